Source: an optimization exercise on an open RTL-to-GDS flow (aim: small area, a short achievable clock period and few clock cycles per item). Production flows keep margins and buffers that such runs may drop.
At most, simulation tests tie the RTL to the original design; equivalence was not proved.
The runs stand in the order in which they began. Some may have run side by side, so a run need not build on the results above it, and the first need not be the original design.
The series may have gaps, and a smaller design here may also do less where the tests do not look.
Only the layout flow was run in runs 2 to 4, 6, 7, 9, 29 and 30; the RTL was not checked for function there.
Power and IR drop assume default switching activity.

==> design/flow/design.v <==
module projectCPU2020(
  clk,
  rst,
  wrEn,
  data_fromRAM,
  addr_toRAM,
  data_toRAM,
  PC,
  W
);
input clk, rst;
input wire [15:0] data_fromRAM;
output reg [15:0] data_toRAM;
output reg wrEn;
output reg [12:0] addr_toRAM;
output reg [12:0] PC;  
output reg [15:0] W;  
reg [15:0] Wnext;
reg [2:0] state, stateNext;
reg [12:0] a, aNext;
reg [15:0] starA, starAnext;
reg [2:0] opcode, opcodeNext;
reg [12:0] pcNext;
always @(posedge clk) begin
state <= stateNext;
PC <= pcNext;
W <= Wnext;
opcode <= opcodeNext;
starA <= starAnext;
a <= aNext;
end
always @* begin
stateNext = state;
opcodeNext = opcode;
aNext = a;
starAnext = starA;
pcNext = PC;
data_toRAM = 0;
addr_toRAM = 0;
wrEn = 0;
Wnext = W;
if(rst)
  begin
  stateNext = 0;
  opcodeNext = 0;
  aNext = 0;
  starAnext = 0;
  Wnext = 0;
  pcNext = 0;
  wrEn = 0;
  data_toRAM = 0;
  addr_toRAM = 0;
end
else
case(state)
  0: begin
  pcNext = PC;
  opcodeNext = opcode;
  aNext = 0;
  addr_toRAM = PC;
  starAnext = 0;
  wrEn = 0;
  data_toRAM = 0;
  stateNext = 1;
  end
  1: begin
  pcNext = PC;
  opcodeNext = data_fromRAM[15:13];
  aNext = data_fromRAM[12:0];
  addr_toRAM = data_fromRAM[12:0];
  starAnext = 0;
  wrEn = 0;
  data_toRAM = 0;
  stateNext = 2;
  end
  2: begin
  pcNext = PC;
  opcodeNext = opcode;
  aNext = a;
  addr_toRAM = a;
  starAnext = data_fromRAM;
  wrEn = 0;
  data_toRAM = 0;
    if(a==0)begin
      stateNext = 4;
      starAnext = 0;
      addr_toRAM = 2;
    end else
      stateNext = 3;
    end
  3: begin
  opcodeNext = opcode;
  aNext = a;
  addr_toRAM = a;
    case(opcode)
      3'b111: begin
        data_toRAM = 0;
        pcNext = starA;
        wrEn = 0;
        stateNext = 0;
      end
      3'b110: begin
        pcNext = PC+1;
        wrEn = 1;
        data_toRAM = W;
        stateNext = 0;
      end
      3'b101: begin
        pcNext = PC+1;
        wrEn = 0;
        data_toRAM = 0;
        Wnext = starA;
        stateNext = 0;
      end
      3'b100: begin
        if(starA==0)
          pcNext = PC+2;
        else
          pcNext = PC+1;
        wrEn = 0;
        data_toRAM = 0;
        stateNext = 0;
      end
      3'b011: begin
        pcNext = PC+1;
        wrEn = 0;
        data_toRAM = 0;
        Wnext = W > starA;
        stateNext = 0;
      end
      3'b010: begin
        pcNext = PC+1;
        wrEn = 0;
        data_toRAM = 0;
        if(starA<16)
        Wnext = W >> starA;
        else if(starA<32)
        Wnext = W << starA[3:0];
        else if(starA<48)
        Wnext = (W >> starA[3:0] | W << (5'd16 - starA[3:0]));
        else
        Wnext = (W << starA[3:0] | W >> (5'd16 - starA[3:0]));
        stateNext = 0;
      end
      3'b001: begin
        pcNext = PC+1;
        wrEn = 0;
        data_toRAM = 0;
        Wnext = ~(W | starA);
        stateNext = 0;
      end
      3'b000: begin
        pcNext = PC+1;
        wrEn = 0;
        data_toRAM = 0;
        Wnext = W + starA;
        stateNext = 0;
      end
    endcase
  end
  4: begin
    pcNext = PC;
  	data_toRAM = 0;
  	opcodeNext = opcode;
  	addr_toRAM = data_fromRAM;
    starAnext = 0;
    aNext = data_fromRAM;
    wrEn = 0;
    data_toRAM = 0;
    stateNext = 5;
    end
  5: begin
    pcNext = PC;
    data_toRAM = 0;
    opcodeNext = opcode;
    addr_toRAM = a;
    starAnext = data_fromRAM;
    aNext = a;
    wrEn = 0;
    data_toRAM = 0;
    stateNext = 3;
      end
endcase
end
endmodule
==> design/flow/run.sh <==
#!/bin/bash
# synth_recipe.tcl (not shown) runs the flow's synth.tcl, then flattens the netlist and writes it again
# the make line also repeats each setting of config.mk as NAME=value (left out here)
make -C /OpenROAD-flow-scripts/flow DESIGN_CONFIG=/design/flow/config.mk WORK_HOME=/design/flow/orfs CLKGATE_MAP_FILE= SYNTH_SCRIPT=/design/flow/synth_recipe.tcl finish
==> design/flow/config.mk <==
export PLATFORM = sky130hd
export DESIGN_NAME = projectCPU2020
export DESIGN_NICKNAME = projectCPU2020
export VERILOG_FILES = /design/flow/design.v
export SDC_FILE = /design/flow/constraint.sdc
export NUM_CORES = 4
export LEC_CHECK = 0
export CAP_MARGIN = 20
export CORE_MARGIN = 2
export CORE_UTILIZATION = 40
export SLEW_MARGIN = 20
==> design/flow/constraint.sdc <==
create_clock -name core_clock -period 6.0 [get_ports {clk}]
set_input_delay 1.2000 -clock core_clock [delete_from_list [all_inputs] [get_ports {clk}]]
set_output_delay 1.2000 -clock core_clock [all_outputs]
set_load 0.01 [all_outputs]
==> impl_metrics.env, run 1 <==
export IMPL_synth_edf_count=0
export IMPL_worst_pin_slew_ns=1.13
export IMPL_fillers=2208
export IMPL_hpwl_um=26100
export IMPL_clk_latency_ns=0.35
export IMPL_layout_common_cells="nor2_1 (123), nand2_1 (89), clkdlybuf4s50_1 (75), dfxtp_1 (61), o21ai_0 (60)"
export IMPL_cts_tree="built"
export IMPL_grt_max_degree=61
export IMPL_cts_buffers_inserted=9
export IMPL_ctsLongestPathBuffers=2
export IMPL_placed_area_mm2=0.00989
export IMPL_powerDensity_mw_per_mm2=157
export IMPL_grt_util_met3=0.0524
export IMPL_synth_distinct_cells=79
export IMPL_die_x_um=154
export IMPL_antennaDiodeCount=0
export IMPL_fin_area_mm2=0.0102
export IMPL_max_cap_violations=0
export IMPL_routed_wl_um=37400
export IMPL_use_met2=0.483
export IMPL_syn_inst=1172
export IMPL_postCtsHoldBufs=0
export IMPL_synth_area_per_cell_um2=7.68
export IMPL_finalCriticalPeriod_ns=4.78
export IMPL_h_tree_depth=3
export IMPL_ant_nets=0
export IMPL_area_delta_synth_final_pct=13.0
export IMPL_power_mw=1.60
export IMPL_min_path_type="register to register"
export IMPL_yosysSeqAreaShare=0.142
export IMPL_drcViolationCount=0
export IMPL_slew_headroom=0.248
export IMPL_grt_pass1_wl_um=57300
export IMPL_setup_violations=0
export IMPL_die_area_mm2=0.0237
export IMPL_cp_required_ns=4.80
export IMPL_cp_data_arrival_time_ns=3.58
export IMPL_design_core_area_mm2=0.0220
export IMPL_track_usage=0.309
export IMPL_rsz0062_at_grt="no"
export IMPL_initial_core_util=0.410
export IMPL_root_buffer="clkbuf_16"
export IMPL_async_flop_share=0
export IMPL_crit_type="register to output pin"
export IMPL_grt_pass1_vias=9313
export IMPL_viasPerCell=6.90
export IMPL_max_freq_mhz=209
export IMPL_status="finished clean"
export IMPL_synth_adder_area_share=0.0773
export IMPL_num_vias=10100
export IMPL_synth_flop_cell="dfxtp_1"
export IMPL_use_met1=0.422
export IMPL_fin_worst_skew_ns=0.0140
export IMPL_cp_start_kind="register"
export IMPL_row_count=54
export IMPL_die_h_um=154
export IMPL_critPathMaxFanout=24
export IMPL_synthSimpleGateAreaFrac=0.212
export IMPL_fin_nets=1252
export IMPL_grt_overflow=0
export IMPL_synthesis_area_mm2=0.00900
export IMPL_drive_gt1_frac=0.109
export IMPL_fin_tns_setup_ns=0
export IMPL_p_leak_nw=3.53
export IMPL_initialDrtViolationCount=1341
export IMPL_yosysWarningCount=1
export IMPL_synth_seq_cells=64
export IMPL_num_io_pins=77
export IMPL_fin_crit_sh=0.796
export IMPL_peakVddDrop_uv=133
export IMPL_end_kind="output pin"
export IMPL_wl_per_cell_um=25.6
export IMPL_clk_pin_slew_ns=0.07
export IMPL_multi_input_area_mm2=0.00702
export IMPL_slew_violations=0
export IMPL_synth_top_family_by_area="compound AO/OA/AOI/OAI gates"
export IMPL_cts_sink_count=64
export IMPL_hold_viol_final=0
export IMPL_busiest_layer="met2"
export IMPL_routabilityCongestion=0.984
export IMPL_grt_antenna_before_repair=0
export IMPL_synth_compound_area_share=0.277
export IMPL_muxShareOfSynthArea=0.192
export IMPL_portBuffers=76
export IMPL_synth_xor_area_frac=0.0203
export IMPL_ctsResizeCount=0
export IMPL_seq_area_mm2=0.00129
export IMPL_final_common_cell="nor2_1"
export IMPL_post_cts_buffers=0
export IMPL_firstDrtPassIters=6
[registers in the layout, indices dropped and copies added (netlist names)]
name	cells
PC	13
W	16
a	13
opcode	3
starA	16
state	3
[cells in the mapped netlist, types with 16 or more instances]
library cell	n	area [um^2]
mux2_2	17	191
nor2b_1	18	113
nor4_1	34	213
dfxtp_1	64	1280
nor2_1	124	465
nand2_1	89	334
a21oi_1	56	280
o211ai_1	20	150
nor3_1	36	180
mux2i_1	59	591
nand3_1	26	130
inv_1	50	188
a31oi_1	17	106
o21ai_0	60	300
buf_2	19	95.1
ha_1	54	676
mux4_2	42	946
nand2b_1	16	100
clkbuf_1	78	293
a22oi_1	34	255
[worst max-delay path: stages, from the launching register on]
cell	delay (ns)
dfxtp_1	0.31
buf_4	0.27
and3b_1	0.63
nand2_1	0.83
nor4_1	0.56
clkdlybuf4s50_1	0.61
[layout make-up]
type / count / share of cell area
clock buffers: 10 / 0.0235
clock inverters: 6 / 0.00430
inverters: 55 / 0.0203
multi-input cells: 937 / 0.690
flip-flops and latches: 64 / 0.127
well taps: 280 / 0.0344
repair buffers: 112 / 0.101
[where the power goes]
group	switching, mW	internal, mW	total (mW)
Sequential	0.0364	0.443	0.480
Combinational	0.386	0.215	0.601
Clock	0.228	0.292	0.519
Total	0.650	0.950	1.60
[logic make-up (layout without fill, tap and decap cells)]
logic type	count (synthesis)	count (layout)
buffers and inverters	171	183
XOR/XNOR	20	20
flip-flops	64	64
AND/OR/NAND/NOR	393	393
adder cells (fa/ha/maj)	55	55
multiplexers	118	118
AO/OA/AOI/OAI	351	351
[stage by stage]
| stage | hold WS [ns] | setup slack, ns | std cells | utilization |
|---|---|---|---|---|
| after floorplan | 0.501 | 2.70 | 1172 | - |
| after global placement | 0.546 | 1.50 | 1448 | 0.450 |
| after detailed placement | 0.557 | 1.38 | 1448 | 0.450 |
| after CTS | 0.576 | 1.30 | 1464 | 0.463 |
| after global routing | 0.601 | 1.11 | 1464 | 0.463 |
| final | 0.571 | 1.22 | 1464 | 0.463 |
[metal layers]
metal	part of all wire	wire, um
met2	0.45	16700
met1	0.41	15300
met5	0	0
met3	0.10	3890
met4	0.040	1510
[final timing paths]
kind | from | end | slack [ns] | cells after the start
worst max-delay path | state[1] | data_toRAM[4] | 1.22 | 5
worst min-delay path | a[11] | a[11] | 0.57 | 2
worst max register to register | starA[0] | W[0] | 2.48 | 9
worst min register to register | a[11] | a[11] | 0.57 | 2
Testbench counts, summed over its fixed seeds: cycles 110,756, instructions 26,571.
==> run 2, diff against run 1 <==
==> design/flow/design.v (replaced) <==
module projectCPU2020(
  clk,
  rst,
  wrEn,
  data_fromRAM,
  addr_toRAM,
  data_toRAM,
  PC,
  W
);
input clk, rst;
input wire [15:0] data_fromRAM;
output reg [15:0] data_toRAM;
output reg wrEn;
output reg [12:0] addr_toRAM;
output reg [12:0] PC;
output reg [15:0] W;
localparam S_D = 2'd0, S_I = 2'd1, S_E = 2'd2;
reg [1:0] state;
reg [2:0] opcode;
wire [2:0]  op_in = data_fromRAM[15:13];
wire        a_zero = (data_fromRAM[12:0] == 13'd0);
wire [15:0] s = data_fromRAM;
wire        skip = (opcode == 3'b100) && (s == 16'd0);
wire [11:0] pc_hi_inc = PC[12:1] + 12'd1;
wire [12:0] pc_seq = {(skip | PC[0]) ? pc_hi_inc : PC[12:1], PC[0] ^ ~skip};
reg [15:0] w_alu;
always @* begin
  case (opcode)
    3'b000: w_alu = W + s;
    3'b001: w_alu = ~(W | s);
    3'b010:
      if (s < 16)      w_alu = W >> s[3:0];
      else if (s < 32) w_alu = W << s[3:0];
      else if (s < 48) w_alu = (W >> s[3:0]) | (W << (5'd16 - s[3:0]));
      else             w_alu = (W << s[3:0]) | (W >> (5'd16 - s[3:0]));
    3'b011: w_alu = {15'd0, W > s};
    3'b101: w_alu = s;
    default: w_alu = W;
  endcase
end
always @* begin
  data_toRAM = W;
  wrEn = 1'b0;
  addr_toRAM = data_fromRAM[12:0];
  case (state)
    S_D: begin
      if (a_zero) addr_toRAM = 13'd2;
      wrEn = (op_in == 3'b110) && !a_zero;
    end
    S_I: wrEn = (opcode == 3'b110);
    default: if (opcode != 3'b111) addr_toRAM = pc_seq;
  endcase
  if (rst) begin
    wrEn = 1'b0;
    addr_toRAM = 13'd0;
  end
end
always @(posedge clk) begin
  if (rst) begin
    state <= S_D;
    opcode <= 3'd0;
    PC <= 13'd0;
    W <= 16'd0;
  end else begin
    case (state)
      S_D: begin
        opcode <= op_in;
        state <= a_zero ? S_I : S_E;
      end
      S_I: state <= S_E;
      default: begin
        state <= S_D;
        PC <= addr_toRAM;
        W <= w_alu;
      end
    endcase
  end
end
endmodule
==> run 2 against run 1 <==
Combinational power increased by 24%. Global-route usage decreased by 0.15 points. Die area is 25% lower. Non-clock buffer count is 12 higher. Total power down 19%.
==> impl_metrics.env, run 2 <==
export IMPL_fin_tns_setup_ns=0
export IMPL_die_h_um=133
export IMPL_busiest_layer="met2"
export IMPL_ctsLongestPathBuffers=2
export IMPL_max_freq_mhz=173
export IMPL_cts_sink_count=34
export IMPL_instances_no_fill=1185
export IMPL_use_met1=0.451
export IMPL_die_x_um=133
export IMPL_setup_violations=0
export IMPL_synth_top_cell_by_area="dfxtp_1"
export IMPL_viasPerCell=6.44
export IMPL_power_mw=1.29
export IMPL_synth_distinct_cells=71
export IMPL_cp_start_kind="primary input"
export IMPL_cts_tree="built"
export IMPL_setup_slack_ns=0.219
export IMPL_rsz0062_at_grt="no"
export IMPL_fin_util=0.470
export IMPL_synth_most_common_cell="nand2_1"
export IMPL_yosysWarningCount=1
export IMPL_min_path_type="register to register"
export IMPL_grt_max_degree=58
export IMPL_fin_area_mm2=0.00774
export IMPL_drive_gt1_frac=0.112
export IMPL_p_int_mw=0.695
export IMPL_fillers=1675
export IMPL_portBuffers=76
export IMPL_hold_viol_final=0
export IMPL_synth_seq_cells=34
export IMPL_multi_input_area_mm2=0.00537
export IMPL_dp_cells=1177
export IMPL_cp_required_ns=4.80
export IMPL_largest_reg_flops=16
export IMPL_h_tree_depth=2
export IMPL_end_kind="output pin"
export IMPL_pre_cts_ws_ns=0.107
export IMPL_root_buffer="clkbuf_16"
export IMPL_r2r_slack_ns=2.77
export IMPL_fin_nets=1035
export IMPL_design_core_area_mm2=0.0165
export IMPL_crit_type="primary input to output pin"
export IMPL_critPathMaxFanout=5
export IMPL_die_area_mm2=0.0178
export IMPL_grt_util_met3=0.0411
export IMPL_p_leak_nw=3.10
export IMPL_slew_headroom=0.279
export IMPL_synth_common_cells="nand2_1 (94), nor2_1 (78), o21ai_0 (75), a21oi_1 (59), mux2i_1 (57)"
export IMPL_netlist_area_leader_share=0.102
export IMPL_routed_wl_um=27900
export IMPL_grt_pass1_vias=6941
export IMPL_firstDrtPassIters=5
export IMPL_placed_area_mm2=0.00760
export IMPL_layout_common_cells="nand2_1 (94), nor2_1 (78), o21ai_0 (75), clkdlybuf4s50_1 (73), a21oi_1 (59)"
export IMPL_clk_pin_slew_ns=0.06
export IMPL_ant_nets=0
export IMPL_track_usage=0.308
export IMPL_peakVddDrop_uv=102
export IMPL_net_switching_power_mw=0.599
export IMPL_synthesis_area_mm2=0.00669
export IMPL_synthTopCellsByArea="dfxtp_1 (10%), ha_1 (9.7%), mux2i_1 (8.5%)"
export IMPL_final_common_cell="nand2_1"
export IMPL_async_flop_share=0
export IMPL_combPwrFrac=0.576
export IMPL_regMostFlops="W"
export IMPL_clkPwrFrac=0.198
export IMPL_fin_crit_sh=0.963
export IMPL_area_delta_synth_final_pct=15.8
export IMPL_finalCriticalPeriod_ns=5.78
export IMPL_seqPwrFrac=0.226
export IMPL_drcViolationCount=0
export IMPL_syn_inst=926
export IMPL_cts_buffers_inserted=5
export IMPL_num_vias=7636
export IMPL_synth_area_per_cell_um2=7.22
export IMPL_use_met2=0.466
export IMPL_grt_overflow=0
export IMPL_postCtsHoldBufs=0
export IMPL_whs_ns=0.487
export IMPL_hpwl_um=20100
export IMPL_grt_antenna_before_repair=0
export IMPL_initialDrtViolationCount=1058
export IMPL_powerDensity_mw_per_mm2=167
export IMPL_cp_data_arrival_time_ns=4.58
export IMPL_worst_pin_slew_ns=1.08
export IMPL_seq_area_um2=681
export IMPL_slew_violations=0
export IMPL_num_io_pins=77
export IMPL_grt_pass1_wl_um=42500
export IMPL_reg_largest_list="W x16, PC x13, opcode x3"
export IMPL_wl_per_cell_um=23.5
export IMPL_routabilityCongestion=1.04
export IMPL_p_sw_frac=0.463
export IMPL_clk_latency_ns=0.29
export IMPL_synth_edf_count=0
export IMPL_fin_worst_skew_ns=0.0102
export IMPL_status="finished clean"
export IMPL_initial_core_util=0.406
export IMPL_row_count=47
export IMPL_synth_flop_cell="dfxtp_1"
export IMPL_max_cap_violations=0
export IMPL_yosysSeqAreaShare=0.102
==> run 2: cell types whose count changed in the layout (fill, tap and decap cells not counted), moves of 18 or more <==
| cell | before | now |
|---|---|---|
| nor2_1 | 123 | 78 |
| dfxtp_1 | 61 | 34 |
| nor4_1 | 34 | 8 |
| mux4_2 | 42 | 19 |
| a22oi_1 | 34 | 12 |
| nor3_1 | 36 | 18 |
==> run 2: power groups by stage <==
stage / Sequential, mW / Combinational (mW) / Clock (mW)
2_1_floorplan: 0.277 / 0.483 / 0
3_3_place_gp: 0.296 / 0.723 / 0
3_5_place_dp: 0.295 / 0.720 / 0
4_1_cts: 0.290 / 0.725 / 0.262
5_1_grt: 0.293 / 0.797 / 0.268
6_report: 0.293 / 0.745 / 0.257
==> run 2: metal layers <==
metal	share of wire	vias to the layer above	wire, um
met5	0	-	0
met4	0.032	0	886
met3	0.091	69	2540
met2	0.43	461	12000
met1	0.44	3636	12400
li1	-	3470	-
==> run 2: path summary, 6_finish.rpt <==
kind,cells past startpoint,start,end
max,12,data_fromRAM[13],addr_toRAM[9]
min,2,PC[10],PC[10]
max reg2reg,10,W[0],W[12]
min reg2reg,2,PC[10],PC[10]
==> run 2: cell type report <==
cell class,instances,area share
sequential,34,0.0879
clock buffer,5,0.0162
inverter,46,0.0223
antenna,1,0.000323
timing repair buffer,124,0.144
multi-input combinational,753,0.693
tap,220,0.0355
clock inverter,2,0.00129
==> run 2: critical path, cell delays in order <==
cell	delay [ns]
clkdlybuf4s50_1	0.42
nor3_1	0.42
nand4_1	0.17
or4_1	0.50
ha_1	0.22
nor2b_1	0.16
and3_1	0.23
and3_2	0.26
nand3_1	0.14
xor2_1	0.17
o21ai_0	0.14
clkdlybuf4s50_1	0.56
==> run 2: logic make-up after synthesis <==
kind of cell,after synthesis,synth area share
and+or+nand+nor,294,0.210
AOI/OAI and AO/OA,292,0.284
buffers and inverters,139,0.0969
muxes,92,0.176
adders and majority gates,53,0.100
DFF,34,0.102
xor gates and xnor gates,22,0.0311
==> run 2: repair_timing <==
item | CTS | global route
endpoints found under the setup margin | 0 | 3
resized for setup | 0 | 3
setup buffers | 0 | 0
hold endpoints to repair | 0 | 0
==> run 3, diff against run 2 <==
--- a/design/flow/design.v
+++ b/design/flow/design.v
@@ -26,2 +26,23 @@
 wire [12:0] pc_seq = {(skip | PC[0]) ? pc_hi_inc : PC[12:1], PC[0] ^ ~skip};
+wire [3:0]  n = s[3:0];
+wire        c_shr = ~|s[15:4];                  
+wire        c_shl = ~|s[15:5] & s[4];           
+wire        c_ror = ~|s[15:6] & s[5] & ~s[4];   
+wire        left = ~(c_shr | c_ror);
+wire [3:0]  r = left ? (~n + 4'd1) : n;
+wire [15:0] x1 = r[0] ? {W[0], W[15:1]} : W;
+wire [15:0] x2 = r[1] ? {x1[1:0], x1[15:2]} : x1;
+wire [15:0] x4 = r[2] ? {x2[3:0], x2[15:4]} : x2;
+wire [15:0] x8 = r[3] ? {x4[7:0], x4[15:8]} : x4;
+reg  [15:0] t, keep;
+integer k;
+always @* begin
+  for (k = 0; k < 16; k = k + 1) begin
+    t[k] = (k >= n);
+  end
+  for (k = 0; k < 16; k = k + 1) begin
+    keep[k] = ~(c_shr | c_shl) | (c_shl & t[k]) | (c_shr & t[15-k]);
+  end
+end
+wire [15:0] w_shift = x8 & keep;
 reg [15:0] w_alu;
@@ -31,7 +52,3 @@
     3'b001: w_alu = ~(W | s);
-    3'b010:
-      if (s < 16)      w_alu = W >> s[3:0];
-      else if (s < 32) w_alu = W << s[3:0];
-      else if (s < 48) w_alu = (W >> s[3:0]) | (W << (5'd16 - s[3:0]));
-      else             w_alu = (W << s[3:0]) | (W >> (5'd16 - s[3:0]));
+    3'b010: w_alu = w_shift;
     3'b011: w_alu = {15'd0, W > s};
--- a/design/flow/config.mk
+++ b/design/flow/config.mk
@@ -10,2 +10,3 @@
 export CORE_UTILIZATION = 40
+export SETUP_SLACK_MARGIN = 2.5
 export SLEW_MARGIN = 20
==> run 3 against run 2 <==
Wire length decreased by 15%. Global-route usage increased by 0.70 points. First-iteration DRC count decreased by 23%. Final area increased by 1.3%. Core utilization increased by 15 points. Clock-buffer cell count unchanged. Clock power increased by 25%. Sequential power decreased by 2%. Die area decreased by 21%.
==> impl_metrics.env, run 3 <==
export IMPL_status="finished clean"
export IMPL_end_kind="register"
export IMPL_track_usage=0.315
export IMPL_cp_common_cell="buf_6"
export IMPL_grt_max_degree=35
export IMPL_hold_viol_final=0
export IMPL_drive_gt1_frac=0.332
export IMPL_finalCriticalPeriod_ns=5.22
export IMPL_powerDensity_mw_per_mm2=151
export IMPL_r2r_end="W[9]"
export IMPL_critPathMaxFanout=2
export IMPL_slew_violations=0
export IMPL_synthTopCellsByArea="dfxtp_1 (13%), ha_1 (12%), mux4_2 (6.9%)"
export IMPL_hold_depth=2
export IMPL_initial_core_util=0.412
export IMPL_routed_wl_um=23600
export IMPL_h_tree_depth=2
export IMPL_grt_antenna_before_repair=0
export IMPL_ant_nets=0
export IMPL_portBuffers=76
export IMPL_synth_most_common_cell="o21ai_0"
export IMPL_synth_xor_area_frac=0.0336
export IMPL_ff2ff_path_depth=7
export IMPL_synth_common_cells="o21ai_0 (62), nand2_1 (60), a21oi_1 (52), ha_1 (52), nor2_1 (51)"
export IMPL_grt_overflow=0
export IMPL_die_area_mm2=0.0140
export IMPL_setup_violations=0
export IMPL_syn_inst=710
export IMPL_synth_compound_area_share=0.310
export IMPL_cp_start_kind="primary input"
export IMPL_final_common_cell="buf_6"
export IMPL_die_h_um=118
export IMPL_async_flop_share=0
export IMPL_synth_edf_count=0
export IMPL_synth_top_cell_by_area="dfxtp_1"
export IMPL_yosysWarningCount=1
export IMPL_crit_type="primary input to register"
export IMPL_muxShareOfSynthArea=0.112
export IMPL_routabilityCongestion=0.984
export IMPL_hold_path_endpoint="PC[0]"
export IMPL_synth_seq_cells=34
export IMPL_ctsLongestPathBuffers=2
export IMPL_drcViolationCount=0
export IMPL_cts_sink_count=34
export IMPL_cts_buffers_inserted=5
export IMPL_regMostFlops="W"
export IMPL_design_core_area_mm2=0.0127
export IMPL_firstDrtPassIters=6
export IMPL_clk_latency_ns=0.30
export IMPL_viasPerCell=6.37
export IMPL_cp_data_arrival_time_ns=5.37
export IMPL_num_vias=6622
export IMPL_fin_util=0.619
export IMPL_antennaDiodeCount=0
export IMPL_fin_worst_skew_ns=0.00932
export IMPL_slew_headroom=0.218
export IMPL_slowest_stage="nor4_4"
export IMPL_cpPeakStageDelay_ns=0.30
export IMPL_synthSimpleGateAreaFrac=0.190
export IMPL_synth_top_family_by_area="compound AO/OA/AOI/OAI gates"
export IMPL_synth_area_per_cell_um2=7.35
export IMPL_hpwl_um=15000
export IMPL_fin_nets=937
export IMPL_cp_top_family="buffers and inverters"
export IMPL_reg_largest_list="W x16, PC x13, opcode x3"
export IMPL_cts_tree="built"
export IMPL_crit_buf_inv=29
export IMPL_fin_crit_sh=0.870
export IMPL_yosysSeqAreaShare=0.130
export IMPL_grt_pass1_vias=6115
export IMPL_synthesis_area_mm2=0.00522
export IMPL_grt_pass1_wl_um=34600
export IMPL_synth_adder_area_share=0.129
export IMPL_fin_tns_setup_ns=0
export IMPL_reg2reg_from="state[1]"
export IMPL_wl_per_cell_um=22.7
export IMPL_netlist_area_leader_share=0.130
export IMPL_largest_reg_flops=16
export IMPL_area_delta_synth_final_pct=50.5
export IMPL_synth_flop_cell="dfxtp_1"
export IMPL_num_io_pins=77
export IMPL_layout_common_cells="buf_6 (71), buf_4 (68), nand2_1 (57), nor2_1 (47)"
export IMPL_peakVddDrop_uv=104
export IMPL_clk_pin_slew_ns=0.07
export IMPL_initialDrtViolationCount=811
export IMPL_die_x_um=118
export IMPL_max_freq_mhz=192
export IMPL_p_leak_nw=3.17
export IMPL_min_from="PC[0]"
export IMPL_r2r_slack_ns=2.72
export IMPL_max_cap_violations=0
export IMPL_synth_distinct_cells=69
export IMPL_cp_required_ns=6.15
export IMPL_min_path_type="register to register"
export IMPL_root_buffer="clkbuf_16"
export IMPL_rsz0062_at_grt="yes"
export IMPL_worst_pin_slew_ns=1.17
export IMPL_row_count=41
==> run 3: changes by cell type after synthesis, sizes merged, moves of 10 or more <==
cell    change
buf        -13
clkbuf     -17
mux2i      -45
nand2      -33
nand3b     -10
nor2       -26
o21ai      -16
==> run 3: area by class of cell <==
| class | count | area [um^2] |
|---|---|---|
| Sequential cell | 34 | 681 |
| Fill cell | 1091 | 4820 |
| Clock inverter | 3 | 45.0 |
| Tap cell | 172 | 215 |
| Inverter | 50 | 200 |
| Clock buffer | 5 | 125 |
| Timing Repair Buffer | 211 | 1980 |
| Multi-Input combinational cell | 564 | 4600 |
==> run 3: timing repair <==
item,4_1_cts,5_1_grt
hold buffers,0,0
gates resized for setup,225,80
setup endpoints to repair,40,36
cloned,2,0
pin swaps,38,37
buffers inserted,67,34
==> run 3: metrics by stage <==
step / total power, mW / instance area (um^2) / hold slack [ns] / setup WS (ns) / instances
2_1_floorplan: 0.594 / 5330 / 0.531 / 1.02 / 710
3_3_place_gp: 0.764 / 6210 / 0.515 / 0.161 / 928
3_5_place_dp: 0.769 / 6210 / 0.528 / 0.0903 / 928
4_1_cts: 1.13 / 7300 / 0.538 / 0.899 / 1005
5_1_grt: 1.23 / 7850 / 0.572 / 0.720 / 1039
6_report: 1.18 / 7850 / 0.533 / 0.778 / 1039
==> run 3: cells by family (layout without fill, tap and decap cells) <==
family                     after synthesis  in the layout
buffers and inverters                  113            269
xor gates and xnor gates                20             20
DFF                                     34             34
muxes                                   36             36
adders and majority gates               53             53
and+or+nand+nor                        204            205
AOI/OAI and AO/OA                      250            250
==> run 3: report_power, final <==
| group | switching, mW | internal [mW] | total, mW |
|---|---|---|---|
| registers | 0.0458 | 0.240 | 0.286 |
| clock network | 0.126 | 0.197 | 0.322 |
| logic | 0.315 | 0.259 | 0.574 |
| total | 0.487 | 0.695 | 1.18 |
==> run 3: worst max path at each step <==
stage	start	endpoint	depth (start not counted)	slack, ns
final	data_fromRAM[12]	W[10]	35	0.78
after global placement	data_fromRAM[9]	addr_toRAM[12]	12	0.16
after floorplan	data_fromRAM[9]	addr_toRAM[12]	12	1.02
after detailed placement	data_fromRAM[9]	addr_toRAM[12]	12	0.09
after global routing	data_fromRAM[12]	W[10]	35	0.72
after CTS	data_fromRAM[12]	addr_toRAM[12]	13	0.90
==> run 3: metal layers <==
| metal | GRT usage | wire (um) |
|---|---|---|
| met2 | 0.488 | 10700 |
| met5 | 0 | 0 |
| met3 | 0.0589 | 2140 |
| met4 | 0.163 | 1180 |
| met1 | 0.415 | 9510 |
==> run 3: worst min-delay path: stages, from the launching register on <==
cell,delay (ns)
dfxtp_1,0.33
nor2_1,0.10
a211oi_1,0.05
==> run 4, diff against run 3 <==
--- a/design/flow/config.mk
+++ b/design/flow/config.mk
@@ -10,3 +10,3 @@
 export CORE_UTILIZATION = 40
-export SETUP_SLACK_MARGIN = 2.5
+export SETUP_SLACK_MARGIN = 3.0
 export SLEW_MARGIN = 20
==> run 4 against run 3 <==
Critical path depth did not move. Hold slack barely moved. Setup slack got worse by 0.053 ns. Wire length fell by 0.92%. Clock-buffer cell count did not move. Critical path type unchanged. Final area rose by 2.4%. Synthesized cell count did not move. Core utilization rose by 1.5 points. Highest routed layer unchanged. Area after synthesis did not move. Sequential share of layout area fell by 0.21 points. Non-clock buffer count rose by 7. Still clean. Sequential power barely moved.
==> impl_metrics.env, run 4 <==
export IMPL_status="finished clean"
export IMPL_netlist_area_leader_share=0.130
export IMPL_num_vias=6685
export IMPL_hold_viol_final=0
export IMPL_cts_buffers_inserted=5
export IMPL_cp_start_kind="primary input"
export IMPL_synth_common_cells="o21ai_0 (62), nand2_1 (60), a21oi_1 (52), ha_1 (52), nor2_1 (51)"
export IMPL_max_cap_violations=0
export IMPL_async_flop_share=0
export IMPL_fin_nets=943
export IMPL_yosysSeqAreaShare=0.130
export IMPL_largest_reg_flops=16
export IMPL_design_core_area_mm2=0.0127
export IMPL_ctsLongestPathBuffers=2
export IMPL_final_common_cell="buf_6"
export IMPL_synth_most_common_cell="o21ai_0"
export IMPL_powerDensity_mw_per_mm2=149
export IMPL_num_io_pins=77
export IMPL_h_tree_depth=2
export IMPL_synth_distinct_cells=69
export IMPL_slew_headroom=0.131
export IMPL_drive_gt1_frac=0.345
export IMPL_syn_inst=710
export IMPL_min_path_type="register to register"
export IMPL_finalCriticalPeriod_ns=5.27
export IMPL_cp_required_ns=6.15
export IMPL_slew_violations=0
export IMPL_fin_tns_setup_ns=0
export IMPL_min_from="PC[0]"
export IMPL_critPathMaxFanout=2
export IMPL_initialDrtViolationCount=737
export IMPL_cp_common_cell="buf_6"
export IMPL_drcViolationCount=0
export IMPL_die_x_um=118
export IMPL_synth_seq_cells=34
export IMPL_antennaDiodeCount=0
export IMPL_synth_top_cell_by_area="dfxtp_1"
export IMPL_fin_crit_sh=0.879
export IMPL_hpwl_um=14800
export IMPL_fin_worst_skew_ns=0.00907
export IMPL_end_kind="register"
export IMPL_power_mw=1.20
export IMPL_viasPerCell=6.40
export IMPL_initial_core_util=0.412
export IMPL_grt_antenna_before_repair=0
export IMPL_cts_tree="built"
export IMPL_fillers=1081
export IMPL_max_freq_mhz=190
export IMPL_synth_edf_count=0
export IMPL_routed_wl_um=23400
export IMPL_synth_flop_cell="dfxtp_1"
export IMPL_reg_largest_list="W x16, PC x13, opcode x3"
export IMPL_worst_pin_slew_ns=1.30
export IMPL_portBuffers=76
export IMPL_setup_violations=0
export IMPL_synthTopCellsByArea="dfxtp_1 (13%), ha_1 (12%), mux4_2 (6.9%)"
export IMPL_synth_area_per_cell_um2=7.35
export IMPL_die_h_um=118
export IMPL_area_delta_synth_final_pct=54.1
export IMPL_firstDrtPassIters=6
export IMPL_grt_pass1_wl_um=35200
export IMPL_cpPeakStageDelay_ns=0.32
export IMPL_root_buffer="clkbuf_16"
export IMPL_yosysWarningCount=1
export IMPL_postCtsHoldBufs=0
export IMPL_routabilityCongestion=0.983
export IMPL_synthesis_area_mm2=0.00522
export IMPL_cp_data_arrival_time_ns=5.43
export IMPL_die_area_mm2=0.0140
export IMPL_clk_latency_ns=0.30
export IMPL_p_leak_nw=3.26
export IMPL_ant_nets=0
export IMPL_wl_per_cell_um=22.3
export IMPL_clk_pin_slew_ns=0.07
export IMPL_layout_common_cells="buf_6 (73), buf_4 (67), nand2_1 (54), ha_1 (49), nor2_1 (48)"
export IMPL_track_usage=0.317
export IMPL_row_count=41
export IMPL_peakVddDrop_uv=97.9
export IMPL_reg2reg_from="state[1]"
export IMPL_grt_max_degree=35
export IMPL_regMostFlops="W"
export IMPL_rsz0062_at_grt="yes"
export IMPL_cts_sink_count=34
export IMPL_grt_overflow=0
export IMPL_grt_pass1_vias=6214
export IMPL_slowest_stage="nor4_4"
export IMPL_crit_type="primary input to register"
export IMPL_crit_start="data_fromRAM[12]"
[run 4: layer usage]
layer / GRT usage / vias to the layer above / routed length [um]
met5: 0 / - / 0
met4: 0.136 / 0 / 1100
met3: 0.0545 / 93 / 2460
met2: 0.515 / 464 / 10700
met1: 0.414 / 3195 / 9090
li1: - / 2933 / -
[run 4: power by group]
part	total [mW]	internal, mW	leakage (nW)	switching [mW]
registers	0.289	0.240	0.278	0.0492
logic	0.588	0.271	2.91	0.316
clock network	0.319	0.196	0.0760	0.123
total	1.20	0.708	3.26	0.488
[run 4: worst paths after layout]
path	to	slack, ns	cells past startpoint
setup reg to reg	W[9]	2.80	7
hold / removal	PC[0]	0.53	2
setup / recovery	W[10]	0.73	35
hold reg to reg	PC[0]	0.53	2
[run 4: area by class of cell]
type                       count  area [um^2]  area share
timing repair buffer         218         2120       0.263
inverter                      50          200      0.0249
tap                          172          215      0.0268
multi-input combinational    563         4660       0.579
clock buffer                   5          125      0.0156
sequential                    34          681      0.0847
clock inverter                 3         45.0     0.00560
[run 4: kinds of logic (layout without fill, tap and decap cells)]
logic type	Yosys count	count (layout)	synth area share
muxes	36	36	0.112
DFF	34	34	0.130
and+or+nand+nor	204	204	0.190
buffers and inverters	113	276	0.0962
adders and majority gates	53	53	0.129
xor gates and xnor gates	20	20	0.0336
AOI/OAI and AO/OA	250	250	0.310
[run 4: through the flow]
stage,setup slack [ns],util,hold slack [ns],area [um^2],instances
6_report,0.726,0.635,0.533,8040,1045
4_1_cts,0.878,0.605,0.533,7670,1027
2_1_floorplan,1.03,-,0.531,5440,710
3_3_place_gp,0.132,0.496,0.511,6280,926
3_5_place_dp,0.0839,0.496,0.524,6280,926
5_1_grt,0.675,0.635,0.541,8040,1045
[run 4: critical path, delay by kind of cell]
kind	cells	cell delay, ns
AO/OA/AOI/OAI	3	0.41
buffers and inverters	29	3.09
AND/OR/NAND/NOR	3	0.66
[run 4: timing repair]
action	4_1_cts	5_1_grt
buffers inserted	91	18
setup endpoints to repair	43	43
gates cloned	2	0
pin swaps	56	53
gates resized for setup	233	72
==> run 5, diff against run 4 <==
--- a/design/flow/design.v
+++ b/design/flow/design.v
@@ -17,3 +17,3 @@
 output reg [15:0] W;
-localparam S_D = 2'd0, S_I = 2'd1, S_E = 2'd2;
+localparam S_D = 2'd0, S_I = 2'd1, S_E = 2'd2, S_K = 2'd3;
 reg [1:0] state;
@@ -23,5 +23,8 @@
 wire [15:0] s = data_fromRAM;
-wire        skip = (opcode == 3'b100) && (s == 16'd0);
-wire [11:0] pc_hi_inc = PC[12:1] + 12'd1;
-wire [12:0] pc_seq = {(skip | PC[0]) ? pc_hi_inc : PC[12:1], PC[0] ^ ~skip};
+reg  [12:0] pc_inc;
+integer i;
+always @* begin
+  for (i = 0; i < 13; i = i + 1)
+    pc_inc[i] = PC[i] ^ (&(PC | ~((13'd1 << i) - 13'd1)));
+end
 wire [3:0]  n = s[3:0];
@@ -39,8 +42,6 @@
 always @* begin
-  for (k = 0; k < 16; k = k + 1) begin
+  for (k = 0; k < 16; k = k + 1)
     t[k] = (k >= n);
-  end
-  for (k = 0; k < 16; k = k + 1) begin
+  for (k = 0; k < 16; k = k + 1)
     keep[k] = ~(c_shr | c_shl) | (c_shl & t[k]) | (c_shr & t[15-k]);
-  end
 end
@@ -58,2 +59,3 @@
 end
+wire sel_pc = (state == S_K) || (state == S_E && opcode != 3'b111);
 always @* begin
@@ -61,11 +63,9 @@
   wrEn = 1'b0;
-  addr_toRAM = data_fromRAM[12:0];
-  case (state)
-    S_D: begin
-      if (a_zero) addr_toRAM = 13'd2;
-      wrEn = (op_in == 3'b110) && !a_zero;
-    end
-    S_I: wrEn = (opcode == 3'b110);
-    default: if (opcode != 3'b111) addr_toRAM = pc_seq;
-  endcase
+  addr_toRAM = sel_pc ? pc_inc : data_fromRAM[12:0];
+  if (state == S_D) begin
+    if (a_zero) addr_toRAM[1] = 1'b1;
+    wrEn = (op_in == 3'b110) && !a_zero;
+  end
+  if (state == S_I)
+    wrEn = (opcode == 3'b110);
   if (rst) begin
@@ -88,2 +88,7 @@
       S_I: state <= S_E;
+      S_E: begin
+        state <= (opcode == 3'b100 && s == 16'd0) ? S_K : S_D;
+        PC <= addr_toRAM;
+        W <= w_alu;
+      end
       default: begin
@@ -91,3 +96,2 @@
         PC <= addr_toRAM;
-        W <= w_alu;
       end
--- a/design/flow/config.mk
+++ b/design/flow/config.mk
@@ -10,3 +10,3 @@
 export CORE_UTILIZATION = 40
-export SETUP_SLACK_MARGIN = 3.0
+export SETUP_SLACK_MARGIN = 3.5
 export SLEW_MARGIN = 20
==> run 5 against run 4 <==
Via count fell by 20%. Hold slack lost 0.0024 ns. First-iteration DRC count decreased by 20%. Global-route usage shrank 2.0 points. Flip-flop and latch count did not move. Die area fell by 7.8%. Wire length down 17%. Clock skew shrank 0.0054 ns. Combinational power up 13%. Non-clock buffer count fell by 45. Sequential power about the same. Sequential share of layout area rose by 1.8 points. Largest power group unchanged.
==> impl_metrics.env, run 5 <==
export IMPL_fillers=965
export IMPL_slew_headroom=0.343
export IMPL_grt_overflow=0
export IMPL_num_vias=5335
export IMPL_postCtsHoldBufs=0
export IMPL_routabilityCongestion=0.954
export IMPL_layout_common_cells="buf_4 (73), nor2_1 (51), ha_1 (47), nand2_1 (46), a21oi_1 (42)"
export IMPL_async_flop_share=0
export IMPL_netlist_area_leader_share=0.142
export IMPL_synth_common_cells="nand2_1 (55), nor2_1 (55), ha_1 (54), a21oi_1 (52), mux2i_1 (49)"
export IMPL_synthesis_area_mm2=0.00479
export IMPL_min_path_type="register to register"
export IMPL_slew_violations=0
export IMPL_synth_top_cell_by_area="dfxtp_1"
export IMPL_grt_pass1_wl_um=29700
export IMPL_end_kind="output pin"
export IMPL_cp_data_arrival_time_ns=2.37
export IMPL_finalCriticalPeriod_ns=3.57
export IMPL_yosysWarningCount=1
export IMPL_cp_required_ns=4.80
export IMPL_row_count=39
export IMPL_die_area_mm2=0.0129
export IMPL_synth_distinct_cells=57
export IMPL_die_h_um=113
export IMPL_fin_worst_skew_ns=0.00369
export IMPL_cts_buffers_inserted=5
export IMPL_syn_inst=598
export IMPL_instances_no_fill=874
export IMPL_cts_sink_count=34
export IMPL_rsz0062_at_grt="yes"
export IMPL_routed_wl_um=19300
export IMPL_ctsLongestPathBuffers=2
export IMPL_p_leak_nw=3.30
export IMPL_peakVddDrop_uv=109
export IMPL_synth_flop_cell="dfxtp_1"
export IMPL_root_buffer="clkbuf_16"
export IMPL_hold_depth=1
export IMPL_hpwl_um=12700
export IMPL_h_tree_depth=2
export IMPL_fin_nets=803
export IMPL_num_io_pins=77
export IMPL_clk_latency_ns=0.29
export IMPL_initialDrtViolationCount=590
export IMPL_ant_nets=0
export IMPL_synth_area_per_cell_um2=8.02
export IMPL_ff2ff_path_depth=11
export IMPL_design_core_area_mm2=0.0116
export IMPL_synth_edf_count=0
export IMPL_cts_tree="built"
export IMPL_max_freq_mhz=280
export IMPL_drive_gt1_frac=0.380
export IMPL_wl_per_cell_um=22.1
export IMPL_drcViolationCount=0
export IMPL_final_common_cell="buf_4"
export IMPL_portBuffers=76
export IMPL_critPathMaxFanout=4
export IMPL_setup_violations=0
export IMPL_fin_tns_setup_ns=0
export IMPL_die_x_um=113
export IMPL_status="finished clean"
export IMPL_track_usage=0.298
export IMPL_hold_viol_final=0
export IMPL_powerDensity_mw_per_mm2=174
export IMPL_grt_antenna_before_repair=0
export IMPL_cp_start_kind="primary input"
export IMPL_synthTopCellsByArea="dfxtp_1 (14%), ha_1 (14%), mux2i_1 (10%)"
export IMPL_yosysSeqAreaShare=0.142
export IMPL_viasPerCell=6.10
export IMPL_firstDrtPassIters=5
export IMPL_area_delta_synth_final_pct=54.6
export IMPL_crit_type="primary input to output pin"
export IMPL_grt_max_degree=25
export IMPL_reg_largest_list="W x16, PC x13, opcode x3"
export IMPL_worst_pin_slew_ns=0.978
export IMPL_dp_cells=781
export IMPL_regMostFlops="W"
export IMPL_largest_reg_flops=16
export IMPL_grt_pass1_vias=5190
export IMPL_synth_seq_cells=34
export IMPL_max_cap_violations=0
export IMPL_clk_pin_slew_ns=0.06
export IMPL_initial_core_util=0.415
export IMPL_antennaDiodeCount=0
export IMPL_fin_crit_sh=0.595
[run 5: critical path, stage by stage]
cell	delay, ns
buf_8	0.11
nor4_4	0.34
nand2_2	0.12
nor3_4	0.20
o32a_1	0.21
nor3_2	0.05
buf_2	0.14
[run 5: metrics by stage]
step | utilization | power, mW | hold slack [ns] | setup slack (ns) | cell area, um^2
3_3_place_gp | 0.506 | 0.804 | 0.524 | 1.22 | 5860
2_1_floorplan | - | 0.645 | 0.525 | 2.53 | 5220
6_report | 0.641 | 1.29 | 0.530 | 2.43 | 7410
5_1_grt | 0.641 | 1.34 | 0.560 | 2.39 | 7410
3_5_place_dp | 0.506 | 0.808 | 0.533 | 1.20 | 5860
4_1_cts | 0.610 | 1.24 | 0.543 | 2.35 | 7050
[run 5: final timing paths]
path,to,start,slack [ns]
worst max-delay path,wrEn,data_fromRAM[9],2.43
worst min register to register,PC[1],state[1],0.53
worst max register to register,W[14],W[0],3.20
worst min-delay path,PC[1],state[1],0.53
[run 5: power breakdown]
part	internal (mW)	leakage, nW	total, mW	switching (mW)
sequential	0.245	0.295	0.289	0.0437
combinational	0.324	2.91	0.663	0.339
clock	0.222	0.0922	0.336	0.114
total	0.791	3.30	1.29	0.497
[run 5: area by class of cell]
| cell class | count | area, um^2 | share of cell area |
|---|---|---|---|
| inverters | 43 | 188 | 0.0253 |
| flip-flops and latches | 34 | 763 | 0.103 |
| well taps | 143 | 179 | 0.0241 |
| repair buffers | 173 | 1790 | 0.242 |
| clock buffers | 6 | 150 | 0.0203 |
| multi-input cells | 473 | 4300 | 0.580 |
| clock inverters | 2 | 38.8 | 0.00523 |
[run 5: timing repair]
| action | in CTS | in global routing |
|---|---|---|
| endpoints found under the setup margin | 64 | 54 |
| setup buffers | 53 | 29 |
| gates resized for setup | 270 | 47 |
| endpoints found under the hold margin | 0 | 0 |
| pin swaps | 43 | 24 |
| gates cloned | 3 | 0 |
[run 5: kinds of logic after synthesis]
| family | Yosys count | synth area share |
|---|---|---|
| fa+ha+maj | 55 | 0.145 |
| buf+inv | 91 | 0.0892 |
| mux | 74 | 0.206 |
| simple gates | 161 | 0.156 |
| xor+xnor | 22 | 0.0441 |
| flops | 34 | 0.142 |
| compound gates | 161 | 0.218 |
[run 5: metal layers]
| metal | vias up | track usage | routed length [um] |
|---|---|---|---|
| li1 | 2436 | - | - |
| met1 | 2568 | 0.402 | 8030 |
| met2 | 280 | 0.480 | 9080 |
| met3 | 51 | 0.0484 | 1510 |
| met4 | 0 | 0.114 | 671 |
| met5 | - | 0 | 0 |
Testbench counts for the RTL of run 5, summed over its fixed seeds: cycles 56,082, instructions 26,571.
==> run 6, diff against run 5 <==
--- a/design/flow/design.v
+++ b/design/flow/design.v
@@ -23,8 +23,3 @@
 wire [15:0] s = data_fromRAM;
-reg  [12:0] pc_inc;
-integer i;
-always @* begin
-  for (i = 0; i < 13; i = i + 1)
-    pc_inc[i] = PC[i] ^ (&(PC | ~((13'd1 << i) - 13'd1)));
-end
+wire [12:0] pc_inc = PC + 13'd1;
 wire [3:0]  n = s[3:0];
@@ -60,16 +55,14 @@
 wire sel_pc = (state == S_K) || (state == S_E && opcode != 3'b111);
+wire a_or = |{data_fromRAM[12:2], data_fromRAM[0]};
+wire st_d = (state == S_D);
+wire st_i = (state == S_I);
 always @* begin
   data_toRAM = W;
-  wrEn = 1'b0;
-  addr_toRAM = sel_pc ? pc_inc : data_fromRAM[12:0];
-  if (state == S_D) begin
-    if (a_zero) addr_toRAM[1] = 1'b1;
-    wrEn = (op_in == 3'b110) && !a_zero;
+  addr_toRAM = 13'd0;
+  if (!rst) begin
+    addr_toRAM = sel_pc ? pc_inc : data_fromRAM[12:0];
+    if (!sel_pc && st_d && !a_or) addr_toRAM[1] = 1'b1;
   end
-  if (state == S_I)
-    wrEn = (opcode == 3'b110);
-  if (rst) begin
-    wrEn = 1'b0;
-    addr_toRAM = 13'd0;
-  end
+  wrEn = !rst && ((st_d && op_in == 3'b110 && (a_or || data_fromRAM[1])) ||
+                  (st_i && opcode == 3'b110));
 end
--- a/design/flow/config.mk
+++ b/design/flow/config.mk
@@ -10,3 +10,3 @@
 export CORE_UTILIZATION = 40
-export SETUP_SLACK_MARGIN = 3.5
+export SETUP_SLACK_MARGIN = 3.0
 export SLEW_MARGIN = 20
==> run 6 against run 5 <==
Clock skew is 0.00060 ns lower. Non-clock buffer count fell by 11. Maximum frequency decreased by 2.6%. Flip-flop and latch count is the same. Critical path depth is the same. Clock-buffer cell count is 1 higher. Hold slack lost 0.0080 ns. Die area up 3.1%. Final cell count increased by 2.9%.
==> impl_metrics.env, run 6 <==
export IMPL_slowest_stage="nor4_4"
export IMPL_cpPeakStageDelay_ns=0.37
export IMPL_initialDrtViolationCount=629
export IMPL_clk_latency_ns=0.28
export IMPL_clk_pin_slew_ns=0.06
export IMPL_synth_distinct_cells=62
export IMPL_grt_antenna_before_repair=0
export IMPL_fin_tns_setup_ns=0
export IMPL_cts_buffers_inserted=5
export IMPL_antennaDiodeCount=0
export IMPL_max_cap_violations=0
export IMPL_fin_area_mm2=0.00727
export IMPL_synthTopCellsByArea="dfxtp_1 (14%), ha_1 (13%), mux4_2 (8.6%)"
export IMPL_netlist_area_leader_share=0.138
export IMPL_reg_largest_list="W x16, PC x13, opcode x3"
export IMPL_synth_common_cells="nor2_1 (62), ha_1 (51), inv_1 (41), nand2_1 (41)"
export IMPL_drcViolationCount=0
export IMPL_placed_area_mm2=0.00585
export IMPL_viasPerCell=6.16
export IMPL_synth_seq_cells=34
export IMPL_synth_edf_count=0
export IMPL_cp_required_ns=4.80
export IMPL_portBuffers=76
export IMPL_status="finished clean"
export IMPL_largest_reg_flops=16
export IMPL_synth_most_common_cell="nor2_1"
export IMPL_min_path_type="register to register"
export IMPL_regMostFlops="W"
export IMPL_drive_gt1_frac=0.332
export IMPL_peakVddDrop_uv=79.7
export IMPL_yosysWarningCount=1
export IMPL_synth_top_cell_by_area="dfxtp_1"
export IMPL_final_common_cell="nor2_1"
export IMPL_syn_inst=608
export IMPL_grt_overflow=0
export IMPL_h_tree_depth=2
export IMPL_critPathMaxFanout=3
export IMPL_fin_nets=800
export IMPL_powerDensity_mw_per_mm2=164
export IMPL_dp_cells=814
export IMPL_crit_buf_inv=2
export IMPL_root_buffer="clkbuf_16"
export IMPL_synthesis_area_mm2=0.00495
export IMPL_num_vias=5536
export IMPL_instances_no_fill=899
export IMPL_cts_sink_count=34
export IMPL_ant_nets=0
export IMPL_hold_viol_final=0
export IMPL_grt_pass1_wl_um=30200
export IMPL_routed_wl_um=20100
export IMPL_rsz0062_at_grt="yes"
export IMPL_hpwl_um=13300
export IMPL_p_leak_nw=2.89
export IMPL_slew_headroom=0.278
export IMPL_wl_per_cell_um=22.3
export IMPL_r2r_slack_ns=3.12
export IMPL_pre_cts_ws_ns=1.13
export IMPL_cp_start_kind="primary input"
export IMPL_num_io_pins=77
export IMPL_design_core_area_mm2=0.0121
export IMPL_die_area_mm2=0.0133
export IMPL_cts_tree="built"
export IMPL_firstDrtPassIters=5
export IMPL_track_usage=0.299
export IMPL_crit_chain="buf_8, nor4_4, and2_4, and4_4, a31o_4, a21oi_2, buf_2"
export IMPL_end_kind="output pin"
export IMPL_cp_data_arrival_time_ns=2.47
export IMPL_crit_type="primary input to output pin"
export IMPL_layout_common_cells="nor2_1 (59), buf_4 (57), ha_1 (45), clkdlybuf4s50_1 (45)"
export IMPL_finalCriticalPeriod_ns=3.67
export IMPL_ctsLongestPathBuffers=2
export IMPL_power_mw=1.19
export IMPL_die_h_um=115
export IMPL_area_delta_synth_final_pct=47.0
export IMPL_initial_core_util=0.410
export IMPL_die_x_um=115
export IMPL_fin_crit_sh=0.611
export IMPL_cp_top_family="simple AND/OR/NAND/NOR gates"
export IMPL_async_flop_share=0
export IMPL_grt_pass1_vias=5329
export IMPL_fin_worst_skew_ns=0.00309
export IMPL_synth_area_per_cell_um2=8.14
export IMPL_row_count=40
export IMPL_worst_pin_slew_ns=1.08
export IMPL_synth_flop_cell="dfxtp_1"
export IMPL_routabilityCongestion=0.928
export IMPL_setup_violations=0
export IMPL_setup_slack_ns=2.33
export IMPL_yosysSeqAreaShare=0.138
export IMPL_grt_max_degree=21
export IMPL_slew_violations=0
export IMPL_max_freq_mhz=273
## run 6: path summary, 6_finish.rpt
kind | from | depth (start not counted) | endpoint
min | opcode[0] | 2 | opcode[0]
max reg2reg | W[9] | 9 | W[15]
min reg2reg | opcode[0] | 2 | opcode[0]
max | data_fromRAM[11] | 7 | wrEn
## run 6: stage by stage
step | util | hold WS [ns]
5_1_grt | 0.603 | 0.561
4_1_cts | 0.572 | 0.545
2_1_floorplan | - | 0.550
3_3_place_gp | 0.485 | 0.529
3_5_place_dp | 0.485 | 0.532
6_report | 0.603 | 0.522
## run 6: per-layer routing
metal / global-route usage / wire (um)
met4: 0.120 / 800
met2: 0.496 / 9560
met3: 0.0559 / 1840
met5: 0 / 0
met1: 0.383 / 7870
## run 6: area by class of cell
type	instances	area [um^2]
clock inverter	1	5.00
inverter	44	204
fill	1072	4790
clock buffer	7	143
multi-input combinational	483	4370
sequential	34	708
timing repair buffer	162	1640
tap	168	210
## run 6: where the power goes
| group | internal, mW | switching, mW |
|---|---|---|
| registers | 0.243 | 0.0570 |
| clock network | 0.165 | 0.103 |
| logic | 0.310 | 0.312 |
## run 6: timing repair
item,CTS,global route
hold endpoints to repair,0,0
endpoints found under the setup margin,30,30
pin swaps,39,25
gates cloned,3,0
gates resized for setup,250,40
setup buffers,44,30
hold buffers,0,0
## run 6: kinds of logic (layout without fill, tap and decap cells)
kind of cell | count (synthesis) | in the layout | share of synthesized area
mux | 60 | 60 | 0.201
buf+inv | 91 | 214 | 0.0827
xor+xnor | 23 | 23 | 0.0483
simple gates | 182 | 182 | 0.180
flops | 34 | 34 | 0.138
fa+ha+maj | 52 | 52 | 0.133
compound gates | 166 | 166 | 0.218
## run 6: worst register-to-register path: cells and delay by family (launching register included)
kind / cells / cell delay (ns)
buffers and inverters: 1 / 0.09
adder cells (fa/ha/maj): 1 / 0.42
AO/OA/AOI/OAI: 6 / 1.49
multiplexers: 1 / 0.14
flip-flops: 1 / 0.60
==> run 7, diff against run 6 <==
--- a/design/flow/config.mk
+++ b/design/flow/config.mk
@@ -10,3 +10,3 @@
 export CORE_UTILIZATION = 40
-export SETUP_SLACK_MARGIN = 3.0
+export SETUP_SLACK_MARGIN = 2.5
 export SLEW_MARGIN = 20
==> run 7 against run 6 <==
First-iteration DRC count fell by 22%. Flip-flop and latch count did not move. Core utilization fell by 6.7 points. Register-to-register slack got worse by 0.08 ns. Clock power barely moved. Sequential power barely moved. Highest routed layer unchanged. Maximum frequency rose by 0.21%. Clock-buffer cell count did not move. Synthesized cell count did not move.
==> impl_metrics.env, run 7 <==
export IMPL_status="finished clean"
export IMPL_combPwrFrac=0.489
export IMPL_async_flop_share=0
export IMPL_num_vias=5223
export IMPL_worst_pin_slew_ns=1.15
export IMPL_drcViolationCount=0
export IMPL_ctsLongestPathBuffers=2
export IMPL_synth_flop_cell="dfxtp_1"
export IMPL_firstDrtPassIters=5
export IMPL_grt_pass1_vias=5184
export IMPL_area_delta_synth_final_pct=30.6
export IMPL_max_cap_violations=0
export IMPL_regMostFlops="W"
export IMPL_instances_no_fill=854
export IMPL_track_usage=0.279
export IMPL_die_area_mm2=0.0133
export IMPL_p_leak_nw=2.56
export IMPL_net_switching_power_mw=0.435
export IMPL_postCtsHoldBufs=0
export IMPL_clkPwrFrac=0.240
export IMPL_num_io_pins=77
export IMPL_crit_buf_inv=2
export IMPL_drive_gt1_frac=0.213
export IMPL_grt_max_degree=33
export IMPL_hold_viol_final=0
export IMPL_min_path_type="register to register"
export IMPL_rsz0062_at_grt="yes"
export IMPL_slew_headroom=0.224
export IMPL_crit_start="data_fromRAM[12]"
export IMPL_setup_slack_ns=2.34
export IMPL_finalCriticalPeriod_ns=3.66
export IMPL_die_x_um=115
export IMPL_max_freq_mhz=273
export IMPL_synthTopCellsByArea="dfxtp_1 (14%), ha_1 (13%), mux4_2 (8.6%)"
export IMPL_synth_area_per_cell_um2=8.14
export IMPL_synth_edf_count=0
export IMPL_grt_antenna_before_repair=0
export IMPL_cp_num_cells=7
export IMPL_root_buffer="clkbuf_16"
export IMPL_seqPwrFrac=0.272
export IMPL_synth_top_cell_by_area="dfxtp_1"
export IMPL_final_common_cell="nor2_1"
export IMPL_use_met2=0.465
export IMPL_cts_buffers_inserted=5
export IMPL_slew_violations=0
export IMPL_yosysSeqAreaShare=0.138
export IMPL_cp_required_ns=4.80
export IMPL_placed_area_mm2=0.00576
export IMPL_reg2reg_from="opcode[0]"
export IMPL_crit_type="primary input to output pin"
export IMPL_synth_most_common_cell="nor2_1"
export IMPL_pre_cts_ws_ns=1.13
export IMPL_use_met1=0.360
export IMPL_end_kind="output pin"
export IMPL_busiest_layer="met2"
export IMPL_yosysWarningCount=1
export IMPL_synthesis_area_mm2=0.00495
export IMPL_cpPeakStageDelay_ns=0.34
export IMPL_r2r_slack_ns=3.04
export IMPL_synth_seq_cells=34
export IMPL_fin_nets=755
export IMPL_initial_core_util=0.410
export IMPL_hpwl_um=13400
export IMPL_ff2ff_path_depth=7
export IMPL_ant_nets=0
export IMPL_portBuffers=76
export IMPL_cp_data_arrival_time_ns=2.46
export IMPL_crit_chain="buf_8, nor4_4, and2_4, and4_4, nand3_2, a21oi_2, buf_2"
export IMPL_wl_per_cell_um=21.3
export IMPL_initialDrtViolationCount=489
export IMPL_design_core_area_mm2=0.0121
export IMPL_setup_violations=0
export IMPL_powerDensity_mw_per_mm2=171
export IMPL_row_count=40
export IMPL_slowest_stage="nor4_4"
export IMPL_synth_common_cells="nor2_1 (62), ha_1 (51), inv_1 (41), nand2_1 (41)"
export IMPL_h_tree_depth=2
export IMPL_cp_top_family="simple AND/OR/NAND/NOR gates"
export IMPL_routabilityCongestion=0.947
export IMPL_min_from="PC[12]"
export IMPL_grt_pass1_wl_um=28600
export IMPL_grt_overflow=0
export IMPL_cts_tree="built"
export IMPL_synth_distinct_cells=62
export IMPL_clk_pin_slew_ns=0.05
export IMPL_antennaDiodeCount=0
export IMPL_largest_reg_flops=16
export IMPL_netlist_area_leader_share=0.138
export IMPL_reg_largest_list="W x16, PC x13, opcode x3"
export IMPL_fin_worst_skew_ns=0.00556
export IMPL_fin_tns_setup_ns=0
export IMPL_syn_inst=608
export IMPL_fin_crit_sh=0.610
export IMPL_die_h_um=115
export IMPL_grt_util_met3=0.0501
export IMPL_fin_area_mm2=0.00646
export IMPL_layout_common_cells="nor2_1 (62), ha_1 (49), clkdlybuf4s50_1 (47), nand2_1 (41), inv_1 (38)"
export IMPL_critPathMaxFanout=3
export IMPL_peakVddDrop_uv=157
export IMPL_hold_depth=2
export IMPL_dp_cells=813
export IMPL_routed_wl_um=18200
export IMPL_cts_sink_count=34
export IMPL_p_int_mw=0.673
export IMPL_fin_util=0.536
export IMPL_viasPerCell=6.12
export IMPL_cp_start_kind="primary input"
export IMPL_p_sw_frac=0.393
export IMPL_clk_latency_ns=0.28
-- run 7: cell families after synthesis --
group,Yosys count,synth area share
XOR/XNOR,23,0.0483
adder cells (fa/ha/maj),52,0.133
multiplexers,60,0.201
buffers and inverters,91,0.0827
flip-flops,34,0.138
AND/OR/NAND/NOR,182,0.180
AO/OA/AOI/OAI,166,0.218
-- run 7: area by class of cell --
class                           instances  area, um^2
Tap cell                              168         210
Clock inverter                          1        5.00
Multi-Input combinational cell        483        4080
Fill cell                            1118        5600
Timing Repair Buffer                  117        1150
Clock buffer                            7         143
Sequential cell                        34         696
Inverter                               44         185
-- run 7: metal layers --
layer / wire length, um / share of wire / vias to the layer above
met4: 615 / 0.034 / 0
met5: 0 / 0 / -
met2: 8630 / 0.47 / 297
li1: - / - / 2385
met3: 1590 / 0.087 / 53
met1: 7390 / 0.41 / 2488
-- run 7: worst min-delay path, delay by kind of cell (launching register included) --
kind	cells	cell delay, ns
and+or+nand+nor	1	0.04
AOI/OAI and AO/OA	1	0.12
DFF	1	0.32
-- run 7: what timing repair did --
item	CTS	global route
resized for setup	140	35
buffers inserted	25	8
hold endpoints to repair	0	0
setup endpoints to repair	30	23
pin swaps	17	13
-- run 7: per-stage QoR --
step | hold slack, ns | total power, mW
floorplan | 0.550 | 0.611
CTS | 0.546 | 1.09
global route | 0.577 | 1.16
detailed placement | 0.533 | 0.785
global placement | 0.534 | 0.777
finish | 0.536 | 1.11
-- run 7: final timing paths --
kind,to
min,PC[12]
max,addr_toRAM[1]
max reg2reg,W[0]
min reg2reg,PC[12]
-- run 7: power by group through the flow --
stage          combinational [mW]  clock, mW  sequential (mW)
6_report                    0.541      0.266            0.301
4_1_cts                     0.521      0.268            0.299
5_1_grt                     0.582      0.277            0.303
3_3_place_gp                0.477          0            0.301
3_5_place_dp                0.483          0            0.302
2_1_floorplan               0.330          0            0.280
==> run 8, diff against run 7 <==
--- a/design/flow/design.v
+++ b/design/flow/design.v
@@ -23,3 +23,8 @@
 wire [15:0] s = data_fromRAM;
-wire [12:0] pc_inc = PC + 13'd1;
+reg  [12:0] pc_inc;
+integer i;
+always @* begin
+  for (i = 0; i < 13; i = i + 1)
+    pc_inc[i] = PC[i] ^ (&(PC | ~((13'd1 << i) - 13'd1)));
+end
 wire [3:0]  n = s[3:0];
@@ -55,14 +60,16 @@
 wire sel_pc = (state == S_K) || (state == S_E && opcode != 3'b111);
-wire a_or = |{data_fromRAM[12:2], data_fromRAM[0]};
-wire st_d = (state == S_D);
-wire st_i = (state == S_I);
 always @* begin
   data_toRAM = W;
-  addr_toRAM = 13'd0;
-  if (!rst) begin
-    addr_toRAM = sel_pc ? pc_inc : data_fromRAM[12:0];
-    if (!sel_pc && st_d && !a_or) addr_toRAM[1] = 1'b1;
+  wrEn = 1'b0;
+  addr_toRAM = sel_pc ? pc_inc : data_fromRAM[12:0];
+  if (state == S_D) begin
+    if (a_zero) addr_toRAM[1] = 1'b1;
+    wrEn = (op_in == 3'b110) && !a_zero;
   end
-  wrEn = !rst && ((st_d && op_in == 3'b110 && (a_or || data_fromRAM[1])) ||
-                  (st_i && opcode == 3'b110));
+  if (state == S_I)
+    wrEn = (opcode == 3'b110);
+  if (rst) begin
+    wrEn = 1'b0;
+    addr_toRAM = 13'd0;
+  end
 end
==> run 8 against run 7 <==
Via count down 0.69%. Wire length down 2.2%. Sequential share of layout area is essentially flat. Combinational power rose by 5.5%. Hold slack got worse by 0.026 ns. Largest power group unchanged.
==> impl_metrics.env, run 8 <==
export IMPL_route_met3_wl_um=1490
export IMPL_drcViolationCount=0
export IMPL_firstDrtPassIters=5
export IMPL_reg_largest_list="W x16, PC x13, opcode x3"
export IMPL_synthTopCellsByArea="dfxtp_1 (14%), ha_1 (14%), mux2i_1 (10%)"
export IMPL_max_freq_mhz=277
export IMPL_min_from="PC[1]"
export IMPL_reg2reg_from="W[1]"
export IMPL_drive_gt1_frac=0.250
export IMPL_row_count=39
export IMPL_largest_reg_flops=16
export IMPL_async_flop_share=0
export IMPL_yosysSeqAreaShare=0.142
export IMPL_ff2ff_path_depth=10
export IMPL_cp_required_ns=4.80
export IMPL_crit_type="primary input to output pin"
export IMPL_p_leak_nw=2.67
export IMPL_highest_layer="met4"
export IMPL_design_core_area_mm2=0.0116
export IMPL_end_kind="output pin"
export IMPL_hold_depth=2
export IMPL_instances_no_fill=832
export IMPL_dp_cells=780
export IMPL_hold_path_endpoint="PC[1]"
export IMPL_powerDensity_mw_per_mm2=180
export IMPL_grt_overflow=0
export IMPL_worst_pin_slew_ns=1.04
export IMPL_r2r_end="W[15]"
export IMPL_whs_ns=0.510
export IMPL_area_delta_synth_final_pct=33.3
export IMPL_syn_inst=598
export IMPL_regMostFlops="W"
export IMPL_min_path_type="register to register"
export IMPL_cts_tree="built"
export IMPL_cp_start_kind="primary input"
export IMPL_setup_slack_ns=2.39
export IMPL_cp_data_arrival_time_ns=2.41
export IMPL_max_cap_violations=0
export IMPL_initial_core_util=0.415
export IMPL_rsz0062_at_grt="yes"
export IMPL_power_mw=1.15
export IMPL_synth_distinct_cells=57
export IMPL_yosysWarningCount=1
export IMPL_cts_sink_count=34
export IMPL_netlist_area_leader_share=0.142
export IMPL_synth_top_cell_by_area="dfxtp_1"
export IMPL_cts_buffers_inserted=5
export IMPL_hpwl_um=12300
export IMPL_synth_area_per_cell_um2=8.02
export IMPL_status="finished clean"
export IMPL_die_area_mm2=0.0129
export IMPL_synth_flop_cell="dfxtp_1"
export IMPL_hold_viol_final=0
export IMPL_fin_nets=761
export IMPL_viasPerCell=6.23
export IMPL_ant_nets=0
export IMPL_grt_max_degree=26
export IMPL_grt_pass1_wl_um=27200
export IMPL_cpPeakStageDelay_ns=0.36
export IMPL_slowest_stage="nor4_4"
export IMPL_final_common_cell="nor2_1"
export IMPL_pre_cts_ws_ns=1.04
export IMPL_die_h_um=113
export IMPL_slew_violations=0
export IMPL_fin_crit_sh=0.601
export IMPL_peakVddDrop_uv=114
export IMPL_ctsLongestPathBuffers=2
export IMPL_cp_common_cell="nand2_2"
export IMPL_antennaDiodeCount=0
export IMPL_routabilityCongestion=0.928
export IMPL_crit_chain="buf_12, nor4_4, nand2_2, nor3_4, nand2_2, a21oi_2, buf_2"
export IMPL_finalCriticalPeriod_ns=3.61
export IMPL_fin_worst_skew_ns=0.00279
export IMPL_slew_headroom=0.302
export IMPL_fin_area_mm2=0.00639
export IMPL_crit_buf_inv=2
export IMPL_wl_met1_um=7440
export IMPL_num_vias=5187
export IMPL_fin_tns_setup_ns=0
export IMPL_initialDrtViolationCount=545
export IMPL_portBuffers=76
export IMPL_synth_edf_count=0
export IMPL_routed_wl_um=17800
export IMPL_fin_util=0.553
export IMPL_setup_violations=0
export IMPL_track_usage=0.269
export IMPL_h_tree_depth=2
export IMPL_grt_antenna_before_repair=0
export IMPL_clk_latency_ns=0.29
export IMPL_synthesis_area_mm2=0.00479
export IMPL_synth_common_cells="nand2_1 (55), nor2_1 (55), ha_1 (54), a21oi_1 (52), mux2i_1 (49)"
export IMPL_synth_seq_cells=34
export IMPL_grt_pass1_vias=4923
export IMPL_critPathMaxFanout=3
export IMPL_placed_area_mm2=0.00557
export IMPL_clk_pin_slew_ns=0.06
export IMPL_layout_common_cells="nor2_1 (55), nand2_1 (53), ha_1 (50), a21oi_1 (45), clkdlybuf4s50_1 (45)"
export IMPL_root_buffer="clkbuf_16"
export IMPL_r2r_slack_ns=2.95
export IMPL_wl_met2_um=8160
export IMPL_cp_top_family="simple AND/OR/NAND/NOR gates"
export IMPL_die_x_um=113
export IMPL_num_io_pins=77
export IMPL_wl_per_cell_um=21.4
==> run 8: cell count changes after synthesis, sizes merged, moves of 5 or more <==
cell,before,now
or3,5,0
nand2,41,55
xnor2,18,13
nand3,19,11
a21oi,39,52
mux2i,29,49
nand2b,8,3
o21ai,41,32
a211oi,18,10
mux4,28,19
nor2,62,55
==> run 8: cell families (layout without fill, tap and decap cells) <==
| kind of cell | count (synthesis) | in the layout | synth area share |
|---|---|---|---|
| AOI/OAI and AO/OA | 161 | 161 | 0.218 |
| and+or+nand+nor | 161 | 161 | 0.156 |
| buffers and inverters | 91 | 182 | 0.0892 |
| muxes | 74 | 74 | 0.206 |
| adders and majority gates | 55 | 55 | 0.145 |
| DFF | 34 | 34 | 0.142 |
| xor gates and xnor gates | 22 | 22 | 0.0441 |
==> run 8: routing by layer <==
layer / up-vias / global-route usage
li1: 2352 / -
met1: 2487 / 0.354
met2: 287 / 0.432
met3: 61 / 0.0531
met4: 0 / 0.110
met5: - / 0
==> run 8: where the power goes <==
| part | total, mW | switching, mW | leakage (nW) | internal, mW |
|---|---|---|---|---|
| sequential | 0.297 | 0.0540 | 0.280 | 0.243 |
| clock | 0.278 | 0.113 | 0.0739 | 0.165 |
| combinational | 0.571 | 0.298 | 2.31 | 0.273 |
==> run 8: cell type report <==
| cell class | count | area [um^2] |
|---|---|---|
| clock inverter | 1 | 5.00 |
| timing repair buffer | 131 | 1250 |
| sequential | 34 | 686 |
| multi-input combinational | 473 | 3960 |
| fill | 1093 | 5170 |
| clock buffer | 7 | 143 |
| inverter | 43 | 176 |
| tap | 143 | 179 |
==> run 8: worst max-delay path by stage <==
stage	from	to	depth (start not counted)
after floorplan	data_fromRAM[1]	W[8]	9
after global placement	data_fromRAM[2]	W[13]	11
after detailed placement	data_fromRAM[2]	W[13]	11
after CTS	data_fromRAM[12]	addr_toRAM[1]	7
after global routing	data_fromRAM[3]	addr_toRAM[1]	8
final	data_fromRAM[12]	addr_toRAM[1]	7
==> run 8: tightest hold or removal path: stages, from the launching register on <==
cell and delay (ns):
dfxtp_2 0.33, nor2_1 0.09, a211oi_1 0.05
==> run 8: timing repair <==
item,4_1_cts,5_1_grt
endpoints found under the setup margin,30,24
hold buffers,0,0
cloned,1,1
resized for setup,154,45
pin swaps,24,16
buffers inserted,28,14
Testbench counts for the RTL of run 8, summed over its fixed seeds: cycles 56,082, instructions 26,571.
==> run 9, diff against run 8 <==
--- a/design/flow/design.v
+++ b/design/flow/design.v
@@ -23,8 +23,3 @@
 wire [15:0] s = data_fromRAM;
-reg  [12:0] pc_inc;
-integer i;
-always @* begin
-  for (i = 0; i < 13; i = i + 1)
-    pc_inc[i] = PC[i] ^ (&(PC | ~((13'd1 << i) - 13'd1)));
-end
+wire [12:0] pc_inc = PC + 13'd1;
 wire [3:0]  n = s[3:0];
@@ -60,16 +55,14 @@
 wire sel_pc = (state == S_K) || (state == S_E && opcode != 3'b111);
+wire a_or = |{data_fromRAM[12:2], data_fromRAM[0]};
+wire st_d = (state == S_D);
+wire st_i = (state == S_I);
 always @* begin
   data_toRAM = W;
-  wrEn = 1'b0;
-  addr_toRAM = sel_pc ? pc_inc : data_fromRAM[12:0];
-  if (state == S_D) begin
-    if (a_zero) addr_toRAM[1] = 1'b1;
-    wrEn = (op_in == 3'b110) && !a_zero;
+  addr_toRAM = 13'd0;
+  if (!rst) begin
+    addr_toRAM = sel_pc ? pc_inc : data_fromRAM[12:0];
+    if (!sel_pc && st_d && !a_or) addr_toRAM[1] = 1'b1;
   end
-  if (state == S_I)
-    wrEn = (opcode == 3'b110);
-  if (rst) begin
-    wrEn = 1'b0;
-    addr_toRAM = 13'd0;
-  end
+  wrEn = !rst && ((st_d && op_in == 3'b110 && (a_or || data_fromRAM[1])) ||
+                  (st_i && opcode == 3'b110));
 end
==> design/flow/flow/run.sh (new file) <==
#!/bin/bash
# The standard layout, with plain buffers (not delay cells) on the ports.
set -euo pipefail
export BUFFER_PORTS_ARGS="-buffer_cell sky130_fd_sc_hd__buf_1"
bash standard.sh > flow_make.log 2>&1
==> design/flow/standard.sh (new file) <==
#!/bin/bash
# synth_recipe.tcl (not shown) runs the flow's synth.tcl, then flattens the netlist and writes it again
# the make line also repeats each setting of config.mk as NAME=value (left out here)
make -C /OpenROAD-flow-scripts/flow DESIGN_CONFIG=/design/flow/config.mk WORK_HOME=/design/flow/orfs CLKGATE_MAP_FILE= SYNTH_SCRIPT=/design/flow/synth_recipe.tcl "${@:-finish}"
--- a/design/flow/config.mk
+++ b/design/flow/config.mk
@@ -10,3 +10,3 @@
 export CORE_UTILIZATION = 40
-export SETUP_SLACK_MARGIN = 2.5
+export SETUP_SLACK_MARGIN = 2.8
 export SLEW_MARGIN = 20
removed: design/flow/run.sh
==> run 9 against run 8 <==
Total power fell by 5.6%. First-iteration DRC count rose by 5.3%. Sequential power barely moved. Wire length rose by 2.2%. Global-route usage rose by 0.31 points. Critical path depth rose by 1. Synthesized cell count rose by 1.7%. Via count rose by 1.7%. Clock power fell by 3%. Clock-buffer cell count did not move. Maximum frequency fell by 2.1%. Combinational power fell by about 10%. Largest cell class unchanged. Highest routed layer unchanged.
==> impl_metrics.env, run 9 <==
export IMPL_status="finished clean"
export IMPL_netlist_area_leader_share=0.138
export IMPL_p_leak_nw=2.34
export IMPL_reg_largest_list="W x16, PC x13, opcode x3"
export IMPL_root_buffer="clkbuf_16"
export IMPL_fillers=1155
export IMPL_instances_no_fill=848
export IMPL_wl_met1_um=7480
export IMPL_num_vias=5274
export IMPL_setup_violations=0
export IMPL_synthTopCellsByArea="dfxtp_1 (14%), ha_1 (13%), mux4_2 (8.6%)"
export IMPL_viasPerCell=6.22
export IMPL_fin_area_mm2=0.00611
export IMPL_max_freq_mhz=271
export IMPL_fin_util=0.506
export IMPL_cts_tree="built"
export IMPL_multi_input_area_mm2=0.00414
export IMPL_reg2reg_from="W[1]"
export IMPL_crit_chain="buf_12, nor4_4, buf_4, and2_4, and4_4, nand3_2, a21oi_2, buf_2"
export IMPL_placed_area_mm2=0.00529
export IMPL_synth_flop_cell="dfxtp_1"
export IMPL_fin_worst_skew_ns=0.00426
export IMPL_cpPeakStageDelay_ns=0.25
export IMPL_syn_inst=608
export IMPL_crit_start="data_fromRAM[8]"
export IMPL_synth_common_cells="nor2_1 (62), ha_1 (51), inv_1 (41), nand2_1 (41)"
export IMPL_layout_common_cells="nor2_1 (62), buf_1 (56), ha_1 (48), nand2_1 (40), inv_1 (40)"
export IMPL_ant_nets=0
export IMPL_slew_headroom=0.340
export IMPL_yosysSeqAreaShare=0.138
export IMPL_synth_area_per_cell_um2=8.14
export IMPL_fin_crit_sh=0.614
export IMPL_min_from="PC[12]"
export IMPL_powerDensity_mw_per_mm2=177
export IMPL_finalCriticalPeriod_ns=3.68
export IMPL_cp_data_arrival_time_ns=2.48
export IMPL_row_count=40
export IMPL_synth_edf_count=0
export IMPL_peakVddDrop_uv=96.9
export IMPL_rsz0062_at_grt="yes"
export IMPL_slowest_stage="and4_4"
export IMPL_cts_buffers_inserted=5
export IMPL_wl_per_cell_um=21.5
export IMPL_track_usage=0.272
export IMPL_grt_overflow=0
export IMPL_area_delta_synth_final_pct=23.4
export IMPL_portBuffers=76
export IMPL_design_core_area_mm2=0.0121
export IMPL_async_flop_share=0
export IMPL_die_x_um=115
export IMPL_slew_violations=0
export IMPL_h_tree_depth=2
export IMPL_wl_met2_um=8350
export IMPL_largest_reg_flops=16
export IMPL_cp_top_family="simple AND/OR/NAND/NOR gates"
export IMPL_synth_distinct_cells=62
export IMPL_ctsLongestPathBuffers=2
export IMPL_initial_core_util=0.410
export IMPL_cts_sink_count=34
export IMPL_fin_nets=749
export IMPL_critPathMaxFanout=3
export IMPL_highest_layer="met4"
export IMPL_cp_start_kind="primary input"
export IMPL_routed_wl_um=18200
export IMPL_synth_seq_cells=34
export IMPL_crit_buf_inv=3
export IMPL_min_path_type="register to register"
export IMPL_synthesis_area_mm2=0.00495
export IMPL_crit_type="primary input to output pin"
export IMPL_grt_max_degree=28
export IMPL_num_io_pins=77
export IMPL_antennaDiodeCount=0
export IMPL_dp_cells=810
export IMPL_cp_required_ns=4.80
export IMPL_drcViolationCount=0
export IMPL_fin_tns_setup_ns=0
export IMPL_grt_antenna_before_repair=0
export IMPL_whs_ns=0.538
export IMPL_synth_top_cell_by_area="dfxtp_1"
export IMPL_die_area_mm2=0.0133
export IMPL_final_common_cell="nor2_1"
export IMPL_power_mw=1.08
export IMPL_max_cap_violations=0
export IMPL_seq_area_um2=701
export IMPL_setup_slack_ns=2.32
export IMPL_regMostFlops="W"
export IMPL_pre_cts_ws_ns=1.59
export IMPL_firstDrtPassIters=5
export IMPL_yosysWarningCount=1
export IMPL_die_h_um=115
export IMPL_grt_pass1_wl_um=27800
export IMPL_route_met3_wl_um=1720
export IMPL_hold_viol_final=0
export IMPL_synth_most_common_cell="nor2_1"
export IMPL_grt_pass1_vias=5011
export IMPL_routabilityCongestion=0.961
export IMPL_clk_latency_ns=0.29
export IMPL_drive_gt1_frac=0.224
export IMPL_worst_pin_slew_ns=0.983
export IMPL_end_kind="output pin"
export IMPL_hpwl_um=13100
export IMPL_clk_pin_slew_ns=0.06
export IMPL_initialDrtViolationCount=574
[run 9: cell count changes after synthesis, moves of 5 or more]
cell      previous run  this run
a211oi_1            10        18
a21oi_1             52        39
nor2_1              55        62
nand3_1             11        19
nand2_1             55        41
nand2b_1             3         8
or3_1                0         5
o21ai_0             31        39
mux2i_1             49        28
mux4_1               1         9
[run 9: final timing paths]
path              cells past startpoint  slack (ns)            end
hold / removal                        2        0.54         PC[12]
setup reg to reg                      9        3.02          W[15]
setup / recovery                      8        2.32  addr_toRAM[1]
hold reg to reg                       2        0.54         PC[12]
[run 9: logic make-up after synthesis]
kind of cell,share of synthesized area
and+or+nand+nor,0.180
AOI/OAI and AO/OA,0.218
buffers and inverters,0.0827
muxes,0.201
adders and majority gates,0.133
DFF,0.138
xor gates and xnor gates,0.0483
[run 9: tightest hold or removal path: stages, from the launching register on]
cell and delay (ns):
dfxtp_1 0.33, a21oi_1 0.12, nor2_1 0.04
[run 9: area by class of cell]
cell class,instances,share of cell area
clock buffers,7,0.0234
repair buffers,111,0.119
well taps,168,0.0344
flip-flops and latches,34,0.115
inverters,44,0.0293
multi-input cells,483,0.678
clock inverters,1,0.000820
[run 9: routing by layer]
metal	up-vias	global-route usage
met1	2522	0.361
met3	56	0.0617
met4	0	0.0956
met2	327	0.435
li1	2369	-
met5	-	0
[run 9: timing repair]
item,4_1_cts,5_1_grt
hold endpoints to repair,0,0
buffers inserted,23,7
setup endpoints to repair,30,28
hold buffers,0,0
pin swaps,17,12
resized for setup,89,38
[run 9: power by group]
part	switching (mW)	total (mW)	internal, mW
sequential	0.0560	0.299	0.243
clock	0.106	0.270	0.165
combinational	0.284	0.513	0.229
==> run 10, diff against run 9 <==
--- a/design/flow/design.v
+++ b/design/flow/design.v
@@ -20,5 +20,5 @@
 reg [2:0] opcode;
-wire [2:0]  op_in = data_fromRAM[15:13];
-wire        a_zero = (data_fromRAM[12:0] == 13'd0);
 wire [15:0] s = data_fromRAM;
+wire [2:0]  op_in = s[15:13];
+wire        a_zero = (s[12:0] == 13'd0);
 wire [12:0] pc_inc = PC + 13'd1;
@@ -27,4 +27,3 @@
 wire        c_shl = ~|s[15:5] & s[4];           
-wire        c_ror = ~|s[15:6] & s[5] & ~s[4];   
-wire        left = ~(c_shr | c_ror);
+wire        left = (|s[15:6]) | s[4];           
 wire [3:0]  r = left ? (~n + 4'd1) : n;
@@ -55,14 +54,11 @@
 wire sel_pc = (state == S_K) || (state == S_E && opcode != 3'b111);
-wire a_or = |{data_fromRAM[12:2], data_fromRAM[0]};
 wire st_d = (state == S_D);
 wire st_i = (state == S_I);
+wire a_or = |{s[12:2], s[0]};
 always @* begin
   data_toRAM = W;
-  addr_toRAM = 13'd0;
-  if (!rst) begin
-    addr_toRAM = sel_pc ? pc_inc : data_fromRAM[12:0];
-    if (!sel_pc && st_d && !a_or) addr_toRAM[1] = 1'b1;
-  end
-  wrEn = !rst && ((st_d && op_in == 3'b110 && (a_or || data_fromRAM[1])) ||
-                  (st_i && opcode == 3'b110));
+  addr_toRAM = sel_pc ? pc_inc : s[12:0];
+  if (st_d && !a_or) addr_toRAM[1] = 1'b1;
+  wrEn = (st_d && op_in == 3'b110 && (a_or || s[1])) ||
+         (st_i && opcode == 3'b110);
 end
@@ -70,5 +66,5 @@
   if (rst) begin
-    state <= S_D;
+    state <= S_K;
     opcode <= 3'd0;
-    PC <= 13'd0;
+    PC <= 13'h1fff;
     W <= 16'd0;
==> design/flow/flow/run.sh (replaced) <==
#!/bin/bash
# The standard layout, except:
#  - synthesis is ORFS's own synthesis script, run with a different ABC
#    script (flow/remap.abc: area recovery under a delay target) in place of
#    abc_speed.script; everything else in synthesis, and the registers, stay
#    as the standard synthesis makes them;
#  - the ports get plain buffers (buf_1) instead of delay cells.
set -euo pipefail
here=$(pwd)
rm -rf "$here/scripts_custom"
cp -r "$FLOW_HOME/scripts" "$here/scripts_custom"
cp "$here/flow/remap.abc" "$here/scripts_custom/abc_speed.script"
SCRIPTS_DIR="$here/scripts_custom" bash standard.sh synth > make_synth.log 2>&1
export BUFFER_PORTS_ARGS="-buffer_cell sky130_fd_sc_hd__buf_1"
bash standard.sh > make_layout.log 2>&1
==> design/flow/flow/remap.abc (new file) <==
strash
balance -l; resub -K 6 -l; rewrite -l; resub -K 6 -N 2 -l; refactor -l; resub -K 8 -l; balance -l; resub -K 8 -N 2 -l; rewrite -l; resub -K 10 -l; rewrite -z -l; resub -K 10 -N 2 -l; balance -l; resub -K 12 -l; refactor -z -l; resub -K 12 -N 2 -l; rewrite -z -l; balance -l
dch
map -D 1000
topo
==> run 10 against run 9 <==
Maximum frequency is 1.5% higher. Sequential power is 3% lower. Area after synthesis is 16% lower. Critical path depth stayed put. Clock power is 3% higher. Clock-buffer cell count is 2 lower. Synthesized cell count is 9.9% higher. Sequential share of layout area is 0.24 points lower. Global-route usage is 3.6 points higher. Final cell count is 13% higher. Die area is 15% lower. Critical path type unchanged. Critical endpoint is now wrEn. Highest routed layer unchanged.
==> impl_metrics.env, run 10 <==
export IMPL_synth_flop_cell="dfxtp_1"
export IMPL_synth_xor_area_frac=0.0126
export IMPL_synth_distinct_cells=34
export IMPL_fin_worst_skew_ns=0.00930
export IMPL_max_cap_violations=0
export IMPL_die_area_mm2=0.0113
export IMPL_initialDrtViolationCount=479
export IMPL_synth_compound_area_share=0.333
export IMPL_end_kind="output pin"
export IMPL_grt_max_degree=27
export IMPL_synth_seq_cells=34
export IMPL_root_buffer="clkbuf_8"
export IMPL_seq_area_um2=689
export IMPL_synth_area_per_cell_um2=6.24
export IMPL_row_count=37
export IMPL_drcViolationCount=0
export IMPL_synth_top_cell_by_area="dfxtp_1"
export IMPL_fillers=975
export IMPL_whs_ns=0.519
export IMPL_final_common_cell="nand2_1"
export IMPL_layout_common_cells="nand2_1 (99), clkinv_1 (85), a21oi_1 (69), buf_1 (62), nor2_1 (56)"
export IMPL_finalCriticalPeriod_ns=3.63
export IMPL_routed_wl_um=18500
export IMPL_cts_buffers_inserted=5
export IMPL_async_flop_share=0
export IMPL_design_core_area_mm2=0.0102
export IMPL_firstDrtPassIters=5
export IMPL_netlist_area_leader_share=0.163
export IMPL_cp_data_arrival_time_ns=2.43
export IMPL_hpwl_um=11900
export IMPL_synth_common_cells="nand2_1 (102), clkinv_1 (99), a21oi_1 (90), o21ai_0 (84), nor2_1 (70)"
export IMPL_h_tree_depth=2
export IMPL_power_mw=1.20
export IMPL_reg_largest_list="W x16, PC x13, opcode x3"
export IMPL_crit_type="primary input to output pin"
export IMPL_die_x_um=106
export IMPL_fin_nets=888
export IMPL_synthesis_area_mm2=0.00417
export IMPL_cp_start_kind="primary input"
export IMPL_min_path_type="register to register"
export IMPL_setup_violations=0
export IMPL_regMostFlops="W"
export IMPL_synthSimpleGateAreaFrac=0.215
export IMPL_slew_violations=0
export IMPL_grt_antenna_before_repair=0
export IMPL_powerDensity_mw_per_mm2=195
export IMPL_rsz0062_at_grt="yes"
export IMPL_critPathMaxFanout=2
export IMPL_cp_required_ns=4.80
export IMPL_hold_depth=2
export IMPL_synthTopCellsByArea="dfxtp_1 (16%), ha_1 (15%), a21oi_1 (11%)"
export IMPL_cts_tree="built"
export IMPL_initial_core_util=0.407
export IMPL_drive_gt1_frac=0.256
export IMPL_num_io_pins=77
export IMPL_yosysSeqAreaShare=0.163
export IMPL_grt_pass1_wl_um=27200
export IMPL_clk_pin_slew_ns=0.09
export IMPL_muxShareOfSynthArea=0
export IMPL_ff2ff_path_depth=7
export IMPL_area_delta_synth_final_pct=47.3
export IMPL_synth_adder_area_share=0.158
export IMPL_yosysWarningCount=1
export IMPL_status="finished clean"
export IMPL_syn_inst=668
export IMPL_portBuffers=76
export IMPL_fin_util=0.600
export IMPL_synth_top_family_by_area="compound AO/OA/AOI/OAI gates"
export IMPL_p_leak_nw=2.42
export IMPL_track_usage=0.308
export IMPL_ctsLongestPathBuffers=2
export IMPL_fin_crit_sh=0.605
export IMPL_routabilityCongestion=0.974
export IMPL_antennaDiodeCount=0
export IMPL_clk_latency_ns=0.30
export IMPL_fin_tns_setup_ns=0
export IMPL_viasPerCell=5.94
export IMPL_synth_most_common_cell="nand2_1"
export IMPL_cts_sink_count=34
export IMPL_peakVddDrop_uv=111
export IMPL_largest_reg_flops=16
export IMPL_grt_overflow=0
export IMPL_multi_input_area_mm2=0.00365
export IMPL_wl_per_cell_um=19.4
export IMPL_synth_edf_count=0
export IMPL_ant_nets=0
export IMPL_worst_pin_slew_ns=0.870
export IMPL_grt_pass1_vias=5135
export IMPL_hold_viol_final=0
export IMPL_max_freq_mhz=275
export IMPL_die_h_um=106
export IMPL_slew_headroom=0.418
export IMPL_num_vias=5677
run 10: what timing repair did:
item                                    4_1_cts  5_1_grt
cloned                                        8        2
pin swaps                                    39       44
hold buffers                                  0        0
setup buffers                                42       26
endpoints found under the setup margin       30       30
gates resized for setup                      96       84
run 10: path summary, 6_finish.rpt:
path               startpoint      to  slack [ns]
max          data_fromRAM[11]    wrEn        2.37
min                    PC[11]  PC[11]        0.52
max reg2reg         opcode[0]    W[0]        2.74
min reg2reg            PC[11]  PC[11]        0.52
run 10: worst max-delay path, stage by stage:
cell and delay [ns]:
buf_8 0.10, nor4_4 0.33, clkinv_2 0.14, nor2_4 0.11
nand4_1 0.17, nor2_4 0.17, o21ai_1 0.07, buf_2 0.14
run 10: power breakdown:
group	leakage [nW]	internal (mW)	total [mW]	switching, mW
Clock	0.0683	0.167	0.277	0.111
Combinational	2.07	0.245	0.631	0.385
Sequential	0.283	0.250	0.290	0.0404
Total	2.42	0.662	1.20	0.536
run 10: layout make-up:
cell class              count  area share
clock buffers               5      0.0112
clock inverters             3      0.0112
inverters                  99      0.0726
multi-input cells         527       0.595
flip-flops and latches     34       0.112
well taps                 136      0.0277
repair buffers            151       0.170
run 10: cell families (layout without fill, tap and decap cells):
family	count (synthesis)	count (layout)
compound gates	243	250
xor+xnor	6	6
fa+ha+maj	52	52
buf+inv	115	258
flops	34	34
simple gates	218	219
run 10: stage by stage:
stage               cells  cell area, um^2  setup WS (ns)
CTS                   927             5610           2.31
detailed placement    869             4720           1.47
finish                955             6140           2.37
floorplan             668             4340           2.53
global route          955             6140           2.31
global placement      869             4720           1.53
run 10: per-layer routing:
metal	track usage	vias up	routed length (um)
met5	0	-	0
met4	0.118	0	774
met3	0.0515	70	1720
met2	0.507	324	8530
met1	0.401	2640	7520
li1	-	2643	-
Testbench counts for the RTL of run 10, summed over its fixed seeds: cycles 56,242, instructions 26,571.
==> run 11, diff against run 10 <==
--- a/design/flow/flow/remap.abc
+++ b/design/flow/flow/remap.abc
@@ -5 +5,5 @@
 topo
+stime -c
+buffer -c
+upsize -c
+dnsize -c
==> run 11 against run 10 <==
Still clean on timing, DRC and antenna. Core utilization is 3.3 points lower. Global-route usage shrank 1.6 points. Final cell count is 1.7% lower. Critical endpoint unchanged.
==> impl_metrics.env, run 11 <==
export IMPL_status="finished clean"
export IMPL_async_flop_share=0
export IMPL_slew_violations=0
export IMPL_routed_wl_um=18000
export IMPL_clk_latency_ns=0.31
export IMPL_synthesis_area_mm2=0.00442
export IMPL_grt_antenna_before_repair=0
export IMPL_grt_overflow=0
export IMPL_layout_common_cells="nand2_1 (89), inv_1 (87), a21oi_1 (67), buf_1 (64), o21ai_0 (52)"
export IMPL_h_tree_depth=2
export IMPL_busiest_layer="met2"
export IMPL_initial_core_util=0.409
export IMPL_synth_most_common_cell="nand2_1"
export IMPL_fillers=1047
export IMPL_cp_start_kind="primary input"
export IMPL_postCtsHoldBufs=0
export IMPL_cp_required_ns=4.80
export IMPL_worst_pin_slew_ns=1.07
export IMPL_syn_inst=692
export IMPL_firstDrtPassIters=5
export IMPL_synth_seq_cells=34
export IMPL_cts_buffers_inserted=5
export IMPL_p_leak_nw=2.60
export IMPL_setup_violations=0
export IMPL_fin_tns_setup_ns=0
export IMPL_wl_per_cell_um=19.2
export IMPL_hpwl_um=12100
export IMPL_cts_tree="built"
export IMPL_design_core_area_mm2=0.0108
export IMPL_cp_data_arrival_time_ns=2.47
export IMPL_synth_top_cell_by_area="dfxtp_1"
export IMPL_track_usage=0.292
export IMPL_powerDensity_mw_per_mm2=189
export IMPL_critPathMaxFanout=3
export IMPL_pre_cts_ws_ns=1.57
export IMPL_seq_area_um2=692
export IMPL_synth_area_per_cell_um2=6.38
export IMPL_ant_nets=0
export IMPL_max_freq_mhz=273
export IMPL_fin_nets=868
export IMPL_use_met1=0.378
export IMPL_drive_gt1_frac=0.277
export IMPL_ctsLongestPathBuffers=2
export IMPL_die_x_um=109
export IMPL_use_met2=0.473
export IMPL_largest_reg_flops=16
export IMPL_netlist_area_leader_share=0.154
export IMPL_fin_crit_sh=0.611
export IMPL_yosysSeqAreaShare=0.154
export IMPL_routabilityCongestion=1.04
export IMPL_rsz0062_at_grt="yes"
export IMPL_setup_slack_ns=2.33
export IMPL_portBuffers=76
export IMPL_viasPerCell=5.82
export IMPL_area_delta_synth_final_pct=38.5
export IMPL_final_common_cell="nand2_1"
export IMPL_cts_sink_count=34
export IMPL_synthTopCellsByArea="dfxtp_1 (15%), ha_1 (14%), a21oi_1 (9.5%)"
export IMPL_num_vias=5464
export IMPL_row_count=38
export IMPL_multi_input_area_mm2=0.00378
export IMPL_crit_type="primary input to output pin"
export IMPL_grt_pass1_wl_um=26600
export IMPL_die_h_um=109
export IMPL_num_io_pins=77
export IMPL_synth_distinct_cells=53
export IMPL_antennaDiodeCount=0
export IMPL_max_cap_violations=0
export IMPL_hold_viol_final=0
export IMPL_fin_worst_skew_ns=0.0145
export IMPL_synth_flop_cell="dfxtp_1"
export IMPL_grt_util_met3=0.0436
export IMPL_peakVddDrop_uv=127
export IMPL_synth_edf_count=0
export IMPL_grt_max_degree=25
export IMPL_finalCriticalPeriod_ns=3.67
export IMPL_drcViolationCount=0
export IMPL_initialDrtViolationCount=497
export IMPL_reg_largest_list="W x16, PC x13, opcode x3"
export IMPL_root_buffer="clkbuf_8"
export IMPL_die_area_mm2=0.0119
export IMPL_regMostFlops="W"
export IMPL_synth_common_cells="nand2_1 (101), inv_1 (95), a21oi_1 (84), nor2_1 (68), o21ai_0 (67)"
export IMPL_grt_pass1_vias=5075
export IMPL_min_path_type="register to register"
export IMPL_slew_headroom=0.283
export IMPL_end_kind="output pin"
export IMPL_yosysWarningCount=1
export IMPL_clk_pin_slew_ns=0.08
==> run 11: cells by family after synthesis <==
logic type | count (synthesis) | synth area share
flip-flops | 34 | 0.154
AO/OA/AOI/OAI | 243 | 0.331
AND/OR/NAND/NOR | 218 | 0.213
adder cells (fa/ha/maj) | 52 | 0.149
XOR/XNOR | 6 | 0.0161
buffers and inverters | 139 | 0.137
==> run 11: power by group <==
group / total, mW / switching (mW) / internal, mW
Combinational: 0.636 / 0.392 / 0.244
Sequential: 0.291 / 0.0414 / 0.250
Clock: 0.231 / 0.107 / 0.124
==> run 11: area by class of cell <==
cell class	instances	share of cell area
timing repair buffer	136	0.158
clock buffer	5	0.0112
inverter	99	0.0638
sequential	34	0.113
multi-input combinational	522	0.618
clock inverter	3	0.00736
tap	140	0.0286
==> run 11: worst max-delay path: stages <==
cell and delay [ns]:
buf_8 0.10, nor4_4 0.37, inv_2 0.10, nor2_4 0.09, nand4_1 0.18, nor2_2 0.20
o21ai_1 0.08, buf_2 0.14
==> run 11: path summary, 6_finish.rpt <==
check,start,endpoint,slack (ns),cells past startpoint
hold reg to reg,PC[12],PC[12],0.53,2
setup reg to reg,W[1],W[15],2.91,17
setup / recovery,data_fromRAM[11],wrEn,2.33,8
hold / removal,PC[12],PC[12],0.53,2
==> run 11: what timing repair did <==
item / 4_1_cts / 5_1_grt
setup endpoints to repair: 30 / 29
cloned: 6 / 0
setup buffers: 40 / 12
pin swaps: 58 / 68
resized for setup: 118 / 91
==> run 11: through the flow <==
step / util / instance area [um^2] / power (mW) / hold WS [ns] / std cells
global placement: 0.436 / 4710 / 0.744 / 0.507 / 873
finish: 0.567 / 6120 / 1.16 / 0.530 / 939
global route: 0.567 / 6120 / 1.22 / 0.594 / 939
detailed placement: 0.436 / 4710 / 0.742 / 0.515 / 873
floorplan: - / 4450 / 0.619 / 0.534 / 692
CTS: 0.524 / 5660 / 1.07 / 0.535 / 927
==> run 11: per-layer routing <==
metal	up-vias	wire length [um]
met4	0	770
met1	2567	7630
met5	-	0
met3	61	1300
li1	2565	-
met2	271	8320
==> run 12, diff against run 11 <==
--- a/design/flow/flow/remap.abc
+++ b/design/flow/flow/remap.abc
@@ -5,5 +5 @@
 topo
-stime -c
-buffer -c
-upsize -c
-dnsize -c
--- a/design/flow/config.mk
+++ b/design/flow/config.mk
@@ -10,3 +10,3 @@
 export CORE_UTILIZATION = 40
-export SETUP_SLACK_MARGIN = 2.8
+export SETUP_SLACK_MARGIN = 1.5
 export SLEW_MARGIN = 20
==> run 12 against run 11 <==
Still clean. Setup slack worse by 0.65 ns. Core utilization decreased by 11 points. Sequential power is essentially flat. Non-clock buffer count decreased by 52. Register-to-register slack lost 0.53 ns. First-iteration DRC count fell by 27%. Sequential share of layout area up 3.1 points. Clock skew down 0.0035 ns. Final cell count is 6.3% lower. Critical path depth up 9. Critical path type is now primary input to register. Critical endpoint is now W[13].
==> impl_metrics.env, run 12 <==
export IMPL_synth_common_cells="nand2_1 (102), clkinv_1 (99), a21oi_1 (90), o21ai_0 (84), nor2_1 (70)"
export IMPL_combPwrFrac=0.480
export IMPL_p_leak_nw=1.86
export IMPL_grt_pass1_wl_um=24400
export IMPL_slew_headroom=0.328
export IMPL_net_switching_power_mw=0.451
export IMPL_synth_distinct_cells=34
export IMPL_cts_sink_count=34
export IMPL_cp_data_arrival_time_ns=4.53
export IMPL_reg2reg_from="W[2]"
export IMPL_netlist_area_leader_share=0.163
export IMPL_portBuffers=76
export IMPL_dp_cells=872
export IMPL_num_vias=4959
export IMPL_synth_adder_area_share=0.158
export IMPL_fin_tns_setup_ns=0
export IMPL_grt_pass1_vias=4593
export IMPL_ctsLongestPathBuffers=2
export IMPL_h_tree_depth=2
export IMPL_die_area_mm2=0.0113
export IMPL_rsz0062_at_grt="no"
export IMPL_synth_xor_area_frac=0.0126
export IMPL_fin_nets=813
export IMPL_row_count=37
export IMPL_clk_latency_ns=0.30
export IMPL_cts_tree="built"
export IMPL_drive_gt1_frac=0.0390
export IMPL_critPathMaxFanout=8
export IMPL_hold_viol_final=0
export IMPL_cts_buffers_inserted=5
export IMPL_async_flop_share=0
export IMPL_drcViolationCount=0
export IMPL_antennaDiodeCount=0
export IMPL_num_io_pins=77
export IMPL_cp_required_ns=6.21
export IMPL_yosysWarningCount=1
export IMPL_powerDensity_mw_per_mm2=200
export IMPL_max_freq_mhz=232
export IMPL_hold_depth=2
export IMPL_largest_reg_flops=16
export IMPL_area_delta_synth_final_pct=13.1
export IMPL_firstDrtPassIters=5
export IMPL_fin_worst_skew_ns=0.0110
export IMPL_grt_antenna_before_repair=0
export IMPL_max_cap_violations=0
export IMPL_min_path_type="register to register"
export IMPL_synth_most_common_cell="nand2_1"
export IMPL_p_sw_frac=0.478
export IMPL_routabilityCongestion=0.958
export IMPL_hold_path_endpoint="PC[11]"
export IMPL_whs_ns=0.521
export IMPL_track_usage=0.277
export IMPL_fin_crit_sh=0.720
export IMPL_routed_wl_um=15600
export IMPL_cp_start_kind="primary input"
export IMPL_final_common_cell="nand2_1"
export IMPL_synthesis_area_mm2=0.00417
export IMPL_worst_pin_slew_ns=1.00
export IMPL_finalCriticalPeriod_ns=4.32
export IMPL_synth_top_family_by_area="compound AO/OA/AOI/OAI gates"
export IMPL_fillers=1143
export IMPL_clkPwrFrac=0.214
export IMPL_yosysSeqAreaShare=0.163
export IMPL_synthSimpleGateAreaFrac=0.215
export IMPL_reg_largest_list="W x16, PC x13, opcode x3"
export IMPL_design_core_area_mm2=0.0102
export IMPL_slew_violations=0
export IMPL_min_from="PC[11]"
export IMPL_synth_compound_area_share=0.333
export IMPL_end_kind="register"
export IMPL_die_x_um=106
export IMPL_instances_no_fill=880
export IMPL_peakVddDrop_uv=83.4
export IMPL_synth_area_per_cell_um2=6.24
export IMPL_r2r_end="W[13]"
export IMPL_p_int_mw=0.491
export IMPL_wl_per_cell_um=17.7
export IMPL_r2r_slack_ns=2.38
export IMPL_setup_violations=0
export IMPL_layout_common_cells="nand2_1 (102), clkinv_1 (97), a21oi_1 (89), o21ai_0 (81), buf_1 (75)"
export IMPL_die_h_um=106
export IMPL_synth_flop_cell="dfxtp_1"
export IMPL_synth_seq_cells=34
export IMPL_crit_type="primary input to register"
export IMPL_seqPwrFrac=0.306
export IMPL_clk_pin_slew_ns=0.09
export IMPL_postCtsHoldBufs=0
export IMPL_initial_core_util=0.407
export IMPL_synthTopCellsByArea="dfxtp_1 (16%), ha_1 (15%), a21oi_1 (11%)"
export IMPL_regMostFlops="W"
export IMPL_muxShareOfSynthArea=0
export IMPL_root_buffer="clkbuf_8"
export IMPL_grt_max_degree=40
export IMPL_hpwl_um=12000
export IMPL_synth_edf_count=0
export IMPL_initialDrtViolationCount=364
export IMPL_syn_inst=668
export IMPL_ff2ff_path_depth=16
export IMPL_viasPerCell=5.64
export IMPL_synth_top_cell_by_area="dfxtp_1"
export IMPL_grt_overflow=0
export IMPL_status="finished clean"
export IMPL_ant_nets=0
==> run 12: cell count changes after synthesis, sizes merged <==
cell	delta
clkinv	+96
inv	-96
buf	-7
clkbuf	-17
==> run 12: cell families (layout without fill, tap and decap cells) <==
| family | Yosys count | after routing |
|---|---|---|
| AO/OA/AOI/OAI | 243 | 243 |
| flip-flops | 34 | 34 |
| buffers and inverters | 115 | 191 |
| AND/OR/NAND/NOR | 218 | 218 |
| XOR/XNOR | 6 | 6 |
| adder cells (fa/ha/maj) | 52 | 52 |
==> run 12: worst max path at each step <==
stage,start,end
6_report,data_fromRAM[2],W[13]
5_1_grt,data_fromRAM[9],W[10]
4_1_cts,state[1],addr_toRAM[1]
3_5_place_dp,data_fromRAM[1],W[13]
3_3_place_gp,data_fromRAM[1],W[15]
2_1_floorplan,data_fromRAM[9],W[11]
==> run 12: area by class of cell <==
class / count / area (um^2) / area share
well taps: 136 / 170 / 0.0361
clock inverters: 2 / 12.5 / 0.00265
inverters: 99 / 375 / 0.0796
multi-input cells: 519 / 3030 / 0.643
clock buffers: 6 / 82.6 / 0.0175
flip-flops and latches: 34 / 681 / 0.144
repair buffers: 84 / 359 / 0.0762
==> run 12: power by group through the flow <==
stage	sequential (mW)	combinational, mW	clock [mW]
2_1_floorplan	0.293	0.302	0
3_3_place_gp	0.292	0.439	0
3_5_place_dp	0.293	0.438	0
4_1_cts	0.288	0.441	0.205
5_1_grt	0.293	0.506	0.211
6_report	0.288	0.452	0.202
==> run 12: stage by stage <==
| step | utilization | power (mW) | setup WS (ns) | area (um^2) |
|---|---|---|---|---|
| after floorplan | - | 0.595 | 1.80 | 4170 |
| after detailed placement | 0.447 | 0.732 | 1.07 | 4580 |
| after global routing | 0.461 | 1.01 | 1.49 | 4710 |
| after CTS | 0.457 | 0.934 | 1.53 | 4670 |
| after global placement | 0.447 | 0.731 | 1.14 | 4580 |
| final | 0.461 | 0.942 | 1.68 | 4710 |
==> run 12: timing repair <==
action	4_1_cts	5_1_grt
buffers inserted	0	0
endpoints found under the setup margin	3	22
hold endpoints to repair	0	0
gates resized for setup	2	11
==> run 12: worst max-delay path, cell delays in order <==
cell and delay [ns]:
buf_1 0.30, inv_4 0.13, ha_1 0.35, clkinv_1 0.16, o21bai_1 0.26, a21oi_1 0.12, o21bai_1 0.21, a21oi_1 0.11
o21bai_1 0.28, a21oi_1 0.16, o21bai_2 0.23, a31oi_1 0.15, o21ai_0 0.31, a21oi_1 0.11, o21ai_0 0.16, a21oi_1 0.10
a211oi_1 0.20
==> run 12: metal layers <==
layer | vias to the layer above | global-route usage | share of wire
met5 | - | 0 | 0
met4 | 0 | 0.110 | 0.031
met3 | 33 | 0.0343 | 0.065
met2 | 229 | 0.444 | 0.45
met1 | 2231 | 0.377 | 0.45
li1 | 2466 | - | -
==> run 13, diff against run 12 <==
==> design/flow/flow/run.sh (replaced) <==
#!/bin/bash
# The standard layout, with two changes:
#  - synthesis runs ORFS's own synth.tcl, patched (patch_synth.py) so that
#    ABC first maps the logic cone of the memory outputs (addr_toRAM, wrEn)
#    on its own, then the rest; optionally without full-adder extraction.
#    The registers, their cells and names are those of the standard synthesis.
#  - the ports get plain buffers (buf_1) instead of delay cells.
set -euo pipefail
here=$(pwd)
rm -rf "$here/scripts_custom"
cp -r "$FLOW_HOME/scripts" "$here/scripts_custom"
python3 "$here/flow/patch_synth.py" "$here/scripts_custom/synth.tcl"
cp "$FLOW_HOME/scripts/abc_speed.script" "$here/scripts_custom/abc_fast.script"
if [[ -f "$here/flow/main.abc" ]]; then cp "$here/flow/main.abc" "$here/scripts_custom/abc_speed.script"; fi
if [[ -f "$here/flow/no_extract_fa" ]]; then export NO_EXTRACT_FA=1; fi
SCRIPTS_DIR="$here/scripts_custom" bash standard.sh synth > make_synth.log 2>&1
unset NO_EXTRACT_FA
export BUFFER_PORTS_ARGS="-buffer_cell sky130_fd_sc_hd__buf_1"
bash standard.sh > make_layout.log 2>&1
==> design/flow/flow/no_extract_fa (new file) <==
present: synthesis skips full-adder extraction
==> design/flow/flow/patch_synth.py (new file) <==
import sys
p = sys.argv[1]
s = open(p).read()
old = "  log_cmd abc {*}$abc_args\n"
new = '''  # the cone of the memory address and write enable: map it on its own first
  select -set oc o:wrEn o:addr_toRAM %ci*:-sky130_fd_sc_hd__dfxtp_1
  log_cmd abc {*}[lreplace $abc_args 1 1 $::env(SCRIPTS_DIR)/abc_fast.script] @oc
  select -clear
  log_cmd abc {*}$abc_args
'''
assert s.count(old) == 1
s = s.replace(old, new)
old = "  extract_fa {*}[dont_use_extract_fa_args]\n"
assert s.count(old) == 1
s = s.replace(old, "  if {![info exists ::env(NO_EXTRACT_FA)]} { extract_fa {*}[dont_use_extract_fa_args] }\n")
open(p, 'w').write(s)
--- a/design/flow/config.mk
+++ b/design/flow/config.mk
@@ -10,3 +10,3 @@
 export CORE_UTILIZATION = 40
-export SETUP_SLACK_MARGIN = 1.5
+export SETUP_SLACK_MARGIN = 2.2
 export SLEW_MARGIN = 20
removed: design/flow/flow/remap.abc
==> run 13 against run 12 <==
Setup slack improved by 0.55 ns. Final cell count fell by 12%. Flip-flop and latch count did not move. Die area rose by 9.6%. Critical endpoint is now addr_toRAM[1]. Maximum frequency rose by 15%. Synthesized cell count fell by 8.5%.
==> impl_metrics.env, run 13 <==
export IMPL_synth_seq_cells=34
export IMPL_area_delta_synth_final_pct=10.4
export IMPL_die_x_um=111
export IMPL_synth_flop_cell="dfxtp_1"
export IMPL_h_tree_depth=2
export IMPL_yosysWarningCount=1
export IMPL_clk_pin_slew_ns=0.06
export IMPL_ant_nets=0
export IMPL_worst_pin_slew_ns=0.856
export IMPL_fin_crit_sh=0.628
export IMPL_synth_area_per_cell_um2=7.51
export IMPL_hpwl_um=11500
export IMPL_setup_violations=0
export IMPL_synth_distinct_cells=69
export IMPL_cp_top_family="simple AND/OR/NAND/NOR gates"
export IMPL_grt_overflow=0
export IMPL_wl_per_cell_um=20.6
export IMPL_max_freq_mhz=265
export IMPL_clk_latency_ns=0.29
export IMPL_cpPeakStageDelay_ns=0.49
export IMPL_cts_sink_count=34
export IMPL_cp_common_cell="buf_1"
export IMPL_drcViolationCount=0
export IMPL_reg2reg_from="W[5]"
export IMPL_crit_chain="buf_1, nor4_1, nand4_1, o211ai_1, buf_1"
export IMPL_drive_gt1_frac=0.105
export IMPL_fillers=1149
export IMPL_min_path_type="register to register"
export IMPL_peakVddDrop_uv=212
export IMPL_crit_start="data_fromRAM[6]"
export IMPL_die_h_um=111
export IMPL_grt_max_degree=39
export IMPL_grt_pass1_vias=4412
export IMPL_synthesis_area_mm2=0.00459
export IMPL_finalCriticalPeriod_ns=3.77
export IMPL_initialDrtViolationCount=366
export IMPL_antennaDiodeCount=0
export IMPL_synth_common_cells="mux2i_1 (62), o21ai_0 (49), a21oi_1 (44), nor2_1 (39), dfxtp_1 (34)"
export IMPL_slowest_stage="nor4_1"
export IMPL_cts_buffers_inserted=5
export IMPL_num_io_pins=77
export IMPL_routed_wl_um=16000
export IMPL_max_cap_violations=0
export IMPL_cp_data_arrival_time_ns=2.57
export IMPL_slew_headroom=0.424
export IMPL_power_mw=1.15
export IMPL_root_buffer="clkbuf_16"
export IMPL_ctsLongestPathBuffers=2
export IMPL_critPathMaxFanout=11
export IMPL_powerDensity_mw_per_mm2=226
export IMPL_min_from="PC[12]"
export IMPL_routabilityCongestion=1.03
export IMPL_cp_required_ns=4.80
export IMPL_status="finished clean"
export IMPL_synth_edf_count=0
export IMPL_fin_worst_skew_ns=0.00511
export IMPL_row_count=39
export IMPL_whs_ns=0.656
export IMPL_crit_buf_inv=2
export IMPL_multi_input_area_mm2=0.00354
export IMPL_syn_inst=611
export IMPL_fin_nets=648
export IMPL_firstDrtPassIters=4
export IMPL_portBuffers=76
export IMPL_regMostFlops="W"
export IMPL_slew_violations=0
export IMPL_grt_pass1_wl_um=24600
export IMPL_grt_antenna_before_repair=0
export IMPL_dp_cells=761
export IMPL_layout_common_cells="buf_1 (69), mux2i_1 (62), o21ai_0 (49), a21oi_1 (44), nor2_1 (39)"
export IMPL_fin_tns_setup_ns=0
export IMPL_synthTopCellsByArea="dfxtp_1 (15%), mux2i_1 (14%), o21ai_0 (5.3%)"
export IMPL_die_area_mm2=0.0123
export IMPL_rsz0062_at_grt="yes"
export IMPL_synth_most_common_cell="mux2i_1"
export IMPL_async_flop_share=0
export IMPL_num_vias=4864
export IMPL_hold_viol_final=0
export IMPL_end_kind="output pin"
export IMPL_cp_start_kind="primary input"
export IMPL_netlist_area_leader_share=0.148
export IMPL_reg_largest_list="W x16, PC x13, opcode x3"
export IMPL_instances_no_fill=774
export IMPL_initial_core_util=0.405
export IMPL_design_core_area_mm2=0.0113
export IMPL_seq_area_um2=681
export IMPL_synth_top_cell_by_area="dfxtp_1"
export IMPL_yosysSeqAreaShare=0.148
export IMPL_crit_type="primary input to output pin"
export IMPL_track_usage=0.248
export IMPL_viasPerCell=6.28
export IMPL_p_leak_nw=1.92
export IMPL_cts_tree="built"
export IMPL_final_common_cell="buf_1"
export IMPL_largest_reg_flops=16
==> run 13: cell count changes after synthesis, moves of 18 or more <==
| cell | change |
|---|---|
| nand2_1 | -70 |
| clkinv_1 | -99 |
| ha_1 | -51 |
| xnor2_1 | +21 |
| clkbuf_1 | +32 |
| buf_2 | +18 |
| mux2i_1 | +62 |
| o21ai_0 | -35 |
| a21oi_1 | -46 |
| inv_1 | +23 |
| nor2b_1 | +19 |
| nor2_1 | -31 |
==> run 13: cell type report <==
type / instances / area share
tap: 143 / 0.0353
sequential: 34 / 0.134
clock inverter: 3 / 0.00890
inverter: 23 / 0.0171
clock buffer: 5 / 0.0247
timing repair buffer: 88 / 0.0801
multi-input combinational: 478 / 0.699
==> run 13: power by group <==
part / total [mW] / switching, mW / internal [mW] / leakage [nW]
Clock: 0.312 / 0.116 / 0.196 / 0.0760
Sequential: 0.327 / 0.0741 / 0.253 / 0.282
Combinational: 0.507 / 0.307 / 0.200 / 1.56
==> run 13: timing repair <==
item	in CTS	in global routing
hold buffers	0	0
setup buffers	1	2
pin swaps	2	1
cloned	1	1
gates resized for setup	9	15
endpoints found under the setup margin	30	30
==> run 13: cells by family (layout without fill, tap and decap cells) <==
group,after synthesis,count (layout),synth area share
buffers and inverters,101,119,0.108
XOR/XNOR,32,34,0.0628
AND/OR/NAND/NOR,179,179,0.214
multiplexers,65,65,0.148
adder cells (fa/ha/maj),13,13,0.0284
flip-flops,34,34,0.148
AO/OA/AOI/OAI,187,187,0.289
==> run 13: worst min-delay path, stage by stage, from the launching register on <==
cell and delay, ns:
dfxtp_1 0.38, nor2b_1 0.15, a211o_1 0.10
==> run 13: stage by stage <==
| stage | util | area (um^2) | worst slack [ns] |
|---|---|---|---|
| floorplan | - | 4590 | 2.52 |
| global placement | 0.417 | 4720 | 1.40 |
| detailed placement | 0.417 | 4720 | 1.27 |
| CTS | 0.437 | 4950 | 2.16 |
| global route | 0.447 | 5060 | 2.14 |
| finish | 0.447 | 5060 | 2.23 |
==> run 13: path summary, 6_finish.rpt <==
kind                                 endpoint  slack [ns]  cells past startpoint
worst max-delay path            addr_toRAM[1]        2.23                      5
worst max register to register          W[12]        2.84                     10
worst min register to register         PC[12]        0.66                      2
worst min-delay path                   PC[12]        0.66                      2
==> run 13: layer usage <==
layer | vias up | wire, um | global-route usage
met5 | - | 0 | 0
met1 | 2332 | 6990 | 0.338
met2 | 201 | 7400 | 0.393
met4 | 0 | 437 | 0.0840
met3 | 41 | 1130 | 0.0492
li1 | 2290 | - | -
==> run 14, diff against run 13 <==
removed: design/flow/flow/no_extract_fa
==> run 14 against run 13 <==
Still clean on timing, DRC and antenna. Sequential share of layout area is 1.9 points lower. Setup slack worse by 0.028 ns. Die area is 14% higher. Synthesized cell count is 11% higher. Final cell count is 17% higher. First-iteration DRC count is 89% higher. Area after synthesis is 14% higher. Core utilization is 1.7 points higher. Wire length is 25% higher. Largest power group unchanged.
==> impl_metrics.env, run 14 <==
export IMPL_critPathMaxFanout=6
export IMPL_p_leak_nw=2.43
export IMPL_drcViolationCount=0
export IMPL_netlist_area_leader_share=0.130
export IMPL_fin_nets=799
export IMPL_drive_gt1_frac=0.110
export IMPL_synth_common_cells="a21oi_1 (61), mux2i_1 (60), inv_1 (54), ha_1 (51), nand2_1 (47)"
export IMPL_wl_per_cell_um=22.1
export IMPL_fin_worst_skew_ns=0.0125
export IMPL_synth_top_cell_by_area="dfxtp_1"
export IMPL_die_h_um=118
export IMPL_root_buffer="clkbuf_16"
export IMPL_grt_pass1_wl_um=30400
export IMPL_largest_reg_flops=16
export IMPL_instances_no_fill=902
export IMPL_hpwl_um=14800
export IMPL_ctsLongestPathBuffers=2
export IMPL_async_flop_share=0
export IMPL_r2r_end="W[4]"
export IMPL_dp_cells=886
export IMPL_area_delta_synth_final_pct=12.5
export IMPL_fin_tns_setup_ns=0
export IMPL_cp_common_cell="buf_1"
export IMPL_setup_violations=0
export IMPL_max_freq_mhz=263
export IMPL_synth_flop_cell="dfxtp_1"
export IMPL_fin_util=0.464
export IMPL_fillers=1295
export IMPL_layout_common_cells="buf_1 (73), a21oi_1 (60), mux2i_1 (60), inv_1 (54), ha_1 (49)"
export IMPL_slowest_stage="nor4_2"
export IMPL_seq_area_um2=681
export IMPL_track_usage=0.271
export IMPL_antennaDiodeCount=0
export IMPL_row_count=41
export IMPL_worst_pin_slew_ns=1.27
export IMPL_crit_type="primary input to output pin"
export IMPL_min_from="PC[12]"
export IMPL_peakVddDrop_uv=128
export IMPL_clk_latency_ns=0.29
export IMPL_grt_overflow=0
export IMPL_max_cap_violations=0
export IMPL_cts_buffers_inserted=5
export IMPL_yosysWarningCount=1
export IMPL_yosysSeqAreaShare=0.130
export IMPL_grt_max_degree=29
export IMPL_cp_start_kind="primary input"
export IMPL_reg_largest_list="W x16, PC x13, opcode x3"
export IMPL_cts_sink_count=34
export IMPL_ff2ff_path_depth=5
export IMPL_powerDensity_mw_per_mm2=207
export IMPL_hold_viol_final=0
export IMPL_regMostFlops="W"
export IMPL_ant_nets=0
export IMPL_routabilityCongestion=1.02
export IMPL_num_io_pins=77
export IMPL_design_core_area_mm2=0.0127
export IMPL_hold_depth=2
export IMPL_die_area_mm2=0.0140
export IMPL_slew_headroom=0.154
export IMPL_h_tree_depth=2
export IMPL_status="finished clean"
export IMPL_die_x_um=118
export IMPL_rsz0062_at_grt="yes"
export IMPL_cp_data_arrival_time_ns=2.60
export IMPL_pre_cts_ws_ns=1.47
export IMPL_postCtsHoldBufs=0
export IMPL_min_path_type="register to register"
export IMPL_synth_most_common_cell="a21oi_1"
export IMPL_initial_core_util=0.413
export IMPL_end_kind="output pin"
export IMPL_synth_area_per_cell_um2=7.70
export IMPL_routed_wl_um=19900
export IMPL_synth_seq_cells=34
export IMPL_r2r_slack_ns=2.35
export IMPL_grt_pass1_vias=5399
export IMPL_reg2reg_from="state[1]"
export IMPL_viasPerCell=6.39
export IMPL_slew_violations=0
export IMPL_crit_chain="buf_1, nor4_2, nand3_1, nor2_1, o41ai_2, buf_1"
export IMPL_setup_slack_ns=2.20
export IMPL_final_common_cell="buf_1"
export IMPL_fin_crit_sh=0.633
export IMPL_synth_distinct_cells=73
export IMPL_hold_path_endpoint="PC[12]"
export IMPL_synthTopCellsByArea="dfxtp_1 (13%), ha_1 (12%), mux2i_1 (11%)"
export IMPL_synthesis_area_mm2=0.00523
export IMPL_whs_ns=0.533
export IMPL_grt_antenna_before_repair=0
export IMPL_cp_required_ns=4.80
export IMPL_cpPeakStageDelay_ns=0.49
export IMPL_syn_inst=679
export IMPL_cts_tree="built"
export IMPL_multi_input_area_mm2=0.00419
export IMPL_firstDrtPassIters=5
export IMPL_synth_edf_count=0
export IMPL_initialDrtViolationCount=691
export IMPL_portBuffers=76
export IMPL_num_vias=5764
export IMPL_clk_pin_slew_ns=0.06
export IMPL_finalCriticalPeriod_ns=3.80
run 14: per-stage QoR:
| stage | instance area [um^2] | power, mW |
|---|---|---|
| detailed placement | 5520 | 0.909 |
| finish | 5880 | 1.21 |
| global placement | 5520 | 0.903 |
| floorplan | 5230 | 0.737 |
| CTS | 5760 | 1.19 |
| global route | 5880 | 1.28 |
run 14: per-layer routing:
metal,track usage,routed length (um),share of wire
met1,0.361,8460,0.42
met2,0.422,8750,0.44
met3,0.0526,1840,0.092
met4,0.124,867,0.044
met5,0,0,0
run 14: kinds of logic (layout without fill, tap and decap cells):
family | after synthesis | count (layout) | synth area share
XOR/XNOR | 12 | 12 | 0.0215
adder cells (fa/ha/maj) | 52 | 52 | 0.126
buffers and inverters | 106 | 157 | 0.0933
flip-flops | 34 | 34 | 0.130
multiplexers | 79 | 79 | 0.178
AO/OA/AOI/OAI | 210 | 210 | 0.263
AND/OR/NAND/NOR | 186 | 186 | 0.188
run 14: worst max-delay path by stage:
stage,start,endpoint,slack (ns)
2_1_floorplan,data_fromRAM[0],W[13],2.29
3_3_place_gp,data_fromRAM[0],W[11],1.58
3_5_place_dp,data_fromRAM[0],W[14],1.47
4_1_cts,data_fromRAM[0],W[14],2.18
5_1_grt,data_fromRAM[0],W[14],2.12
6_report,data_fromRAM[5],wrEn,2.20
run 14: timing repair:
| item | 4_1_cts | 5_1_grt |
|---|---|---|
| gates resized for setup | 12 | 18 |
| pin swaps | 1 | 4 |
| setup endpoints to repair | 16 | 28 |
| buffers inserted | 3 | 5 |
run 14: power breakdown:
part / switching [mW] / leakage [nW] / internal, mW
combinational: 0.380 / 2.07 / 0.240
sequential: 0.0660 / 0.281 / 0.253
clock: 0.110 / 0.0739 / 0.165
run 14: area by class of cell:
class                   count  share of cell area
clock buffers               7              0.0242
well taps                 172              0.0366
clock inverters             1            0.000851
flip-flops and latches     34               0.116
repair buffers             94              0.0746
inverters                  55              0.0351
multi-input cells         539               0.713
run 14: worst max-delay path, delay by kind of cell:
family,cells,cell delay [ns]
AO/OA/AOI/OAI,1,0.15
buffers and inverters,2,0.38
AND/OR/NAND/NOR,3,0.87
==> run 15, diff against run 14 <==
==> design/flow/flow/run.sh (replaced) <==
#!/bin/bash
# The standard layout, except:
#  - synthesis is ORFS's own synthesis script, run with a different ABC
#    script (flow/remap.abc: area recovery under a delay target) in place of
#    abc_speed.script; everything else in synthesis, and the registers, stay
#    as the standard synthesis makes them;
#  - the ports get plain buffers (buf_1) instead of delay cells.
set -euo pipefail
here=$(pwd)
rm -rf "$here/scripts_custom"
cp -r "$FLOW_HOME/scripts" "$here/scripts_custom"
cp "$here/flow/remap.abc" "$here/scripts_custom/abc_speed.script"
SCRIPTS_DIR="$here/scripts_custom" bash standard.sh synth > make_synth.log 2>&1
export BUFFER_PORTS_ARGS="-buffer_cell sky130_fd_sc_hd__buf_1"
bash standard.sh > make_layout.log 2>&1
==> design/flow/flow/remap.abc (new file) <==
strash
balance -l; resub -K 6 -l; rewrite -l; resub -K 6 -N 2 -l; refactor -l; resub -K 8 -l; balance -l; resub -K 8 -N 2 -l; rewrite -l; resub -K 10 -l; rewrite -z -l; resub -K 10 -N 2 -l; balance -l; resub -K 12 -l; refactor -z -l; resub -K 12 -N 2 -l; rewrite -z -l; balance -l
dch
map -D 1000
topo
removed: design/flow/flow/patch_synth.py
==> run 15 against run 14 <==
Critical path type unchanged. Core utilization grew 3.4 points. Combinational power shrank about 20%. Critical path depth grew 2. Still clean. Largest power group unchanged. Sequential power shrank 9.7%.
==> impl_metrics.env, run 15 <==
export IMPL_slew_violations=0
export IMPL_cp_start_kind="primary input"
export IMPL_synth_top_family_by_area="compound AO/OA/AOI/OAI gates"
export IMPL_largest_reg_flops=16
export IMPL_firstDrtPassIters=5
export IMPL_routed_wl_um=16400
export IMPL_synthTopCellsByArea="dfxtp_1 (16%), ha_1 (15%), a21oi_1 (11%)"
export IMPL_net_switching_power_mw=0.478
export IMPL_muxShareOfSynthArea=0
export IMPL_cp_data_arrival_time_ns=2.58
export IMPL_hpwl_um=12000
export IMPL_routabilityCongestion=0.969
export IMPL_cpPeakStageDelay_ns=0.34
export IMPL_final_common_cell="nand2_1"
export IMPL_area_delta_synth_final_pct=22.3
export IMPL_regMostFlops="W"
export IMPL_cts_buffers_inserted=5
export IMPL_synth_seq_cells=34
export IMPL_grt_max_degree=39
export IMPL_reg_largest_list="W x16, PC x13, opcode x3"
export IMPL_fin_crit_sh=0.630
export IMPL_p_int_mw=0.588
export IMPL_critPathMaxFanout=3
export IMPL_grt_pass1_vias=4539
export IMPL_synth_xor_area_frac=0.0126
export IMPL_viasPerCell=5.72
export IMPL_status="finished clean"
export IMPL_worst_pin_slew_ns=1.16
export IMPL_yosysSeqAreaShare=0.163
export IMPL_root_buffer="clkbuf_8"
export IMPL_grt_antenna_before_repair=0
export IMPL_die_area_mm2=0.0113
export IMPL_setup_violations=0
export IMPL_row_count=37
export IMPL_pre_cts_ws_ns=1.05
export IMPL_synth_area_per_cell_um2=6.24
export IMPL_netlist_area_leader_share=0.163
export IMPL_synth_edf_count=0
export IMPL_ctsLongestPathBuffers=2
export IMPL_synth_common_cells="nand2_1 (102), clkinv_1 (99), a21oi_1 (90), o21ai_0 (84), nor2_1 (70)"
export IMPL_clkPwrFrac=0.264
export IMPL_fin_nets=831
export IMPL_initialDrtViolationCount=412
export IMPL_cts_sink_count=34
export IMPL_synth_top_cell_by_area="dfxtp_1"
export IMPL_die_h_um=106
export IMPL_clk_latency_ns=0.31
export IMPL_end_kind="output pin"
export IMPL_synthesis_area_mm2=0.00417
export IMPL_fin_tns_setup_ns=0
export IMPL_max_cap_violations=0
export IMPL_peakVddDrop_uv=92.6
export IMPL_crit_type="primary input to output pin"
export IMPL_clk_pin_slew_ns=0.08
export IMPL_synth_most_common_cell="nand2_1"
export IMPL_max_freq_mhz=265
export IMPL_min_path_type="register to register"
export IMPL_drive_gt1_frac=0.114
export IMPL_powerDensity_mw_per_mm2=209
export IMPL_layout_common_cells="nand2_1 (101), clkinv_1 (90), a21oi_1 (84), o21ai_0 (78), buf_1 (72)"
export IMPL_design_core_area_mm2=0.0102
export IMPL_grt_pass1_wl_um=24500
export IMPL_combPwrFrac=0.465
export IMPL_yosysWarningCount=1
export IMPL_synthSimpleGateAreaFrac=0.215
export IMPL_h_tree_depth=2
export IMPL_drcViolationCount=0
export IMPL_seqPwrFrac=0.270
export IMPL_slowest_stage="nor4_4"
export IMPL_synth_adder_area_share=0.158
export IMPL_slew_headroom=0.225
export IMPL_p_leak_nw=2.00
export IMPL_num_io_pins=77
export IMPL_synth_flop_cell="dfxtp_1"
export IMPL_syn_inst=668
export IMPL_ant_nets=0
export IMPL_antennaDiodeCount=0
export IMPL_p_sw_frac=0.448
export IMPL_finalCriticalPeriod_ns=3.78
export IMPL_num_vias=5140
export IMPL_hold_viol_final=0
export IMPL_synth_distinct_cells=34
export IMPL_track_usage=0.280
export IMPL_wl_per_cell_um=18.2
export IMPL_crit_chain="buf_1, nor4_4, clkinv_1, nor2_2, nand4_1, nor2_2, o21ai_0, buf_1"
export IMPL_fin_worst_skew_ns=0.00923
export IMPL_rsz0062_at_grt="yes"
export IMPL_initial_core_util=0.407
export IMPL_setup_slack_ns=2.22
export IMPL_cts_tree="built"
export IMPL_synth_compound_area_share=0.333
export IMPL_grt_overflow=0
export IMPL_cp_required_ns=4.80
export IMPL_die_x_um=106
export IMPL_async_flop_share=0
export IMPL_portBuffers=76
==> run 15: critical path, delay by kind of cell <==
| kind | cells | cell delay (ns) |
|---|---|---|
| buffers and inverters | 3 | 0.47 |
| AO/OA/AOI/OAI | 1 | 0.14 |
| AND/OR/NAND/NOR | 4 | 0.77 |
==> run 15: path summary, 6_finish.rpt <==
kind | slack (ns) | start | cells after the start | end
worst min-delay path | 0.52 | PC[3] | 2 | PC[3]
worst max register to register | 2.78 | W[1] | 18 | W[14]
worst max-delay path | 2.22 | data_fromRAM[9] | 8 | wrEn
worst min register to register | 0.52 | PC[3] | 2 | PC[3]
==> run 15: kinds of logic after synthesis <==
| kind of cell | after synthesis |
|---|---|
| and+or+nand+nor | 218 |
| buffers and inverters | 115 |
| adders and majority gates | 52 |
| AOI/OAI and AO/OA | 243 |
| DFF | 34 |
| xor gates and xnor gates | 6 |
==> run 15: timing repair <==
action                     CTS  global route
setup buffers                7            10
pin swaps                    7            16
setup endpoints to repair   30            18
cloned                       2             1
resized for setup           31            33
hold buffers                 0             0
==> run 15: routing by layer <==
layer | global-route usage | up-vias | part of all wire
met1 | 0.385 | 2361 | 0.44
met5 | 0 | - | 0
met2 | 0.445 | 234 | 0.45
met4 | 0.102 | 0 | 0.029
met3 | 0.0392 | 37 | 0.074
li1 | - | 2508 | -
==> run 15: final cells by class <==
cell class / count / area, um^2
inverter: 99 / 392
sequential: 34 / 682
clock inverter: 3 / 68.8
clock buffer: 5 / 68.8
multi-input combinational: 522 / 3240
timing repair buffer: 99 / 475
tap: 136 / 170
fill: 1060 / 5130
==> run 15: power groups by stage <==
stage	clock network (mW)	registers (mW)	logic, mW
finish	0.282	0.288	0.496
global route	0.292	0.292	0.549
CTS	0.284	0.287	0.462
detailed placement	0	0.292	0.438
global placement	0	0.290	0.437
floorplan	0	0.293	0.303
==> run 15: per-stage QoR <==
stage	utilization	std cells	area [um^2]	hold slack (ns)	total power [mW]
2_1_floorplan	-	668	4180	0.492	0.595
3_3_place_gp	0.447	870	4570	0.500	0.727
3_5_place_dp	0.447	870	4570	0.500	0.730
4_1_cts	0.477	887	4880	0.518	1.03
5_1_grt	0.498	898	5100	0.543	1.13
6_report	0.498	898	5100	0.516	1.07
==> run 16, diff against run 15 <==
==> design/flow/flow/run.sh (replaced) <==
#!/bin/bash
# The standard layout, with two changes:
#  - synthesis runs ORFS's own synth.tcl, patched (patch_synth.py) so that
#    ABC first maps the logic cone of the memory outputs (addr_toRAM, wrEn)
#    on its own, then the rest; optionally without full-adder extraction.
#    The registers, their cells and names are those of the standard synthesis.
#  - the ports get plain buffers (buf_1) instead of delay cells.
set -euo pipefail
here=$(pwd)
rm -rf "$here/scripts_custom"
cp -r "$FLOW_HOME/scripts" "$here/scripts_custom"
python3 "$here/flow/patch_synth.py" "$here/scripts_custom/synth.tcl"
cp "$FLOW_HOME/scripts/abc_speed.script" "$here/scripts_custom/abc_fast.script"
if [[ -f "$here/flow/main.abc" ]]; then cp "$here/flow/main.abc" "$here/scripts_custom/abc_speed.script"; fi
if [[ -f "$here/flow/no_extract_fa" ]]; then export NO_EXTRACT_FA=1; fi
SCRIPTS_DIR="$here/scripts_custom" bash standard.sh synth > make_synth.log 2>&1
unset NO_EXTRACT_FA
export BUFFER_PORTS_ARGS="-buffer_cell sky130_fd_sc_hd__buf_1"
bash standard.sh > make_layout.log 2>&1
==> design/flow/flow/no_extract_fa (new file) <==
present: synthesis skips full-adder extraction
==> design/flow/flow/patch_synth.py (new file) <==
import sys
p = sys.argv[1]
s = open(p).read()
old = "  log_cmd abc {*}$abc_args\n"
new = '''  # the cone of the memory address and write enable: map it on its own first
  select -set oc o:wrEn o:addr_toRAM %ci*:-sky130_fd_sc_hd__dfxtp_1
  log_cmd abc {*}[lreplace $abc_args 1 1 $::env(SCRIPTS_DIR)/abc_fast.script] @oc
  select -clear
  log_cmd abc {*}$abc_args
'''
assert s.count(old) == 1
s = s.replace(old, new)
old = "  extract_fa {*}[dont_use_extract_fa_args]\n"
assert s.count(old) == 1
s = s.replace(old, "  if {![info exists ::env(NO_EXTRACT_FA)]} { extract_fa {*}[dont_use_extract_fa_args] }\n")
open(p, 'w').write(s)
--- a/design/flow/config.mk
+++ b/design/flow/config.mk
@@ -10,3 +10,3 @@
 export CORE_UTILIZATION = 40
-export SETUP_SLACK_MARGIN = 2.2
+export SETUP_SLACK_MARGIN = 2.8
 export SLEW_MARGIN = 20
removed: design/flow/flow/remap.abc
==> run 16 against run 15 <==
Global-route usage is 2.1 points lower. Critical endpoint is now W[10]. Clock-buffer cell count rose by 1. Clock power hardly changed. Via count up 0.12%. Highest routed layer unchanged. Area after synthesis is 10% higher. Flip-flop and latch count unchanged. Core utilization up 2.4 points. First-iteration DRC count down 3.6%. Final area rose by 16%. Hold slack better by 0.11 ns.
==> impl_metrics.env, run 16 <==
export IMPL_synth_common_cells="mux2i_1 (62), o21ai_0 (49), a21oi_1 (44), nor2_1 (39), dfxtp_1 (34)"
export IMPL_grt_overflow=0
export IMPL_fin_tns_setup_ns=0
export IMPL_hpwl_um=11300
export IMPL_syn_inst=611
export IMPL_setup_slack_ns=2.49
export IMPL_regMostFlops="W"
export IMPL_placed_area_mm2=0.00473
export IMPL_ctsLongestPathBuffers=2
export IMPL_cp_required_ns=6.14
export IMPL_firstDrtPassIters=5
export IMPL_synth_top_cell_by_area="dfxtp_1"
export IMPL_die_h_um=111
export IMPL_synthTopCellsByArea="dfxtp_1 (15%), mux2i_1 (14%), o21ai_0 (5.3%)"
export IMPL_crit_chain="buf_6, buf_8, buf_12, nor4_4, a31oi_4, xnor2_4, buf_12, mux2i_2, mux2i_2, mux2i_1, mux2i_1, a221oi_2, nor3_1"
export IMPL_async_flop_share=0
export IMPL_track_usage=0.259
export IMPL_cp_start_kind="primary input"
export IMPL_status="finished clean"
export IMPL_max_freq_mhz=285
export IMPL_yosysSeqAreaShare=0.148
export IMPL_initialDrtViolationCount=397
export IMPL_crit_buf_inv=4
export IMPL_drcViolationCount=0
export IMPL_root_buffer="clkbuf_16"
export IMPL_cts_tree="built"
export IMPL_whs_ns=0.625
export IMPL_wl_per_cell_um=21.0
export IMPL_clk_pin_slew_ns=0.06
export IMPL_rsz0062_at_grt="yes"
export IMPL_design_core_area_mm2=0.0113
export IMPL_grt_antenna_before_repair=0
export IMPL_synth_seq_cells=34
export IMPL_antennaDiodeCount=0
export IMPL_row_count=39
export IMPL_reg_largest_list="W x16, PC x13, opcode x3"
export IMPL_synth_area_per_cell_um2=7.51
export IMPL_ant_nets=0
export IMPL_num_io_pins=77
export IMPL_end_kind="register"
export IMPL_slew_headroom=0.416
export IMPL_multi_input_area_mm2=0.00380
export IMPL_hold_viol_final=0
export IMPL_p_leak_nw=2.26
export IMPL_num_vias=5146
export IMPL_synth_distinct_cells=69
export IMPL_cts_buffers_inserted=5
export IMPL_area_delta_synth_final_pct=29.0
export IMPL_die_area_mm2=0.0123
export IMPL_die_x_um=111
export IMPL_seq_area_um2=693
export IMPL_drive_gt1_frac=0.244
export IMPL_routabilityCongestion=1.07
export IMPL_initial_core_util=0.405
export IMPL_peakVddDrop_uv=128
export IMPL_fin_area_mm2=0.00592
export IMPL_fin_crit_sh=0.585
export IMPL_finalCriticalPeriod_ns=3.51
export IMPL_grt_max_degree=38
export IMPL_fin_util=0.523
export IMPL_h_tree_depth=2
export IMPL_pre_cts_ws_ns=1.46
export IMPL_routed_wl_um=17200
export IMPL_fin_worst_skew_ns=0.00662
export IMPL_critPathMaxFanout=10
export IMPL_portBuffers=76
export IMPL_min_path_type="register to register"
export IMPL_clk_latency_ns=0.29
export IMPL_grt_pass1_vias=4687
export IMPL_setup_violations=0
export IMPL_largest_reg_flops=16
export IMPL_postCtsHoldBufs=0
export IMPL_yosysWarningCount=1
export IMPL_cp_data_arrival_time_ns=3.66
export IMPL_layout_common_cells="buf_1 (59), o21ai_0 (48), mux2i_1 (48), a21oi_1 (35), buf_4 (35)"
export IMPL_slew_violations=0
export IMPL_synth_flop_cell="dfxtp_1"
export IMPL_synth_edf_count=0
export IMPL_fillers=1036
export IMPL_synth_most_common_cell="mux2i_1"
export IMPL_final_common_cell="buf_1"
export IMPL_viasPerCell=6.28
export IMPL_slowest_stage="a221oi_2"
export IMPL_max_cap_violations=0
export IMPL_powerDensity_mw_per_mm2=212
export IMPL_crit_type="primary input to register"
export IMPL_fin_nets=693
export IMPL_netlist_area_leader_share=0.148
export IMPL_synthesis_area_mm2=0.00459
export IMPL_worst_pin_slew_ns=0.876
export IMPL_grt_pass1_wl_um=25800
export IMPL_cp_top_family="multiplexers"
export IMPL_cts_sink_count=34
export IMPL_cpPeakStageDelay_ns=0.32
-- run 16: report_power, final --
group	total (mW)	internal, mW	switching [mW]	leakage (nW)
clock network	0.285	0.167	0.118	0.0735
registers	0.333	0.253	0.0796	0.282
logic	0.639	0.290	0.349	1.90
-- run 16: logic make-up (layout without fill, tap and decap cells) --
logic type,count (synthesis),count (layout),share of synthesized area
AO/OA/AOI/OAI,187,187,0.289
AND/OR/NAND/NOR,179,179,0.214
buffers and inverters,101,165,0.108
multiplexers,65,65,0.148
flip-flops,34,34,0.148
XOR/XNOR,32,33,0.0628
adder cells (fa/ha/maj),13,13,0.0284
-- run 16: final timing paths --
path / startpoint / depth (start not counted) / slack [ns] / end
worst max-delay path: data_fromRAM[4] / 13 / 2.49 / W[10]
worst min-delay path: opcode[1] / 2 / 0.62 / opcode[1]
worst min register to register: opcode[1] / 2 / 0.62 / opcode[1]
worst max register to register: W[5] / 10 / 2.82 / W[12]
-- run 16: tightest hold or removal path: cells and delay by family (launching register included) --
family / cells / cell delay, ns
flip-flops: 1 / 0.40
multiplexers: 1 / 0.14
AND/OR/NAND/NOR: 1 / 0.04
-- run 16: timing repair --
action / 4_1_cts / 5_1_grt
cloned: 3 / 1
buffers inserted: 32 / 13
endpoints found under the setup margin: 31 / 27
pin swaps: 29 / 24
resized for setup: 72 / 70
-- run 16: metrics by stage --
| step | std cells | total power [mW] |
|---|---|---|
| floorplan | 611 | 0.690 |
| global placement | 762 | 0.799 |
| detailed placement | 762 | 0.805 |
| CTS | 805 | 1.17 |
| global route | 819 | 1.31 |
| finish | 819 | 1.26 |
-- run 16: layout make-up --
class / count / area share
well taps: 143 / 0.0302
flip-flops and latches: 34 / 0.117
multi-input cells: 477 / 0.642
inverters: 23 / 0.0146
clock buffers: 6 / 0.0235
repair buffers: 134 / 0.169
clock inverters: 2 / 0.00275
-- run 16: metal layers --
layer / part of all wire / global-route usage / vias to the layer above
met1: 0.41 / 0.344 / 2446
li1: - / - / 2379
met5: 0 / 0 / -
met2: 0.47 / 0.408 / 269
met4: 0.039 / 0.118 / 0
met3: 0.084 / 0.0498 / 52
==> run 17, diff against run 16 <==
--- a/design/flow/config.mk
+++ b/design/flow/config.mk
@@ -10,3 +10,3 @@
 export CORE_UTILIZATION = 40
-export SETUP_SLACK_MARGIN = 2.8
+export SETUP_SLACK_MARGIN = 2.5
 export SLEW_MARGIN = 20
==> run 17 against run 16 <==
Clock skew is essentially flat. Setup slack gained 0.014 ns. Global-route usage shrank 0.76 points. Die area is the same. Final area shrank 5.0%. Critical path depth shrank 1. First-iteration DRC count grew 27%. Clock power grew 8.4%. Wire length shrank 3.2%.
==> impl_metrics.env, run 17 <==
export IMPL_drive_gt1_frac=0.193
export IMPL_largest_reg_flops=16
export IMPL_synth_top_cell_by_area="dfxtp_1"
export IMPL_synth_seq_cells=34
export IMPL_fin_worst_skew_ns=0.00679
export IMPL_r2r_slack_ns=2.92
export IMPL_slew_violations=0
export IMPL_fin_crit_sh=0.583
export IMPL_yosysWarningCount=1
export IMPL_track_usage=0.251
export IMPL_max_freq_mhz=286
export IMPL_syn_inst=611
export IMPL_antennaDiodeCount=0
export IMPL_cp_required_ns=6.16
export IMPL_die_area_mm2=0.0123
export IMPL_fin_util=0.497
export IMPL_ctsLongestPathBuffers=2
export IMPL_cp_data_arrival_time_ns=3.66
export IMPL_viasPerCell=6.29
export IMPL_row_count=39
export IMPL_portBuffers=76
export IMPL_clk_pin_slew_ns=0.06
export IMPL_cp_start_kind="primary input"
export IMPL_ant_nets=0
export IMPL_netlist_area_leader_share=0.148
export IMPL_pre_cts_ws_ns=1.27
export IMPL_grt_overflow=0
export IMPL_hpwl_um=11500
export IMPL_synth_flop_cell="dfxtp_1"
export IMPL_initialDrtViolationCount=503
export IMPL_fillers=1088
export IMPL_finalCriticalPeriod_ns=3.50
export IMPL_synth_distinct_cells=69
export IMPL_seq_area_um2=681
export IMPL_cts_tree="built"
export IMPL_yosysSeqAreaShare=0.148
export IMPL_fin_tns_setup_ns=0
export IMPL_final_common_cell="buf_1"
export IMPL_area_delta_synth_final_pct=22.6
export IMPL_critPathMaxFanout=10
export IMPL_slew_headroom=0.406
export IMPL_die_x_um=111
export IMPL_layout_common_cells="buf_1 (61), o21ai_0 (49), mux2i_1 (46), a21oi_1 (44), nor2_1 (37)"
export IMPL_h_tree_depth=2
export IMPL_fin_nets=675
export IMPL_synth_edf_count=0
export IMPL_cts_sink_count=34
export IMPL_clk_latency_ns=0.29
export IMPL_grt_antenna_before_repair=0
export IMPL_synthesis_area_mm2=0.00459
export IMPL_multi_input_area_mm2=0.00375
export IMPL_end_kind="register"
export IMPL_status="finished clean"
export IMPL_die_h_um=111
export IMPL_drcViolationCount=0
export IMPL_grt_pass1_vias=4477
export IMPL_synth_area_per_cell_um2=7.51
export IMPL_reg_largest_list="W x16, PC x13, opcode x3"
export IMPL_grt_pass1_wl_um=24900
export IMPL_max_cap_violations=0
export IMPL_routabilityCongestion=1.03
export IMPL_crit_type="primary input to register"
export IMPL_cts_buffers_inserted=5
export IMPL_p_leak_nw=2.11
export IMPL_firstDrtPassIters=5
export IMPL_grt_max_degree=39
export IMPL_design_core_area_mm2=0.0113
export IMPL_powerDensity_mw_per_mm2=217
export IMPL_regMostFlops="W"
export IMPL_routed_wl_um=16600
export IMPL_synth_common_cells="mux2i_1 (62), o21ai_0 (49), a21oi_1 (44), nor2_1 (39), dfxtp_1 (34)"
export IMPL_worst_pin_slew_ns=0.883
export IMPL_wl_per_cell_um=20.8
export IMPL_root_buffer="clkbuf_16"
export IMPL_hold_viol_final=0
export IMPL_initial_core_util=0.405
export IMPL_async_flop_share=0
export IMPL_rsz0062_at_grt="yes"
export IMPL_num_io_pins=77
export IMPL_setup_slack_ns=2.50
export IMPL_synth_most_common_cell="mux2i_1"
export IMPL_setup_violations=0
export IMPL_num_vias=5038
export IMPL_peakVddDrop_uv=223
export IMPL_min_path_type="register to register"
export IMPL_synthTopCellsByArea="dfxtp_1 (15%), mux2i_1 (14%), o21ai_0 (5.3%)"
## run 17: layer usage
layer,track usage,routed length (um),up-vias
li1,-,-,2355
met1,0.346,7140,2430
met2,0.401,7950,218
met3,0.0426,1150,35
met4,0.0831,397,0
met5,0,0,-
## run 17: cell type report
cell class / instances / area share
multi-input cells: 477 / 0.666
repair buffers: 116 / 0.135
flip-flops and latches: 34 / 0.121
well taps: 143 / 0.0318
clock buffers: 5 / 0.0223
inverters: 23 / 0.0154
clock inverters: 3 / 0.00801
## run 17: path summary, 6_finish.rpt
| kind | startpoint | endpoint | cells after the start |
|---|---|---|---|
| worst min-delay path | PC[12] | PC[12] | 2 |
| worst max-delay path | data_fromRAM[11] | W[8] | 12 |
| worst min register to register | PC[12] | PC[12] | 2 |
| worst max register to register | W[5] | W[12] | 10 |
## run 17: cells by family (layout without fill, tap and decap cells)
logic type      Yosys count  in the layout  synth area share
compound gates          187            187             0.289
xor+xnor                 32             33            0.0628
flops                    34             34             0.148
buf+inv                 101            147             0.108
simple gates            179            179             0.214
mux                      65             65             0.148
fa+ha+maj                13             13            0.0284
## run 17: stage by stage
stage	hold WS (ns)	cell area (um^2)	cells	power (mW)
5_1_grt	0.688	5620	801	1.28
3_3_place_gp	0.601	4720	761	0.804
6_report	0.665	5620	801	1.22
2_1_floorplan	0.587	4590	611	0.687
4_1_cts	0.637	5150	778	1.15
3_5_place_dp	0.620	4720	761	0.812
## run 17: what timing repair did
item,CTS,global route
endpoints found under the hold margin,0,0
resized for setup,34,75
pin swaps,5,19
hold buffers,0,0
setup endpoints to repair,30,18
setup buffers,8,21
cloned,1,2
## run 17: where the power goes
part | switching (mW) | internal [mW]
clock | 0.113 | 0.196
combinational | 0.330 | 0.245
sequential | 0.0817 | 0.253
## run 17: critical path: stages
cell,delay (ns)
clkbuf_4,0.19
nor4_4,0.33
a31oi_4,0.22
xnor2_4,0.27
clkbuf_16,0.22
mux2i_4,0.25
mux2i_2,0.12
mux4_2,0.51
nand2_2,0.08
nand4_1,0.08
a21oi_1,0.14
nor3_1,0.05
==> run 18, diff against run 17 <==
--- a/design/flow/flow/run.sh
+++ b/design/flow/flow/run.sh
@@ -17,2 +17,3 @@
 unset NO_EXTRACT_FA
+export REMOVE_ABC_BUFFERS=1
 export BUFFER_PORTS_ARGS="-buffer_cell sky130_fd_sc_hd__buf_1"
--- a/design/flow/config.mk
+++ b/design/flow/config.mk
@@ -10,3 +10,3 @@
 export CORE_UTILIZATION = 40
-export SETUP_SLACK_MARGIN = 2.5
+export SETUP_SLACK_MARGIN = 2.2
 export SLEW_MARGIN = 20
==> run 18 against run 17 <==
Total power fell by 12%. Critical path depth did not move. Via count fell by 4.4%. Final cell count fell by 3.7%. Hold slack got worse by 0.035 ns. Area after synthesis did not move. Flip-flop and latch count did not move. Setup slack got worse by 0.28 ns. Sequential share of layout area rose by 1.7 points. Highest routed layer unchanged. Still clean. Combinational power fell by 14%.
==> impl_metrics.env, run 18 <==
export IMPL_die_x_um=111
export IMPL_cp_data_arrival_time_ns=3.92
export IMPL_h_tree_depth=2
export IMPL_row_count=39
export IMPL_slowest_stage="buf_1"
export IMPL_die_area_mm2=0.0123
export IMPL_rsz0062_at_grt="yes"
export IMPL_synth_top_family_by_area="compound AO/OA/AOI/OAI gates"
export IMPL_routabilityCongestion=0.919
export IMPL_muxShareOfSynthArea=0.148
export IMPL_synthTopCellsByArea="dfxtp_1 (15%), mux2i_1 (14%), o21ai_0 (5.3%)"
export IMPL_num_vias=4818
export IMPL_finalCriticalPeriod_ns=3.78
export IMPL_p_int_mw=0.596
export IMPL_clk_pin_slew_ns=0.05
export IMPL_min_from="PC[12]"
export IMPL_grt_overflow=0
export IMPL_grt_antenna_before_repair=0
export IMPL_synth_seq_cells=34
export IMPL_fin_worst_skew_ns=0.00574
export IMPL_synth_most_common_cell="mux2i_1"
export IMPL_grt_pass1_vias=4479
export IMPL_cts_buffers_inserted=5
export IMPL_wl_met1_um=7080
export IMPL_slew_violations=0
export IMPL_min_path_type="register to register"
export IMPL_initialDrtViolationCount=501
export IMPL_synth_adder_area_share=0.0284
export IMPL_route_met3_wl_um=930
export IMPL_cts_tree="built"
export IMPL_cp_required_ns=6.14
export IMPL_fillers=1171
export IMPL_drcViolationCount=0
export IMPL_drive_gt1_frac=0.102
export IMPL_hold_path_endpoint="PC[12]"
export IMPL_portBuffers=76
export IMPL_routed_wl_um=15400
export IMPL_seqPwrFrac=0.301
export IMPL_synth_common_cells="mux2i_1 (62), o21ai_0 (49), a21oi_1 (44), nor2_1 (39), dfxtp_1 (34)"
export IMPL_setup_violations=0
export IMPL_cpPeakStageDelay_ns=0.53
export IMPL_synthSimpleGateAreaFrac=0.214
export IMPL_synth_distinct_cells=69
export IMPL_slew_headroom=0.417
export IMPL_fin_crit_sh=0.630
export IMPL_crit_chain="buf_1, nor4_4, a31oi_1, xnor2_2, buf_6, mux2i_1, mux2i_1, mux4_2, nand2_1, nand4_1, a21oi_1, nor3_1"
export IMPL_ant_nets=0
export IMPL_yosysWarningCount=1
export IMPL_syn_inst=611
export IMPL_largest_reg_flops=16
export IMPL_grt_max_degree=39
export IMPL_grt_pass1_wl_um=24400
export IMPL_max_freq_mhz=264
export IMPL_clkPwrFrac=0.239
export IMPL_multi_input_area_mm2=0.00346
export IMPL_hold_depth=2
export IMPL_whs_ns=0.631
export IMPL_initial_core_util=0.405
export IMPL_root_buffer="clkbuf_16"
export IMPL_die_h_um=111
export IMPL_max_cap_violations=0
export IMPL_synth_top_cell_by_area="dfxtp_1"
export IMPL_net_switching_power_mw=0.476
export IMPL_track_usage=0.247
export IMPL_combPwrFrac=0.460
export IMPL_reg2reg_from="W[5]"
export IMPL_firstDrtPassIters=5
export IMPL_ff2ff_path_depth=10
export IMPL_r2r_slack_ns=2.71
export IMPL_viasPerCell=6.25
export IMPL_regMostFlops="W"
export IMPL_synth_flop_cell="dfxtp_1"
export IMPL_seq_area_um2=681
export IMPL_num_io_pins=77
export IMPL_hold_viol_final=0
export IMPL_postCtsHoldBufs=0
export IMPL_cp_start_kind="primary input"
export IMPL_powerDensity_mw_per_mm2=217
export IMPL_netlist_area_leader_share=0.148
export IMPL_design_core_area_mm2=0.0113
export IMPL_cp_common_cell="mux2i_1"
export IMPL_layout_common_cells="buf_1 (69), mux2i_1 (62), o21ai_0 (49), a21oi_1 (44), nor2_1 (39)"
export IMPL_end_kind="register"
export IMPL_synthesis_area_mm2=0.00459
export IMPL_hpwl_um=11100
export IMPL_yosysSeqAreaShare=0.148
export IMPL_area_delta_synth_final_pct=7.72
export IMPL_ctsLongestPathBuffers=2
export IMPL_reg_largest_list="W x16, PC x13, opcode x3"
export IMPL_highest_layer="met4"
export IMPL_synth_area_per_cell_um2=7.51
export IMPL_synth_compound_area_share=0.289
export IMPL_wl_met2_um=6960
export IMPL_fin_tns_setup_ns=0
export IMPL_worst_pin_slew_ns=0.875
export IMPL_final_common_cell="buf_1"
export IMPL_peakVddDrop_uv=167
export IMPL_fin_nets=646
export IMPL_cts_sink_count=34
export IMPL_p_sw_frac=0.444
export IMPL_async_flop_share=0
export IMPL_synth_edf_count=0
export IMPL_clk_latency_ns=0.29
export IMPL_status="finished clean"
export IMPL_r2r_end="W[12]"
export IMPL_crit_type="primary input to register"
export IMPL_antennaDiodeCount=0
export IMPL_p_leak_nw=1.89
export IMPL_wl_per_cell_um=20.0
export IMPL_synth_xor_area_frac=0.0628
export IMPL_critPathMaxFanout=20
-- run 18: cell types whose count changed in the layout (fill, tap and decap cells not counted), sizes merged --
cell	delta
buf	-24
bufinv	-1
clkbuf	-4
clkinv	+2
clkinvlp	-2
xnor2	-1
-- run 18: worst max-delay path by stage --
| stage | to | from | cells past startpoint | slack [ns] |
|---|---|---|---|---|
| 6_report | W[8] | data_fromRAM[12] | 12 | 2.22 |
| 5_1_grt | W[8] | data_fromRAM[12] | 12 | 2.07 |
| 4_1_cts | wrEn | data_fromRAM[10] | 6 | 2.16 |
| 3_5_place_dp | W[12] | data_fromRAM[0] | 11 | 1.66 |
| 3_3_place_gp | W[8] | data_fromRAM[0] | 12 | 1.69 |
| 2_1_floorplan | W[8] | data_fromRAM[9] | 10 | 1.69 |
-- run 18: kinds of logic (layout without fill, tap and decap cells) --
logic type | Yosys count | in the layout
compound gates | 187 | 187
xor+xnor | 32 | 32
fa+ha+maj | 13 | 13
buf+inv | 101 | 118
flops | 34 | 34
mux | 65 | 65
simple gates | 179 | 179
-- run 18: stage by stage --
stage / setup WS, ns / instance area, um^2 / std cells / util / power, mW
3_5_place_dp: 1.66 / 4720 / 760 / 0.417 / 0.805
2_1_floorplan: 1.69 / 4180 / 533 / - / 0.633
3_3_place_gp: 1.69 / 4720 / 760 / 0.417 / 0.797
5_1_grt: 2.07 / 4940 / 771 / 0.436 / 1.13
4_1_cts: 2.16 / 4860 / 767 / 0.430 / 1.07
6_report: 2.22 / 4940 / 771 / 0.436 / 1.07
-- run 18: layout make-up --
| class | instances | share of cell area |
|---|---|---|
| timing repair buffer | 88 | 0.0798 |
| sequential | 34 | 0.138 |
| clock inverter | 2 | 0.00203 |
| clock buffer | 5 | 0.0253 |
| inverter | 23 | 0.0175 |
| multi-input combinational | 476 | 0.701 |
| tap | 143 | 0.0362 |
-- run 18: worst max-delay path, delay by kind of cell --
family,cells,cell delay [ns]
multiplexers,3,0.98
buffers and inverters,2,0.78
AO/OA/AOI/OAI,2,0.42
AND/OR/NAND/NOR,4,0.38
XOR/XNOR,1,0.15
-- run 18: repair_timing --
item | in CTS | in global routing
hold endpoints to repair | 0 | 0
setup buffers | 0 | 4
endpoints found under the setup margin | 25 | 25
pin swaps | 2 | 3
resized for setup | 7 | 9
gates cloned | 0 | 0
-- run 18: per-layer routing --
metal | up-vias | GRT usage
li1 | 2271 | -
met1 | 2288 | 0.341
met2 | 223 | 0.393
met3 | 36 | 0.0383
met4 | 0 | 0.0831
met5 | - | 0
-- run 18: power by group through the flow --
stage                     clock, mW  sequential [mW]  combinational [mW]
final                         0.256            0.323               0.493
after global routing          0.267            0.328               0.537
after CTS                     0.262            0.321               0.483
after detailed placement          0            0.325               0.480
after global placement            0            0.323               0.474
after floorplan                   0            0.323               0.310
==> run 19, diff against run 18 <==
--- a/design/flow/config.mk
+++ b/design/flow/config.mk
@@ -9,3 +9,3 @@
 export CORE_MARGIN = 2
-export CORE_UTILIZATION = 40
+export CORE_UTILIZATION = 75
 export SETUP_SLACK_MARGIN = 2.2
==> run 19 against run 18 <==
Register-to-register slack better by 0.07 ns. First-iteration DRC count rose by 53%. Global-route usage up 19 points. Synthesized cell count stayed put. Die area down 45%. Flip-flop and latch count unchanged. Final area increased by 1.3%. Core utilization grew 41 points. Sequential power hardly changed. Non-clock buffer count is 7 higher.
==> impl_metrics.env, run 19 <==
export IMPL_p_leak_nw=1.92
export IMPL_routabilityCongestion=1.01
export IMPL_synth_most_common_cell="mux2i_1"
export IMPL_synth_area_per_cell_um2=7.51
export IMPL_status="finished clean"
export IMPL_yosysWarningCount=1
export IMPL_r2r_slack_ns=2.78
export IMPL_setup_violations=0
export IMPL_cp_required_ns=4.80
export IMPL_portBuffers=76
export IMPL_root_buffer="clkbuf_8"
export IMPL_final_common_cell="buf_1"
export IMPL_track_usage=0.440
export IMPL_wl_per_cell_um=21.7
export IMPL_cp_data_arrival_time_ns=2.53
export IMPL_powerDensity_mw_per_mm2=208
export IMPL_slew_violations=0
export IMPL_synth_edf_count=0
export IMPL_max_freq_mhz=268
export IMPL_grt_pass1_wl_um=22900
export IMPL_die_area_mm2=0.00676
export IMPL_critPathMaxFanout=10
export IMPL_placed_area_mm2=0.00465
export IMPL_antennaDiodeCount=0
export IMPL_slew_headroom=0.426
export IMPL_fin_worst_skew_ns=0.00820
export IMPL_fin_nets=654
export IMPL_crit_type="primary input to output pin"
export IMPL_grt_pass1_vias=4567
export IMPL_row_count=28
export IMPL_crit_chain="buf_1, nor4_2, nand3_1, nor2_1, o22ai_1, buf_1"
export IMPL_ctsLongestPathBuffers=2
export IMPL_grt_util_met3=0.0870
export IMPL_grt_max_degree=39
export IMPL_ff2ff_path_depth=10
export IMPL_die_h_um=82.2
export IMPL_finalCriticalPeriod_ns=3.73
export IMPL_peakVddDrop_uv=176
export IMPL_regMostFlops="W"
export IMPL_max_cap_violations=0
export IMPL_design_core_area_mm2=0.00592
export IMPL_p_int_mw=0.551
export IMPL_reg_largest_list="W x16, PC x13, opcode x3"
export IMPL_cts_tree="built"
export IMPL_seq_area_um2=681
export IMPL_num_io_pins=77
export IMPL_hpwl_um=10500
export IMPL_synthTopCellsByArea="dfxtp_1 (15%), mux2i_1 (14%), o21ai_0 (5.3%)"
export IMPL_min_from="PC[12]"
export IMPL_layout_common_cells="buf_1 (70), mux2i_1 (62), o21ai_0 (49), a21oi_1 (44), nor2_1 (39)"
export IMPL_synthesis_area_mm2=0.00459
export IMPL_grt_antenna_before_repair=0
export IMPL_use_met1=0.557
export IMPL_slowest_stage="nor4_2"
export IMPL_seqPwrFrac=0.310
export IMPL_fin_tns_setup_ns=0
export IMPL_instances_no_fill=712
export IMPL_hold_path_endpoint="PC[12]"
export IMPL_rsz0062_at_grt="no"
export IMPL_yosysSeqAreaShare=0.148
export IMPL_end_kind="output pin"
export IMPL_initial_core_util=0.775
export IMPL_cts_buffers_inserted=5
export IMPL_netlist_area_leader_share=0.148
export IMPL_die_x_um=82.2
export IMPL_hold_depth=2
export IMPL_net_switching_power_mw=0.491
export IMPL_clk_pin_slew_ns=0.07
export IMPL_worst_pin_slew_ns=0.852
export IMPL_ant_nets=0
export IMPL_num_vias=5275
export IMPL_crit_buf_inv=2
export IMPL_cts_sink_count=34
export IMPL_combPwrFrac=0.506
export IMPL_multi_input_area_mm2=0.00358
export IMPL_viasPerCell=7.41
export IMPL_fillers=347
export IMPL_fin_crit_sh=0.621
export IMPL_firstDrtPassIters=6
export IMPL_syn_inst=611
export IMPL_synth_distinct_cells=69
export IMPL_initialDrtViolationCount=766
export IMPL_synth_flop_cell="dfxtp_1"
export IMPL_drcViolationCount=0
export IMPL_h_tree_depth=2
export IMPL_r2r_end="W[12]"
export IMPL_min_path_type="register to register"
export IMPL_synth_common_cells="mux2i_1 (62), o21ai_0 (49), a21oi_1 (44), nor2_1 (39), dfxtp_1 (34)"
export IMPL_cp_common_cell="buf_1"
export IMPL_use_met2=0.715
export IMPL_dp_cells=694
export IMPL_clkPwrFrac=0.184
export IMPL_drive_gt1_frac=0.115
export IMPL_grt_overflow=0
export IMPL_fin_util=0.845
export IMPL_routed_wl_um=15400
export IMPL_clk_latency_ns=0.30
export IMPL_synth_seq_cells=34
export IMPL_reg2reg_from="W[5]"
export IMPL_area_delta_synth_final_pct=9.09
export IMPL_p_sw_frac=0.471
export IMPL_fin_area_mm2=0.00500
export IMPL_largest_reg_flops=16
export IMPL_power_mw=1.04
export IMPL_cp_start_kind="primary input"
export IMPL_cp_top_family="simple AND/OR/NAND/NOR gates"
export IMPL_hold_viol_final=0
export IMPL_busiest_layer="met2"
export IMPL_async_flop_share=0
export IMPL_cpPeakStageDelay_ns=0.51
export IMPL_synth_top_cell_by_area="dfxtp_1"
[run 19: cell counts after synthesis]
No cell type changed its count.
[run 19: cells by family (layout without fill, tap and decap cells)]
kind of cell	count (synthesis)	count (layout)	share of synthesized area
AOI/OAI and AO/OA	187	187	0.289
and+or+nand+nor	179	179	0.214
buffers and inverters	101	126	0.108
muxes	65	65	0.148
DFF	34	34	0.148
xor gates and xnor gates	32	33	0.0628
adders and majority gates	13	13	0.0284
[run 19: timing repair]
action,CTS,global route
resized for setup,7,18
setup buffers,1,8
endpoints found under the setup margin,30,18
pin swaps,2,7
hold buffers,0,0
gates cloned,1,0
[run 19: layout make-up]
cell class,instances,area share
timing repair buffer,95,0.0925
inverter,23,0.0173
clock inverter,2,0.00250
clock buffer,6,0.0165
tap,75,0.0188
multi-input combinational,477,0.716
sequential,34,0.136
[run 19: tightest hold or removal path, stage by stage (launching register included)]
cell	delay, ns
dfxtp_1	0.36
nor2b_1	0.14
a211o_1	0.10
[run 19: how the worst max path moves through the flow]
stage | from | end | depth (start not counted)
3_3_place_gp | data_fromRAM[0] | W[8] | 11
4_1_cts | data_fromRAM[2] | addr_toRAM[1] | 6
2_1_floorplan | data_fromRAM[9] | W[8] | 10
3_5_place_dp | data_fromRAM[0] | W[8] | 11
5_1_grt | data_fromRAM[8] | W[8] | 12
6_report | data_fromRAM[9] | wrEn | 6
[run 19: stage by stage]
| stage | hold slack (ns) | worst slack, ns |
|---|---|---|
| detailed placement | 0.606 | 1.46 |
| CTS | 0.626 | 2.21 |
| global placement | 0.587 | 1.56 |
| global route | 0.692 | 2.15 |
| floorplan | 0.596 | 1.69 |
| finish | 0.623 | 2.27 |
[run 19: routing by layer]
metal / part of all wire / up-vias
met5: 0 / -
met3: 0.13 / 107
met4: 0.061 / 0
li1: - / 2298
met1: 0.36 / 2398
met2: 0.45 / 472
[run 19: power by group through the flow]
stage          Sequential, mW  Clock [mW]  Combinational (mW)
5_1_grt                 0.326       0.197               0.563
4_1_cts                 0.318       0.189               0.484
3_3_place_gp            0.320           0               0.462
2_1_floorplan           0.323           0               0.310
6_report                0.323       0.191               0.527
3_5_place_dp            0.323           0               0.477
==> run 20, diff against run 19 <==
--- a/design/flow/config.mk
+++ b/design/flow/config.mk
@@ -9,3 +9,3 @@
 export CORE_MARGIN = 2
-export CORE_UTILIZATION = 75
+export CORE_UTILIZATION = 60
 export SETUP_SLACK_MARGIN = 2.2
==> run 20 against run 19 <==
Still clean on timing, DRC and antenna. Critical path depth is 5 higher. Via count decreased by 8.0%. Combinational power shrank 5.9%. Total power decreased by 3.4%. Wire length fell by 8.5%. Setup slack gained 0.072 ns. First-iteration DRC count down 48%. Critical path type is now primary input to register.
==> impl_metrics.env, run 20 <==
export IMPL_setup_violations=0
export IMPL_layout_common_cells="buf_1 (68), mux2i_1 (62), o21ai_0 (49), a21oi_1 (44), nor2_1 (39)"
export IMPL_max_freq_mhz=274
export IMPL_antennaDiodeCount=0
export IMPL_die_h_um=91.4
export IMPL_row_count=31
export IMPL_design_core_area_mm2=0.00733
export IMPL_synth_distinct_cells=69
export IMPL_wl_per_cell_um=19.3
export IMPL_portBuffers=76
export IMPL_firstDrtPassIters=5
export IMPL_grt_max_degree=39
export IMPL_drcViolationCount=0
export IMPL_reg_largest_list="W x16, PC x13, opcode x3"
export IMPL_cp_data_arrival_time_ns=3.83
export IMPL_die_x_um=91.4
export IMPL_die_area_mm2=0.00836
export IMPL_cp_required_ns=6.18
export IMPL_area_delta_synth_final_pct=7.67
export IMPL_cts_tree="built"
export IMPL_slew_violations=0
export IMPL_power_mw=1.01
export IMPL_async_flop_share=0
export IMPL_max_cap_violations=0
export IMPL_hpwl_um=10100
export IMPL_cts_buffers_inserted=5
export IMPL_powerDensity_mw_per_mm2=204
export IMPL_rsz0062_at_grt="yes"
export IMPL_cts_sink_count=34
export IMPL_num_io_pins=77
export IMPL_ant_nets=0
export IMPL_synthTopCellsByArea="dfxtp_1 (15%), mux2i_1 (14%), o21ai_0 (5.3%)"
export IMPL_fin_nets=651
export IMPL_fin_worst_skew_ns=0.0118
export IMPL_drive_gt1_frac=0.114
export IMPL_syn_inst=611
export IMPL_final_common_cell="buf_1"
export IMPL_postCtsHoldBufs=0
export IMPL_routabilityCongestion=0.983
export IMPL_synthesis_area_mm2=0.00459
export IMPL_critPathMaxFanout=14
export IMPL_fin_tns_setup_ns=0
export IMPL_synth_most_common_cell="mux2i_1"
export IMPL_slew_headroom=0.469
export IMPL_routed_wl_um=14100
export IMPL_hold_viol_final=0
export IMPL_synth_edf_count=0
export IMPL_clk_pin_slew_ns=0.08
export IMPL_clk_latency_ns=0.30
export IMPL_h_tree_depth=2
export IMPL_root_buffer="clkbuf_8"
export IMPL_cp_start_kind="primary input"
export IMPL_grt_antenna_before_repair=0
export IMPL_end_kind="register"
export IMPL_synth_flop_cell="dfxtp_1"
export IMPL_regMostFlops="W"
export IMPL_ctsLongestPathBuffers=2
export IMPL_synth_common_cells="mux2i_1 (62), o21ai_0 (49), a21oi_1 (44), nor2_1 (39), dfxtp_1 (34)"
export IMPL_min_path_type="register to register"
export IMPL_synth_top_cell_by_area="dfxtp_1"
export IMPL_grt_pass1_vias=4440
export IMPL_fin_crit_sh=0.609
export IMPL_p_leak_nw=1.91
export IMPL_status="finished clean"
export IMPL_netlist_area_leader_share=0.148
export IMPL_peakVddDrop_uv=133
export IMPL_yosysWarningCount=1
export IMPL_crit_type="primary input to register"
export IMPL_yosysSeqAreaShare=0.148
export IMPL_fillers=669
export IMPL_viasPerCell=6.62
export IMPL_num_vias=4854
export IMPL_synth_seq_cells=34
export IMPL_grt_pass1_wl_um=22900
export IMPL_grt_overflow=0
export IMPL_initialDrtViolationCount=401
export IMPL_finalCriticalPeriod_ns=3.65
export IMPL_initial_core_util=0.626
export IMPL_track_usage=0.338
export IMPL_synth_area_per_cell_um2=7.51
export IMPL_largest_reg_flops=16
export IMPL_worst_pin_slew_ns=0.796
[run 20: cell counts after synthesis]
No cell type changed its count.
[run 20: worst paths after layout]
path	to	slack (ns)	cells past startpoint	from
max	W[12]	2.35	11	data_fromRAM[2]
min	PC[12]	0.64	2	PC[12]
max reg2reg	W[12]	2.90	10	W[5]
min reg2reg	PC[12]	0.64	2	PC[12]
[run 20: timing repair]
| item | CTS | global route |
|---|---|---|
| setup endpoints to repair | 29 | 15 |
| resized for setup | 10 | 13 |
| pin swaps | 3 | 2 |
| setup buffers | 4 | 2 |
| cloned | 1 | 0 |
[run 20: final cells by class]
cell class,count,area (um^2),area share
Clock buffer,6,82.6,0.0167
Sequential cell,34,681,0.138
Tap cell,99,124,0.0251
Multi-Input combinational cell,477,3500,0.710
Inverter,23,86.3,0.0175
Timing Repair Buffer,92,448,0.0907
Clock inverter,2,12.5,0.00253
[run 20: critical path, cell delays in order]
cell and delay, ns:
buf_2 0.40, o21ai_0 0.17, o211ai_2 0.25, a21oi_4 0.14, o211ai_2 0.28, a41oi_2 0.24, o31ai_2 0.30, xor2_1 0.21
mux2_4 0.32, a221oi_2 0.22, o21ai_1 0.08
[run 20: through the flow]
stage	hold slack, ns	worst slack, ns	utilization	area, um^2	std cells
after floorplan	0.596	1.69	-	4180	533
after global placement	0.594	1.54	0.637	4670	717
after detailed placement	0.609	1.47	0.637	4670	717
after CTS	0.635	2.17	0.661	4850	730
after global routing	0.685	2.18	0.673	4940	733
final	0.637	2.35	0.673	4940	733
[run 20: cells by family after synthesis]
family                     Yosys count  share of synthesized area
buffers and inverters              101                      0.108
and+or+nand+nor                    179                      0.214
adders and majority gates           13                     0.0284
AOI/OAI and AO/OA                  187                      0.289
muxes                               65                      0.148
DFF                                 34                      0.148
xor gates and xnor gates            32                     0.0628
[run 20: where the power goes]
group	leakage (nW)	internal [mW]	switching, mW
Combinational	1.58	0.201	0.295
Sequential	0.282	0.252	0.0663
Clock	0.0472	0.0925	0.0993
Total	1.91	0.545	0.461
[run 20: routing by layer]
| metal | vias up | GRT usage | routed length [um] |
|---|---|---|---|
| met1 | 2279 | 0.439 | 5900 |
| met4 | 0 | 0.136 | 527 |
| met3 | 44 | 0.0490 | 1130 |
| li1 | 2283 | - | - |
| met5 | - | 0 | 0 |
| met2 | 248 | 0.558 | 6580 |
==> run 21, diff against run 20 <==
==> design/flow/flow/main.abc (new file) <==
strash
balance -l; resub -K 6 -l; rewrite -l; resub -K 6 -N 2 -l; refactor -l; resub -K 8 -l; balance -l; resub -K 8 -N 2 -l; rewrite -l; resub -K 10 -l; rewrite -z -l; resub -K 10 -N 2 -l; balance -l; resub -K 12 -l; refactor -z -l; resub -K 12 -N 2 -l; rewrite -z -l; balance -l
dch
map -D 1000
topo
stime -p
==> run 21 against run 20 <==
Combinational power decreased by 4.0%. Synthesized cell count increased by 8.8%. Register-to-register slack improved by 0.07 ns. Largest cell class unchanged. Via count increased by 12%. Non-clock buffer count decreased by 6. Final area decreased by 10%. Area after synthesis decreased by 16%. Flip-flop and latch count unchanged. Final cell count increased by 11%. Clock power increased by 44%. Sequential share of layout area increased by 1.6 points.
==> impl_metrics.env, run 21 <==
export IMPL_die_x_um=84.1
export IMPL_h_tree_depth=2
export IMPL_ctsLongestPathBuffers=2
export IMPL_syn_inst=665
export IMPL_critPathMaxFanout=7
export IMPL_synthTopCellsByArea="dfxtp_1 (18%), nand2_1 (11%), nor2_1 (9.9%)"
export IMPL_peakVddDrop_uv=178
export IMPL_initialDrtViolationCount=828
export IMPL_die_area_mm2=0.00707
export IMPL_largest_reg_flops=16
export IMPL_layout_common_cells="nand2_1 (109), nor2_1 (99), clkinv_1 (87), buf_1 (68), a21oi_1 (66)"
export IMPL_power_mw=1.05
export IMPL_synth_seq_cells=34
export IMPL_hold_depth=2
export IMPL_cp_common_cell="buf_1"
export IMPL_cts_buffers_inserted=5
export IMPL_instances_no_fill=816
export IMPL_fillers=571
export IMPL_hold_viol_final=0
export IMPL_die_h_um=84.1
export IMPL_routabilityCongestion=1.01
export IMPL_row_count=29
export IMPL_powerDensity_mw_per_mm2=237
export IMPL_end_kind="output pin"
export IMPL_synth_edf_count=0
export IMPL_design_core_area_mm2=0.00628
export IMPL_synth_most_common_cell="nand2_1"
export IMPL_num_vias=5424
export IMPL_synthesis_area_mm2=0.00385
export IMPL_synth_distinct_cells=42
export IMPL_yosysSeqAreaShare=0.177
export IMPL_reg_largest_list="W x16, PC x13, opcode x3"
export IMPL_worst_pin_slew_ns=0.805
export IMPL_rsz0062_at_grt="no"
export IMPL_portBuffers=76
export IMPL_slowest_stage="nor4_2"
export IMPL_grt_antenna_before_repair=0
export IMPL_clk_pin_slew_ns=0.08
export IMPL_yosysWarningCount=1
export IMPL_finalCriticalPeriod_ns=3.77
export IMPL_max_cap_violations=0
export IMPL_synth_area_per_cell_um2=5.79
export IMPL_grt_pass1_vias=4641
export IMPL_status="finished clean"
export IMPL_fin_nets=756
export IMPL_grt_overflow=0
export IMPL_root_buffer="clkbuf_8"
export IMPL_async_flop_share=0
export IMPL_fin_crit_sh=0.628
export IMPL_dp_cells=806
export IMPL_max_freq_mhz=266
export IMPL_synth_common_cells="nand2_1 (109), nor2_1 (102), clkinv_1 (90), a21oi_1 (67), o21ai_0 (65)"
export IMPL_setup_slack_ns=2.23
export IMPL_synth_top_cell_by_area="dfxtp_1"
export IMPL_track_usage=0.389
export IMPL_cp_data_arrival_time_ns=2.57
export IMPL_area_delta_synth_final_pct=14.8
export IMPL_antennaDiodeCount=0
export IMPL_cpPeakStageDelay_ns=0.50
export IMPL_drcViolationCount=0
export IMPL_netlist_area_leader_share=0.177
export IMPL_slew_violations=0
export IMPL_hpwl_um=10400
export IMPL_slew_headroom=0.463
export IMPL_grt_max_degree=38
export IMPL_ff2ff_path_depth=14
export IMPL_cp_start_kind="primary input"
export IMPL_drive_gt1_frac=0.0744
export IMPL_routed_wl_um=14500
export IMPL_cp_required_ns=4.80
export IMPL_fin_tns_setup_ns=0
export IMPL_cts_sink_count=34
export IMPL_crit_type="primary input to output pin"
export IMPL_synth_flop_cell="dfxtp_1"
export IMPL_firstDrtPassIters=8
export IMPL_setup_violations=0
export IMPL_crit_chain="buf_1, nor4_2, nand3_1, o21ai_1, o31ai_1, buf_1"
export IMPL_cts_tree="built"
export IMPL_viasPerCell=6.65
export IMPL_initial_core_util=0.613
export IMPL_pre_cts_ws_ns=1.86
export IMPL_min_path_type="register to register"
export IMPL_wl_per_cell_um=17.8
export IMPL_clk_latency_ns=0.30
export IMPL_grt_pass1_wl_um=22500
export IMPL_regMostFlops="W"
export IMPL_ant_nets=0
export IMPL_final_common_cell="nand2_1"
export IMPL_fin_worst_skew_ns=0.00452
export IMPL_num_io_pins=77
export IMPL_p_leak_nw=1.63
## run 21: cells by family (layout without fill, tap and decap cells)
logic type      Yosys count  in the layout  share of synthesized area
xor+xnor                  5              5                     0.0114
flops                    34             34                      0.177
buf+inv                 116            190                      0.129
simple gates            278            278                      0.310
mux                       7              7                     0.0195
compound gates          225            225                      0.353
## run 21: critical path: cells and delay by family
family,cells,cell delay (ns)
and+or+nand+nor,2,0.65
AOI/OAI and AO/OA,2,0.35
buffers and inverters,2,0.36
## run 21: through the flow
stage                util  area, um^2  hold slack, ns
finish              0.704        4420           0.552
global placement    0.662        4150           0.499
CTS                 0.686        4310           0.548
global route        0.704        4420           0.574
floorplan               -        3710           0.493
detailed placement  0.662        4150           0.534
## run 21: routing by layer
layer | wire length [um] | share of wire | GRT usage | up-vias
met5 | 0 | 0 | 0 | -
met4 | 720 | 0.050 | 0.180 | 0
met3 | 1750 | 0.12 | 0.0682 | 91
met2 | 6530 | 0.45 | 0.611 | 446
met1 | 5520 | 0.38 | 0.517 | 2389
li1 | - | - | - | 2498
## run 21: repair_timing
action,CTS,global route
hold buffers,0,0
resized for setup,3,27
endpoints found under the setup margin,3,24
endpoints found under the hold margin,0,0
pin swaps,0,5
setup buffers,0,2
## run 21: final timing paths
check,startpoint,end,slack (ns)
setup / recovery,data_fromRAM[5],wrEn,2.23
hold / removal,PC[12],PC[12],0.55
setup reg to reg,W[2],W[15],2.97
hold reg to reg,PC[12],PC[12],0.55
## run 21: area by class of cell
cell class,count,area [um^2],share of cell area
Clock buffer,6,82.6,0.0187
Sequential cell,34,681,0.154
Tap cell,77,96.3,0.0218
Timing Repair Buffer,86,374,0.0847
Clock inverter,2,60.1,0.0136
Inverter,96,365,0.0827
Multi-Input combinational cell,515,2760,0.625
## run 21: where the power goes
part	leakage [nW]	internal, mW	switching (mW)
Sequential	0.282	0.252	0.0451
Combinational	1.27	0.157	0.319
Clock	0.0714	0.177	0.0990
==> run 22, diff against run 21 <==
--- a/design/flow/flow/run.sh
+++ b/design/flow/flow/run.sh
@@ -17,3 +17,2 @@
 unset NO_EXTRACT_FA
-export REMOVE_ABC_BUFFERS=1
 export BUFFER_PORTS_ARGS="-buffer_cell sky130_fd_sc_hd__buf_1"
removed: design/flow/flow/main.abc
==> run 22 against run 21 <==
Clock-buffer cell count rose by 1. Register-to-register slack lost 0.04 ns. Synthesized cell count is 8.1% lower. Global-route usage fell by 2.6 points. Total power down 3.9%. Clock power is 31% lower. Critical path type unchanged. Largest cell class unchanged. Highest routed layer unchanged.
==> impl_metrics.env, run 22 <==
export IMPL_syn_inst=611
export IMPL_max_cap_violations=0
export IMPL_hpwl_um=11000
export IMPL_min_from="PC[12]"
export IMPL_grt_max_degree=39
export IMPL_num_vias=4886
export IMPL_rsz0062_at_grt="yes"
export IMPL_r2r_slack_ns=2.93
export IMPL_cts_buffers_inserted=5
export IMPL_pre_cts_ws_ns=1.76
export IMPL_crit_type="primary input to output pin"
export IMPL_initialDrtViolationCount=500
export IMPL_cp_start_kind="primary input"
export IMPL_synth_seq_cells=34
export IMPL_reg2reg_from="W[5]"
export IMPL_critPathMaxFanout=10
export IMPL_routabilityCongestion=0.970
export IMPL_synthesis_area_mm2=0.00459
export IMPL_p_leak_nw=1.86
export IMPL_ctsLongestPathBuffers=2
export IMPL_worst_pin_slew_ns=0.847
export IMPL_setup_slack_ns=2.29
export IMPL_area_delta_synth_final_pct=5.13
export IMPL_instances_no_fill=725
export IMPL_synth_common_cells="mux2i_1 (62), o21ai_0 (49), a21oi_1 (44), nor2_1 (39), dfxtp_1 (34)"
export IMPL_slew_headroom=0.436
export IMPL_wl_per_cell_um=20.9
export IMPL_fin_nets=643
export IMPL_grt_antenna_before_repair=0
export IMPL_grt_pass1_vias=4456
export IMPL_fin_worst_skew_ns=0.00515
export IMPL_setup_violations=0
export IMPL_cp_required_ns=4.80
export IMPL_final_common_cell="buf_1"
export IMPL_portBuffers=76
export IMPL_hold_viol_final=0
export IMPL_synth_edf_count=0
export IMPL_async_flop_share=0
export IMPL_synth_most_common_cell="mux2i_1"
export IMPL_yosysSeqAreaShare=0.148
export IMPL_fin_tns_setup_ns=0
export IMPL_initial_core_util=0.626
export IMPL_yosysWarningCount=1
export IMPL_endpoint="wrEn"
export IMPL_firstDrtPassIters=8
export IMPL_num_io_pins=77
export IMPL_ff2ff_path_depth=10
export IMPL_r2r_end="W[12]"
export IMPL_end_kind="output pin"
export IMPL_row_count=31
export IMPL_finalCriticalPeriod_ns=3.71
export IMPL_postCtsHoldBufs=0
export IMPL_die_x_um=91.4
export IMPL_power_mw=1.01
export IMPL_reg_largest_list="W x16, PC x13, opcode x3"
export IMPL_die_h_um=91.4
export IMPL_routed_wl_um=15200
export IMPL_design_core_area_mm2=0.00733
export IMPL_synth_distinct_cells=69
export IMPL_track_usage=0.363
export IMPL_max_freq_mhz=270
export IMPL_viasPerCell=6.74
export IMPL_antennaDiodeCount=0
export IMPL_dp_cells=714
export IMPL_fin_area_mm2=0.00482
export IMPL_grt_pass1_wl_um=24400
export IMPL_cts_tree="built"
export IMPL_synth_area_per_cell_um2=7.51
export IMPL_regMostFlops="W"
export IMPL_slew_violations=0
export IMPL_root_buffer="clkbuf_8"
export IMPL_grt_overflow=0
export IMPL_synthTopCellsByArea="dfxtp_1 (15%), mux2i_1 (14%), o21ai_0 (5.3%)"
export IMPL_clk_pin_slew_ns=0.08
export IMPL_synth_flop_cell="dfxtp_1"
export IMPL_ant_nets=0
export IMPL_drive_gt1_frac=0.102
export IMPL_cts_sink_count=34
export IMPL_layout_common_cells="buf_1 (66), mux2i_1 (62), o21ai_0 (49), a21oi_1 (44), nor2_1 (39)"
export IMPL_h_tree_depth=2
export IMPL_crit_start="data_fromRAM[10]"
export IMPL_status="finished clean"
export IMPL_peakVddDrop_uv=153
export IMPL_cp_data_arrival_time_ns=2.51
export IMPL_min_path_type="register to register"
export IMPL_drcViolationCount=0
export IMPL_netlist_area_leader_share=0.148
export IMPL_fin_crit_sh=0.618
export IMPL_synth_top_cell_by_area="dfxtp_1"
export IMPL_largest_reg_flops=16
export IMPL_clk_latency_ns=0.30
export IMPL_die_area_mm2=0.00836
export IMPL_placed_area_mm2=0.00465
export IMPL_powerDensity_mw_per_mm2=209
==> run 22: final cells by class <==
class	count	area, um^2
fillers	670	2510
multi-input cells	476	3460
clock buffers	7	86.3
repair buffers	85	379
clock inverters	1	5.00
flip-flops and latches	34	682
inverters	23	86.3
well taps	99	124
==> run 22: critical path, cell delays in order <==
cell and delay [ns]:
buf_1 0.29, nor4_2 0.44, nand3_1 0.12, nor2_1 0.22, o22ai_1 0.11, buf_1 0.13
==> run 22: how the worst min path moves through the flow <==
stage / cells past startpoint / slack (ns) / to
6_report: 2 / 0.65 / PC[12]
5_1_grt: 2 / 0.70 / PC[12]
4_1_cts: 2 / 0.64 / PC[12]
3_5_place_dp: 2 / 0.62 / PC[12]
3_3_place_gp: 2 / 0.59 / PC[12]
2_1_floorplan: 2 / 0.59 / W[3]
==> run 22: repair_timing <==
| item | in CTS | in global routing |
|---|---|---|
| hold endpoints to repair | 0 | 0 |
| gates resized for setup | 8 | 12 |
| setup endpoints to repair | 20 | 12 |
| buffers inserted | 1 | 2 |
| pin swaps | 1 | 3 |
==> run 22: power breakdown <==
group / internal (mW) / switching, mW
Combinational: 0.193 / 0.297
Sequential: 0.252 / 0.0753
Clock: 0.0929 / 0.0983
==> run 22: logic make-up after synthesis <==
kind of cell    Yosys count  share of synthesized area
compound gates          187                      0.289
simple gates            179                      0.214
buf+inv                 101                      0.108
mux                      65                      0.148
flops                    34                      0.148
xor+xnor                 32                     0.0628
fa+ha+maj                13                     0.0284
==> run 22: metrics by stage <==
step / utilization / hold WS (ns)
6_report: 0.658 / 0.649
2_1_floorplan: - / 0.587
3_3_place_gp: 0.634 / 0.591
3_5_place_dp: 0.634 / 0.620
4_1_cts: 0.651 / 0.641
5_1_grt: 0.658 / 0.697
==> run 22: per-layer routing <==
layer | routed length, um | up-vias | part of all wire | GRT usage
li1 | - | 2260 | - | -
met1 | 6390 | 2316 | 0.42 | 0.493
met2 | 6910 | 270 | 0.46 | 0.572
met3 | 1480 | 40 | 0.098 | 0.0714
met4 | 383 | 0 | 0.025 | 0.121
met5 | 0 | - | 0 | 0
==> run 23, diff against run 22 <==
--- a/design/flow/flow/run.sh
+++ b/design/flow/flow/run.sh
@@ -17,2 +17,3 @@
 unset NO_EXTRACT_FA
+export REMOVE_ABC_BUFFERS=1
 export BUFFER_PORTS_ARGS="-buffer_cell sky130_fd_sc_hd__buf_1"
==> design/flow/flow/main.abc (new file) <==
strash
balance -l; resub -K 6 -l; rewrite -l; resub -K 6 -N 2 -l; refactor -l; resub -K 8 -l; balance -l; resub -K 8 -N 2 -l; rewrite -l; resub -K 10 -l; rewrite -z -l; resub -K 10 -N 2 -l; balance -l; resub -K 12 -l; refactor -z -l; resub -K 12 -N 2 -l; rewrite -z -l; balance -l
dch
map -a
topo
==> run 23 against run 22 <==
Maximum frequency decreased by 9.5%. Register-to-register slack got worse by 0.64 ns. Total power increased by 2.7%. Hold slack got worse by 0.11 ns. Combinational power increased by 16%. Clock skew increased by 0.00095 ns. Largest power group unchanged. Synthesized cell count increased by 5.4%.
==> impl_metrics.env, run 23 <==
export IMPL_die_x_um=83.6
export IMPL_placed_area_mm2=0.00411
export IMPL_ctsLongestPathBuffers=2
export IMPL_synth_adder_area_share=0
export IMPL_clk_latency_ns=0.30
export IMPL_cts_buffers_inserted=5
export IMPL_dp_cells=784
export IMPL_setup_violations=0
export IMPL_synth_top_family_by_area="compound AO/OA/AOI/OAI gates"
export IMPL_power_mw=1.04
export IMPL_clkPwrFrac=0.165
export IMPL_crit_type="primary input to register"
export IMPL_routabilityCongestion=1.07
export IMPL_antennaDiodeCount=0
export IMPL_muxShareOfSynthArea=0.0422
export IMPL_synth_flop_cell="dfxtp_1"
export IMPL_async_flop_share=0
export IMPL_p_sw_frac=0.487
export IMPL_p_leak_nw=1.78
export IMPL_postCtsHoldBufs=0
export IMPL_drcViolationCount=0
export IMPL_fin_tns_setup_ns=0
export IMPL_initial_core_util=0.630
export IMPL_synth_area_per_cell_um2=5.90
export IMPL_seqPwrFrac=0.289
export IMPL_grt_pass1_wl_um=23600
export IMPL_finalCriticalPeriod_ns=4.10
export IMPL_final_common_cell="nand2_1"
export IMPL_slowest_stage="a21oi_2"
export IMPL_cp_required_ns=6.18
export IMPL_fin_nets=775
export IMPL_crit_buf_inv=7
export IMPL_slew_headroom=0.125
export IMPL_grt_pass1_vias=4787
export IMPL_root_buffer="clkbuf_8"
export IMPL_routed_wl_um=16400
export IMPL_slew_violations=0
export IMPL_num_io_pins=77
export IMPL_cp_top_family="compound AO/OA/AOI/OAI gates"
export IMPL_critPathMaxFanout=3
export IMPL_max_freq_mhz=244
export IMPL_regMostFlops="W"
export IMPL_reg_largest_list="W x16, PC x13, opcode x3"
export IMPL_firstDrtPassIters=6
export IMPL_synthesis_area_mm2=0.00380
export IMPL_r2r_slack_ns=2.29
export IMPL_combPwrFrac=0.546
export IMPL_synth_xor_area_frac=0.0161
export IMPL_clk_pin_slew_ns=0.07
export IMPL_initialDrtViolationCount=1193
export IMPL_h_tree_depth=2
export IMPL_layout_common_cells="nand2_1 (86), nor2_1 (85), clkinv_1 (81), buf_1 (72), a21oi_1 (63)"
export IMPL_cts_sink_count=34
export IMPL_die_h_um=83.6
export IMPL_synth_compound_area_share=0.358
export IMPL_grt_overflow=0
export IMPL_wl_per_cell_um=19.7
export IMPL_rsz0062_at_grt="yes"
export IMPL_synth_common_cells="nor2_1 (99), clkinv_1 (92), nand2_1 (87), a21oi_1 (75), o21ai_0 (70)"
export IMPL_synth_distinct_cells=41
export IMPL_row_count=28
export IMPL_cpPeakStageDelay_ns=0.19
export IMPL_fin_crit_sh=0.683
export IMPL_largest_reg_flops=16
export IMPL_yosysSeqAreaShare=0.179
export IMPL_drive_gt1_frac=0.159
export IMPL_synth_seq_cells=34
export IMPL_area_delta_synth_final_pct=26.8
export IMPL_hold_viol_final=0
export IMPL_fin_area_mm2=0.00482
export IMPL_cp_data_arrival_time_ns=4.27
export IMPL_min_path_type="register to register"
export IMPL_synth_top_cell_by_area="dfxtp_1"
export IMPL_syn_inst=644
export IMPL_status="finished clean"
export IMPL_design_core_area_mm2=0.00603
export IMPL_num_vias=5712
export IMPL_synthSimpleGateAreaFrac=0.272
export IMPL_viasPerCell=6.87
export IMPL_netlist_area_leader_share=0.179
export IMPL_p_int_mw=0.531
export IMPL_die_area_mm2=0.00698
export IMPL_instances_no_fill=832
export IMPL_cp_start_kind="primary input"
export IMPL_yosysWarningCount=1
export IMPL_worst_pin_slew_ns=1.31
export IMPL_synth_most_common_cell="nor2_1"
export IMPL_end_kind="register"
export IMPL_powerDensity_mw_per_mm2=215
export IMPL_fin_worst_skew_ns=0.00610
export IMPL_portBuffers=76
export IMPL_net_switching_power_mw=0.504
export IMPL_track_usage=0.411
export IMPL_synthTopCellsByArea="dfxtp_1 (18%), a21oi_1 (9.9%), nor2_1 (9.8%)"
export IMPL_hpwl_um=10400
export IMPL_grt_antenna_before_repair=0
export IMPL_ant_nets=0
export IMPL_synth_edf_count=0
export IMPL_grt_max_degree=37
export IMPL_max_cap_violations=0
export IMPL_fin_util=0.800
export IMPL_peakVddDrop_uv=240
export IMPL_cts_tree="built"
run 23: cell types whose count changed in the layout (fill, tap and decap cells not counted), moves of 17 or more:
cell and delta:
nor2b_1 -18, xnor2_1 -19, clkinv_1 +81, nor2_1 +46, buf_4 +41, inv_1 -17
mux2i_1 -47, a21oi_1 +19, nand2_1 +54
run 23: layout make-up:
type,instances,area [um^2]
Tap cell,75,93.8
Clock buffer,5,68.8
Clock inverter,2,10.0
Sequential cell,34,681
Timing Repair Buffer,126,697
Fill cell,392,1210
Multi-Input combinational cell,492,2870
Inverter,98,395
run 23: final timing paths:
path                                to            start  cells past startpoint
worst min-delay path            PC[12]           PC[12]                      2
worst max-delay path             W[15]  data_fromRAM[1]                     31
worst max register to register   W[15]             W[0]                     29
worst min register to register  PC[12]           PC[12]                      2
run 23: per-stage QoR:
| step | setup slack, ns | hold WS (ns) |
|---|---|---|
| floorplan | 1.02 | 0.493 |
| global placement | 0.888 | 0.509 |
| detailed placement | 0.667 | 0.522 |
| CTS | 1.76 | 0.531 |
| global route | 1.76 | 0.579 |
| finish | 1.90 | 0.544 |
run 23: cells by family (layout without fill, tap and decap cells):
logic type | after synthesis | after routing
xor gates and xnor gates | 7 | 7
muxes | 16 | 16
AOI/OAI and AO/OA | 228 | 228
DFF | 34 | 34
buffers and inverters | 118 | 231
and+or+nand+nor | 241 | 241
run 23: metal layers:
layer,up-vias,share of wire,GRT usage
li1,2501,-,-
met1,2455,0.35,0.521
met2,584,0.41,0.623
met3,172,0.16,0.139
met4,0,0.069,0.201
met5,-,0,0
run 23: worst min-delay path, cell delays in order (launching register included):
cell      delay [ns]
dfxtp_1         0.34
nand2_1         0.07
o211ai_1        0.07
run 23: timing repair:
action                                  in CTS  in global routing
endpoints found under the setup margin      17                 18
buffers inserted                            26                 15
pin swaps                                   20                 31
gates resized for setup                     37                 58
hold endpoints to repair                     0                  0
run 23: power by group through the flow:
stage	Combinational [mW]	Clock [mW]	Sequential (mW)
2_1_floorplan	0.284	0	0.308
6_report	0.566	0.171	0.299
5_1_grt	0.605	0.178	0.302
3_5_place_dp	0.433	0	0.301
4_1_cts	0.480	0.164	0.296
3_3_place_gp	0.424	0	0.298
==> run 24, diff against run 23 <==
==> design/flow/flow/main.abc (replaced) <==
strash
balance -l; resub -K 6 -l; rewrite -l; resub -K 6 -N 2 -l; refactor -l; resub -K 8 -l; balance -l; resub -K 8 -N 2 -l; rewrite -l; resub -K 10 -l; rewrite -z -l; resub -K 10 -N 2 -l; balance -l; resub -K 12 -l; refactor -z -l; resub -K 12 -N 2 -l; rewrite -z -l; balance -l
balance -l; resub -K 6 -l; rewrite -l; resub -K 6 -N 2 -l; refactor -l; resub -K 8 -l; balance -l; resub -K 8 -N 2 -l; rewrite -l; resub -K 10 -l; rewrite -z -l; resub -K 10 -N 2 -l; balance -l; resub -K 12 -l; refactor -z -l; resub -K 12 -N 2 -l; rewrite -z -l; balance -l
&get -n
&dch
&nf -a
&put
topo
==> run 24 against run 23 <==
Area after synthesis shrank 0.89%. Via count shrank 12%. Total power fell by 7.0%. Sequential share of layout area grew 0.98 points. Wire length decreased by 16%. Final area down 6.5%. Setup slack got worse by 0.13 ns. Clock skew grew 0.0014 ns. Largest cell class unchanged.
==> impl_metrics.env, run 24 <==
export IMPL_async_flop_share=0
export IMPL_p_int_mw=0.520
export IMPL_die_x_um=83.2
export IMPL_synth_flop_cell="dfxtp_1"
export IMPL_seq_area_um2=681
export IMPL_max_freq_mhz=237
export IMPL_grt_overflow=0
export IMPL_die_h_um=83.2
export IMPL_hold_viol_final=0
export IMPL_seqPwrFrac=0.319
export IMPL_setup_violations=0
export IMPL_max_cap_violations=0
export IMPL_grt_antenna_before_repair=0
export IMPL_slew_violations=0
export IMPL_drcViolationCount=0
export IMPL_drive_gt1_frac=0.113
export IMPL_setup_slack_ns=1.77
export IMPL_cts_buffers_inserted=5
export IMPL_fin_crit_sh=0.704
export IMPL_cts_sink_count=34
export IMPL_synth_most_common_cell="a21oi_1"
export IMPL_status="finished clean"
export IMPL_fin_nets=678
export IMPL_rsz0062_at_grt="yes"
export IMPL_grt_max_degree=35
export IMPL_regMostFlops="W"
export IMPL_num_vias=5029
export IMPL_layout_common_cells="a21oi_1 (80), nand2_1 (75), nor2_1 (71), buf_1 (68), o21ai_0 (37)"
export IMPL_yosysSeqAreaShare=0.181
export IMPL_reg_largest_list="W x16, PC x13, opcode x3"
export IMPL_viasPerCell=6.83
export IMPL_grt_pass1_vias=4330
export IMPL_power_mw=0.963
export IMPL_firstDrtPassIters=7
export IMPL_initialDrtViolationCount=608
export IMPL_root_buffer="clkbuf_8"
export IMPL_num_io_pins=77
export IMPL_largest_reg_flops=16
export IMPL_slew_headroom=0.305
export IMPL_netlist_area_leader_share=0.181
export IMPL_die_area_mm2=0.00692
export IMPL_final_common_cell="a21oi_1"
export IMPL_clkPwrFrac=0.199
export IMPL_fin_tns_setup_ns=0
export IMPL_peakVddDrop_uv=189
export IMPL_ctsLongestPathBuffers=2
export IMPL_yosysWarningCount=1
export IMPL_cts_tree="built"
export IMPL_design_core_area_mm2=0.00599
export IMPL_synth_area_per_cell_um2=6.62
export IMPL_synth_edf_count=0
export IMPL_syn_inst=569
export IMPL_portBuffers=76
export IMPL_clk_pin_slew_ns=0.09
export IMPL_antennaDiodeCount=0
export IMPL_area_delta_synth_final_pct=19.7
export IMPL_wl_per_cell_um=18.7
export IMPL_cp_data_arrival_time_ns=4.45
export IMPL_cp_required_ns=6.22
export IMPL_synthTopCellsByArea="dfxtp_1 (18%), a21oi_1 (11%), nand2_1 (7.5%)"
export IMPL_powerDensity_mw_per_mm2=214
export IMPL_h_tree_depth=2
export IMPL_crit_type="primary input to register"
export IMPL_worst_pin_slew_ns=1.04
export IMPL_fillers=472
export IMPL_hpwl_um=9760
export IMPL_pre_cts_ws_ns=0.903
export IMPL_net_switching_power_mw=0.443
export IMPL_whs_ns=0.490
export IMPL_track_usage=0.378
export IMPL_synth_top_cell_by_area="dfxtp_1"
export IMPL_clk_latency_ns=0.30
export IMPL_synth_seq_cells=34
export IMPL_cp_start_kind="primary input"
export IMPL_grt_pass1_wl_um=21800
export IMPL_initial_core_util=0.628
export IMPL_fin_worst_skew_ns=0.00749
export IMPL_r2r_slack_ns=2.36
export IMPL_routabilityCongestion=1.01
export IMPL_min_path_type="register to register"
export IMPL_routed_wl_um=13700
export IMPL_p_sw_frac=0.460
export IMPL_end_kind="register"
export IMPL_multi_input_area_mm2=0.00302
export IMPL_critPathMaxFanout=4
export IMPL_synth_common_cells="a21oi_1 (83), nand2_1 (75), nor2_1 (72), o21ai_0 (41), dfxtp_1 (34)"
export IMPL_synthesis_area_mm2=0.00376
export IMPL_p_leak_nw=1.64
export IMPL_row_count=28
export IMPL_synth_distinct_cells=53
export IMPL_ant_nets=0
export IMPL_combPwrFrac=0.482
export IMPL_finalCriticalPeriod_ns=4.23
[run 24: changes by cell type after synthesis, moves of 10 or more]
cell / delta
nor2_1: -27
o21ai_0: -29
and2_0: +11
clkinv_1: -77
xnor2_1: +11
o211ai_1: -10
nand2_1: -12
[run 24: through the flow]
step / util / area [um^2] / cells
3_3_place_gp: 0.680 / 4070 / 708
6_report: 0.752 / 4510 / 736
4_1_cts: 0.723 / 4330 / 726
2_1_floorplan: - / 3630 / 549
3_5_place_dp: 0.680 / 4070 / 708
5_1_grt: 0.752 / 4510 / 736
[run 24: logic make-up after synthesis]
kind of cell,Yosys count,synth area share
simple gates,233,0.288
fa+ha+maj,8,0.0213
flops,34,0.181
xor+xnor,20,0.0465
mux,26,0.0701
buf+inv,41,0.0575
compound gates,207,0.335
[run 24: power by group through the flow]
stage	logic, mW	clock network (mW)	registers [mW]
finish	0.464	0.192	0.307
global route	0.509	0.201	0.311
CTS	0.435	0.191	0.305
detailed placement	0.412	0	0.310
global placement	0.402	0	0.307
floorplan	0.271	0	0.312
[run 24: path summary, 6_finish.rpt]
| path | endpoint | depth (start not counted) | startpoint |
|---|---|---|---|
| max reg2reg | W[13] | 13 | W[0] |
| max | W[13] | 14 | data_fromRAM[0] |
| min | PC[12] | 2 | PC[12] |
| min reg2reg | PC[12] | 2 | PC[12] |
[run 24: routing by layer]
layer / GRT usage / wire length, um
met5: 0 / 0
met4: 0.151 / 699
met2: 0.602 / 6130
met3: 0.0765 / 1600
met1: 0.499 / 5300
[run 24: timing repair]
action,4_1_cts,5_1_grt
gates cloned,0,0
hold buffers,0,0
pin swaps,18,13
gates resized for setup,26,26
setup buffers,10,9
setup endpoints to repair,15,29
[run 24: final cells by class]
type / count / share of cell area
clock buffer: 6 / 0.0183
sequential: 34 / 0.151
tap: 75 / 0.0208
clock inverter: 2 / 0.00278
multi-input combinational: 494 / 0.671
timing repair buffer: 104 / 0.118
inverter: 21 / 0.0175
[run 24: worst max-delay path, stage by stage]
cell and delay [ns]:
buf_8 0.10, and2_4 0.16, maj3_2 0.32, maj3_2 0.32, maj3_2 0.34, o211ai_1 0.26
nand3_1 0.15, a311oi_2 0.36, o31ai_2 0.12, maj3_2 0.38, a21oi_2 0.16, o21ai_1 0.10
a32o_2 0.29, a211oi_2 0.19
==> run 25, diff against run 24 <==
==> design/flow/flow/main.abc (replaced) <==
strash
balance -l; resub -K 6 -l; rewrite -l; resub -K 6 -N 2 -l; refactor -l; resub -K 8 -l; balance -l; resub -K 8 -N 2 -l; rewrite -l; resub -K 10 -l; rewrite -z -l; resub -K 10 -N 2 -l; balance -l; resub -K 12 -l; refactor -z -l; resub -K 12 -N 2 -l; rewrite -z -l; balance -l
dch
map -D 1000
topo
stime -p
--- a/design/flow/config.mk
+++ b/design/flow/config.mk
@@ -10,3 +10,3 @@
 export CORE_UTILIZATION = 60
-export SETUP_SLACK_MARGIN = 2.2
+export SETUP_SLACK_MARGIN = 2.4
 export SLEW_MARGIN = 20
==> run 25 against run 24 <==
Still clean on timing, DRC and antenna. First-iteration DRC count grew 51%. Non-clock buffer count shrank 7. Via count grew 10%. Final cell count grew 13%. Setup slack gained 0.61 ns. Maximum frequency grew 17%. Combinational power grew 7.5%. Critical path depth shrank 7. Sequential share of layout area shrank 0.31 points. Wire length grew 9.4%. Register-to-register slack gained 0.59 ns. Flip-flop and latch count is the same. Critical path type is now primary input to output pin. Critical endpoint is now wrEn. Largest power group unchanged. Highest routed layer unchanged.
==> impl_metrics.env, run 25 <==
export IMPL_final_common_cell="nand2_1"
export IMPL_num_io_pins=77
export IMPL_row_count=29
export IMPL_fin_nets=768
export IMPL_routabilityCongestion=1.01
export IMPL_status="finished clean"
export IMPL_ant_nets=0
export IMPL_synth_top_cell_by_area="dfxtp_1"
export IMPL_end_kind="output pin"
export IMPL_antennaDiodeCount=0
export IMPL_area_delta_synth_final_pct=19.5
export IMPL_clk_latency_ns=0.30
export IMPL_worst_pin_slew_ns=0.820
export IMPL_critPathMaxFanout=37
export IMPL_regMostFlops="W"
export IMPL_cp_top_family="buffers and inverters"
export IMPL_yosysWarningCount=1
export IMPL_fin_crit_sh=0.603
export IMPL_drive_gt1_frac=0.113
export IMPL_initial_core_util=0.613
export IMPL_design_core_area_mm2=0.00628
export IMPL_syn_inst=665
export IMPL_setup_violations=0
export IMPL_synth_seq_cells=34
export IMPL_wl_per_cell_um=18.1
export IMPL_peakVddDrop_uv=179
export IMPL_max_freq_mhz=276
export IMPL_crit_chain="buf_1, buf_8, nor4_4, nand3_1, o21ai_1, o31ai_1, buf_1"
export IMPL_viasPerCell=6.68
export IMPL_initialDrtViolationCount=917
export IMPL_hold_viol_final=0
export IMPL_synth_area_per_cell_um2=5.79
export IMPL_die_area_mm2=0.00707
export IMPL_cp_required_ns=4.80
export IMPL_hpwl_um=10400
export IMPL_cp_common_cell="buf_1"
export IMPL_placed_area_mm2=0.00415
export IMPL_die_h_um=84.1
export IMPL_seq_area_um2=681
export IMPL_slowest_stage="o21ai_1"
export IMPL_p_leak_nw=1.71
export IMPL_h_tree_depth=2
export IMPL_synthesis_area_mm2=0.00385
export IMPL_slew_headroom=0.453
export IMPL_dp_cells=806
export IMPL_reg_largest_list="W x16, PC x13, opcode x3"
export IMPL_routed_wl_um=15000
export IMPL_multi_input_area_mm2=0.00284
export IMPL_fin_worst_skew_ns=0.00464
export IMPL_fillers=541
export IMPL_largest_reg_flops=16
export IMPL_die_x_um=84.1
export IMPL_async_flop_share=0
export IMPL_track_usage=0.392
export IMPL_grt_pass1_vias=4644
export IMPL_cts_tree="built"
export IMPL_rsz0062_at_grt="yes"
export IMPL_grt_antenna_before_repair=0
export IMPL_firstDrtPassIters=10
export IMPL_synth_flop_cell="dfxtp_1"
export IMPL_cts_buffers_inserted=5
export IMPL_clk_pin_slew_ns=0.07
export IMPL_fin_area_mm2=0.00460
export IMPL_layout_common_cells="nand2_1 (108), nor2_1 (96), clkinv_1 (84), buf_1 (65), a21oi_1 (64)"
export IMPL_fin_tns_setup_ns=0
export IMPL_cp_start_kind="primary input"
export IMPL_instances_no_fill=828
export IMPL_grt_overflow=0
export IMPL_yosysSeqAreaShare=0.177
export IMPL_num_vias=5532
export IMPL_synth_edf_count=0
export IMPL_synth_common_cells="nand2_1 (109), nor2_1 (102), clkinv_1 (90), a21oi_1 (67), o21ai_0 (65)"
export IMPL_grt_max_degree=38
export IMPL_grt_pass1_wl_um=22800
export IMPL_drcViolationCount=0
export IMPL_root_buffer="clkbuf_8"
export IMPL_slew_violations=0
export IMPL_synth_distinct_cells=42
export IMPL_synthTopCellsByArea="dfxtp_1 (18%), nand2_1 (11%), nor2_1 (9.9%)"
export IMPL_max_cap_violations=0
export IMPL_synth_most_common_cell="nand2_1"
export IMPL_powerDensity_mw_per_mm2=233
export IMPL_ctsLongestPathBuffers=2
export IMPL_portBuffers=76
export IMPL_cp_data_arrival_time_ns=2.42
export IMPL_cpPeakStageDelay_ns=0.27
export IMPL_finalCriticalPeriod_ns=3.62
export IMPL_crit_buf_inv=3
export IMPL_netlist_area_leader_share=0.177
export IMPL_cts_sink_count=34
export IMPL_crit_type="primary input to output pin"
export IMPL_min_path_type="register to register"
==> run 25: cell types whose count changed after synthesis, sizes merged, moves of 11 or more <==
cell    before  now
a21oi       83   67
mux2i       23    3
clkinv      15   90
nand2       75  109
nor2        72  102
o21ai       41   65
xnor2       13    2
nand3       13   26
==> run 25: logic make-up after synthesis <==
kind of cell / after synthesis / synth area share
and+or+nand+nor: 278 / 0.310
buffers and inverters: 116 / 0.129
muxes: 7 / 0.0195
DFF: 34 / 0.177
AOI/OAI and AO/OA: 225 / 0.353
xor gates and xnor gates: 5 / 0.0114
==> run 25: metrics by stage <==
stage | hold slack, ns | setup WS, ns | util | power [mW]
2_1_floorplan | 0.493 | 1.26 | - | 0.598
3_3_place_gp | 0.499 | 1.93 | 0.662 | 0.728
3_5_place_dp | 0.534 | 1.86 | 0.662 | 0.738
4_1_cts | 0.548 | 2.38 | 0.696 | 1.02
5_1_grt | 0.574 | 2.29 | 0.733 | 1.13
6_report | 0.547 | 2.38 | 0.733 | 1.07
==> run 25: report_power, final <==
part           total (mW)  switching [mW]  internal (mW)  leakage (nW)
Clock               0.274          0.0969          0.177        0.0714
Combinational       0.499           0.332          0.168          1.35
Sequential          0.297          0.0454          0.252         0.282
==> run 25: routing by layer <==
metal  vias up  wire [um]  GRT usage
li1       2518          -          -
met1      2426       5690      0.525
met2       495       6700      0.628
met3        93       1840     0.0544
met4         0        792      0.170
met5         -          0          0
==> run 25: path summary, 6_finish.rpt <==
kind / end / slack, ns / start / cells after the start
min reg2reg: PC[12] / 0.55 / PC[12] / 2
min: PC[12] / 0.55 / PC[12] / 2
max reg2reg: W[15] / 2.95 / W[2] / 14
max: wrEn / 2.38 / data_fromRAM[0] / 7
==> run 25: worst register-to-register path, delay by kind of cell, from the launching register on <==
family,cells,cell delay [ns]
simple gates,3,0.64
buf+inv,1,0.21
compound gates,10,1.64
flops,1,0.47
==> run 25: area by class of cell <==
type / instances / area share
multi-input combinational: 515 / 0.617
tap: 77 / 0.0209
inverter: 96 / 0.0805
sequential: 34 / 0.148
timing repair inverter: 1 / 0.00109
timing repair buffer: 97 / 0.102
clock buffer: 6 / 0.0179
clock inverter: 2 / 0.0131
==> run 25: repair_timing <==
| item | 4_1_cts | 5_1_grt |
|---|---|---|
| gates resized for setup | 22 | 35 |
| buffers inserted | 1 | 11 |
| pin swaps | 1 | 9 |
| hold buffers | 0 | 0 |
| gates cloned | 0 | 2 |
| setup endpoints to repair | 15 | 28 |
==> run 26, diff against run 25 <==
--- a/design/flow/flow/main.abc
+++ b/design/flow/flow/main.abc
@@ -3,3 +3,3 @@
 dch
-map -D 1000
+map -D 1600
 topo
--- a/design/flow/config.mk
+++ b/design/flow/config.mk
@@ -10,3 +10,3 @@
 export CORE_UTILIZATION = 60
-export SETUP_SLACK_MARGIN = 2.4
+export SETUP_SLACK_MARGIN = 2.2
 export SLEW_MARGIN = 20
==> run 26 against run 25 <==
Combinational power fell by 4.6%. Total power decreased by 2.0%. Wire length shrank 3.3%. Maximum frequency is 3.9% lower. Highest routed layer unchanged. Clock-buffer cell count did not move. Clock skew hardly changed.
==> impl_metrics.env, run 26 <==
export IMPL_regMostFlops="W"
export IMPL_grt_pass1_vias=4641
export IMPL_synth_most_common_cell="nand2_1"
export IMPL_multi_input_area_mm2=0.00276
export IMPL_min_path_type="register to register"
export IMPL_layout_common_cells="nand2_1 (109), nor2_1 (99), clkinv_1 (87), buf_1 (68), a21oi_1 (66)"
export IMPL_crit_type="primary input to output pin"
export IMPL_yosysSeqAreaShare=0.177
export IMPL_largest_reg_flops=16
export IMPL_grt_antenna_before_repair=0
export IMPL_async_flop_share=0
export IMPL_finalCriticalPeriod_ns=3.77
export IMPL_drcViolationCount=0
export IMPL_routed_wl_um=14500
export IMPL_rsz0062_at_grt="no"
export IMPL_synthTopCellsByArea="dfxtp_1 (18%), nand2_1 (11%), nor2_1 (9.9%)"
export IMPL_slew_headroom=0.463
export IMPL_synthesis_area_mm2=0.00385
export IMPL_synth_top_cell_by_area="dfxtp_1"
export IMPL_cp_top_family="simple AND/OR/NAND/NOR gates"
export IMPL_grt_pass1_wl_um=22500
export IMPL_p_leak_nw=1.63
export IMPL_fin_crit_sh=0.628
export IMPL_die_x_um=84.1
export IMPL_r2r_end="W[15]"
export IMPL_hold_path_endpoint="PC[12]"
export IMPL_ctsLongestPathBuffers=2
export IMPL_cp_required_ns=4.80
export IMPL_synth_seq_cells=34
export IMPL_wl_per_cell_um=17.8
export IMPL_initial_core_util=0.613
export IMPL_viasPerCell=6.65
export IMPL_routabilityCongestion=1.01
export IMPL_peakVddDrop_uv=178
export IMPL_r2r_slack_ns=2.97
export IMPL_critPathMaxFanout=7
export IMPL_track_usage=0.389
export IMPL_initialDrtViolationCount=828
export IMPL_netlist_area_leader_share=0.177
export IMPL_max_cap_violations=0
export IMPL_worst_pin_slew_ns=0.805
export IMPL_crit_buf_inv=2
export IMPL_cp_start_kind="primary input"
export IMPL_powerDensity_mw_per_mm2=237
export IMPL_final_common_cell="nand2_1"
export IMPL_yosysWarningCount=1
export IMPL_grt_overflow=0
export IMPL_fin_nets=756
export IMPL_cp_data_arrival_time_ns=2.57
export IMPL_slew_violations=0
export IMPL_min_from="PC[12]"
export IMPL_fin_tns_setup_ns=0
export IMPL_max_freq_mhz=266
export IMPL_row_count=29
export IMPL_design_core_area_mm2=0.00628
export IMPL_cts_sink_count=34
export IMPL_die_area_mm2=0.00707
export IMPL_firstDrtPassIters=8
export IMPL_die_h_um=84.1
export IMPL_seq_area_um2=681
export IMPL_syn_inst=665
export IMPL_synth_distinct_cells=42
export IMPL_cts_tree="built"
export IMPL_reg2reg_from="W[2]"
export IMPL_hold_viol_final=0
export IMPL_synth_flop_cell="dfxtp_1"
export IMPL_num_vias=5424
export IMPL_cp_common_cell="buf_1"
export IMPL_hold_depth=2
export IMPL_crit_chain="buf_1, nor4_2, nand3_1, o21ai_1, o31ai_1, buf_1"
export IMPL_hpwl_um=10400
export IMPL_synth_area_per_cell_um2=5.79
export IMPL_fin_worst_skew_ns=0.00452
export IMPL_end_kind="output pin"
export IMPL_h_tree_depth=2
export IMPL_clk_latency_ns=0.30
export IMPL_postCtsHoldBufs=0
export IMPL_cts_buffers_inserted=5
export IMPL_portBuffers=76
export IMPL_ant_nets=0
export IMPL_setup_violations=0
export IMPL_area_delta_synth_final_pct=14.8
export IMPL_synth_common_cells="nand2_1 (109), nor2_1 (102), clkinv_1 (90), a21oi_1 (67), o21ai_0 (65)"
export IMPL_grt_max_degree=38
export IMPL_slowest_stage="nor4_2"
export IMPL_drive_gt1_frac=0.0744
export IMPL_root_buffer="clkbuf_8"
export IMPL_clk_pin_slew_ns=0.08
export IMPL_reg_largest_list="W x16, PC x13, opcode x3"
export IMPL_fin_util=0.704
export IMPL_status="finished clean"
export IMPL_cpPeakStageDelay_ns=0.50
export IMPL_antennaDiodeCount=0
export IMPL_num_io_pins=77
export IMPL_ff2ff_path_depth=14
export IMPL_synth_edf_count=0
export IMPL_fillers=571
==> run 26: worst max path at each step <==
stage	slack [ns]	cells past startpoint	end	startpoint
2_1_floorplan	1.26	11	W[14]	data_fromRAM[4]
3_3_place_gp	1.93	15	W[15]	data_fromRAM[1]
3_5_place_dp	1.86	15	W[15]	data_fromRAM[3]
4_1_cts	2.17	7	wrEn	data_fromRAM[0]
5_1_grt	2.08	14	W[14]	data_fromRAM[5]
6_report	2.23	6	wrEn	data_fromRAM[5]
==> run 26: final cells by class <==
| class | instances | share of cell area |
|---|---|---|
| multi-input combinational | 515 | 0.625 |
| clock inverter | 2 | 0.0136 |
| sequential | 34 | 0.154 |
| clock buffer | 6 | 0.0187 |
| inverter | 96 | 0.0827 |
| tap | 77 | 0.0218 |
| timing repair buffer | 86 | 0.0847 |
==> run 26: power by group <==
part,internal (mW),switching (mW)
clock network,0.177,0.0990
registers,0.252,0.0451
logic,0.157,0.319
==> run 26: kinds of logic after synthesis <==
family	count (synthesis)	synth area share
AO/OA/AOI/OAI	225	0.353
XOR/XNOR	5	0.0114
buffers and inverters	116	0.129
flip-flops	34	0.177
multiplexers	7	0.0195
AND/OR/NAND/NOR	278	0.310
==> run 26: metrics by stage <==
| step | instance area, um^2 | hold WS (ns) | setup slack, ns | total power, mW | instances |
|---|---|---|---|---|---|
| 2_1_floorplan | 3710 | 0.493 | 1.26 | 0.598 | 645 |
| 3_3_place_gp | 4150 | 0.499 | 1.93 | 0.728 | 806 |
| 3_5_place_dp | 4150 | 0.534 | 1.86 | 0.738 | 806 |
| 4_1_cts | 4310 | 0.548 | 2.17 | 1.01 | 814 |
| 5_1_grt | 4420 | 0.574 | 2.08 | 1.11 | 816 |
| 6_report | 4420 | 0.552 | 2.23 | 1.05 | 816 |
==> run 26: what timing repair did <==
item,in CTS,in global routing
setup buffers,0,2
gates cloned,0,0
pin swaps,0,5
hold endpoints to repair,0,0
gates resized for setup,3,27
endpoints found under the setup margin,3,24
==> run 26: worst register-to-register path, stage by stage (launching register included) <==
cell      delay, ns
dfxtp_1        0.43
clkinv_1       0.18
nor2_1         0.27
o22ai_2        0.17
a21oi_2        0.21
o22ai_1        0.15
nand3_1        0.20
a31oi_4        0.14
o211ai_1       0.28
nand3_2        0.18
a41oi_2        0.25
o21bai_1       0.10
o21ai_0        0.16
o22ai_1        0.11
a21oi_1        0.14
==> run 26: per-layer routing <==
metal  share of wire  GRT usage  vias to the layer above
met5               0          0                        -
met4           0.050      0.180                        0
met3            0.12     0.0682                       91
met2            0.45      0.611                      446
met1            0.38      0.517                     2389
li1                -          -                     2498
==> run 27, diff against run 26 <==
--- a/design/flow/flow/main.abc
+++ b/design/flow/flow/main.abc
@@ -3,3 +3,3 @@
 dch
-map -D 1600
+map -D 1000
 topo
--- a/design/flow/config.mk
+++ b/design/flow/config.mk
@@ -10,2 +10,3 @@
 export CORE_UTILIZATION = 60
+export CTS_BUF_LIST = sky130_fd_sc_hd__clkbuf_4 sky130_fd_sc_hd__clkbuf_8
 export SETUP_SLACK_MARGIN = 2.2
==> run 27 against run 26 <==
Synthesized cell count unchanged. Combinational power about the same. Highest routed layer unchanged. Largest cell class unchanged. Clock skew unchanged. Via count unchanged. Global-route usage unchanged. Final area unchanged. Hold slack unchanged. Clock power about the same.
==> impl_metrics.env, run 27 <==
export IMPL_wl_per_cell_um=17.8
export IMPL_die_h_um=84.1
export IMPL_netlist_area_leader_share=0.177
export IMPL_die_x_um=84.1
export IMPL_max_freq_mhz=266
export IMPL_portBuffers=76
export IMPL_fin_worst_skew_ns=0.00452
export IMPL_synth_common_cells="nand2_1 (109), nor2_1 (102), clkinv_1 (90), a21oi_1 (67), o21ai_0 (65)"
export IMPL_status="finished clean"
export IMPL_final_common_cell="nand2_1"
export IMPL_synth_most_common_cell="nand2_1"
export IMPL_cts_sink_count=34
export IMPL_synthTopCellsByArea="dfxtp_1 (18%), nand2_1 (11%), nor2_1 (9.9%)"
export IMPL_design_core_area_mm2=0.00628
export IMPL_ff2ff_path_depth=14
export IMPL_power_mw=1.05
export IMPL_placed_area_mm2=0.00415
export IMPL_p_sw_frac=0.441
export IMPL_grt_max_degree=38
export IMPL_whs_ns=0.552
export IMPL_firstDrtPassIters=8
export IMPL_seqPwrFrac=0.283
export IMPL_critPathMaxFanout=7
export IMPL_slew_violations=0
export IMPL_synth_edf_count=0
export IMPL_synth_area_per_cell_um2=5.79
export IMPL_cp_common_cell="buf_1"
export IMPL_hold_depth=2
export IMPL_r2r_end="W[15]"
export IMPL_viasPerCell=6.65
export IMPL_syn_inst=665
export IMPL_rsz0062_at_grt="no"
export IMPL_synth_flop_cell="dfxtp_1"
export IMPL_synth_top_cell_by_area="dfxtp_1"
export IMPL_routed_wl_um=14500
export IMPL_async_flop_share=0
export IMPL_combPwrFrac=0.454
export IMPL_num_io_pins=77
export IMPL_min_path_type="register to register"
export IMPL_synth_seq_cells=34
export IMPL_regMostFlops="W"
export IMPL_reg_largest_list="W x16, PC x13, opcode x3"
export IMPL_grt_overflow=0
export IMPL_p_int_mw=0.586
export IMPL_seq_area_um2=681
export IMPL_grt_pass1_vias=4641
export IMPL_routabilityCongestion=1.01
export IMPL_fillers=571
export IMPL_worst_pin_slew_ns=0.805
export IMPL_synth_distinct_cells=42
export IMPL_track_usage=0.389
export IMPL_crit_type="primary input to output pin"
export IMPL_num_vias=5424
export IMPL_cp_data_arrival_time_ns=2.57
export IMPL_h_tree_depth=2
export IMPL_crit_chain="buf_1, nor4_2, nand3_1, o21ai_1, o31ai_1, buf_1"
export IMPL_fin_nets=756
export IMPL_largest_reg_flops=16
export IMPL_fin_util=0.704
export IMPL_max_cap_violations=0
export IMPL_clk_latency_ns=0.30
export IMPL_hpwl_um=10400
export IMPL_cts_tree="built"
export IMPL_die_area_mm2=0.00707
export IMPL_clk_pin_slew_ns=0.08
export IMPL_fin_crit_sh=0.628
export IMPL_drcViolationCount=0
export IMPL_end_kind="output pin"
export IMPL_initial_core_util=0.613
export IMPL_initialDrtViolationCount=828
export IMPL_setup_violations=0
export IMPL_r2r_slack_ns=2.97
export IMPL_hold_viol_final=0
export IMPL_cp_start_kind="primary input"
export IMPL_clkPwrFrac=0.264
export IMPL_multi_input_area_mm2=0.00276
export IMPL_ctsLongestPathBuffers=2
export IMPL_cts_buffers_inserted=5
export IMPL_reg2reg_from="W[2]"
export IMPL_antennaDiodeCount=0
export IMPL_drive_gt1_frac=0.0744
export IMPL_cp_top_family="simple AND/OR/NAND/NOR gates"
export IMPL_p_leak_nw=1.63
export IMPL_grt_pass1_wl_um=22500
export IMPL_area_delta_synth_final_pct=14.8
export IMPL_finalCriticalPeriod_ns=3.77
export IMPL_row_count=29
export IMPL_fin_tns_setup_ns=0
export IMPL_fin_area_mm2=0.00442
export IMPL_peakVddDrop_uv=178
export IMPL_cp_required_ns=4.80
export IMPL_hold_path_endpoint="PC[12]"
export IMPL_powerDensity_mw_per_mm2=237
export IMPL_crit_buf_inv=2
export IMPL_yosysSeqAreaShare=0.177
export IMPL_net_switching_power_mw=0.463
export IMPL_slew_headroom=0.463
export IMPL_root_buffer="clkbuf_8"
export IMPL_synthesis_area_mm2=0.00385
export IMPL_grt_antenna_before_repair=0
export IMPL_layout_common_cells="nand2_1 (109), nor2_1 (99), clkinv_1 (87), buf_1 (68), a21oi_1 (66)"
export IMPL_yosysWarningCount=1
export IMPL_slowest_stage="nor4_2"
export IMPL_ant_nets=0
export IMPL_cpPeakStageDelay_ns=0.50
export IMPL_min_from="PC[12]"
## run 27: cell counts in the layout (fill, tap and decap cells not counted)
No cell type changed its count.
## run 27: kinds of logic after synthesis
kind of cell / count (synthesis) / share of synthesized area
and+or+nand+nor: 278 / 0.310
muxes: 7 / 0.0195
AOI/OAI and AO/OA: 225 / 0.353
DFF: 34 / 0.177
buffers and inverters: 116 / 0.129
xor gates and xnor gates: 5 / 0.0114
## run 27: timing repair
action,4_1_cts,5_1_grt
pin swaps,0,5
setup buffers,0,2
hold buffers,0,0
endpoints found under the setup margin,3,24
gates resized for setup,3,27
## run 27: worst register-to-register path: cells and delay by family, from the launching register on
kind                   cells  cell delay [ns]
AND/OR/NAND/NOR            3             0.65
flip-flops                 1             0.43
buffers and inverters      1             0.18
AO/OA/AOI/OAI             10             1.71
## run 27: layer usage
metal,vias up,wire (um),global-route usage
li1,2498,-,-
met1,2389,5520,0.517
met3,91,1750,0.0682
met5,-,0,0
met2,446,6530,0.611
met4,0,720,0.180
## run 27: layout make-up
type                            instances  area share
Clock buffer                            6      0.0187
Tap cell                               77      0.0218
Clock inverter                          2      0.0136
Inverter                               96      0.0827
Sequential cell                        34       0.154
Timing Repair Buffer                   86      0.0847
Multi-Input combinational cell        515       0.625
## run 27: power by group through the flow
stage / sequential, mW / clock, mW / combinational (mW)
5_1_grt: 0.301 / 0.283 / 0.521
4_1_cts: 0.294 / 0.273 / 0.445
2_1_floorplan: 0.307 / 0 / 0.290
6_report: 0.297 / 0.276 / 0.476
3_5_place_dp: 0.300 / 0 / 0.439
3_3_place_gp: 0.298 / 0 / 0.430
## run 27: per-stage QoR
| step | setup WS [ns] | std cells |
|---|---|---|
| floorplan | 1.26 | 645 |
| global placement | 1.93 | 806 |
| detailed placement | 1.86 | 806 |
| CTS | 2.17 | 814 |
| global route | 2.08 | 816 |
| finish | 2.23 | 816 |
## run 27: worst max-delay path by stage
stage,start,endpoint,depth (start not counted)
2_1_floorplan,data_fromRAM[4],W[14],11
6_report,data_fromRAM[5],wrEn,6
3_3_place_gp,data_fromRAM[1],W[15],15
4_1_cts,data_fromRAM[0],wrEn,7
3_5_place_dp,data_fromRAM[3],W[15],15
5_1_grt,data_fromRAM[5],W[14],14
==> run 28, diff against run 27 <==
--- a/design/flow/flow/run.sh
+++ b/design/flow/flow/run.sh
@@ -1,8 +1,14 @@
 #!/bin/bash
-# The standard layout, with two changes:
+# The standard layout, with these changes:
 #  - synthesis runs ORFS's own synth.tcl, patched (patch_synth.py) so that
 #    ABC first maps the logic cone of the memory outputs (addr_toRAM, wrEn)
-#    on its own, then the rest; optionally without full-adder extraction.
-#    The registers, their cells and names are those of the standard synthesis.
+#    on its own with the standard speed script, then maps the rest with
+#    flow/main.abc (area recovery under a delay target) in place of
+#    abc_speed.script, and without full-adder extraction. The registers,
+#    their cells and names are those of the standard synthesis.
+#  - the buffers ABC inserted are removed at floorplan (REMOVE_ABC_BUFFERS),
+#    leaving buffering to the resizer.
 #  - the ports get plain buffers (buf_1) instead of delay cells.
+# Each tool's output goes to make_synth.log and make_layout.log here (and
+# ORFS's own per-step logs under orfs/logs).
 set -euo pipefail
--- a/design/flow/config.mk
+++ b/design/flow/config.mk
@@ -10,3 +10,2 @@
 export CORE_UTILIZATION = 60
-export CTS_BUF_LIST = sky130_fd_sc_hd__clkbuf_4 sky130_fd_sc_hd__clkbuf_8
 export SETUP_SLACK_MARGIN = 2.2
==> run 28 against run 27 <==
Hold slack did not move. Clock skew did not move. Critical path depth did not move. Critical endpoint unchanged.
==> impl_metrics.env, run 28 <==
export IMPL_cts_buffers_inserted=5
export IMPL_clk_latency_ns=0.30
export IMPL_synth_top_cell_by_area="dfxtp_1"
export IMPL_rsz0062_at_grt="no"
export IMPL_die_x_um=84.1
export IMPL_h_tree_depth=2
export IMPL_grt_pass1_wl_um=22500
export IMPL_regMostFlops="W"
export IMPL_synth_distinct_cells=42
export IMPL_routed_wl_um=14500
export IMPL_grt_overflow=0
export IMPL_die_area_mm2=0.00707
export IMPL_initialDrtViolationCount=828
export IMPL_firstDrtPassIters=8
export IMPL_cp_required_ns=4.80
export IMPL_fin_crit_sh=0.628
export IMPL_syn_inst=665
export IMPL_hold_viol_final=0
export IMPL_synth_compound_area_share=0.353
export IMPL_reg_largest_list="W x16, PC x13, opcode x3"
export IMPL_fin_tns_setup_ns=0
export IMPL_ctsLongestPathBuffers=2
export IMPL_hpwl_um=10400
export IMPL_portBuffers=76
export IMPL_cp_start_kind="primary input"
export IMPL_grt_antenna_before_repair=0
export IMPL_min_path_type="register to register"
export IMPL_fin_worst_skew_ns=0.00452
export IMPL_largest_reg_flops=16
export IMPL_finalCriticalPeriod_ns=3.77
export IMPL_drcViolationCount=0
export IMPL_postCtsHoldBufs=0
export IMPL_routabilityCongestion=1.01
export IMPL_status="finished clean"
export IMPL_slew_headroom=0.463
export IMPL_setup_violations=0
export IMPL_synthTopCellsByArea="dfxtp_1 (18%), nand2_1 (11%), nor2_1 (9.9%)"
export IMPL_worst_pin_slew_ns=0.805
export IMPL_synthesis_area_mm2=0.00385
export IMPL_peakVddDrop_uv=178
export IMPL_p_leak_nw=1.63
export IMPL_instances_no_fill=816
export IMPL_initial_core_util=0.613
export IMPL_grt_max_degree=38
export IMPL_cts_tree="built"
export IMPL_wl_per_cell_um=17.8
export IMPL_layout_common_cells="nand2_1 (109), nor2_1 (99), clkinv_1 (87), buf_1 (68), a21oi_1 (66)"
export IMPL_root_buffer="clkbuf_8"
export IMPL_synth_seq_cells=34
export IMPL_synth_edf_count=0
export IMPL_synth_adder_area_share=0
export IMPL_yosysSeqAreaShare=0.177
export IMPL_dp_cells=806
export IMPL_cts_sink_count=34
export IMPL_synthSimpleGateAreaFrac=0.310
export IMPL_synth_top_family_by_area="compound AO/OA/AOI/OAI gates"
export IMPL_viasPerCell=6.65
export IMPL_row_count=29
export IMPL_fillers=571
export IMPL_async_flop_share=0
export IMPL_synth_most_common_cell="nand2_1"
export IMPL_cp_data_arrival_time_ns=2.57
export IMPL_slew_violations=0
export IMPL_muxShareOfSynthArea=0.0195
export IMPL_num_io_pins=77
export IMPL_num_vias=5424
export IMPL_yosysWarningCount=1
export IMPL_ant_nets=0
export IMPL_synth_area_per_cell_um2=5.79
export IMPL_synth_common_cells="nand2_1 (109), nor2_1 (102), clkinv_1 (90), a21oi_1 (67), o21ai_0 (65)"
export IMPL_synth_flop_cell="dfxtp_1"
export IMPL_powerDensity_mw_per_mm2=237
export IMPL_end_kind="output pin"
export IMPL_grt_pass1_vias=4641
export IMPL_antennaDiodeCount=0
export IMPL_area_delta_synth_final_pct=14.8
export IMPL_track_usage=0.389
export IMPL_netlist_area_leader_share=0.177
export IMPL_clk_pin_slew_ns=0.08
export IMPL_max_cap_violations=0
export IMPL_crit_type="primary input to output pin"
export IMPL_design_core_area_mm2=0.00628
export IMPL_critPathMaxFanout=7
export IMPL_max_freq_mhz=266
export IMPL_final_common_cell="nand2_1"
export IMPL_synth_xor_area_frac=0.0114
export IMPL_fin_nets=756
export IMPL_power_mw=1.05
export IMPL_die_h_um=84.1
export IMPL_drive_gt1_frac=0.0744
## run 28: cell counts after synthesis
No cell type changed its count.
## run 28: repair_timing
item | CTS | global route
resized for setup | 3 | 27
endpoints found under the setup margin | 3 | 24
pin swaps | 0 | 5
gates cloned | 0 | 0
endpoints found under the hold margin | 0 | 0
buffers inserted | 0 | 2
## run 28: routing by layer
layer | track usage | share of wire | routed length (um)
met3 | 0.0682 | 0.12 | 1750
met4 | 0.180 | 0.050 | 720
met1 | 0.517 | 0.38 | 5520
met5 | 0 | 0 | 0
met2 | 0.611 | 0.45 | 6530
## run 28: logic make-up after synthesis
| kind of cell | Yosys count |
|---|---|
| xor gates and xnor gates | 5 |
| AOI/OAI and AO/OA | 225 |
| and+or+nand+nor | 278 |
| muxes | 7 |
| DFF | 34 |
| buffers and inverters | 116 |
## run 28: cell type report
type	count	area [um^2]	area share
timing repair buffer	86	374	0.0847
tap	77	96.3	0.0218
clock inverter	2	60.1	0.0136
inverter	96	365	0.0827
clock buffer	6	82.6	0.0187
sequential	34	681	0.154
multi-input combinational	515	2760	0.625
## run 28: path summary, 6_finish.rpt
| kind | slack (ns) | cells past startpoint | start | to |
|---|---|---|---|---|
| worst max-delay path | 2.23 | 6 | data_fromRAM[5] | wrEn |
| worst min-delay path | 0.55 | 2 | PC[12] | PC[12] |
| worst max register to register | 2.97 | 14 | W[2] | W[15] |
| worst min register to register | 0.55 | 2 | PC[12] | PC[12] |
## run 28: stage by stage
stage               setup WS, ns   util  hold slack [ns]  area (um^2)
global route                2.08  0.704            0.574         4420
finish                      2.23  0.704            0.552         4420
detailed placement          1.86  0.662            0.534         4150
CTS                         2.17  0.686            0.548         4310
floorplan                   1.26      -            0.493         3710
global placement            1.93  0.662            0.499         4150
## run 28: worst max-delay path, stage by stage
cell	delay, ns
buf_1	0.23
nor4_2	0.50
nand3_1	0.15
o21ai_1	0.25
o31ai_1	0.10
buf_1	0.13
## run 28: power breakdown
group	internal [mW]	switching, mW	total [mW]
Sequential	0.252	0.0451	0.297
Clock	0.177	0.0990	0.276
Combinational	0.157	0.319	0.476
==> run 29, diff against run 28 <==
--- a/design/flow/design.v
+++ b/design/flow/design.v
@@ -27,17 +27,21 @@
 wire        c_shl = ~|s[15:5] & s[4];           
-wire        left = (|s[15:6]) | s[4];           
-wire [3:0]  r = left ? (~n + 4'd1) : n;
-wire [15:0] x1 = r[0] ? {W[0], W[15:1]} : W;
-wire [15:0] x2 = r[1] ? {x1[1:0], x1[15:2]} : x1;
-wire [15:0] x4 = r[2] ? {x2[3:0], x2[15:4]} : x2;
-wire [15:0] x8 = r[3] ? {x4[7:0], x4[15:8]} : x4;
-reg  [15:0] t, keep;
-integer k;
+wire        right = ~((|s[15:6]) | s[4]);       
+wire        rot = ~(c_shr | c_shl);
+reg  [15:0] x [0:4];
+integer k, j, d;
 always @* begin
-  for (k = 0; k < 16; k = k + 1)
-    t[k] = (k >= n);
-  for (k = 0; k < 16; k = k + 1)
-    keep[k] = ~(c_shr | c_shl) | (c_shl & t[k]) | (c_shr & t[15-k]);
+  x[0] = W;
+  for (k = 0; k < 4; k = k + 1) begin
+    d = 1 << k;
+    for (j = 0; j < 16; j = j + 1) begin
+      if (!n[k])
+        x[k+1][j] = x[k][j];
+      else if (right)
+        x[k+1][j] = (j + d < 16) ? x[k][j+d] : (rot & x[k][j+d-16]);
+      else
+        x[k+1][j] = (j - d >= 0) ? x[k][j-d] : (rot & x[k][j-d+16]);
+    end
+  end
 end
-wire [15:0] w_shift = x8 & keep;
+wire [15:0] w_shift = x[4];
 reg [15:0] w_alu;
==> run 29 against run 28 <==
Die area up 5.0%. Critical endpoint is now W[12]. Highest routed layer unchanged. Largest cell class unchanged. Global-route usage up 5.9 points. Via count increased by 17%.
==> impl_metrics.env, run 29 <==
export IMPL_crit_start="data_fromRAM[6]"
export IMPL_crit_type="primary input to register"
export IMPL_instances_no_fill=859
export IMPL_power_mw=1.01
export IMPL_dp_cells=833
export IMPL_p_leak_nw=1.78
export IMPL_area_delta_synth_final_pct=18.7
export IMPL_rsz0062_at_grt="yes"
export IMPL_synth_flop_cell="dfxtp_1"
export IMPL_powerDensity_mw_per_mm2=210
export IMPL_peakVddDrop_uv=199
export IMPL_max_freq_mhz=263
export IMPL_synth_most_common_cell="nand2_1"
export IMPL_routed_wl_um=18000
export IMPL_r2r_slack_ns=2.82
export IMPL_synth_edf_count=0
export IMPL_seqPwrFrac=0.299
export IMPL_p_sw_frac=0.493
export IMPL_route_met3_wl_um=2970
export IMPL_yosysSeqAreaShare=0.168
export IMPL_clkPwrFrac=0.189
export IMPL_hold_viol_final=0
export IMPL_cp_data_arrival_time_ns=3.96
export IMPL_fillers=512
export IMPL_antennaDiodeCount=0
export IMPL_synth_area_per_cell_um2=5.86
export IMPL_largest_reg_flops=16
export IMPL_yosysWarningCount=2
export IMPL_synth_top_cell_by_area="dfxtp_1"
export IMPL_postCtsHoldBufs=0
export IMPL_wl_per_cell_um=21.0
export IMPL_grt_pass1_wl_um=26500
export IMPL_p_int_mw=0.513
export IMPL_highest_layer="met4"
export IMPL_finalCriticalPeriod_ns=3.80
export IMPL_design_core_area_mm2=0.00646
export IMPL_initial_core_util=0.627
export IMPL_fin_crit_sh=0.633
export IMPL_fin_util=0.745
export IMPL_synth_distinct_cells=53
export IMPL_portBuffers=76
export IMPL_track_usage=0.448
export IMPL_netlist_area_leader_share=0.168
export IMPL_hpwl_um=11900
export IMPL_max_cap_violations=0
export IMPL_status="finished clean"
export IMPL_grt_overflow=0
export IMPL_firstDrtPassIters=12
export IMPL_cp_start_kind="primary input"
export IMPL_combPwrFrac=0.511
export IMPL_drive_gt1_frac=0.124
export IMPL_row_count=29
export IMPL_grt_max_degree=34
export IMPL_synthesis_area_mm2=0.00405
export IMPL_multi_input_area_mm2=0.00311
export IMPL_setup_violations=0
export IMPL_routabilityCongestion=1.12
export IMPL_pre_cts_ws_ns=1.33
export IMPL_die_x_um=86.2
export IMPL_critPathMaxFanout=7
export IMPL_r2r_end="W[1]"
export IMPL_root_buffer="clkbuf_8"
export IMPL_reg_largest_list="W x16, PC x13, opcode x3"
export IMPL_min_path_type="register to register"
export IMPL_fin_nets=799
export IMPL_seq_area_um2=681
export IMPL_wl_met1_um=6180
export IMPL_drcViolationCount=0
export IMPL_ctsLongestPathBuffers=2
export IMPL_final_common_cell="nand2_1"
export IMPL_slew_headroom=0.171
export IMPL_worst_pin_slew_ns=1.23
export IMPL_clk_latency_ns=0.31
export IMPL_net_switching_power_mw=0.499
export IMPL_cts_buffers_inserted=5
export IMPL_ff2ff_path_depth=6
export IMPL_clk_pin_slew_ns=0.09
export IMPL_fin_tns_setup_ns=0
export IMPL_endpoint="W[12]"
export IMPL_setup_slack_ns=2.20
export IMPL_wl_met2_um=7390
export IMPL_h_tree_depth=2
export IMPL_synth_common_cells="nand2_1 (100), o21ai_0 (94), clkinv_1 (76), a21oi_1 (75), nor2_1 (71)"
export IMPL_synth_seq_cells=34
export IMPL_slew_violations=0
export IMPL_async_flop_share=0
export IMPL_num_vias=6334
export IMPL_cts_sink_count=34
export IMPL_synthTopCellsByArea="dfxtp_1 (17%), o21ai_0 (12%), a21oi_1 (9.3%)"
export IMPL_ant_nets=0
export IMPL_grt_antenna_before_repair=0
export IMPL_end_kind="register"
export IMPL_initialDrtViolationCount=1538
export IMPL_viasPerCell=7.37
export IMPL_cp_required_ns=6.17
export IMPL_die_h_um=86.2
export IMPL_layout_common_cells="nand2_1 (98), o21ai_0 (77), a21oi_1 (71), nor2_1 (68), clkinv_1 (68)"
export IMPL_regMostFlops="W"
export IMPL_reg2reg_from="opcode[1]"
export IMPL_fin_worst_skew_ns=0.0184
export IMPL_grt_pass1_vias=5139
export IMPL_syn_inst=691
export IMPL_die_area_mm2=0.00743
export IMPL_cts_tree="built"
export IMPL_num_io_pins=77
==> run 29: cell types whose count changed in the layout (fill, tap and decap cells not counted), sizes merged, moves of 10 or more <==
cell	delta
o211ai	-10
o21ai	+29
a31oi	+10
a211oi	-10
clkinv	-17
nor2	-31
nand3	+41
a221oi	-11
buf	+15
o221ai	+10
==> run 29: layer usage <==
layer / track usage / vias up
li1: - / 2716
met3: 0.116 / 208
met5: 0 / -
met1: 0.593 / 2716
met2: 0.683 / 694
met4: 0.206 / 0
==> run 29: how the worst min path moves through the flow <==
stage               from         to  slack [ns]  depth (start not counted)
2_1_floorplan  opcode[0]  opcode[0]        0.49                          2
3_3_place_gp      PC[12]     PC[12]        0.47                          2
3_5_place_dp      PC[12]     PC[12]        0.48                          2
4_1_cts           PC[12]     PC[12]        0.50                          2
5_1_grt           PC[12]     PC[12]        0.56                          2
6_report          PC[12]     PC[12]        0.54                          2
==> run 29: kinds of logic (layout without fill, tap and decap cells) <==
logic type | after synthesis | in the layout | synth area share
AO/OA/AOI/OAI | 263 | 263 | 0.381
XOR/XNOR | 4 | 4 | 0.00865
buffers and inverters | 103 | 193 | 0.117
AND/OR/NAND/NOR | 286 | 287 | 0.323
flip-flops | 34 | 34 | 0.168
multiplexers | 1 | 1 | 0.00247
==> run 29: layout make-up <==
type                    count  area share
well taps                  77      0.0200
clock buffers               6      0.0172
flip-flops and latches     34       0.141
repair buffers            102       0.105
clock inverters             2     0.00260
multi-input cells         555       0.647
inverters                  83      0.0668
==> run 29: worst max-delay path, cell delays in order <==
cell and delay [ns]:
clkbuf_2 0.20, nor4_2 0.37, inv_1 0.10, nor3_1 0.27, nand4_1 0.24, nand2_2 0.18, o221ai_1 0.11, o21ai_0 0.17
nand2_1 0.16, a31oi_1 0.18, o21ai_1 0.12, nand3_1 0.08, o21ai_0 0.13, a211o_2 0.34, nand2_1 0.07, a21oi_1 0.05
==> run 29: what timing repair did <==
action | CTS | global route
setup endpoints to repair | 16 | 23
gates cloned | 0 | 1
gates resized for setup | 19 | 60
pin swaps | 3 | 7
setup buffers | 6 | 11
==> run 29: power groups by stage <==
stage / Combinational [mW] / Clock [mW] / Sequential, mW
after detailed placement: 0.448 / 0 / 0.304
after global routing: 0.552 / 0.195 / 0.306
after global placement: 0.441 / 0 / 0.301
after floorplan: 0.291 / 0 / 0.308
after CTS: 0.459 / 0.190 / 0.298
final: 0.517 / 0.192 / 0.303
==> run 29: through the flow <==
stage	cell area (um^2)	hold slack, ns
2_1_floorplan	3890	0.493
4_1_cts	4570	0.496
6_report	4810	0.535
3_3_place_gp	4340	0.466
5_1_grt	4810	0.563
3_5_place_dp	4340	0.479
==> run 30, diff against run 29 <==
==> design/flow/design.v (replaced) <==
module projectCPU2020(
  clk,
  rst,
  wrEn,
  data_fromRAM,
  addr_toRAM,
  data_toRAM,
  PC,
  W
);
input clk, rst;
input wire [15:0] data_fromRAM;
output reg [15:0] data_toRAM;
output reg wrEn;
output reg [12:0] addr_toRAM;
output reg [12:0] PC;
output reg [15:0] W;
localparam S_D = 2'd0, S_I = 2'd1, S_E = 2'd2, S_K = 2'd3;
reg [1:0] state;
reg [2:0] opcode;
wire [15:0] s = data_fromRAM;
wire [2:0]  op_in = s[15:13];
wire        a_zero = (s[12:0] == 13'd0);
wire [12:0] pc_inc = PC + 13'd1;
wire [3:0]  n = s[3:0];
wire        c_shr = ~|s[15:4];                  
wire        c_shl = ~|s[15:5] & s[4];           
wire        left = (|s[15:6]) | s[4];           
wire [3:0]  r = left ? (~n + 4'd1) : n;
wire [15:0] x1 = r[0] ? {W[0], W[15:1]} : W;
wire [15:0] x2 = r[1] ? {x1[1:0], x1[15:2]} : x1;
wire [15:0] x4 = r[2] ? {x2[3:0], x2[15:4]} : x2;
wire [15:0] x8 = r[3] ? {x4[7:0], x4[15:8]} : x4;
reg  [15:0] t, keep;
integer k;
always @* begin
  for (k = 0; k < 16; k = k + 1)
    t[k] = (k >= n);
  for (k = 0; k < 16; k = k + 1)
    keep[k] = ~(c_shr | c_shl) | (c_shl & t[k]) | (c_shr & t[15-k]);
end
wire [15:0] w_shift = x8 & keep;
reg [15:0] w_alu;
always @* begin
  case (opcode)
    3'b000: w_alu = W + s;
    3'b001: w_alu = ~(W | s);
    3'b010: w_alu = w_shift;
    3'b011: w_alu = {15'd0, W > s};
    3'b101: w_alu = s;
    default: w_alu = W;
  endcase
end
reg sel_pc, st_d, wr_i;
wire a_or = |{s[12:2], s[0]};
always @* begin
  data_toRAM = W;
  addr_toRAM = sel_pc ? pc_inc : s[12:0];
  if (st_d && !a_or) addr_toRAM[1] = 1'b1;
  wrEn = (st_d && op_in == 3'b110 && (a_or || s[1])) ||
         wr_i;
end
reg [1:0] state_n;
reg [2:0] opcode_n;
always @* begin
  state_n = state;
  opcode_n = opcode;
  case (state)
    S_D: begin
      opcode_n = op_in;
      state_n = a_zero ? S_I : S_E;
    end
    S_I: state_n = S_E;
    S_E: state_n = (opcode == 3'b100 && s == 16'd0) ? S_K : S_D;
    default: state_n = S_D;
  endcase
end
always @(posedge clk) begin
  if (rst) begin
    state <= S_K;
    opcode <= 3'd0;
    PC <= 13'h1fff;
    W <= 16'd0;
    sel_pc <= 1'b1;
    st_d <= 1'b0;
    wr_i <= 1'b0;
  end else begin
    state <= state_n;
    opcode <= opcode_n;
    sel_pc <= (state_n == S_K) || (state_n == S_E && opcode_n != 3'b111);
    st_d <= (state_n == S_D);
    wr_i <= (state_n == S_I) && (opcode_n == 3'b110);
    if (state == S_E) W <= w_alu;
    if (state == S_E || state == S_K) PC <= addr_toRAM;
  end
end
endmodule
==> run 30 against run 29 <==
Area after synthesis down 3.4%. Core utilization down 1.3 points. First-iteration DRC count down 53%. Global-route usage down 4.2 points. Die area down 3.2%. Clock skew down 0.0039 ns. Clock-buffer cell count down 1. Via count down 12%. Final area down 3.9%.
==> impl_metrics.env, run 30 <==
export IMPL_grt_pass1_vias=4863
export IMPL_p_leak_nw=1.77
export IMPL_max_cap_violations=0
export IMPL_regMostFlops="W"
export IMPL_dp_cells=823
export IMPL_instances_no_fill=841
export IMPL_synth_top_family_by_area="compound AO/OA/AOI/OAI gates"
export IMPL_cp_required_ns=4.80
export IMPL_drcViolationCount=0
export IMPL_track_usage=0.405
export IMPL_fillers=531
export IMPL_reg_largest_list="W x16, PC x13, opcode x3"
export IMPL_ant_nets=0
export IMPL_synth_adder_area_share=0
export IMPL_largest_reg_flops=16
export IMPL_hold_viol_final=0
export IMPL_routabilityCongestion=1.08
export IMPL_cts_tree="built"
export IMPL_h_tree_depth=2
export IMPL_peakVddDrop_uv=166
export IMPL_setup_slack_ns=2.16
export IMPL_seq_area_um2=741
export IMPL_routed_wl_um=15300
export IMPL_slew_violations=0
export IMPL_clk_pin_slew_ns=0.08
export IMPL_use_met2=0.618
export IMPL_netlist_area_leader_share=0.189
export IMPL_grt_util_met3=0.0895
export IMPL_max_freq_mhz=261
export IMPL_multi_input_area_mm2=0.00283
export IMPL_area_delta_synth_final_pct=18.1
export IMPL_design_core_area_mm2=0.00631
export IMPL_synth_seq_cells=37
export IMPL_synthSimpleGateAreaFrac=0.325
export IMPL_row_count=29
export IMPL_critPathMaxFanout=4
export IMPL_num_io_pins=77
export IMPL_yosysSeqAreaShare=0.189
export IMPL_synth_area_per_cell_um2=5.77
export IMPL_syn_inst=679
export IMPL_synthesis_area_mm2=0.00392
export IMPL_ctsLongestPathBuffers=2
export IMPL_cp_start_kind="primary input"
export IMPL_muxShareOfSynthArea=0.00767
export IMPL_synth_flop_cell="dfxtp_1"
export IMPL_min_path_type="register to register"
export IMPL_initial_core_util=0.620
export IMPL_seqPwrFrac=0.311
export IMPL_clk_latency_ns=0.31
export IMPL_cp_data_arrival_time_ns=2.64
export IMPL_combPwrFrac=0.455
export IMPL_finalCriticalPeriod_ns=3.84
export IMPL_synth_most_common_cell="nand2_1"
export IMPL_final_common_cell="nand2_1"
export IMPL_cts_buffers_inserted=5
export IMPL_synth_xor_area_frac=0.0134
export IMPL_fin_crit_sh=0.639
export IMPL_num_vias=5579
export IMPL_hpwl_um=11100
export IMPL_fin_nets=781
export IMPL_firstDrtPassIters=8
export IMPL_root_buffer="clkbuf_8"
export IMPL_portBuffers=76
export IMPL_yosysWarningCount=1
export IMPL_grt_pass1_wl_um=23600
export IMPL_pre_cts_ws_ns=1.72
export IMPL_net_switching_power_mw=0.453
export IMPL_p_sw_frac=0.452
export IMPL_grt_antenna_before_repair=0
export IMPL_layout_common_cells="nand2_1 (114), nor2_1 (110), o21ai_0 (82), clkinv_1 (78), a21oi_1 (71)"
export IMPL_synth_compound_area_share=0.346
export IMPL_synthTopCellsByArea="dfxtp_1 (19%), nand2_1 (11%), nor2_1 (11%)"
export IMPL_die_x_um=84.8
export IMPL_crit_type="primary input to output pin"
export IMPL_synth_common_cells="nand2_1 (114), nor2_1 (112), o21ai_0 (84), clkinv_1 (80), a21oi_1 (72)"
export IMPL_fin_worst_skew_ns=0.0145
export IMPL_rsz0062_at_grt="yes"
export IMPL_slew_headroom=0.432
export IMPL_initialDrtViolationCount=724
export IMPL_synth_distinct_cells=50
export IMPL_clkPwrFrac=0.235
export IMPL_die_area_mm2=0.00719
export IMPL_synth_top_cell_by_area="dfxtp_1"
export IMPL_synth_edf_count=0
export IMPL_fin_tns_setup_ns=0
export IMPL_async_flop_share=0
export IMPL_drive_gt1_frac=0.0982
export IMPL_p_int_mw=0.549
export IMPL_end_kind="output pin"
export IMPL_powerDensity_mw_per_mm2=217
export IMPL_use_met1=0.517
export IMPL_viasPerCell=6.63
export IMPL_grt_max_degree=33
export IMPL_setup_violations=0
export IMPL_antennaDiodeCount=0
export IMPL_die_h_um=84.8
export IMPL_wl_per_cell_um=18.2
export IMPL_cts_sink_count=37
export IMPL_worst_pin_slew_ns=0.842
export IMPL_status="finished clean"
export IMPL_busiest_layer="met2"
export IMPL_grt_overflow=0
-- run 30: repair_timing --
action                                  CTS  global route
resized for setup                        22            31
pin swaps                                 4             7
setup buffers                             2             8
endpoints found under the setup margin   11            15
hold buffers                              0             0
-- run 30: power groups by stage --
stage                     clock network [mW]  logic, mW  registers, mW
after floorplan                            0      0.258          0.322
after detailed placement                   0      0.404          0.315
final                                  0.235      0.456          0.311
after global placement                     0      0.395          0.313
after CTS                              0.231      0.413          0.309
after global routing                   0.241      0.495          0.314
-- run 30: layout make-up --
class / instances / area share
multi-input combinational: 535 / 0.611
sequential: 37 / 0.160
timing repair buffer: 98 / 0.112
inverter: 86 / 0.0709
tap: 77 / 0.0208
clock buffer: 5 / 0.0149
clock inverter: 3 / 0.0100
-- run 30: per-layer routing --
layer / wire length (um) / part of all wire / up-vias
met5: 0 / 0 / -
met4: 1050 / 0.069 / 0
met3: 2070 / 0.14 / 118
met2: 6630 / 0.43 / 486
met1: 5570 / 0.36 / 2438
li1: - / - / 2537
-- run 30: cell families (layout without fill, tap and decap cells) --
kind of cell    Yosys count  count (layout)
xor+xnor                  6               6
buf+inv                 107             192
compound gates          233             233
mux                       3               3
simple gates            293             293
flops                    37              37
-- run 30: final timing paths --
kind / start / end / slack, ns / cells past startpoint
worst min-delay path: PC[11] / PC[11] / 0.48 / 2
worst max-delay path: data_fromRAM[9] / wrEn / 2.16 / 6
worst max register to register: W[1] / W[11] / 3.04 / 14
worst min register to register: PC[11] / PC[11] / 0.48 / 2
-- run 30: stage by stage --
step	total power, mW	hold WS, ns	util	instance area, um^2
after floorplan	0.581	0.484	-	3780
after global placement	0.708	0.451	0.674	4250
after detailed placement	0.719	0.472	0.674	4250
after CTS	0.953	0.483	0.703	4440
after global routing	1.05	0.508	0.732	4620
final	1.00	0.481	0.732	4620
-- run 30: worst max-delay path: stages --
cell and delay (ns):
buf_4 0.13, or4_4 0.52, or3_4 0.44, nor2_4 0.12, o21bai_1 0.08, buf_2 0.13
==> run 31, diff against run 30 <==
--- a/design/flow/design.v
+++ b/design/flow/design.v
@@ -53,3 +53,5 @@
 end
-reg sel_pc, st_d, wr_i;
+wire sel_pc = (state == S_K) || (state == S_E && opcode != 3'b111);
+wire st_d = (state == S_D);
+wire st_i = (state == S_I);
 wire a_or = |{s[12:2], s[0]};
@@ -60,18 +62,3 @@
   wrEn = (st_d && op_in == 3'b110 && (a_or || s[1])) ||
-         wr_i;
-end
-reg [1:0] state_n;
-reg [2:0] opcode_n;
-always @* begin
-  state_n = state;
-  opcode_n = opcode;
-  case (state)
-    S_D: begin
-      opcode_n = op_in;
-      state_n = a_zero ? S_I : S_E;
-    end
-    S_I: state_n = S_E;
-    S_E: state_n = (opcode == 3'b100 && s == 16'd0) ? S_K : S_D;
-    default: state_n = S_D;
-  endcase
+         (st_i && opcode == 3'b110);
 end
@@ -83,13 +70,19 @@
     W <= 16'd0;
-    sel_pc <= 1'b1;
-    st_d <= 1'b0;
-    wr_i <= 1'b0;
   end else begin
-    state <= state_n;
-    opcode <= opcode_n;
-    sel_pc <= (state_n == S_K) || (state_n == S_E && opcode_n != 3'b111);
-    st_d <= (state_n == S_D);
-    wr_i <= (state_n == S_I) && (opcode_n == 3'b110);
-    if (state == S_E) W <= w_alu;
-    if (state == S_E || state == S_K) PC <= addr_toRAM;
+    case (state)
+      S_D: begin
+        opcode <= op_in;
+        state <= a_zero ? S_I : S_E;
+      end
+      S_I: state <= S_E;
+      S_E: begin
+        state <= (opcode == 3'b100 && s == 16'd0) ? S_K : S_D;
+        PC <= addr_toRAM;
+        W <= w_alu;
+      end
+      default: begin
+        state <= S_D;
+        PC <= addr_toRAM;
+      end
+    endcase
   end
--- a/design/flow/config.mk
+++ b/design/flow/config.mk
@@ -10,3 +10,3 @@
 export CORE_UTILIZATION = 60
-export SETUP_SLACK_MARGIN = 2.2
+export SETUP_SLACK_MARGIN = 2.0
 export SLEW_MARGIN = 20
==> run 31 against run 30 <==
Critical path depth unchanged. Critical endpoint unchanged. First-iteration DRC count fell by 5.9%. Final cell count decreased by 3.1%. Sequential share of layout area down 0.37 points. Via count is 5.0% lower.
==> impl_metrics.env, run 31 <==
export IMPL_status="finished clean"
export IMPL_placed_area_mm2=0.00415
export IMPL_die_x_um=84.1
export IMPL_die_area_mm2=0.00707
export IMPL_syn_inst=665
export IMPL_cts_sink_count=34
export IMPL_synth_most_common_cell="nand2_1"
export IMPL_peakVddDrop_uv=177
export IMPL_die_h_um=84.1
export IMPL_reg_largest_list="W x16, PC x13, opcode x3"
export IMPL_min_path_type="register to register"
export IMPL_routed_wl_um=14100
export IMPL_cp_required_ns=4.80
export IMPL_hold_viol_final=0
export IMPL_grt_overflow=0
export IMPL_slew_headroom=0.462
export IMPL_grt_antenna_before_repair=0
export IMPL_row_count=29
export IMPL_worst_pin_slew_ns=0.802
export IMPL_slowest_stage="nor4_1"
export IMPL_initialDrtViolationCount=681
export IMPL_synth_edf_count=0
export IMPL_finalCriticalPeriod_ns=3.88
export IMPL_routabilityCongestion=1.01
export IMPL_max_cap_violations=0
export IMPL_grt_pass1_vias=4612
export IMPL_h_tree_depth=2
export IMPL_area_delta_synth_final_pct=13.0
export IMPL_cts_tree="built"
export IMPL_root_buffer="clkbuf_8"
export IMPL_netlist_area_leader_share=0.177
export IMPL_drcViolationCount=0
export IMPL_p_int_mw=0.581
export IMPL_fin_nets=755
export IMPL_ant_nets=0
export IMPL_num_io_pins=77
export IMPL_synth_seq_cells=34
export IMPL_clkPwrFrac=0.267
export IMPL_synth_flop_cell="dfxtp_1"
export IMPL_grt_pass1_wl_um=22400
export IMPL_grt_max_degree=38
export IMPL_cp_common_cell="buf_1"
export IMPL_crit_chain="buf_1, nor4_1, nand3_1, o21ai_0, o31ai_1, buf_1"
export IMPL_synth_common_cells="nand2_1 (109), nor2_1 (102), clkinv_1 (90), a21oi_1 (67), o21ai_0 (65)"
export IMPL_p_sw_frac=0.440
export IMPL_whs_ns=0.550
export IMPL_wl_per_cell_um=17.3
export IMPL_setup_violations=0
export IMPL_clk_latency_ns=0.30
export IMPL_net_switching_power_mw=0.456
export IMPL_design_core_area_mm2=0.00628
export IMPL_portBuffers=76
export IMPL_track_usage=0.387
export IMPL_synth_top_cell_by_area="dfxtp_1"
export IMPL_seqPwrFrac=0.286
export IMPL_fin_tns_setup_ns=0
export IMPL_yosysWarningCount=1
export IMPL_end_kind="output pin"
export IMPL_initial_core_util=0.613
export IMPL_num_vias=5302
export IMPL_async_flop_share=0
export IMPL_combPwrFrac=0.447
export IMPL_yosysSeqAreaShare=0.177
export IMPL_viasPerCell=6.51
export IMPL_fin_area_mm2=0.00435
export IMPL_antennaDiodeCount=0
export IMPL_cp_data_arrival_time_ns=2.68
export IMPL_crit_buf_inv=2
export IMPL_cp_top_family="simple AND/OR/NAND/NOR gates"
export IMPL_p_leak_nw=1.60
export IMPL_hpwl_um=10400
export IMPL_drive_gt1_frac=0.0596
export IMPL_cts_buffers_inserted=5
export IMPL_cpPeakStageDelay_ns=0.54
export IMPL_regMostFlops="W"
export IMPL_synthesis_area_mm2=0.00385
export IMPL_cp_start_kind="primary input"
export IMPL_ctsLongestPathBuffers=2
export IMPL_postCtsHoldBufs=0
export IMPL_clk_pin_slew_ns=0.07
export IMPL_final_common_cell="nand2_1"
export IMPL_critPathMaxFanout=7
export IMPL_synth_distinct_cells=42
export IMPL_largest_reg_flops=16
export IMPL_fin_crit_sh=0.647
export IMPL_layout_common_cells="nand2_1 (109), nor2_1 (100), clkinv_1 (88), buf_1 (72), a21oi_1 (66)"
export IMPL_synthTopCellsByArea="dfxtp_1 (18%), nand2_1 (11%), nor2_1 (9.9%)"
export IMPL_rsz0062_at_grt="no"
export IMPL_slew_violations=0
export IMPL_synth_area_per_cell_um2=5.79
export IMPL_powerDensity_mw_per_mm2=238
export IMPL_max_freq_mhz=258
export IMPL_fin_worst_skew_ns=0.00560
export IMPL_crit_type="primary input to output pin"
export IMPL_firstDrtPassIters=8
[run 31: routing by layer]
layer / vias up / global-route usage / routed length (um)
met4: 0 / 0.167 / 643
met2: 402 / 0.618 / 6360
met3: 82 / 0.0623 / 1560
met1: 2329 / 0.514 / 5560
li1: 2489 / - / -
met5: - / 0 / 0
[run 31: path summary, 6_finish.rpt]
| kind | slack [ns] | start | endpoint | cells after the start |
|---|---|---|---|---|
| hold / removal | 0.55 | PC[12] | PC[12] | 2 |
| setup / recovery | 2.12 | data_fromRAM[5] | wrEn | 6 |
| setup reg to reg | 2.83 | W[1] | W[11] | 14 |
| hold reg to reg | 0.55 | PC[12] | PC[12] | 2 |
[run 31: cell type report]
cell class / count / area, um^2
multi-input combinational: 515 / 2710
fill: 580 / 1930
timing repair buffer: 85 / 358
clock inverter: 2 / 60.1
inverter: 96 / 360
tap: 77 / 96.3
clock buffer: 6 / 82.6
sequential: 34 / 681
[run 31: timing repair]
action                                  4_1_cts  5_1_grt
gates resized for setup                       0       14
endpoints found under the setup margin        0        8
buffers inserted                              0        1
[run 31: power by group through the flow]
stage               Sequential, mW  Clock [mW]  Combinational [mW]
floorplan                    0.307           0               0.290
global placement             0.298           0               0.430
detailed placement           0.300           0               0.439
CTS                          0.294       0.273               0.444
global route                 0.301       0.282               0.512
finish                       0.297       0.276               0.464
[run 31: kinds of logic after synthesis]
| family | count (synthesis) | synth area share |
|---|---|---|
| simple gates | 278 | 0.310 |
| compound gates | 225 | 0.353 |
| buf+inv | 116 | 0.129 |
| flops | 34 | 0.177 |
| mux | 7 | 0.0195 |
| xor+xnor | 5 | 0.0114 |
[run 31: metrics by stage]
stage                     power (mW)  setup WS [ns]  instances  utilization
after detailed placement       0.738           1.86        806        0.662
after floorplan                0.598           1.26        645            -
after global routing            1.09           2.00        815        0.693
after CTS                       1.01           2.15        814        0.684
after global placement         0.728           1.93        806        0.662
final                           1.04           2.12        815        0.693
[run 31: worst min-delay path, delay by kind of cell, from the launching register on]
kind               cells  cell delay (ns)
AOI/OAI and AO/OA      1             0.08
DFF                    1             0.34
and+or+nand+nor        1             0.07
Testbench counts for the RTL of run 31, summed over its fixed seeds: cycles 56,242, instructions 26,571.
==> run 32, diff against run 31 <==
--- a/design/flow/config.mk
+++ b/design/flow/config.mk
@@ -9,4 +9,4 @@
 export CORE_MARGIN = 2
-export CORE_UTILIZATION = 60
-export SETUP_SLACK_MARGIN = 2.0
+export CORE_UTILIZATION = 55
+export SETUP_SLACK_MARGIN = 2.2
 export SLEW_MARGIN = 20
==> run 32 against run 31 <==
Still clean on timing, DRC and antenna. Total power is 7.5% lower. Clock-buffer cell count stayed put. Flip-flop and latch count stayed put. Hold slack worse by 0.023 ns.
==> impl_metrics.env, run 32 <==
export IMPL_status="finished clean"
export IMPL_track_usage=0.368
export IMPL_min_path_type="register to register"
export IMPL_hold_viol_final=0
export IMPL_fin_crit_sh=0.620
export IMPL_root_buffer="clkbuf_8"
export IMPL_synth_common_cells="nand2_1 (109), nor2_1 (102), clkinv_1 (90), a21oi_1 (67), o21ai_0 (65)"
export IMPL_syn_inst=665
export IMPL_slew_headroom=0.169
export IMPL_synth_area_per_cell_um2=5.79
export IMPL_cp_data_arrival_time_ns=3.95
export IMPL_cp_start_kind="primary input"
export IMPL_p_leak_nw=1.62
export IMPL_synthesis_area_mm2=0.00385
export IMPL_max_cap_violations=0
export IMPL_crit_type="primary input to register"
export IMPL_combPwrFrac=0.494
export IMPL_yosysSeqAreaShare=0.177
export IMPL_initial_core_util=0.566
export IMPL_clk_latency_ns=0.30
export IMPL_fillers=636
export IMPL_synth_edf_count=0
export IMPL_grt_antenna_before_repair=0
export IMPL_initialDrtViolationCount=698
export IMPL_synthTopCellsByArea="dfxtp_1 (18%), nand2_1 (11%), nor2_1 (9.9%)"
export IMPL_largest_reg_flops=16
export IMPL_peakVddDrop_uv=160
export IMPL_async_flop_share=0
export IMPL_die_area_mm2=0.00768
export IMPL_design_core_area_mm2=0.00679
export IMPL_multi_input_area_mm2=0.00276
export IMPL_net_switching_power_mw=0.457
export IMPL_synth_most_common_cell="nand2_1"
export IMPL_h_tree_depth=2
export IMPL_wl_per_cell_um=17.2
export IMPL_final_common_cell="nand2_1"
export IMPL_routed_wl_um=14400
export IMPL_num_vias=5247
export IMPL_viasPerCell=6.28
export IMPL_ctsLongestPathBuffers=2
export IMPL_postCtsHoldBufs=0
export IMPL_seqPwrFrac=0.310
export IMPL_synth_seq_cells=34
export IMPL_p_sw_frac=0.477
export IMPL_p_int_mw=0.502
export IMPL_setup_slack_ns=2.28
export IMPL_num_io_pins=77
export IMPL_fin_nets=757
export IMPL_routabilityCongestion=1.04
export IMPL_fin_worst_skew_ns=0.00938
export IMPL_fin_util=0.648
export IMPL_layout_common_cells="nand2_1 (109), nor2_1 (101), clkinv_1 (87), a21oi_1 (66), buf_1 (66)"
export IMPL_end_kind="register"
export IMPL_slew_violations=0
export IMPL_synth_distinct_cells=42
export IMPL_netlist_area_leader_share=0.177
export IMPL_synth_top_cell_by_area="dfxtp_1"
export IMPL_fin_area_mm2=0.00441
export IMPL_grt_pass1_wl_um=22100
export IMPL_firstDrtPassIters=6
export IMPL_clk_pin_slew_ns=0.08
export IMPL_portBuffers=76
export IMPL_seq_area_um2=681
export IMPL_r2r_slack_ns=2.92
export IMPL_critPathMaxFanout=9
export IMPL_row_count=30
export IMPL_drive_gt1_frac=0.0784
export IMPL_ant_nets=0
export IMPL_finalCriticalPeriod_ns=3.72
export IMPL_pre_cts_ws_ns=1.80
export IMPL_yosysWarningCount=1
export IMPL_grt_pass1_vias=4379
export IMPL_clkPwrFrac=0.196
export IMPL_max_freq_mhz=269
export IMPL_worst_pin_slew_ns=1.24
export IMPL_grt_max_degree=38
export IMPL_rsz0062_at_grt="no"
export IMPL_grt_overflow=0
export IMPL_reg_largest_list="W x16, PC x13, opcode x3"
export IMPL_powerDensity_mw_per_mm2=218
export IMPL_antennaDiodeCount=0
export IMPL_cts_tree="built"
export IMPL_setup_violations=0
export IMPL_placed_area_mm2=0.00419
export IMPL_regMostFlops="W"
export IMPL_drcViolationCount=0
export IMPL_cts_buffers_inserted=5
export IMPL_cts_sink_count=34
export IMPL_die_x_um=87.7
export IMPL_fin_tns_setup_ns=0
export IMPL_area_delta_synth_final_pct=14.5
export IMPL_power_mw=0.959
export IMPL_hpwl_um=10800
export IMPL_cp_required_ns=6.22
export IMPL_synth_flop_cell="dfxtp_1"
export IMPL_die_h_um=87.7
[run 32: cell count changes in the layout (fill, tap and decap cells not counted), moves of 2 or more]
cell	previous run	this run
buf_1	72	66
bufinv_16	2	0
nor4_2	1	3
clkinvlp_4	0	2
nor4_1	4	2
clkbuf_2	4	10
buf_6	0	2
[run 32: critical path, cell delays in order]
cell	delay, ns
clkbuf_2	0.18
or2b_4	0.31
a2bb2oi_4	0.17
o22ai_2	0.10
a21oi_2	0.21
o22ai_2	0.12
nand3_1	0.14
a31oi_2	0.15
o211ai_1	0.34
nand3_2	0.20
a41oi_2	0.25
o21bai_1	0.11
o21ai_0	0.19
o22ai_1	0.11
a21oi_1	0.14
[run 32: through the flow]
step,hold WS (ns),instances
final,0.527,836
after global routing,0.587,836
after CTS,0.527,835
after detailed placement,0.513,827
after global placement,0.503,827
after floorplan,0.493,645
[run 32: power groups by stage]
| stage | clock network [mW] | logic, mW | registers, mW |
|---|---|---|---|
| 6_report | 0.188 | 0.474 | 0.298 |
| 4_1_cts | 0.189 | 0.449 | 0.295 |
| 3_3_place_gp | 0 | 0.439 | 0.298 |
| 5_1_grt | 0.196 | 0.522 | 0.301 |
| 2_1_floorplan | 0 | 0.290 | 0.307 |
| 3_5_place_dp | 0 | 0.444 | 0.300 |
[run 32: worst paths after layout]
| check | depth (start not counted) | to | start |
|---|---|---|---|
| min | 2 | PC[12] | PC[12] |
| max | 15 | W[15] | data_fromRAM[1] |
| max reg2reg | 14 | W[15] | W[1] |
| min reg2reg | 2 | PC[12] | PC[12] |
[run 32: cells by family (layout without fill, tap and decap cells)]
logic type             after synthesis  count (layout)  synth area share
AO/OA/AOI/OAI                      225             225             0.353
AND/OR/NAND/NOR                    278             278             0.310
XOR/XNOR                             5               5            0.0114
buffers and inverters              116             191             0.129
flip-flops                          34              34             0.177
multiplexers                         7               7            0.0195
[run 32: final cells by class]
cell class	instances	area share
flip-flops and latches	34	0.155
clock inverters	2	0.00284
repair buffers	87	0.0880
clock buffers	6	0.0187
multi-input cells	515	0.626
well taps	96	0.0273
inverters	96	0.0826
[run 32: metal layers]
layer  up-vias  GRT usage  wire, um
met5         -          0         0
met4         0      0.124       504
met3        60     0.0650      1680
met2       383      0.579      6320
met1      2313      0.508      5870
li1       2491          -         -
[run 32: repair_timing]
| item | 4_1_cts | 5_1_grt |
|---|---|---|
| pin swaps | 0 | 4 |
| buffers inserted | 0 | 1 |
| resized for setup | 3 | 28 |
| setup endpoints to repair | 3 | 15 |
==> run 33, diff against run 32 <==
--- a/design/flow/config.mk
+++ b/design/flow/config.mk
@@ -9,4 +9,4 @@
 export CORE_MARGIN = 2
-export CORE_UTILIZATION = 55
-export SETUP_SLACK_MARGIN = 2.2
+export CORE_UTILIZATION = 50
+export SETUP_SLACK_MARGIN = 2.3
 export SLEW_MARGIN = 20
==> run 33 against run 32 <==
Largest cell class unchanged. Synthesized cell count unchanged. Critical path depth decreased by 8. Combinational power increased by 2%. Critical path type is now primary input to output pin. Via count decreased by 0.15%. Setup slack improved by 0.13 ns.
==> impl_metrics.env, run 33 <==
export IMPL_num_vias=5239
export IMPL_largest_reg_flops=16
export IMPL_synth_area_per_cell_um2=5.79
export IMPL_cp_start_kind="primary input"
export IMPL_grt_overflow=0
export IMPL_rsz0062_at_grt="no"
export IMPL_powerDensity_mw_per_mm2=231
export IMPL_grt_antenna_before_repair=0
export IMPL_status="finished clean"
export IMPL_fin_worst_skew_ns=0.00924
export IMPL_p_leak_nw=1.68
export IMPL_clk_latency_ns=0.30
export IMPL_drive_gt1_frac=0.0952
export IMPL_async_flop_share=0
export IMPL_worst_pin_slew_ns=0.844
export IMPL_portBuffers=76
export IMPL_layout_common_cells="nand2_1 (109), nor2_1 (100), clkinv_1 (87), a21oi_1 (65), buf_1 (65)"
export IMPL_clkPwrFrac=0.260
export IMPL_area_delta_synth_final_pct=18.4
export IMPL_synth_seq_cells=34
export IMPL_whs_ns=0.538
export IMPL_num_io_pins=77
export IMPL_p_int_mw=0.583
export IMPL_cts_buffers_inserted=5
export IMPL_setup_violations=0
export IMPL_grt_pass1_vias=4541
export IMPL_critPathMaxFanout=37
export IMPL_crit_chain="buf_1, buf_4, nor4_4, nand3_1, o21ai_0, o31ai_1, buf_1"
export IMPL_end_kind="output pin"
export IMPL_cp_common_cell="buf_1"
export IMPL_fin_nets=763
export IMPL_yosysWarningCount=1
export IMPL_cts_sink_count=34
export IMPL_peakVddDrop_uv=116
export IMPL_die_area_mm2=0.00842
export IMPL_cp_required_ns=4.80
export IMPL_fin_tns_setup_ns=0
export IMPL_max_cap_violations=0
export IMPL_reg_largest_list="W x16, PC x13, opcode x3"
export IMPL_yosysSeqAreaShare=0.177
export IMPL_crit_type="primary input to output pin"
export IMPL_synth_distinct_cells=42
export IMPL_seqPwrFrac=0.281
export IMPL_initialDrtViolationCount=515
export IMPL_firstDrtPassIters=5
export IMPL_slew_violations=0
export IMPL_grt_pass1_wl_um=22900
export IMPL_synth_most_common_cell="nand2_1"
export IMPL_antennaDiodeCount=0
export IMPL_routabilityCongestion=1.02
export IMPL_drcViolationCount=0
export IMPL_hold_viol_final=0
export IMPL_synth_flop_cell="dfxtp_1"
export IMPL_p_sw_frac=0.446
export IMPL_cp_data_arrival_time_ns=2.40
export IMPL_synthesis_area_mm2=0.00385
export IMPL_cpPeakStageDelay_ns=0.38
export IMPL_design_core_area_mm2=0.00737
export IMPL_synthTopCellsByArea="dfxtp_1 (18%), nand2_1 (11%), nor2_1 (9.9%)"
export IMPL_viasPerCell=6.20
export IMPL_clk_pin_slew_ns=0.08
export IMPL_initial_core_util=0.522
export IMPL_netlist_area_leader_share=0.177
export IMPL_grt_max_degree=38
export IMPL_postCtsHoldBufs=0
export IMPL_synth_common_cells="nand2_1 (109), nor2_1 (102), clkinv_1 (90), a21oi_1 (67), o21ai_0 (65)"
export IMPL_final_common_cell="nand2_1"
export IMPL_fin_crit_sh=0.600
export IMPL_root_buffer="clkbuf_8"
export IMPL_syn_inst=665
export IMPL_row_count=31
export IMPL_finalCriticalPeriod_ns=3.60
export IMPL_ctsLongestPathBuffers=2
export IMPL_track_usage=0.336
export IMPL_h_tree_depth=2
export IMPL_slowest_stage="buf_4"
export IMPL_synth_top_cell_by_area="dfxtp_1"
export IMPL_combPwrFrac=0.459
export IMPL_fin_util=0.618
export IMPL_synth_edf_count=0
export IMPL_net_switching_power_mw=0.469
export IMPL_max_freq_mhz=278
export IMPL_hpwl_um=10900
export IMPL_slew_headroom=0.433
export IMPL_wl_per_cell_um=17.2
export IMPL_regMostFlops="W"
export IMPL_die_x_um=91.7
export IMPL_die_h_um=91.7
export IMPL_routed_wl_um=14500
export IMPL_min_path_type="register to register"
export IMPL_cts_tree="built"
export IMPL_ant_nets=0
run 33: cell types whose count changed in the layout (fill, tap and decap cells not counted), moves of 2 or more:
cell,change
bufinv_16,+2
buf_2,+2
inv_2,-2
nor4_2,-2
buf_4,+5
nor4_4,+2
run 33: timing repair:
| action | CTS | global route |
|---|---|---|
| cloned | 0 | 1 |
| pin swaps | 1 | 6 |
| buffers inserted | 0 | 6 |
| resized for setup | 8 | 33 |
| endpoints found under the setup margin | 8 | 16 |
run 33: per-stage QoR:
| stage | instances | instance area, um^2 | setup slack (ns) | power, mW |
|---|---|---|---|---|
| 6_report | 845 | 4560 | 2.40 | 1.05 |
| 5_1_grt | 845 | 4560 | 2.27 | 1.12 |
| 4_1_cts | 838 | 4360 | 2.28 | 1.01 |
| 3_5_place_dp | 830 | 4200 | 1.70 | 0.743 |
| 3_3_place_gp | 830 | 4200 | 1.71 | 0.736 |
| 2_1_floorplan | 645 | 3710 | 1.26 | 0.598 |
run 33: layer usage:
layer / vias up / GRT usage / wire, um
met5: - / 0 / 0
met4: 0 / 0.108 / 413
met3: 43 / 0.0329 / 1310
met2: 306 / 0.533 / 6580
met1: 2386 / 0.477 / 6230
li1: 2504 / - / -
run 33: final timing paths:
kind              endpoint            start  cells past startpoint  slack (ns)
setup / recovery      wrEn  data_fromRAM[0]                      7        2.40
hold / removal      PC[12]           PC[12]                      2        0.54
setup reg to reg      W[5]        opcode[1]                      8        3.00
hold reg to reg     PC[12]           PC[12]                      2        0.54
run 33: worst max-delay path, delay by kind of cell:
| family | cells | cell delay, ns |
|---|---|---|
| AOI/OAI and AO/OA | 2 | 0.34 |
| and+or+nand+nor | 2 | 0.16 |
| buffers and inverters | 3 | 0.67 |
run 33: layout make-up:
class,instances,area [um^2]
timing repair buffer,93,443
fill,743,2810
clock buffer,5,68.8
inverter,96,369
sequential,34,681
tap,99,124
multi-input combinational,515,2800
clock inverter,3,68.8
run 33: kinds of logic (layout without fill, tap and decap cells):
group	count (synthesis)	after routing	synth area share
XOR/XNOR	5	5	0.0114
flip-flops	34	34	0.177
AND/OR/NAND/NOR	278	278	0.310
AO/OA/AOI/OAI	225	225	0.353
multiplexers	7	7	0.0195
buffers and inverters	116	197	0.129
run 33: power groups by stage:
stage | logic, mW | registers (mW) | clock network, mW
4_1_cts | 0.449 | 0.295 | 0.271
5_1_grt | 0.535 | 0.302 | 0.280
2_1_floorplan | 0.290 | 0.307 | 0
3_5_place_dp | 0.443 | 0.300 | 0
6_report | 0.482 | 0.296 | 0.273
3_3_place_gp | 0.439 | 0.297 | 0

-- port drivers added, routing unchanged --
How much do the figures lean on ideal ports? The routed layouts below were timed once more, with nothing changed but the port constraints.
Step 1 assumes that a clkbuf_16 drives the clock port and a buf_2 every other input.
Step 2 times the ports against the registers' clock, not the clock port: input delays grow and output delays shrink by t, the midpoint of the rising clock arrivals with the driver on.
a / b / c = ideal / step 1 / step 2; a / b = the first two.
| run | t (ns) | slack for setup (ns) | pins driven straight from the clock port |
|---|---|---|---|
| run 1 | 0.391 | 1.221 / 1.174 / 1.270 | 1 |
| run 2 | 0.327 | 0.219 / 0.199 / 0.199 | 1 |
| run 3 | 0.336 | 0.778 / 0.783 / 0.447 | 1 |
| run 4 | 0.336 | 0.726 / 0.730 / 0.395 | 1 |
| run 5 | 0.327 | 2.430 / 2.391 / 2.148 | 1 |
| run 6 | 0.320 | 2.333 / 2.295 / 2.104 | 1 |
| run 7 | 0.325 | 2.341 / 2.303 / 2.093 | 1 |
| run 8 | 0.328 | 2.393 / 2.345 / 2.105 | 1 |
| run 9 | 0.321 | 2.316 / 2.266 / 2.107 | 1 |
| run 10 | 0.330 | 2.369 / 2.252 / 1.923 | 1 |
| run 11 | 0.330 | 2.335 / 2.296 / 2.091 | 1 |
| run 12 | 0.333 | 1.682 / 1.689 / 1.357 | 1 |
| run 13 | 0.332 | 2.231 / 2.211 / 1.937 | 1 |
| run 14 | 0.325 | 2.203 / 2.179 / 1.934 | 1 |
| run 15 | 0.339 | 2.220 / 2.201 / 1.940 | 1 |
| run 16 | 0.327 | 2.488 / 2.493 / 2.166 | 1 |
| run 17 | 0.328 | 2.502 / 2.473 / 2.191 | 1 |
| run 18 | 0.331 | 2.219 / 2.225 / 1.894 | 1 |
| run 19 | 0.325 | 2.275 / 2.252 / 1.996 | 1 |
| run 20 | 0.328 | 2.347 / 2.348 / 2.020 | 1 |
| run 21 | 0.330 | 2.235 / 2.210 / 1.966 | 1 |
| run 22 | 0.328 | 2.295 / 2.272 / 2.003 | 1 |
| run 23 | 0.327 | 1.904 / 1.890 / 1.563 | 1 |
| run 24 | 0.328 | 1.773 / 1.759 / 1.432 | 1 |
| run 25 | 0.329 | 2.381 / 2.359 / 2.148 | 1 |
| run 26 | 0.330 | 2.235 / 2.210 / 1.966 | 1 |
| run 27 | 0.330 | 2.235 / 2.210 / 1.966 | 1 |
| run 28 | 0.330 | 2.235 / 2.210 / 1.966 | 1 |
| run 29 | 0.335 | 2.201 / 2.209 / 1.874 | 1 |
| run 30 | 0.336 | 2.164 / 2.119 / 1.990 | 1 |
| run 31 | 0.332 | 2.117 / 2.092 / 1.848 | 1 |
| run 32 | 0.331 | 2.277 / 2.281 / 1.958 | 1 |
| run 33 | 0.330 | 2.403 / 2.376 / 2.100 | 1 |
After both steps setup and hold are still met in every run listed. The setup slack of run 10, which loses most, moves by -0.117 ns with the drivers and by -0.446 ns with both steps.
